Source: an optimization exercise on an open RTL-to-GDS flow (aim: small area, a short achievable clock period and few clock cycles). Production flows keep margins and buffers that such runs may drop. At most, simulation tests tie the RTL to the original design; equivalence was not proved. Order is by start time. A run may have started before the one above it ended, and the first run may already hold edits. The series may have gaps, and a smaller design here may also do less where the tests do not look. For runs 2 to 6, 14, 21 and 29, only the layout was checked, not whether the RTL still works.

File: flow/design.v
module SP(
	clk,
	rst_n,
	cg_en,
	in_valid,
	in_data,
	in_mode,
	out_valid,
	out_data
);
input		clk;
input		rst_n;
input		in_valid;
input		cg_en;
input [8:0] in_data;
input [2:0] in_mode;
output reg 		  out_valid;
output reg signed[9:0] out_data;
reg [3:0] c_state, n_state;
parameter ST_IDLE = 'd0,
		  ST_IN_MODE = 'd1,
		  ST_IN = 'd2,
		  ST_ADDSUB = 'd3,
		  ST_SMA = 'd4,
		  ST_MMM = 'd5,
		  ST_OUT = 'd6;
reg [2:0] mode;
reg signed [9:0] data [8:0];
reg [1:0] out_cnt;
wire signed [8:0] bin_code;
reg signed [9:0] final_in_data;
wire signed [8:0] bin_code_two_comp;
wire signed [9:0] max_wire, med_wire, min_wire;
wire signed [9:0] max_min_sub,
			  	  max_min_add,
				  half_diff_temp,
				  midpoint_temp,
				  half_diff,
				  midpoint;
reg signed [9:0] addsub_max, addsub_min;
reg signed [9:0] add_sub [8:0];
wire signed [9:0] sma [8:0];
reg signed [9:0] out_max, out_med, out_min;
reg [3:0] in_cnt;
genvar i;
wire signed [9:0] hor_0 [2:0];  
wire signed [9:0] hor_1 [2:0];  
wire signed [9:0] hor_2 [2:0];  
wire signed [9:0] ver_0 [2:0];  
wire signed [9:0] ver_1 [2:0];  
wire signed [9:0] ver_2 [2:0];  
wire signed [9:0] iter1_winner [6:0];
wire signed [9:0] iter1_loser [6:0];
wire signed [9:0] iter2_winner [6:0];
wire signed [9:0] iter2_loser [6:0];
always @(posedge clk or negedge rst_n) begin
	if(!rst_n) c_state <= ST_IDLE;
	else c_state <= n_state;
end
always @(*) begin
	case (c_state)
	ST_IDLE: begin
		if(in_valid) n_state = ST_IN_MODE;
		else n_state = ST_IDLE;
	end
	ST_IN_MODE: n_state = ST_IN;
	ST_IN: begin
		if(in_cnt <= 4'd8) n_state = ST_IN;
		else begin
			if(mode[1]) n_state = ST_ADDSUB;
			else if(mode[2]) n_state = ST_SMA;
			else n_state = ST_OUT;
		end
	end
	ST_ADDSUB: begin
		if(mode[2]) n_state = ST_SMA;
		else n_state = ST_OUT;
	end
	ST_SMA: n_state = ST_OUT;
	ST_OUT: begin
		if(out_cnt == 2'b11) n_state = ST_IDLE;
		else n_state = ST_OUT;
	end
	default: n_state = ST_IDLE;
	endcase
end
always @(posedge clk or negedge rst_n) begin
	if(!rst_n) in_cnt <= 4'b0;
	else begin
		case (n_state)
			ST_IN_MODE: in_cnt <= in_cnt + 1'b1;
			ST_IN: in_cnt <= in_cnt + 1'b1;
			default: in_cnt <= 1'b0;
		endcase
	end
end
always @(posedge clk or negedge rst_n) begin
	if(!rst_n) mode <= 3'b0;
	else begin
		case (n_state)
		ST_IN_MODE: mode <= in_mode;
		default: mode <= mode;
		endcase
	end
end
always @(*) begin
	case (c_state)
	ST_IDLE: begin
		if(in_valid) begin
			if(in_mode[0]) final_in_data = {bin_code[8], bin_code};
			else final_in_data = {in_data[8], in_data};
		end
		else final_in_data = 10'd0;
	end
	ST_IN_MODE: begin
		if(mode[0]) final_in_data = {bin_code[8], bin_code};
		else final_in_data = {in_data[8], in_data};
	end
	ST_IN: begin
		if(in_valid) begin
			if(mode[0]) final_in_data = {bin_code[8], bin_code};
			else final_in_data = {in_data[8], in_data};
		end
		else final_in_data = 10'd0;
	end
	default: final_in_data = 10'd0;
	endcase
end
always @(posedge clk or negedge rst_n) begin
	if(!rst_n) data[0] <= 10'b0;
	else begin
		case (n_state)
		ST_IN_MODE: data[0] <= final_in_data;
		ST_IN: data[0] <= data[0];
		ST_ADDSUB: begin
			if(data[0] > midpoint) data[0] <= data[0] - half_diff;
			else if(data[0] < midpoint) data[0] <= data[0] + half_diff;
			else data[0] <= data[0];
		end
		ST_SMA: data[0] <= sma[0];
		default: data[0] <= data[0];
		endcase
	end
end
generate
for(i = 1; i < 9; i = i + 1) begin
	always @(posedge clk or negedge rst_n) begin
		if(!rst_n) data[i] <= 10'b0;
		else begin
			case (n_state)
			ST_IN: begin
				if(in_cnt == i)	data[i] <= final_in_data;
				else data[i] <= data[i];
			end
			ST_ADDSUB: begin
				if(data[i] > midpoint) data[i] <= data[i] - half_diff;
				else if(data[i] < midpoint) data[i] <= data[i] + half_diff;
				else data[i] <= data[i];
			end
			ST_SMA: data[i] <= sma[i];
			default: data[i] <= ~data[i];
			endcase
		end
	end
end
endgenerate
always @(posedge clk or negedge rst_n) begin
	if(!rst_n) addsub_max <= 10'b0;
	else begin
		case (n_state)
		ST_IN_MODE: addsub_max <= final_in_data;
		ST_IN: begin
			if(final_in_data > addsub_max) addsub_max <= final_in_data;
			else addsub_max <= addsub_max;
		end
		ST_ADDSUB: addsub_max <= addsub_max;
		default: addsub_max <= ~addsub_max;
		endcase
	end
end
always @(posedge clk or negedge rst_n) begin
	if(!rst_n) addsub_min <= 10'b0;
	else begin
		case (n_state)
		ST_IN_MODE: addsub_min <= final_in_data;
		ST_IN: begin
			if(final_in_data < addsub_min) addsub_min <= final_in_data;
			else addsub_min <= addsub_min;
		end
		ST_ADDSUB: addsub_min <= addsub_min;
		default: addsub_min <= ~addsub_min;
		endcase
	end
end
always @(posedge clk or negedge rst_n) begin
	if(!rst_n) out_max <= 10'b0;
	else begin
		case (n_state)
		ST_OUT: begin
			if(c_state == ST_IN || c_state == ST_ADDSUB || c_state == ST_SMA) out_max <= max_wire;
			else out_max <= out_max;
		end
		default: out_max <= ~out_max;
		endcase
	end
end
always @(posedge clk or negedge rst_n) begin
	if(!rst_n) out_med <= 10'b0;
	else begin
		case (n_state)
		ST_OUT: begin
			if(c_state == ST_IN || c_state == ST_ADDSUB || c_state == ST_SMA) out_med <= med_wire;
			else out_med <= out_med;
		end
		default: out_med <= ~out_med;
		endcase
	end
end
always @(posedge clk or negedge rst_n) begin
	if(!rst_n) out_min <= 10'b0;
	else begin
		case (n_state)
		ST_OUT: begin
			if(c_state == ST_IN || c_state == ST_ADDSUB || c_state == ST_SMA) out_min <= min_wire;
			else out_min <= out_min;
		end
		default: out_min <= ~out_min;
		endcase
	end
end
GRAYCODE2BINARY U_g2b(.gray(in_data), .bin(bin_code));
assign bin_code_two_comp = (in_data[8])? {1'b1, (~bin_code[7:0]) + 1'b1} : bin_code;
assign max_min_sub = addsub_max - addsub_min;
assign max_min_add = addsub_max + addsub_min;
assign half_diff = max_min_sub / 2;
assign midpoint = max_min_add / 2;
assign sma[0] = (data[0] + data[1] + data[8]) / 3;
assign sma[8] = (data[7] + data[8] + data[0]) / 3;
generate
for(i = 1; i < 8; i = i + 1) begin
	assign sma[i] = (data[i-1] + data[i] + data[i+1]) / 3;
end	
endgenerate
always @(posedge clk or negedge rst_n) begin
	if(!rst_n) out_cnt <= 2'b0;
	else begin
		case (n_state)
			ST_OUT: out_cnt <= out_cnt + 1'b1;
			default: out_cnt <= 2'b0;
		endcase
	end
end
always @(posedge clk or negedge rst_n) begin
	if(!rst_n) out_valid <= 1'b0;
	else begin
		case (n_state)
		ST_OUT : out_valid <= 1'b1;		
		default: out_valid <= 1'b0;
		endcase
	end
end
always @(*) begin
	case (c_state)
	ST_OUT: begin
		case (out_cnt)
		2'b01: out_data = out_max;
		2'b10: out_data = out_med;
		2'b11: out_data = out_min;
		default: out_data = 10'b0;
		endcase
		end
	default: out_data = 10'b0;
	endcase
end
assign iter1_winner[0] = (data[0] >= data[1])? data[0] : data[1];
assign iter1_loser[0] = (data[0] >= data[1])? data[1] : data[0];
assign iter2_winner[0] = (iter1_loser[0] >= data[2])? iter1_loser[0] : data[2];
assign iter2_loser[0] = (iter1_loser[0] >= data[2])? data[2] : iter1_loser[0];
assign iter1_winner[1] = (data[3] >= data[4])? data[3] : data[4];
assign iter1_loser[1] = (data[3] >= data[4])? data[4] : data[3];
assign iter2_winner[1] = (iter1_loser[1] >= data[5])? iter1_loser[1] : data[5];
assign iter2_loser[1] = (iter1_loser[1] >= data[5])? data[5] : iter1_loser[1];
assign iter1_winner[2] = (data[6] >= data[7])? data[6] : data[7];
assign iter1_loser[2] = (data[6] >= data[7])? data[7] : data[6];
assign iter2_winner[2] = (iter1_loser[2] >= data[8])? iter1_loser[2] : data[8];
assign iter2_loser[2] = (iter1_loser[2] >= data[8])? data[8] : iter1_loser[2];
assign hor_0[0] = (iter1_winner[0] >= iter2_winner[0])? iter1_winner[0] : iter2_winner[0];
assign hor_0[1] = (iter1_winner[0] >= iter2_winner[0])? iter2_winner[0] : iter1_winner[0];
assign hor_0[2] = iter2_loser[0];
assign hor_1[0] = (iter1_winner[1] >= iter2_winner[1])? iter1_winner[1] : iter2_winner[1];
assign hor_1[1] = (iter1_winner[1] >= iter2_winner[1])? iter2_winner[1] : iter1_winner[1];
assign hor_1[2] = iter2_loser[1];
assign hor_2[0] = (iter1_winner[2] >= iter2_winner[2])? iter1_winner[2] : iter2_winner[2];
assign hor_2[1] = (iter1_winner[2] >= iter2_winner[2])? iter2_winner[2] : iter1_winner[2];
assign hor_2[2] = iter2_loser[2];
assign iter1_winner[3] = (hor_0[0] >= hor_1[0])? hor_0[0] : hor_1[0];
assign iter1_loser[3] = (hor_0[0] >= hor_1[0])? hor_1[0] : hor_0[0];
assign iter2_winner[3] = (iter1_loser[3] >= hor_2[0])? iter1_loser[3] : hor_2[0];
assign iter2_loser[3] = (iter1_loser[3] >= hor_2[0])? hor_2[0] : iter1_loser[3];
assign iter1_winner[4] = (hor_0[1] >= hor_1[1])? hor_0[1] : hor_1[1];
assign iter1_loser[4] = (hor_0[1] >= hor_1[1])? hor_1[1] : hor_0[1];
assign iter2_winner[4] = (iter1_loser[4] >= hor_2[1])? iter1_loser[4] : hor_2[1];
assign iter2_loser[4] = (iter1_loser[4] >= hor_2[1])? hor_2[1] : iter1_loser[4];
assign iter1_winner[5] = (hor_0[2] >= hor_1[2])? hor_0[2] : hor_1[2];
assign iter1_loser[5] = (hor_0[2] >= hor_1[2])? hor_1[2] : hor_0[2];
assign iter2_winner[5] = (iter1_loser[5] >= hor_2[2])? iter1_loser[5] : hor_2[2];
assign iter2_loser[5] = (iter1_loser[5] >= hor_2[2])? hor_2[2] : iter1_loser[5];
assign ver_0[0] = (iter1_winner[3] >= iter2_winner[3])? iter1_winner[3] : iter2_winner[3];
assign ver_0[1] = (iter1_winner[3] >= iter2_winner[3])? iter2_winner[3] : iter1_winner[3];
assign ver_0[2] = iter2_loser[3];
assign ver_1[0] = (iter1_winner[4] >= iter2_winner[4])? iter1_winner[4] : iter2_winner[4];
assign ver_1[1] = (iter1_winner[4] >= iter2_winner[4])? iter2_winner[4] : iter1_winner[4];
assign ver_1[2] = iter2_loser[4];
assign ver_2[0] = (iter1_winner[5] >= iter2_winner[5])? iter1_winner[5] : iter2_winner[5];
assign ver_2[1] = (iter1_winner[5] >= iter2_winner[5])? iter2_winner[5] : iter1_winner[5];
assign ver_2[2] = iter2_loser[5];
assign iter1_winner[6] = (ver_0[2] >= ver_1[1])? ver_0[2] : ver_1[1];
assign iter1_loser[6] = (ver_0[2] >= ver_1[1])? ver_1[1] : ver_0[2];
assign iter2_winner[6] = (iter1_loser[6] >= ver_2[0])? iter1_loser[6] : ver_2[0];
assign iter2_loser[6] = (iter1_loser[6] >= ver_2[0])? ver_2[0] : iter1_loser[6];
assign max_wire = ver_0[0];
assign med_wire = (iter1_winner[6] >= iter2_winner[6])? iter2_winner[6] : iter1_winner[6];
assign min_wire = ver_2[2];
endmodule
module GRAYCODE2BINARY(
	gray, bin
);
input signed [8:0] gray;
output signed [8:0] bin;
wire [7:0] w;
wire [7:0] w_neg;
wire zeroFlag;
assign w[7] = gray[7];
assign w[6] = gray[6] ^ w[7];
assign w[5] = gray[5] ^ w[6];
assign w[4] = gray[4] ^ w[5];
assign w[3] = gray[3] ^ w[4];
assign w[2] = gray[2] ^ w[3];
assign w[1] = gray[1] ^ w[2];
assign w[0] = gray[0] ^ w[1];
assign zeroFlag = |w;
assign bin = (zeroFlag)? ((gray[8])? {1'b1, (~w[7:0]) + 1'b1} : w) : 9'b0;
endmodule
File: flow/run.sh
#!/bin/bash
# synth_recipe.tcl (not shown) runs the flow's synth.tcl, then flattens the netlist and writes it again
# the make line also repeats each setting of config.mk as NAME=value (left out here)
make -C /OpenROAD-flow-scripts/flow DESIGN_CONFIG=/design/flow/config.mk WORK_HOME=/design/flow/orfs CLKGATE_MAP_FILE= SYNTH_SCRIPT=/design/flow/synth_recipe.tcl finish
File: flow/config.mk
export PLATFORM = sky130hd
export DESIGN_NAME = SP
export DESIGN_NICKNAME = SP
export VERILOG_FILES = /design/flow/design.v
export SDC_FILE = /design/flow/constraint.sdc
export NUM_CORES = 4
export LEC_CHECK = 0
export CAP_MARGIN = 20
export CORE_MARGIN = 2
export CORE_UTILIZATION = 40
export SLEW_MARGIN = 20
File: flow/constraint.sdc
create_clock -name core_clock -period 22.0 [get_ports {clk}]
set_input_delay 4.4000 -clock core_clock [delete_from_list [all_inputs] [get_ports {clk}]]
set_output_delay 4.4000 -clock core_clock [all_outputs]
set_load 0.01 [all_outputs]
==> metrics list, run 1 <==
- For the worst setup path, the data arrival time is 20900 ps.
- Number of sinks driven by the clock tree: 153
- Met3 routing resource usage after global routing: 3.860%
- Each instance of the synthesized netlist takes up on average 7.395 sq um.
- I/O pin total: 27
- In this run the cell area of the synthesized design comes to 45400 sq um.
- TritonCTS created 17 clock buffers.
* Starting density of the core: 40.36%
- Number of antenna violations at the first check in global routing: 1
* Vias in the first global route: 42420
- For the worst setup path, the data required time is 22390 ps.
- The worst pin sits at a relative slew slack of 20.08%.
- CTS Hold Bufs: 0
* Part of the cycle the worst path needs: 93.23%
- Flip-flop and latch area: 3829 sq um
- Register clock-pin slew on the reported worst setup and hold paths: 70 ps
- Sequential fraction of the synthesis area: 8.433%
- Portion of netlist area occupied by mux cells: 7.228%
* Fraction of met1 tracks used by global routing: 38.64%
- Final setup vio count: 0
- After synthesis, the largest family of logic cells by area is compound AO/OA/AOI/OAI gates.
- EDFF count, synth: 0
- From bottom edge to top edge, the die measures 340.9 um.
- CTS tree: yes
- In this run the tool buffered the top-level ports with 25 buffer cells.
* Endpoint type of the worst setup path: register
- Mean routed wirelength per cell: 21.89 um
- Clock insertion delay at the later pin of the skew report: 510 ps
* DRC Markers: 0
- The first routing iteration left 4516 violations.
* Final Wtd Congestion: 1.020
* Outcome: finished clean
- The final layout contains routed wiring with a total length of 166700 um.
* Synth area leader: ha_1
- Register-to-register path setup slack: 1490 ps
- The largest single stage delay on the critical path is 420 ps.
* Post-synthesis xor/xnor area fraction: 8.389%
- Number of max-slew violations in the final report: 0
- The setup path with the least slack is of type register to register.
- The HPWL after detailed placement is 126600 um.
* Antenna violation net count after detailed routing: 0
- In this run the core area contains 123 standard-cell rows.
- Total global-route track usage: 27.53%
- Most instantiated library cell after synthesis: ha_1
- The Yosys step of the flow raised 2 warnings.
* Adder and majority cell fraction of the synthesized area: 19.82%
- The pre-antenna-repair detailed-routing pass consisted of 8 iterations.
- Post-layout utilization of the core: 43.40%
- The routed layout has 47100 vias.
* Basic-gate share of the synthesized area counting and, or, nand and nor cells: 21.27%
- Of all nets on the critical path, the largest fanout is 18.
* Via-to-Cell Ratio: 6.183
* List of most frequent post-synthesis cells: ha_1, nor2_1, nand2_1
* Layout Nets: 6778
* Nets in the synthesized netlist: 6815
* Total count of hold-check failures in the final report: 0
- For the pin with the worst max-slew slack, the measured transition is 1199 ps.
* Global-route met2 utilization: 42.91%
* Path category of the worst min-delay check: register to register
- Die footprint: 116200 sq um
- After filler insertion, the fill cell instance count of the layout stands at 11400.
- Routing layer with the top usage in global route: met2
* Global-route wire length before repair: 253300 um
- Ratio of cells with drive above 1 in the final layout: 8.666%
- Summing the areas of all compound-gate instances in the mapped netlist gives 29.46% of the synthesized area.
- Synthesis produced a netlist whose cell count is 6140.
* # H-tree levels: 4
* Kind of start point of the critical path: register
* Critical Path Most Common Cell: o21a_1
* Area Growth Syn to Fin: 7.526%
- Async SR Flop Fraction: 100.0%
- Final Skew: 13.29 ps
* Post-layout min period: 20510 ps
- Entering global routing, the biggest net connects 67 pins.
- In this run the horizontal extent of the chip is 340.9 um.
- Count of state elements after synthesis: 153
- Number of distinct library cells after synthesis: 139
- Maximum achievable frequency: 48.76 MHz
* Slowest stage cell, crit path: mux2_2
- Core area: 112500 sq um
* Total overflow reported by the global router: 0
- CTS root buf: clkbuf_16
- Main area contributors after synthesis: ha_1, dfrtp_1, a21oi_1
- No sink is reached through more buffers than the 2 on the longest clock path.
- Summing all multi-input logic gate instances after layout gives 39470 sq um.
- Max Cap Viol: 0
* Ys flop type: dfrtp_1
- Of the post-synthesis cell area, the dominant cell type holds 15.65%.
[what timing repair did]
action                                  in CTS  in global routing
pin swaps                                    0                 11
hold endpoints to repair                     0                  0
endpoints found under the setup margin       6                 10
buffers inserted                             4                 18
gates cloned                                 0                  1
gates resized for setup                      1                 59
[area by class of cell]
cell class                 instances  share of cell area (%)
tap                             1500                   3.844
multi-input combinational       5362                   80.85
inverter                         356                   2.737
clock inverter                    15                  0.3409
antenna                            1                0.005126
sequential                       153                   7.843
timing repair buffer             213                   3.511
clock buffer                      17                  0.8714
[metal layers]
metal	wire [um]	part of all wire, %
met1	74630	45
met2	72830	44
met3	12850	7.7
met4	6391	3.8
met5	18	0.011
[critical path, delay by kind of cell (launching register included)]
kind | cells | cell delay, ps
AO/OA/AOI/OAI | 70 | 11380
adder cells (fa/ha/maj) | 9 | 2540
buffers and inverters | 9 | 1350
flip-flops | 1 | 380
multiplexers | 7 | 2230
AND/OR/NAND/NOR | 28 | 2490
[stage by stage]
step,instance area [sq um],setup slack (ps),std cells,setup TNS [ps],hold WS (ps)
after global placement,47770,-217.8,7560,-569.6,462.3
final,48820,1490,7617,0,485.9
after detailed placement,47780,-212.1,7560,-539.1,473.6
after global routing,48820,-41.27,7616,-70.14,518.0
after floorplan,45420,5.411,6140,0,443.2
after CTS,48400,48.43,7596,0,481.7
[layout by cell type (no fill, tap or decap), drive strengths merged, types with 103 or more instances in the layout]
| cell type | Yosys | layout |
|---|---|---|
| nand3 | 152 | 152 |
| inv | 355 | 362 |
| nor3 | 172 | 172 |
| mux2i | 221 | 221 |
| buf | 72 | 188 |
| xnor2 | 274 | 274 |
| dfrtp | 153 | 153 |
| ha | 568 | 568 |
| o21ai | 485 | 485 |
| nor2 | 554 | 554 |
| xor2 | 145 | 145 |
| nand2b | 103 | 103 |
| nand2 | 496 | 496 |
| a21oi | 489 | 489 |
| nor2b | 144 | 144 |
| o21a | 122 | 122 |
[registers in the layout, summed over array words and instances, names as in the netlist]
| signal | flops |
|---|---|
| addsub_min | 10 |
| out_max | 10 |
| data | 90 |
| in_cnt | 4 |
| out_med | 10 |
| out_valid | 1 |
| out_min | 10 |
| c_state | 3 |
| mode | 3 |
| out_cnt | 2 |
| addsub_max | 10 |
[path summary, 6_finish.rpt]
kind | from | end | cells past startpoint
worst max-delay path | data[1][1] | out_med[3] | 123
worst max register to register | data[1][1] | out_med[3] | 123
worst min register to register | out_min[4] | out_min[4] | 1
min in group asynchronous | rst_n | out_med[5] | 1
max in group asynchronous | rst_n | data[2][0] | 2
worst min-delay path | out_min[4] | out_min[4] | 1
[logic make-up after synthesis]
logic type | after synthesis
AOI/OAI and AO/OA | 1971
and+or+nand+nor | 1985
adders and majority gates | 666
DFF | 153
muxes | 316
xor gates and xnor gates | 423
buffers and inverters | 626
Testbench counts, summed over its fixed seeds: cycles 7,173.
Power of run 1 is left out: the tool's default activity adds up to more than one toggle a clock period on the data nets, which glitch-free logic cannot reach.
==> inputs of run 2 (changes only) <==
==> flow/design.v (replaced) <==
module SP(
	clk,
	rst_n,
	cg_en,
	in_valid,
	in_data,
	in_mode,
	out_valid,
	out_data
);
input		clk;
input		rst_n;
input		in_valid;
input		cg_en;
input [8:0] in_data;
input [2:0] in_mode;
output reg 		  out_valid;
output reg [9:0]  out_data;
integer i;
reg       busy;
reg [4:0] c;
reg [2:0] mode;
reg       o1, o2;
wire start = in_valid && !busy;
always @(posedge clk or negedge rst_n) begin
	if (!rst_n) busy <= 1'b0;
	else if (start) busy <= 1'b1;
	else if (o2) busy <= 1'b0;
end
always @(posedge clk) begin
	c <= busy ? c + 5'd1 : 5'd0;
	if (start) mode <= in_mode;
end
wire m1 = mode[1];
wire m2 = mode[2];
wire inph = (c <= 5'd8);           
wire rep  = (c >= 5'd9);           
wire ins_raw = busy && inph && !m2 && !(m1 && c == 5'd8) ||
               busy && m1 && c <= 5'd7;
wire ins_f   = busy && m1 && !m2 && c >= 5'd10 && c <= 5'd18;
wire ins_q   = busy && m2 && (m1 ? (c >= 5'd13 && c <= 5'd21) : (c >= 5'd4 && c <= 5'd12));
wire ins     = ins_raw || ins_f || ins_q;
wire lastins = busy && (m2 ? (m1 ? c == 5'd21 : c == 5'd12) : (m1 ? c == 5'd18 : c == 5'd8));
wire clr     = busy && m1 && c == 5'd8;    
reg [8:0] raw;
always @(posedge clk) raw <= in_data;
wire [7:0] gb;
wire [7:0] nb;
genvar k;
generate for (k = 0; k < 8; k = k + 1) begin : g_gray
	assign gb[k] = ^raw[7:k];
	if (k == 0) assign nb[k] = gb[0];
	else assign nb[k] = gb[k] ^ (raw[8] & (|gb[k-1:0]));
end endgenerate
wire signed [8:0] vdec = mode[0] ? {raw[8] & (|gb), nb} : $signed(raw);
reg signed [8:0] S [0:8];
wire signed [8:0] e = inph ? vdec : S[0];
always @(posedge clk) begin
	for (i = 0; i < 8; i = i + 1) S[i] <= S[i+1];
	S[8] <= e;
end
reg signed [8:0] mid;
reg [7:0] half;
wire fen = m1 && rep;
wire signed [8:0] hs = {1'b0, half};
wire signed [8:0] fe = !fen ? e : (e > mid) ? e - hs : (e < mid) ? e + hs : e;
reg signed [8:0] f, f1, f2;
always @(posedge clk) begin
	f <= fe; f1 <= f; f2 <= f1;
end
wire signed [10:0] s3 = f + f1 + f2;
wire signed [10:0] q3 = s3 / 3;
reg signed [8:0] q;
always @(posedge clk) q <= q3[8:0];
wire signed [8:0] x = (m2 && !(m1 && inph)) ? q : (rep ? f : vdec);
reg signed [8:0] L [1:5];
reg signed [8:0] mn;
reg [3:0] n;                   
reg [5:0] gt;                  
always @(*) begin
	gt[0] = 1'b1;
	for (i = 1; i <= 5; i = i + 1) gt[i] = (n < i) || (x > L[i]);
end
wire signed [8:0] nmax = gt[1] ? x : L[1];
always @(posedge clk) begin
	if (!busy || clr) n <= 4'd0;
	else if (ins) n <= n + 4'd1;
	if (ins) begin
		L[1] <= nmax;
		for (i = 2; i <= 5; i = i + 1)
			L[i] <= gt[i-1] ? L[i-1] : (gt[i] ? x : L[i]);
		if (n == 4'd0 || x < mn) mn <= x;
	end
end
wire signed [8:0] MX = (vdec > L[1]) ? vdec : L[1];
wire signed [8:0] MN = (vdec < mn) ? vdec : mn;
wire signed [9:0] msum = MX + MN;
wire [9:0] mdiff = MX - MN;
always @(posedge clk) begin
	if (clr) begin
		mid <= (msum + {9'd0, msum[9]}) >>> 1;
		half <= mdiff[8:1];
	end
end
always @(posedge clk or negedge rst_n) begin
	if (!rst_n) begin
		o1 <= 1'b0; o2 <= 1'b0;
		out_valid <= 1'b0;
		out_data <= 10'd0;
	end else begin
		o1 <= lastins;
		o2 <= o1;
		out_valid <= lastins | o1 | o2;
		out_data <= lastins ? {nmax[8], nmax} : o1 ? {L[5][8], L[5]} : o2 ? {mn[8], mn} : 10'd0;
	end
end
endmodule
==> run 2 against run 1 <==
- cell area fell by 69%
- first-iteration DRC count is 80% lower
- critical path depth down 96
- critical endpoint is now q[6]
==> metrics list, run 2 <==
* Sequential fraction of the synthesis area: 38.41% (+30 points)
- Grouping stages by cell kind, the critical path spends the most delay in compound AO/OA/AOI/OAI gates.
* Endpoint type of the worst setup path: register
- Depth of the most critical reg-to-reg path: 27 (-78%)
- Among the stages of the critical path, the cell type that occurs most often is ha_1.
- The height of the chip came to 188.8 um (-45%).
- The startpoint identified for the worst register-to-register timing path is f[1].
- Synth Area per Inst: 9.361 sq um (+27%)
- The number of diodes added for antenna fixing is 0 (-1).
* Part of the cycle the worst path needs: 34.99% (-58 points)
- The vias after detailed routing came to 10770 (-77%).
- The detailed-routed wire length on met2 was 15380 um (-79%).
- The number of global-route vias before repair is 10350 (-76%).
- Among all flip-flop cells after synthesis, the most frequent one is dfxtp_1.
* Max FO, Critical Path: 17 (-1)
* Path category of the worst min-delay check: register to register
- The highest attainable clock frequency is 129.9 MHz (+170%).
- Worst path buffer plus inverter count: 1 (-8)
* Post-layout min period: 7699 ps (-12810 ps)
- Data required time at the worst endpoint: 22450 ps (+60 ps)
- Counting instances in the post-synthesis netlist gives the leading cell types as dfxtp_1, nand2_1, ha_1.
- The number of flops mapped to enable cells by yosys is 74 (+74).
- Total global-route track usage: 18.90% (-8.6 points)
- Main area contributors after synthesis: dfxtp_1, edfxtp_1, ha_1
* CTS root buf: clkbuf_16
- The largest registers in the layout are S (81), L (45).
- Async SR Flop Fraction: 5.856% (-94 points)
- The post-synthesis instance total came to 1460 (-76%).
- Yosys warns: 3 (+1)
- TritonCTS built the clock tree.
* Total overflow reported by the global router: 0 (unchanged)
* Number of cells on the worst hold path: 0 (-1)
- The slowest stage of the critical path belongs to the cell nor2_1.
- Cell area after synthesis: 13670 sq um (-70%)
- Top cell type's share of synthesized area: 19.77% (+4.1 points)
- Final Skew: 10.44 ps (-2.852 ps)
- Worst-case clock buffer depth: 3 (+1)
* Max Cap Viol: 0 (unchanged)
* Die Wd: 188.8 um (-45%)
* M1 WL: 15840 um (-79%)
- Number of distinct library cells after synthesis: 100 (-28%)
* Outcome: finished clean
* Most flop-heavy register: S
- The count of endpoints failing setup in the final report was 0 (unchanged).
- The delay contributed by the slowest stage of the critical path was 670 ps (+250 ps).
* Capturing point of the worst reg2reg path: q[6]
- The fraction of layout instances using a drive strength above 1 was 8.661% (about the same).
- The setup TNS came to 0 ps (unchanged).
* Number of sinks driven by the clock tree: 222 (+45%)
* Mean routed wirelength per cell: 17.35 um (-21%)
- The DRC marker count from the first detailed-route iteration is 885 (-80%).
* First-pass iteration count of the detailed router: 5 (-3)
- The clock transition at the register clock pins on the worst setup and hold paths after CTS was 60 ps (about the same).
- Start-to-end type of the worst setup path: register to register
- Largest register FFs: 81 (-10%)
* Starting density of the core: 40.66% (+0.30 points)
* Area Growth Syn to Fin: 11.43%
- Die footprint: 35660 sq um (-69%)
* Unrepaired setup endpoints after global routing: false
- The count of buffers added by post-CTS timing repair for setup was 0 (-4).
* Global-route wire length before repair: 54700 um (-78%)
- The worst slew margin relative to its limit was 32.36% (+12 points).
* HPWL after detailed placement: 25130 um (-80%)
- The layout filler cell count was 3207 (-72%).
* Slew @ Worst Pin: 1015 ps (-184.2 ps)
- The post-cts gate resize count was 0 (-1).
- The remaining antenna violation count came to 0 (unchanged).
- The number of nets in the layout came to 1642 (-76%).
* I/O pin total: 27 (unchanged)
- Final Wtd Congestion: 0.9164 (-10%)
- The routed wire length came to 33810 um (-80%).
* Number of max-slew violations in the final report: 0 (unchanged)
- Signal routing reaches up to met4.
- Number of antenna violations at the first check in global routing: 0 (-1)
- Synth area leader: dfxtp_1
- Via-to-Cell Ratio: 5.525 (-11%)
* Most instantiated library cell after synthesis: dfxtp_1
- DRC Markers: 0 (unchanged)
- Number of buffers added by the clock tree synthesis step: 25 (+8)
* Flip-flop and latch area: 5250 sq um (+37%)
- The post-synthesis net count was 1620 (-76%).
- The number of hold buffers added after cts came to 0 (unchanged).
- In this run the most critical hold path is launched from S[6][4].
- The H-tree depth came to 1 (-3).
* Terminating pin of the worst hold path: S[5][4]
- Core area: 33620 sq um (-70%)
* Kind of start point of the critical path: register
- CP Data Arrival Time: 8150 ps (-12750 ps)
- Count of state elements after synthesis: 222 (+45%)
- The area of combinational cells with multiple inputs was 7760 sq um (-80%).
- Register-to-register path setup slack: 14300 ps (+12810 ps)
- Total length of routed met3 wires: 1785 um (-86%)
* Largest net degree at the start of global routing: 29 (-57%)
- The number of port buffers is 25 (unchanged).
- Total count of hold-check failures in the final report: 0 (unchanged)
- Most common library cell in the layout ignoring fill and taps: dfxtp_1
- Number of placement rows: 67 (-46%)
- Most used cells in the layout excluding fill and tap cells: dfxtp_1, nand2_1, ha_1
* Clock insertion delay at the later pin of the skew report: 530 ps (+20 ps)
[run 2: changes by cell type after synthesis, moves of 242 or more]
cell	previous run	this run
ha_1	568	130
nor2_1	549	116
a21oi_1	476	79
nand2_1	493	131
o21ai_0	450	98
inv_1	354	112
[run 2: cell type report]
cell class,instances,share of cell area [%]
Timing Repair Buffer,51,2.925
Inverter,112,2.760
Sequential cell,222,34.47
Multi-Input combinational cell,1070,50.95
Clock inverter,11,0.6572
Tap cell,448,3.681
Clock buffer,35,4.551
[run 2: worst max-delay path by stage]
stage | cells past startpoint | start | end
floorplan | 27 | f[1] | q[1]
global placement | 27 | f[1] | q[6]
detailed placement | 27 | f[1] | q[6]
CTS | 27 | f[1] | q[6]
global route | 27 | f[1] | q[6]
finish | 27 | f[1] | q[6]
[run 2: cell families (layout without fill, tap and decap cells)]
logic type	after synthesis	in the layout	synth area share [%]
and+or+nand+nor	422	422	14.86
AOI/OAI and AO/OA	393	393	19.77
DFF	222	222	38.41
buffers and inverters	168	209	4.935
adders and majority gates	144	144	13.95
xor gates and xnor gates	59	59	4.037
muxes	52	52	4.037
[run 2: routing by layer]
layer	up-vias	global-route usage (%)
met1	5076	26.23
met5	-	0
li1	5340	-
met4	0	5.349
met2	291	30.92
met3	61	2.403
[run 2: worst reg2reg max path, stage by stage (launching register included)]
cell	delay, ps
dfxtp_1	340
fa_1	550
ha_1	200
inv_1	70
fa_1	500
nor2b_1	210
o22a_2	210
a31oi_1	130
nor2_1	670
o21ai_1	310
a22oi_2	470
o21ai_1	230
a31oi_4	520
a221oi_1	180
o21ai_0	210
nand3_1	150
nand2_1	90
ha_1	170
nor3_1	80
o221a_2	160
a22o_1	250
a211oi_2	460
mux2_1	390
nor4_1	210
ha_1	220
nand4_1	150
o31ai_1	340
xnor2_1	160
[run 2: per-stage QoR]
step / util [%] / hold slack (ps) / cell area (sq um) / worst slack, ps / instances
after floorplan: - / 309.6 / 13670 / 15450 / 1460
after global placement: 42.90 / 309.8 / 14420 / 14380 / 1903
after detailed placement: 42.93 / 312.1 / 14430 / 14380 / 1903
after CTS: 45.29 / 324.5 / 15220 / 14330 / 1949
after global routing: 45.30 / 324.9 / 15230 / 13700 / 1949
final: 45.30 / 320.5 / 15230 / 14300 / 1949
Power of run 2 is left out for the same reason.
==> inputs of run 3 (changes only) <==
==> flow/design.v (replaced) <==
module SP(
	clk,
	rst_n,
	cg_en,
	in_valid,
	in_data,
	in_mode,
	out_valid,
	out_data
);
input		clk;
input		rst_n;
input		in_valid;
input		cg_en;
input [8:0] in_data;
input [2:0] in_mode;
output reg 		  out_valid;
output reg [9:0]  out_data;
integer i;
reg       busy;
reg [4:0] c;
reg [2:0] mode;
reg       o1, o2;
wire start = in_valid && !busy;
always @(posedge clk or negedge rst_n) begin
	if (!rst_n) busy <= 1'b0;
	else if (start) busy <= 1'b1;
	else if (o2) busy <= 1'b0;
end
always @(posedge clk) begin
	c <= busy ? c + 5'd1 : 5'd0;
	if (start) mode <= in_mode;
end
wire m1 = mode[1];
wire m2 = mode[2];
wire [4:0] nc = c + 5'd1;
reg inph, fen, ins_raw, ins_f, ins_q, clr, lastins;
wire nraw0 = !(in_mode[2] && !in_mode[1]);
always @(posedge clk or negedge rst_n) begin
	if (!rst_n) begin
		inph <= 1'b0; fen <= 1'b0; ins_raw <= 1'b0; ins_f <= 1'b0; ins_q <= 1'b0;
		clr <= 1'b0; lastins <= 1'b0;
	end else begin
		inph    <= start || busy && nc <= 5'd8;
		fen     <= busy && m1 && nc >= 5'd9 && nc <= 5'd17;
		ins_raw <= start && nraw0 ||
		           busy && (m1 ? nc <= 5'd7 : !m2 && nc <= 5'd8);
		ins_f   <= busy && m1 && !m2 && nc >= 5'd10 && nc <= 5'd18;
		ins_q   <= busy && m2 && (m1 ? (nc >= 5'd13 && nc <= 5'd21) : (nc >= 5'd4 && nc <= 5'd12));
		clr     <= busy && m1 && nc == 5'd8;
		lastins <= busy && (m2 ? (m1 ? nc == 5'd21 : nc == 5'd12) : (m1 ? nc == 5'd18 : nc == 5'd8));
	end
end
wire ins = ins_raw || ins_f || ins_q;
reg [7:0] gi;                 
reg       sg;
wire [7:0] gin;
genvar k;
generate for (k = 0; k < 8; k = k + 1) begin : g_gray
	if (k >= 4) assign gin[k] = ^in_data[7:k];
	else assign gin[k] = ^in_data[3:k];
end endgenerate
always @(posedge clk) begin
	gi <= gin;
	sg <= in_data[8];
end
wire [7:0] gb = {gi[7:4], gi[3:0] ^ {4{gi[4]}}};
wire [7:0] gr = {gi[7:4] ^ {1'b0, gi[7:5]}, gi[3:0] ^ {1'b0, gi[3:1]}};    
wire [7:0] nb;
generate for (k = 0; k < 8; k = k + 1) begin : g_neg
	if (k == 0) assign nb[k] = gb[0];
	else assign nb[k] = gb[k] ^ (sg & (|gb[k-1:0]));
end endgenerate
wire signed [8:0] vdec = mode[0] ? {sg & (|gb), nb} : {sg, gr};
reg signed [8:0] S [0:8];
reg signed [9:0] msum;         
reg [7:0] half;                
wire signed [8:0] hs = {1'b0, half};
wire signed [8:0] e = inph ? vdec : S[0];
wire signed [10:0] D = $signed({e, 1'b0}) - msum;
wire signed [10:0] t = msum[0] ? (msum[9] ? 11'sd1 : -11'sd1) : 11'sd0;
wire signed [8:0] fe = !fen ? e : (D > t) ? e - hs : (D < t) ? e + hs : e;
always @(posedge clk) begin
	for (i = 0; i < 8; i = i + 1) S[i] <= S[i+1];
	S[8] <= fe;
end
wire signed [10:0] s3 = S[6] + S[7] + S[8];
wire signed [8:0] q3;
SP_div3 u_div3(.t(s3), .q(q3));
reg signed [8:0] q;
always @(posedge clk) q <= q3;
wire signed [8:0] x = ins_q ? q : ins_f ? S[8] : vdec;
reg signed [8:0] L [1:5];
reg signed [8:0] mn;
reg [5:1] full;                
reg [5:0] gt;                  
always @(*) begin
	gt[0] = 1'b1;
	for (i = 1; i <= 5; i = i + 1) gt[i] = !full[i] || (x > L[i]);
end
wire signed [8:0] nmax = gt[1] ? x : L[1];
always @(posedge clk) begin
	if (!busy || clr) full <= 5'd0;
	else if (ins) full <= {full[4:1], 1'b1};
	if (ins) begin
		L[1] <= nmax;
		for (i = 2; i <= 5; i = i + 1)
			L[i] <= gt[i-1] ? L[i-1] : (gt[i] ? x : L[i]);
		mn <= nmin;
	end
end
wire signed [8:0] nmin = (!full[1] || x < mn) ? x : mn;
wire [9:0] mdiff = nmax - nmin;
always @(posedge clk) begin
	if (clr) begin
		msum <= nmax + nmin;
		half <= mdiff[8:1];
	end
end
always @(posedge clk or negedge rst_n) begin
	if (!rst_n) begin
		o1 <= 1'b0; o2 <= 1'b0;
		out_valid <= 1'b0;
		out_data <= 10'd0;
	end else begin
		o1 <= lastins;
		o2 <= o1;
		out_valid <= lastins | o1 | o2;
		out_data <= lastins ? {nmax[8], nmax} : o1 ? {L[5][8], L[5]} : o2 ? {mn[8], mn} : 10'd0;
	end
end
endmodule
module SP_div3(input [10:0] t, output [8:0] q);
wire [11:0] u;
assign u[8:0] = t[8:0];
assign u[9] = ~t[9];
assign u[10] = ~t[10] ^ t[9];
assign u[11] = ~t[10] & t[9];
wire [1:0] r_0_0 = {1'b0, u[0]};
wire [1:0] r_1_1 = {1'b0, u[1]};
wire [1:0] r_2_2 = {1'b0, u[2]};
wire [1:0] r_3_3 = {1'b0, u[3]};
wire [1:0] r_4_4 = {1'b0, u[4]};
wire [1:0] r_5_5 = {1'b0, u[5]};
wire [1:0] r_6_6 = {1'b0, u[6]};
wire [1:0] r_7_7 = {1'b0, u[7]};
wire [1:0] r_8_8 = {1'b0, u[8]};
wire [1:0] r_9_9 = {1'b0, u[9]};
wire [1:0] r_10_10 = {1'b0, u[10]};
wire [1:0] r_11_11 = {1'b0, u[11]};
wire [1:0] r_11_10 = m3sub(r_10_10, r_11_11);
wire [1:0] r_11_9 = m3sub(r_9_9, r_11_10);
wire [1:0] r_8_7 = m3sub(r_7_7, r_8_8);
wire [1:0] r_8_6 = m3sub(r_6_6, r_8_7);
wire [1:0] r_11_8 = m3sub(r_8_8, r_11_9);
wire [1:0] r_11_7 = m3add(r_11_9, r_8_7);
wire [1:0] r_11_6 = m3sub(r_8_6, r_11_9);
wire [1:0] r_5_4 = m3sub(r_4_4, r_5_5);
wire [1:0] r_5_3 = m3sub(r_3_3, r_5_4);
wire [1:0] r_2_1 = m3sub(r_1_1, r_2_2);
wire [1:0] r_2_0 = m3sub(r_0_0, r_2_1);
wire [1:0] r_5_2 = m3sub(r_2_2, r_5_3);
wire [1:0] r_5_1 = m3add(r_5_3, r_2_1);
wire [1:0] r_5_0 = m3sub(r_2_0, r_5_3);
wire [1:0] r_11_5 = m3sub(r_5_5, r_11_6);
wire [1:0] r_11_4 = m3add(r_11_6, r_5_4);
wire [1:0] r_11_3 = m3sub(r_5_3, r_11_6);
wire [1:0] r_11_2 = m3add(r_11_6, r_5_2);
wire [1:0] r_11_1 = m3sub(r_5_1, r_11_6);
wire [1:0] r_11_0 = m3add(r_11_6, r_5_0);
wire [11:0] qb;
assign qb[11] = 1'b0;
assign qb[0] = r_11_1[1] | (r_11_1[0] & u[0]);
assign qb[1] = r_11_2[1] | (r_11_2[0] & u[1]);
assign qb[2] = r_11_3[1] | (r_11_3[0] & u[2]);
assign qb[3] = r_11_4[1] | (r_11_4[0] & u[3]);
assign qb[4] = r_11_5[1] | (r_11_5[0] & u[4]);
assign qb[5] = r_11_6[1] | (r_11_6[0] & u[5]);
assign qb[6] = r_11_7[1] | (r_11_7[0] & u[6]);
assign qb[7] = r_11_8[1] | (r_11_8[0] & u[7]);
assign qb[8] = r_11_9[1] | (r_11_9[0] & u[8]);
assign qb[9] = r_11_10[1] | (r_11_10[0] & u[9]);
assign qb[10] = r_11_11[1] | (r_11_11[0] & u[10]);
wire neg_rem = t[10] & (r_11_0 != 2'd0);
assign q = qb[8:0] + {8'd0, neg_rem};
function [1:0] m3add(input [1:0] a, input [1:0] b);
  case ({a,b}) 4'b0000: m3add=0; 4'b0001: m3add=1; 4'b0010: m3add=2;
    4'b0100: m3add=1; 4'b0101: m3add=2; 4'b0110: m3add=0;
    4'b1000: m3add=2; 4'b1001: m3add=0; 4'b1010: m3add=1; default: m3add=2'b00; endcase
endfunction
function [1:0] m3sub(input [1:0] b, input [1:0] a);  
  case ({b,a}) 4'b0000: m3sub=0; 4'b0001: m3sub=2; 4'b0010: m3sub=1;
    4'b0100: m3sub=1; 4'b0101: m3sub=0; 4'b0110: m3sub=2;
    4'b1000: m3sub=2; 4'b1001: m3sub=1; 4'b1010: m3sub=0; default: m3sub=2'b00; endcase
endfunction
endmodule
==> flow/flow/run.sh (new file) <==
#!/bin/bash
# Standard layout with stronger port buffers.
set -e
bash standard.sh BUFFER_PORTS_ARGS="-buffer_cell sky130_fd_sc_hd__buf_4" finish > standard.log 2>&1
==> flow/standard.sh (new file) <==
#!/bin/bash
# synth_recipe.tcl (not shown) runs the flow's synth.tcl, then flattens the netlist and writes it again
# the make line also repeats each setting of config.mk as NAME=value (left out here)
make -C /OpenROAD-flow-scripts/flow DESIGN_CONFIG=/design/flow/config.mk WORK_HOME=/design/flow/orfs CLKGATE_MAP_FILE= SYNTH_SCRIPT=/design/flow/synth_recipe.tcl "${@:-finish}"
removed: flow/run.sh
==> run 3 against run 2 <==
- still clean
- via count decreased by 20%
- critical path depth did not move
- synthesized area is 13% lower
- cell area decreased by 12%
- routed wire length decreased by 20%
- core utilization decreased by 0.16 points
- clock skew is essentially flat
- fmax up 16%
- worst hold slack better by 3.9 ps
==> metrics list, run 3 <==
- Antenna violation net count after detailed routing: 0 (unchanged)
* EDFF count, synth: 75 (+1.4%)
- Filler cell count: 2799 (-13%)
* Max FO, Critical Path: 27 (+10)
- Number of sinks driven by the clock tree: 204 (-8.1%)
- Number of antenna violations at the first check in global routing: 0 (unchanged)
- The number of buffers between clock root and the deepest sink was 3 (unchanged).
* Outcome: finished clean
* Yosys warns: 4 (+1)
- The number of nets in the layout is 1394 (-15%).
- Mean routed wirelength per cell: 16.54 um (-4.6%)
* Terminating pin of the worst hold path: S[0][0]
- Worst R2R Start: gi[4]
- The register-to-register setup slack is 15380 ps (+1080 ps).
- Die Wd: 176.8 um (-6.4%)
* Kind of start point of the critical path: register
* Number of buffers added by the clock tree synthesis step: 23 (-8.0%)
- The sequential fraction of the synthesis area was 41.30% (+2.9 points).
- After synthesis, the cell types taking the most area are edfxtp_1, dfxtp_1, ha_1.
* Slowest stage cell, crit path: a32o_1
- Number of max-slew violations in the final report: 0 (unchanged)
* Worst path buffer plus inverter count: 3 (+2)
- Maximum achievable frequency: 151.1 MHz (+16%)
- Area Growth Syn to Fin: 11.69%
* Crit-path leading delay family: compound AO/OA/AOI/OAI gates
* Critical Path Most Common Cell: a21oi_1
- Most common library cell in the layout ignoring fill and taps: inv_1
- Most instantiated library cell after synthesis: inv_1
- Start-to-end type of the worst setup path: register to register
- WL met2: 12390 um (-19%)
- The total iterations of the first detailed-routing run was 7 (+2).
* Vias in the first global route: 8230 (-21%)
- Number of cells on the worst hold path: 0 (unchanged)
- The worst register-to-register path ends at msum[8].
- Endpoint type of the worst setup path: register
- Top routing layer used: met4
* Total overflow reported by the global router: 0 (unchanged)
- The setup TNS came to 0 ps (unchanged).
- The total count of hold-check failures in the final report came to 0 (unchanged).
* M1 WL: 13230 um (-16%)
- Most used cells in the layout excluding fill and tap cells: inv_1, ha_1, dfxtp_1
- Global-route wire length before repair: 43900 um (-20%)
- DRC Markers: 0 (unchanged)
- The height of the chip came to 176.8 um (-6.4%).
* Antenna cell count: 0 (unchanged)
* Synth Area per Inst: 9.924 sq um (+6.0%)
- Slew @ Worst Pin: 952.0 ps (-62.60 ps)
- Largest net degree at the start of global routing: 28 (-3.4%)
* HPWL after detailed placement: 20370 um (-19%)
- Largest register FFs: 81 (unchanged)
- The proportion of register bits with asynchronous set or reset after synthesis came to 9.804% (+3.9 points).
- Top cell type's share of synthesized area: 18.85% (-0.93 points)
- Clock insertion delay at the later pin of the skew report: 500 ps (-30 ps)
- I/O pin total: 27 (unchanged)
- The cell area after synthesis was 11950 sq um (-13%).
* Count of state elements after synthesis: 204 (-8.1%)
- The synthesized design spends more area on one cell type than any other, namely edfxtp_1.
* Buffers added on ports: 25 (unchanged)
- Total length of routed met3 wires: 1063 um (-40%)
- The ratio of routed vias to standard cells came to 5.244 (-5.1%).
- Final Skew: 10.83 ps (+0.3891 ps)
* Number of placement rows: 63 (-6.0%)
- Core area: 29560 sq um (-12%)
* Worst setup path start: gi[4]
* Post-Layout Inst Area: 13350 sq um (-12%)
- # H-tree levels: 1 (unchanged)
* Number of distinct library cells after synthesis: 71 (-29%)
- Detailed Route WL: 27120 um (-20%)
- Path category of the worst min-delay check: register to register
- Post-layout min period: 6619 ps (-1080 ps)
* Most flop-heavy register: S
* CTS root buf: clkbuf_16
- The weighted congestion reported at the end of routability-driven placement is 0.8225 (-10%).
- The commonest cells after synthesis are inv_1, ha_1, dfxtp_1.
* Ys flop type: dfxtp_1
- Register clock-pin slew on the reported worst setup and hold paths: 60 ps (about the same)
- The post-synthesis instance total was 1204 (-18%).
- 1st-iter DRT viols: 495 (-44%)
- The area of combinational cells with multiple inputs is 6410 sq um (-17%).
* Ratio of cells with drive above 1 in the final layout: 11.05% (+2.4 points)
- Nets in the synthesized netlist: 1365 (-16%)
- The required time reported for the critical path endpoint came to 22250 ps (-200 ps).
- The worst slew margin relative to its limit was 36.24% (+3.9 points).
- Final setup vio count: 0 (unchanged)
- CTS tree: yes
- The storage element area is 4935 sq um (-6.0%).
- Number of gates resized after cts: 0 (unchanged)
- Total global-route track usage: 17.69% (-1.2 points)
- Die footprint: 31270 sq um (-12%)
* CP peak stage delay: 840 ps (+170 ps)
* Launch point of the worst hold path: S[1][0]
* CP Data Arrival Time: 6870 ps (-1280 ps)
- CTS Hold Bufs: 0 (unchanged)
- The number of max-capacitance violations reported came to 0 (unchanged).
- Part of the cycle the worst path needs: 30.09% (-4.9 points)
- Setup repair after global routing left no endpoint under its margin.
- The number of cells on the worst reg-to-reg path came to 27 (unchanged).
- Buffers inserted by post-CTS timing repair: 0 (unchanged)
- Starting density of the core: 40.42% (-0.23 points)
- The standard cell area after detailed placement was 12580 sq um (-13%).
- In the final layout, the registers with the most flip-flops are S (81), L (45), msum (10).
- Detailed-route via count: 8595 (-20%)
[run 3: kinds of logic after synthesis]
| family | Yosys count | share of synthesized area (%) |
|---|---|---|
| compound gates | 280 | 15.31 |
| mux | 81 | 7.414 |
| fa+ha+maj | 147 | 16.29 |
| buf+inv | 165 | 5.288 |
| flops | 204 | 41.30 |
| xor+xnor | 49 | 3.592 |
| simple gates | 278 | 10.81 |
[run 3: worst register-to-register path: stages, from the launching register on]
cell and delay [ps]:
dfxtp_1 470, inv_1 160, ha_1 390, nand2_1 90, o21ai_0 70, a21oi_1 160
mux2i_1 100, xnor2_1 290, mux2i_1 120, o21ai_1 130, buf_4 270, ha_1 310
o21ai_0 160, a21oi_1 60, o31ai_1 220, a32o_1 840, mux2i_1 630, inv_1 100
ha_1 240, fa_1 410, nand2_1 90, nand2_1 60, a21oi_1 250, o21ai_0 140
a21oi_1 230, o21ai_0 110, a21oi_1 180, xnor2_1 70
[run 3: how the worst max path moves through the flow]
stage	cells after the start	slack (ps)	to
floorplan	28	16490	msum[8]
global placement	27	15490	msum[8]
detailed placement	27	15480	msum[8]
CTS	27	15390	msum[8]
global route	27	14750	msum[8]
finish	27	15380	msum[8]
[run 3: routing by layer]
layer,GRT usage (%),vias up
li1,-,4329
met1,25.62,4088
met2,28.53,143
met3,2.105,35
met4,3.444,0
met5,0,-
[run 3: final cells by class]
type / instances / area share, %
sequential: 204 / 36.98
clock buffer: 30 / 4.969
multi-input combinational: 835 / 48.03
timing repair buffer: 34 / 1.913
inverter: 135 / 3.797
clock inverter: 11 / 0.6563
tap: 390 / 3.656
[run 3: metrics by stage]
step                util, %  instances  hold slack, ps  setup WS [ps]
global route          45.15       1639           326.1          14750
floorplan                 -       1204           309.6          16490
detailed placement    42.57       1598           312.1          15480
global placement      42.54       1598           310.4          15490
CTS                   45.10       1639           325.7          15390
finish                45.15       1639           324.4          15380
Power of run 3 is left out for the same reason.
==> inputs of run 4 (changes only) <==
==> flow/flow/run.sh (replaced) <==
#!/bin/bash
# Standard layout with stronger port buffers; timing repair aims for slack well
# beyond the clock's (the clock and constraints are unchanged).
set -e
bash standard.sh BUFFER_PORTS_ARGS="-buffer_cell sky130_fd_sc_hd__buf_4" SETUP_SLACK_MARGIN=16.5 finish > standard.log 2>&1
==> run 4 against run 3 <==
- still clean
- worst hold slack about the same
- critical path depth down 26
- synthesized area unchanged
- global-route usage about the same
- flip-flop and latch count unchanged
- final cell count up 2.9%
- register-to-register slack better by 1200 ps
- core utilization up 2.7 points
- fmax up 22%
- via count up 2.9%
- highest routed layer unchanged
==> metrics list, run 4 <==
* Outcome: finished clean
* Nets in the synthesized netlist: 1365 (unchanged)
- By area, the combinational part of the netlist is dominated by adder cells.
- The worst slew margin relative to its limit came to 34.35% (-1.9 points).
- Part of the cycle the worst path needs: 24.70% (-5.4 points)
* Largest register FFs: 81 (unchanged)
- The library cell used most frequently in the layout, excluding fill and tap cells, is inv_1.
- The area growth from synthesis to layout is 18.42%.
- The DRC violation count after routing was 0 (unchanged).
* Antenna violation net count after detailed routing: 0 (unchanged)
- Crit-path leading delay family: flip-flops
- CP peak stage delay: 380 ps (-460 ps)
* Adder and majority cell fraction of the synthesized area: 16.29% (unchanged)
- The vias after detailed routing came to 8845 (+2.9%).
* Max Cap Viol: 0 (unchanged)
* Worst path buffer plus inverter count: 1 (-2)
* Max FO, Critical Path: 2 (-93%)
- Clock insertion delay at the later pin of the skew report: 520 ps (+20 ps)
- Detailed Route WL: 28150 um (+3.8%)
- Worst-case clock buffer depth: 3 (unchanged)
- The die width is 176.8 um (unchanged).
- Number of distinct library cells after synthesis: 71 (unchanged)
- The count of endpoints failing setup in the final report came to 0 (unchanged).
- The fraction of layout instances using a drive strength above 1 was 18.36% (+7.3 points).
* Total overflow reported by the global router: 0 (unchanged)
- HPWL after detailed placement: 20220 um (-0.78%)
- Top cell type's share of synthesized area: 18.85% (unchanged)
* Buffers added on ports: 25 (unchanged)
* Count of state elements after synthesis: 204 (unchanged)
- Largest registers in the final layout: S (81), L (45), msum (10)
- Number of placement rows: 63 (unchanged)
- The routed wire length per instance was 16.70 um (+0.91%).
- Number of antenna violations at the first check in global routing: 0 (unchanged)
- The sequential fraction of the synthesis area is 41.30% (unchanged).
- Final Wtd Congestion: 0.8595 (+4.5%)
- The pin count of the biggest net entering global routing was 28 (unchanged).
- Maximum achievable frequency: 184.0 MHz (+22%)
- The required time reported for the critical path endpoint was 17600 ps (-4650 ps).
- Worst-case setup margin in the final layout: 16570 ps (+1185 ps)
* Die boundary height: 176.8 um (unchanged)
- Start-to-end type of the worst setup path: register to primary output
- The post-placement setup slack was 15770 ps (+290.1 ps).
* Endpoint type of the worst setup path: primary output
- The clock transition at the register clock pins on the worst setup and hold paths after CTS was 60 ps (about the same).
- The placeable core region came to 29560 sq um (unchanged).
- In the layout the commonest cells are inv_1, ha_1, dfxtp_1.
* Global-route wire length before repair: 43550 um (-0.79%)
- The post-synthesis instance total is 1204 (unchanged).
* Kind of start point of the critical path: register
- 1st-iter DRT viols: 629 (+27%)
* Most flop-heavy register: S
- The clock sink count is 204 (unchanged).
- List of most frequent post-synthesis cells: inv_1, ha_1, dfxtp_1
- By area the synthesized netlist is led by edfxtp_1, dfxtp_1, ha_1.
- Total global-route track usage: 17.65% (-0.035 points)
* I/O pin total: 27 (unchanged)
* # H-tree levels: 1 (unchanged)
* CTS tree: yes
- Setup repair after global routing could not meet its margin everywhere.
- The slew at the pin closest to its max-slew limit is 979.4 ps (+27.44 ps).
* Async SR Flop Fraction: 9.804% (unchanged)
* Most instantiated library cell after synthesis: inv_1
- Basic-gate share of the synthesized area counting and, or, nand and nor cells: 10.81% (unchanged)
* Starting density of the core: 40.42% (unchanged)
- CP Data Arrival Time: 1030 ps (-5840 ps)
* Cell area after synthesis: 11950 sq um (unchanged)
- Synth area leader: edfxtp_1
- Setup total negative slack: 0 ps (unchanged)
* Ys flop type: dfxtp_1
- The total count of hold-check failures in the final report came to 0 (unchanged).
- Synthesized-area fraction occupied by ao, oa, aoi and oai cells: 15.31% (unchanged)
- The worst hold path belongs to the class register to register.
* Post-synthesis xor/xnor area fraction: 3.592% (unchanged)
- Layout Nets: 1439 (+3.2%)
- Portion of netlist area occupied by mux cells: 7.414% (unchanged)
- Sequence of cells on the critical path: buf_4
* Antenna cell count: 0 (unchanged)
* Yosys warns: 4 (unchanged)
- The number of slew-limit violations in the final report came to 0 (unchanged).
* CTS root buf: clkbuf_16
* EDFF count, synth: 75 (unchanged)
- The number of hold buffers added after cts is 0 (unchanged).
* Number of buffers added by the clock tree synthesis step: 24 (+4.3%)
- The final critical delay including setup and external delays came to 5434 ps (-1185 ps).
* Final Skew: 18.07 ps (+7.241 ps)
* Die footprint: 31270 sq um (unchanged)
- Vias in the first global route: 8305 (+0.91%)
* Synth Area per Inst: 9.924 sq um (unchanged)
- The total iterations of the first detailed-routing run is 5 (-2).
- The ratio of routed vias to standard cells came to 5.246 (about the same).
* Slowest stage cell, crit path: dfrtp_1
run 4: cell counts after synthesis:
Identical to the previous run, type by type.
run 4: final cells by class:
class	count	area, sq um
Clock buffer	28	636.9
Sequential cell	204	4941
Timing Repair Buffer	78	654.4
Multi-Input combinational cell	835	6739
Inverter	135	509.2
Tap cell	390	488.0
Fill cell	2739	15410
Clock inverter	16	181.4
run 4: per-layer routing:
metal | global-route usage (%) | wire, um | vias up
met1 | 25.70 | 13880 | 4242
met2 | 28.19 | 12800 | 144
met5 | 0 | 0 | -
met4 | 3.926 | 441 | 0
li1 | - | - | 4421
met3 | 1.976 | 1036 | 38
run 4: stage by stage:
step                      utilization (%)  instance area [sq um]  instances  hold slack, ps
after floorplan                         -                  11950       1204           309.6
after global placement              42.63                  12600       1601           310.5
after detailed placement            42.63                  12600       1601           312.1
after CTS                           46.43                  13720       1661           326.7
after global routing                47.87                  14150       1686           328.9
final                               47.87                  14150       1686           324.5
run 4: logic make-up (layout without fill, tap and decap cells):
family / Yosys count / in the layout
compound gates: 280 / 280
xor+xnor: 49 / 49
fa+ha+maj: 147 / 147
buf+inv: 165 / 257
flops: 204 / 204
mux: 81 / 81
simple gates: 278 / 278
run 4: worst paths after layout:
check                            startpoint          end  slack (ps)  depth (start not counted)
worst max-delay path            out_data[8]  out_data[8]       16570                          1
worst min-delay path                S[2][5]      S[1][5]         320                          0
worst max register to register        gi[4]      msum[8]       16600                         29
worst min register to register      S[2][5]      S[1][5]         320                          0
max in group asynchronous             rst_n         inph       18030                          1
min in group asynchronous             rst_n  out_data[4]        3760                          1
run 4: repair_timing:
| action | 4_1_cts | 5_1_grt |
|---|---|---|
| setup buffers | 16 | 24 |
| gates resized for setup | 42 | 52 |
| hold endpoints to repair | 0 | 0 |
| gates cloned | 0 | 1 |
| setup endpoints to repair | 28 | 20 |
| pin swaps | 7 | 22 |
Power of run 4 is left out for the same reason.
==> inputs of run 5 (changes only) <==
==> flow/flow/run.sh (replaced) <==
#!/bin/bash
# Standard layout with stronger port buffers; timing repair aims for slack well
# beyond the clock's (the clock and constraints are unchanged).
set -e
bash standard.sh BUFFER_PORTS_ARGS="-buffer_cell sky130_fd_sc_hd__buf_4" SETUP_SLACK_MARGIN=17.0 finish > standard.log 2>&1
==> run 5 against run 4 <==
- clock skew increased by 5.6 ps
- first-iteration DRC count decreased by 20%
- synthesized cell count unchanged
- worst hold slack got worse by 3.6 ps
- clock-buffer cell count increased by 11
- core utilization increased by 2.6 points
- highest routed layer unchanged
- critical endpoint unchanged
- non-clock buffer count increased by 34
- cell area increased by 5.5%
- sequential share of layout area decreased by 1.7 points
- via count increased by 3.5%
- routed wire length increased by 4.6%
- final cell count increased by 2.1%
==> metrics list, run 5 <==
* Outcome: finished clean
* Worst R2R Start: S[7][2]
- Register clock-pin slew on the reported worst setup and hold paths: 60 ps (about the same)
- The synthesized design spends more area on one cell type than any other, namely edfxtp_1.
- The number of rows in the core area was 63 (unchanged).
* Start-to-end type of the worst setup path: register to primary output
- The detailed router used layers up to and including met4.
- The vias after detailed routing came to 9151 (+3.5%).
- Via-to-Cell Ratio: 5.317 (+1.4%)
- Yosys warns: 4 (unchanged)
- Starting density of the core: 40.42% (unchanged)
* Final setup vio count: 0 (unchanged)
* Number of sinks driven by the clock tree: 204 (unchanged)
- Most used cells in the layout excluding fill and tap cells: inv_1, ha_1, nand2_1
* Most flop-heavy register: S
- Die footprint: 31270 sq um (unchanged)
- The number of slew-limit violations in the final report came to 0 (unchanged).
* Number of antenna violations at the first check in global routing: 0 (unchanged)
- Count of state elements after synthesis: 204 (unchanged)
- Path category of the worst min-delay check: register to register
- Traced cell by cell, the critical path runs through buf_4.
- Number of distinct library cells after synthesis: 71 (unchanged)
- The number of diodes added for antenna fixing is 0 (unchanged).
* Buffers added on ports: 25 (unchanged)
- Main area contributors after synthesis: edfxtp_1, dfxtp_1, ha_1
- CP Data Arrival Time: 1040 ps (about the same)
- The DRC marker count from the first detailed-route iteration came to 503 (-20%).
- CTS root buf: clkbuf_16
- WL met2: 13780 um (+7.7%)
- Relative to the synthesized area, the layout overhead comes to 24.93%.
- Largest register FFs: 81 (unchanged)
- The total clock buffers created by CTS was 24 (unchanged).
* Synth Area per Inst: 9.924 sq um (unchanged)
* Most instantiated library cell after synthesis: inv_1
* Kind of start point of the critical path: register
- Worst-case setup margin in the final layout: 16560 ps (-4.000 ps)
- The setup TNS was 0 ps (unchanged).
- The number of hold buffers added after cts was 0 (unchanged).
- In this run the critical register-to-register path is captured at q[5].
* Worst-case clock buffer depth: 3 (unchanged)
- Die boundary height: 176.8 um (unchanged)
- The number of nets in the layout came to 1474 (+2.4%).
- CTS tree: yes
* First-pass iteration count of the detailed router: 5 (unchanged)
- The number of flops mapped to enable cells by yosys is 75 (unchanged).
- The final cycle utilization of the critical path was 24.72% (about the same).
- The total count of hold-check failures in the final report came to 0 (unchanged).
* Total overflow reported by the global router: 0 (unchanged)
* Total length of routed met3 wires: 1118 um (+7.9%)
* Synthesized instance count: 1204 (unchanged)
- Register-to-register path setup slack: 16780 ps (+180 ps)
* Slowest stage cell, crit path: dfrtp_1
- Antenna violation net count after detailed routing: 0 (unchanged)
- The final critical delay including setup and external delays is 5438 ps (+4.000 ps).
- The largest registers in the layout are S (81), L (45), msum (10).
- Die Wd: 176.8 um (unchanged)
* List of most frequent post-synthesis cells: inv_1, ha_1, dfxtp_1
* Most common library cell in the layout ignoring fill and taps: inv_1
* Data required time at the worst endpoint: 17600 ps (about the same)
* Post-layout utilization of the core: 50.50% (+2.6 points)
- Depth of the most critical reg-to-reg path: 22 (-24%)
- Setup repair after global routing could not meet its margin everywhere.
- Global-route wire length before repair: 45960 um (+5.5%)
- The routed wire length was 29450 um (+4.6%).
* Crit-path leading delay family: flip-flops
- The sequential fraction of the synthesis area came to 41.30% (unchanged).
- Core area: 29560 sq um (unchanged)
* Max Cap Viol: 0 (unchanged)
- The maximum fanout along the worst path was 2 (unchanged).
- Worst setup path start: out_data[8]
- The worst slew margin relative to its limit was 37.00% (+2.6 points).
- The DRC violation count after routing is 0 (unchanged).
* Maximum achievable frequency: 183.9 MHz (about the same)
- The fraction of layout instances using a drive strength above 1 was 25.47% (+7.1 points).
- The slew at the pin closest to its max-slew limit is 940.7 ps (-38.72 ps).
* Mean routed wirelength per cell: 17.11 um (+2.5%)
- Final Wtd Congestion: 0.8751 (+1.8%)
- I/O pin total: 27 (unchanged)
* Top cell type's share of synthesized area: 18.85% (unchanged)
- The post-route met1 wirelength was 13830 um (-0.31%).
* # H-tree levels: 1 (unchanged)
* Cell area after synthesis: 11950 sq um (unchanged)
- The post-synthesis net count is 1365 (unchanged).
- The proportion of register bits with asynchronous set or reset after synthesis came to 9.804% (unchanged).
* Placement Setup Slack: 15740 ps (-34.30 ps)
- The global-route usage over all layers came to 18.44% (+0.78 points).
* Clock insertion delay at the later pin of the skew report: 520 ps (about the same)
* Vias in the first global route: 8702 (+4.8%)
- The critical path buffer and inverter count is 1 (unchanged).
- The pin count of the biggest net entering global routing is 24 (-14%).
* Endpoint type of the worst setup path: primary output
- The total stage count of the critical path came to 1 (unchanged).
* Ys flop type: dfxtp_1
* Crit path to: out_data[8]
* HPWL after detailed placement: 20550 um (+1.6%)
* CP peak stage delay: 380 ps (about the same)
- Final Skew: 23.67 ps (+5.597 ps)
## run 5: cell counts after synthesis
No cell type changed its count.
## run 5: cell families after synthesis
group | Yosys count | synth area share (%)
flops | 204 | 41.30
fa+ha+maj | 147 | 16.29
mux | 81 | 7.414
compound gates | 280 | 15.31
simple gates | 278 | 10.81
xor+xnor | 49 | 3.592
buf+inv | 165 | 5.288
## run 5: worst min path at each step
stage / startpoint / to / slack (ps) / cells past startpoint
3_3_place_gp: S[1][8] / S[0][8] / 310 / 0
4_1_cts: S[1][3] / S[0][3] / 320 / 0
6_report: S[1][5] / S[0][5] / 320 / 0
3_5_place_dp: S[2][0] / S[1][0] / 310 / 0
5_1_grt: S[4][1] / S[3][1] / 330 / 0
2_1_floorplan: S[1][0] / S[0][0] / 310 / 0
## run 5: area by class of cell
cell class	count	area, sq um
fill	2665	14630
timing repair buffer	112	958.4
clock inverter	5	32.53
inverter	135	518.0
sequential	204	4954
multi-input combinational	836	7207
tap	390	488.0
clock buffer	39	770.7
## run 5: through the flow
step | hold WS, ps | cells | instance area (sq um)
2_1_floorplan | 309.6 | 1204 | 12060
6_report | 320.9 | 1721 | 14930
3_5_place_dp | 312.1 | 1600 | 12670
5_1_grt | 325.7 | 1721 | 14930
3_3_place_gp | 309.8 | 1600 | 12670
4_1_cts | 324.5 | 1693 | 14260
## run 5: metal layers
layer / global-route usage (%) / up-vias
li1: - / 4485
met1: 25.69 / 4457
met2: 30.66 / 162
met3: 2.105 / 47
met4: 4.373 / 0
met5: 0 / -
## run 5: what timing repair did
item                                    in CTS  in global routing
resized for setup                           99                 95
pin swaps                                   54                 50
buffers inserted                            48                 28
endpoints found under the setup margin      64                 93
gates cloned                                 1                  0
Power of run 5 is left out for the same reason.
==> inputs of run 6 (changes only) <==
==> flow/flow/run.sh (replaced) <==
#!/bin/bash
# Standard layout with stronger port buffers; timing repair aims for slack well
# beyond the clock's (the clock and constraints are unchanged).
set -e
bash standard.sh BUFFER_PORTS_ARGS="-buffer_cell sky130_fd_sc_hd__buf_4" SETUP_SLACK_MARGIN=17.5 finish > standard.log 2>&1
==> run 6 against run 5 <==
- synthesized area stayed put
- worst hold slack got worse by 1.7 ps
- largest cell class unchanged
- global-route usage increased by 1.1 points
- non-clock buffer count increased by 56
- routed wire length is 6.2% higher
- critical endpoint is now out_data[5]
- sequential share of layout area shrank 2.6 points
- clock-buffer cell count shrank 7
- core utilization increased by 4.3 points
- critical path depth is the same
==> metrics list, run 6 <==
* Vias in the first global route: 9154 (+5.2%)
* CTS root buf: clkbuf_16
* Worst-case clock buffer depth: 3 (unchanged)
- Starting density of the core: 40.42% (unchanged)
* Most instantiated library cell after synthesis: inv_1
- Worst R2R Start: S[6][2]
- The full die area was 31270 sq um (unchanged).
- CP Data Arrival Time: 1070 ps (+30 ps)
- Worst-case setup margin in the final layout: 16530 ps (-32.90 ps)
- Mean routed wirelength per cell: 17.59 um (+2.8%)
- The standard cell area after detailed placement was 12840 sq um (+1.3%).
- Clock insertion delay at the later pin of the skew report: 530 ps (about the same)
- The highest attainable clock frequency was 182.8 MHz (-0.60%).
* Number of gates on the worst path with buffers counted: 1 (unchanged)
- Post-layout min period: 5471 ps (+32.90 ps)
- Filler-free cell count of the finished design: 1777 (+3.3%)
- Number of instances in the placed design: 1599 (-0.063%)
- The pin count of the biggest net entering global routing came to 24 (unchanged).
* HPWL after detailed placement: 20560 um (about the same)
- Layout Nets: 1530 (+3.8%)
- Worst path buffer plus inverter count: 1 (unchanged)
- Crit path to: out_data[5]
* Top cell type's share of synthesized area: 18.85% (unchanged)
- The total iterations of the first detailed-routing run was 5 (unchanged).
- STA classifies the critical path endpoint as a primary output.
* Main area contributors after synthesis: edfxtp_1, dfxtp_1, ha_1
- The path class of the tightest hold or removal check is register to register.
* Global-route wire length before repair: 48200 um (+4.9%)
* Synth Area per Inst: 9.924 sq um (unchanged)
- The area of combinational cells with multiple inputs is 7843 sq um (+8.8%).
* Depth of the most critical reg-to-reg path: 21 (-4.5%)
- CTS Hold Bufs: 0 (unchanged)
- The signal on the critical path passes through buf_6.
* Number of buffers added by the clock tree synthesis step: 24 (unchanged)
- Final Skew: 16.10 ps (-7.569 ps)
- The storage element area is 4954 sq um (unchanged).
- The worst slew margin relative to its limit is 11.37% (-26 points).
- The layout filler cell count was 2479 (-7.0%).
- Most used cells in the layout excluding fill and tap cells: inv_1, buf_4, dfxtp_1, nand2_1, ha_1
* Async SR Flop Fraction: 9.804% (unchanged)
- The slowest stage of the critical path is the dfrtp_1 cell.
- The setup TNS is 0 ps (unchanged).
- The required time reported for the critical path endpoint is 17600 ps (about the same).
- The placeable core region was 29560 sq um (unchanged).
* Count of state elements after synthesis: 204 (unchanged)
* Buffers added on ports: 25 (unchanged)
- Ratio of cells with drive above 1 in the final layout: 35.04% (+9.6 points)
* CTS tree: yes
- The weighted congestion reported at the end of routability-driven placement was 0.8282 (-5.4%).
- Max Cap Viol: 0 (unchanged)
* Placement Setup Slack: 16170 ps (+429.7 ps)
- The delay contributed by the slowest stage of the critical path is 410 ps (+30 ps).
- Detailed-route via count: 9449 (+3.3%)
* Number of distinct library cells after synthesis: 71 (unchanged)
- The number of slew-limit violations in the final report is 0 (unchanged).
- Register-to-register path setup slack: 16860 ps (+80 ps)
- The Yosys warning count was 4 (unchanged).
- Synthesized instance count: 1204 (unchanged)
- EDFF count, synth: 75 (unchanged)
- The final instance area came to 16210 sq um (+8.6%).
* Part of the cycle the worst path needs: 24.87% (+0.15 points)
* Max FO, Critical Path: 1 (-1)
- Slew @ Worst Pin: 1322 ps (+381.6 ps)
- Capturing point of the worst reg2reg path: q[8]
* Die Wd: 176.8 um (unchanged)
* Outcome: finished clean
- Worst setup path start: out_data[5]
- Setup repair after global routing could not meet its margin everywhere.
* Most common library cell in the layout ignoring fill and taps: inv_1
- Area Growth Syn to Fin: 35.65%
* Register clock-pin slew on the reported worst setup and hold paths: 60 ps (about the same)
- In this design, the largest share of critical-path delay is due to flip-flops.
- The largest registers in the layout are S (81), L (45), msum (10).
- The total count of hold-check failures in the final report came to 0 (unchanged).
- Kind of start point of the critical path: register
- # H-tree levels: 1 (unchanged)
* Via-to-Cell Ratio: 5.317 (about the same)
* 1st-iter DRT viols: 568 (+13%)
* Number of placement rows: 63 (unchanged)
* Total global-route track usage: 19.50% (+1.1 points)
- The number of diodes added for antenna fixing came to 0 (unchanged).
- The remaining antenna violation count was 0 (unchanged).
* List of most frequent post-synthesis cells: inv_1, ha_1, dfxtp_1
* Synth area leader: edfxtp_1
- Number of sinks driven by the clock tree: 204 (unchanged)
- The total overflow reported by the global router was 0 (unchanged).
- The DRC violation count after routing came to 0 (unchanged).
- For this run, the leading register cell type out of synthesis is dfxtp_1.
- Nets in the synthesized netlist: 1365 (unchanged)
- The count of endpoints failing setup in the final report was 0 (unchanged).
- Start-to-end type of the worst setup path: register to primary output
- Sequential fraction of the synthesis area: 41.30% (unchanged)
- I/O pin total: 27 (unchanged)
- Die boundary height: 176.8 um (unchanged)
- The number of flip-flops in the largest register came to 81 (unchanged).
- Number of antenna violations at the first check in global routing: 0 (unchanged)
* Most flop-heavy register: S
* Cell area after synthesis: 11950 sq um (unchanged)
- The routed wire length is 31260 um (+6.2%).
run 6: how the worst min path moves through the flow:
stage / endpoint / cells past startpoint / from
floorplan: S[0][0] / 0 / S[1][0]
global placement: S[3][2] / 0 / S[4][2]
detailed placement: S[3][7] / 0 / S[4][7]
CTS: S[2][1] / 0 / S[3][1]
global route: S[2][5] / 0 / S[3][5]
finish: S[2][1] / 0 / S[3][1]
run 6: final cells by class:
| class | count | share of cell area [%] |
|---|---|---|
| inverter | 135 | 3.234 |
| multi-input combinational | 836 | 48.38 |
| clock inverter | 12 | 0.6098 |
| sequential | 204 | 30.56 |
| tap | 390 | 3.010 |
| timing repair buffer | 168 | 9.533 |
| clock buffer | 32 | 4.670 |
run 6: per-stage QoR:
stage / util [%] / hold WS, ps
floorplan: - / 309.6
global placement: 43.44 / 309.9
detailed placement: 43.44 / 312.1
CTS: 51.67 / 320.2
global route: 54.84 / 328.2
finish: 54.84 / 319.2
run 6: cells by family after synthesis:
group           count (synthesis)  share of synthesized area, %
compound gates                280                         15.31
flops                         204                         41.30
fa+ha+maj                     147                         16.29
xor+xnor                       49                         3.592
buf+inv                       165                         5.288
simple gates                  278                         10.81
mux                            81                         7.414
run 6: layer usage:
metal,track usage (%),vias up,share of wire (%)
li1,-,4611,-
met1,27.19,4612,46
met2,32.23,173,47
met3,2.513,53,3.9
met4,4.545,0,2.4
met5,0,-,0
run 6: timing repair:
item | in CTS | in global routing
hold endpoints to repair | 0 | 0
endpoints found under the setup margin | 94 | 113
buffers inserted | 94 | 38
pin swaps | 106 | 97
gates cloned | 1 | 1
resized for setup | 172 | 125
Power of run 6 is left out for the same reason.
==> inputs of run 7 (changes only) <==
--- a/flow/design.v
+++ b/flow/design.v
@@ -77,7 +77,8 @@
 reg [7:0] half;                
 wire signed [8:0] hs = {1'b0, half};
 wire signed [8:0] e = inph ? vdec : S[0];
-wire signed [10:0] D = $signed({e, 1'b0}) - msum;
+wire signed [10:0] e2 = {e[8], e, 1'b0};
+wire signed [10:0] D = e2 - msum;
 wire signed [10:0] t = msum[0] ? (msum[9] ? 11'sd1 : -11'sd1) : 11'sd0;
 wire signed [8:0] fe = !fen ? e : (D > t) ? e - hs : (D < t) ? e + hs : e;
 always @(posedge clk) begin
==> flow/flow/run.sh (replaced) <==
#!/bin/bash
# Standard layout with stronger port buffers; timing repair aims for slack well
# beyond the clock's (the clock and constraints are unchanged).
set -e
bash standard.sh BUFFER_PORTS_ARGS="-buffer_cell sky130_fd_sc_hd__buf_4" SETUP_SLACK_MARGIN=16.5 finish > standard.log 2>&1
==> run 7 against run 6 <==
- highest routed layer unchanged
- synthesized area is the same
- still clean on timing, DRC and antenna
- critical path type unchanged
- first-iteration DRC count grew 11%
- flip-flop and latch count is the same
- final cell count shrank 5.1%
- worst hold slack gained 5.3 ps
- sequential share of layout area grew 4.4 points
==> metrics list, run 7 <==
* Outcome: finished clean
* Final Skew: 18.07 ps (+1.971 ps)
- Sequential fraction of the synthesis area: 41.30% (unchanged)
- Clock insertion delay at the later pin of the skew report: 520 ps (about the same)
* Async SR Flop Fraction: 9.804% (unchanged)
* Largest net degree at the start of global routing: 28 (+17%)
* Antenna cell count: 0 (unchanged)
- The number of rows in the core area came to 63 (unchanged).
- CTS Hold Bufs: 0 (unchanged)
* Slowest stage cell, crit path: dfrtp_1
- The full die area was 31270 sq um (unchanged).
- Data required time at the worst endpoint: 17600 ps (about the same)
- Die boundary height: 176.8 um (unchanged)
- The startpoint identified for the worst hold timing path is S[2][5].
- Starting density of the core: 40.42% (unchanged)
- Most common library cell in the layout ignoring fill and taps: inv_1
* # H-tree levels: 1 (unchanged)
- The initial antenna violation count was 0 (unchanged).
* Number of sinks driven by the clock tree: 204 (unchanged)
- Most used cells in the layout excluding fill and tap cells: inv_1, ha_1, dfxtp_1
- Area Growth Syn to Fin: 18.42%
- The highest attainable clock frequency was 184.0 MHz (+0.68%).
- Cell area after synthesis: 11950 sq um (unchanged)
- The met1 demand-to-capacity share in global routing came to 25.70% (-1.5 points).
* Setup total negative slack: 0 ps (unchanged)
* First-pass iteration count of the detailed router: 5 (unchanged)
- The routing usage on met2 was 28.19% (-4.0 points).
- Capturing point of the worst reg2reg path: msum[8]
- Yosys warns: 4 (unchanged)
* Layout Nets: 1439 (-5.9%)
* 1st-iter DRT viols: 629 (+11%)
* Total overflow reported by the global router: 0 (unchanged)
- Kind of start point of the critical path: register
- Global-route wire length before repair: 43550 um (-9.6%)
- Post-layout min period: 5434 ps (-36.90 ps)
* Via-to-Cell Ratio: 5.246 (-1.3%)
* CTS tree: yes
- Part of the cycle the worst path needs: 24.70% (-0.17 points)
- Unrepaired setup endpoints after global routing: true
* Most instantiated library cell after synthesis: inv_1
* Largest register FFs: 81 (unchanged)
* Synth Area per Inst: 9.924 sq um (unchanged)
- Total count of hold-check failures in the final report: 0 (unchanged)
- CP peak stage delay: 380 ps (-30 ps)
- The filler-free cell count of the finished design is 1686 (-5.1%).
- Met3 routing resource usage after global routing: 1.976% (-0.54 points)
* Worst R2R Start: gi[4]
* Ys flop type: dfxtp_1
* Synth area leader: edfxtp_1
- The slew at the pin closest to its max-slew limit came to 979.4 ps (-342.8 ps).
* Slew margin rel.: 34.35% (+23 points)
* Nets in the synthesized netlist: 1365 (unchanged)
- The worst hold path terminates at S[1][5].
- Register-to-register path setup slack: 16600 ps (-260 ps)
* Vias in the first global route: 8305 (-9.3%)
* Synthesized instance count: 1204 (unchanged)
* Number of max-slew violations in the final report: 0 (unchanged)
* Buffers added on ports: 25 (unchanged)
- The global-route usage over all layers came to 17.65% (-1.8 points).
- Detailed Route WL: 28150 um (-10%)
- Walking the worst path, the cells encountered are buf_4.
- CP Data Arrival Time: 1030 ps (-40 ps)
* Ratio of cells with drive above 1 in the final layout: 18.36% (-17 points)
- List of most frequent post-synthesis cells: inv_1, ha_1, dfxtp_1
* Detailed-route via count: 8845 (-6.4%)
- The cell depth of the worst hold path came to 0 (unchanged).
- Core area: 29560 sq um (unchanged)
- Most flop-heavy register: S
* Final Wtd Congestion: 0.8595 (+3.8%)
- The count of endpoints failing setup in the final report is 0 (unchanged).
- The remaining antenna violation count came to 0 (unchanged).
* Max FO, Critical Path: 2 (+1)
- The boundary pin count came to 27 (unchanged).
* Depth of the most critical reg-to-reg path: 29 (+38%)
- Routing layer with the top usage in global route: met2
- Number of instances in the placed design: 1601 (+0.13%)
- Top cell type's share of synthesized area: 18.85% (unchanged)
- CTS root buf: clkbuf_16
* Largest registers in the final layout: S (81), L (45), msum (10)
* Crit-path leading delay family: flip-flops
- DRC Markers: 0 (unchanged)
* Worst-case clock buffer depth: 3 (unchanged)
- Die Wd: 176.8 um (unchanged)
- Mean routed wirelength per cell: 16.70 um (-5.1%)
* Count of state elements after synthesis: 204 (unchanged)
- Start-to-end type of the worst setup path: register to primary output
* HPWL after detailed placement: 20220 um (-1.7%)
* Worst hold slack across all endpoints: 324.5 ps (+5.288 ps)
* Number of buffers added by the clock tree synthesis step: 24 (unchanged)
- The number of flops mapped to enable cells by yosys is 75 (unchanged).
- The critical path buffer and inverter count was 1 (unchanged).
* Number of distinct library cells after synthesis: 71 (unchanged)
- Path category of the worst min-delay check: register to register
- The clock transition at the register clock pins on the worst setup and hold paths after CTS was 60 ps (about the same).
* Endpoint type of the worst setup path: primary output
- The number of max-capacitance violations reported was 0 (unchanged).
- Main area contributors after synthesis: edfxtp_1, dfxtp_1, ha_1
run 7: area by class of cell:
| type | count | area (sq um) |
|---|---|---|
| Inverter | 135 | 509.2 |
| Clock inverter | 16 | 181.4 |
| Clock buffer | 28 | 636.9 |
| Fill cell | 2739 | 15410 |
| Sequential cell | 204 | 4941 |
| Tap cell | 390 | 488.0 |
| Multi-Input combinational cell | 835 | 6739 |
| Timing Repair Buffer | 78 | 654.4 |
run 7: kinds of logic after synthesis:
kind of cell	Yosys count	share of synthesized area, %
xor gates and xnor gates	49	3.592
AOI/OAI and AO/OA	280	15.31
and+or+nand+nor	278	10.81
DFF	204	41.30
adders and majority gates	147	16.29
muxes	81	7.414
buffers and inverters	165	5.288
run 7: stage by stage:
step	instance area (sq um)	utilization [%]	setup slack [ps]
final	14150	47.87	16570
after global routing	14150	47.87	16320
after CTS	13720	46.43	16500
after detailed placement	12600	42.63	15770
after global placement	12600	42.63	15810
after floorplan	11950	-	16560
run 7: what timing repair did:
| action | in CTS | in global routing |
|---|---|---|
| gates cloned | 0 | 1 |
| pin swaps | 7 | 22 |
| buffers inserted | 16 | 24 |
| resized for setup | 42 | 52 |
| setup endpoints to repair | 28 | 20 |
run 7: worst max path at each step:
stage,to,startpoint,cells after the start
finish,out_data[8],out_data[8],1
CTS,q[8],S[6][1],26
global placement,S[8][2],gi[4],22
floorplan,msum[8],gi[4],27
detailed placement,msum[8],gi[4],28
global route,msum[8],gi[4],29
run 7: per-layer routing:
layer,vias up,part of all wire (%)
li1,4421,-
met1,4242,49
met2,144,45
met3,38,3.7
met4,0,1.6
met5,-,0
Testbench counts for the RTL of run 7, summed over its fixed seeds: cycles 10,357.
Power of run 7 is left out for the same reason.
==> inputs of run 8 (changes only) <==
==> flow/flow/run.sh (replaced) <==
#!/bin/bash
# Standard layout with stronger port buffers and area-oriented mapping; timing
# repair aims for slack well beyond the clock's (clock and constraints unchanged).
set -e
bash standard.sh BUFFER_PORTS_ARGS="-buffer_cell sky130_fd_sc_hd__buf_4" SETUP_SLACK_MARGIN=16.5 ABC_AREA=1 finish > standard.log 2>&1
==> run 8 against run 7 <==
- still clean on timing, DRC and antenna
- via count rose by 5.3%
- fmax barely moved
- non-clock buffer count fell by 19
- worst hold slack got worse by 1.6 ps
- clock skew fell by 3.3 ps
- global-route usage rose by 0.39 points
- first-iteration DRC count fell by 16%
- critical path type unchanged
- critical endpoint is now out_data[3]
- highest routed layer unchanged
==> metrics list, run 8 <==
- Outcome: finished clean
- The cell count after placement is 1789 (+12%).
- The minimum hold slack is 322.9 ps (-1.615 ps).
- Most instantiated library cell after synthesis: nand2_1
- Most common library cell in the layout ignoring fill and taps: nand2_1
- Broken down by cell family, the worst path's largest delay share belongs to flip-flops.
* EDFF count, synth: 75 (unchanged)
- The maximum fanout along the worst path came to 1 (-1).
- The proportion of register bits with asynchronous set or reset after synthesis came to 9.804% (unchanged).
- The half-perimeter wire length after detailed placement is 21050 um (+4.1%).
- The die width came to 176.5 um (-0.21%).
- Antenna cell count: 0 (unchanged)
- The number of cells on the worst reg-to-reg path is 30 (+3.4%).
- Buffers added on ports: 25 (unchanged)
- Count of state elements after synthesis: 204 (unchanged)
* Detailed Route WL: 28110 um (-0.14%)
- Walking the worst path, the cells encountered are buf_4.
- Unrepaired setup endpoints after global routing: true
- The clock transition at the register clock pins on the worst setup and hold paths after CTS is 60 ps (about the same).
- Post-layout min period: 5428 ps (-5.400 ps)
- Detailed-route via count: 9311 (+5.3%)
* Worst-case clock buffer depth: 3 (unchanged)
- Slowest stage cell, crit path: dfrtp_1
- Slew margin rel.: 38.28% (+3.9 points)
- The worst setup path is captured at a primary output.
* Layout Nets: 1617 (+12%)
* Filler-free cell count of the finished design: 1864 (+11%)
- The DRC marker count from the first detailed-route iteration came to 526 (-16%).
* Final Wtd Congestion: 0.8699 (+1.2%)
- The post-synthesis instance total was 1392 (+16%).
- The number of slew-limit violations in the final report is 0 (unchanged).
- Antenna violation net count after detailed routing: 0 (unchanged)
- Setup total negative slack: 0 ps (unchanged)
- Worst R2R Start: gi[4]
- The share of the synthesized area in the top cell type was 18.93% (+0.083 points).
* Most used cells in the layout excluding fill and tap cells: nand2_1, inv_1, ha_1
* Core area: 29480 sq um (-0.27%)
* Die footprint: 31140 sq um (-0.43%)
- Maximum achievable frequency: 184.2 MHz (about the same)
* Via-to-Cell Ratio: 4.995 (-4.8%)
* I/O pin total: 27 (unchanged)
* Number of distinct library cells after synthesis: 53 (-25%)
* DRC Markers: 0 (unchanged)
- The final cycle utilization of the critical path is 24.67% (about the same).
- Most flop-heavy register: S
- Die boundary height: 176.5 um (-0.21%)
* Ratio of cells with drive above 1 in the final layout: 12.62% (-5.7 points)
* Mean routed wirelength per cell: 15.08 um (-9.7%)
- The pin count of the biggest net entering global routing came to 24 (-14%).
* Final setup vio count: 0 (unchanged)
- # H-tree levels: 1 (unchanged)
- Sequential fraction of the synthesis area: 41.48% (+0.18 points)
* Kind of start point of the critical path: register
* Total overflow reported by the global router: 0 (unchanged)
- Starting density of the core: 40.35% (-0.070 points)
* Register-to-register path setup slack: 16790 ps (+190 ps)
* Clock insertion delay at the later pin of the skew report: 520 ps (about the same)
- Cell area after synthesis: 11900 sq um (-0.44%)
- The tree is rooted in a clkbuf_16.
- The worst clock skew on the final layout came to 14.81 ps (-3.262 ps).
* Number of gates on the worst path with buffers counted: 1 (unchanged)
- Main area contributors after synthesis: edfxtp_1, dfxtp_1, ha_1
- Number of placement rows: 63 (unchanged)
* First-pass iteration count of the detailed router: 5 (unchanged)
* CP Data Arrival Time: 1030 ps (about the same)
* Worst path buffer plus inverter count: 1 (unchanged)
- Nets in the synthesized netlist: 1553 (+14%)
- Area Growth Syn to Fin: 15.68%
- Synth Area per Inst: 8.546 sq um (-14%)
* Number of sinks driven by the clock tree: 204 (unchanged)
- By count the netlist is led by nand2_1, inv_1, ha_1.
- CP peak stage delay: 370 ps (about the same)
- Worst setup path start: out_data[3]
- Start-to-end type of the worst setup path: register to primary output
- Data required time at the worst endpoint: 17600 ps (about the same)
- The total count of hold-check failures in the final report was 0 (unchanged).
* Slew @ Worst Pin: 925.8 ps (-53.60 ps)
- Max Cap Viol: 0 (unchanged)
* Largest register FFs: 81 (unchanged)
- Number of buffers added by the clock tree synthesis step: 24 (unchanged)
- CTS tree: yes
* Synth area leader: edfxtp_1
- The endpoint identified for the worst register-to-register timing path is half[7].
- Number of antenna violations at the first check in global routing: 0 (unchanged)
* Total global-route track usage: 18.05% (+0.39 points)
* Path category of the worst min-delay check: register to register
* Yosys warns: 4 (unchanged)
* Global-route wire length before repair: 44590 um (+2.4%)
- The most used flip-flop cell after synthesis is dfxtp_1.
- Crit path to: out_data[3]
- The number of global-route vias before repair is 8678 (+4.5%).
* Largest registers in the final layout: S (81), L (45), msum (10)
-- run 8: cell types whose count changed after synthesis, sizes merged, moves of 26 or more --
| cell | delta |
|---|---|
| nor2 | +37 |
| mux2 | -54 |
| o21ai | +50 |
| inv | +69 |
| nand3 | +26 |
| mux2i | -27 |
| a21oi | +27 |
| nand2 | +170 |
-- run 8: timing repair --
item,in CTS,in global routing
gates cloned,0,3
resized for setup,23,48
hold buffers,0,0
setup buffers,7,21
pin swaps,1,24
setup endpoints to repair,34,34
-- run 8: kinds of logic after synthesis --
logic type / synth area share (%)
flops: 41.48
buf+inv: 7.530
compound gates: 13.79
simple gates: 16.96
xor+xnor: 4.039
fa+ha+maj: 16.20
-- run 8: worst min path at each step --
stage	from	endpoint	slack, ps	depth (start not counted)
after floorplan	S[1][0]	S[0][0]	310	0
after global placement	S[3][5]	S[2][5]	310	0
after detailed placement	S[3][2]	S[2][2]	310	0
after CTS	S[3][5]	S[2][5]	330	0
after global routing	S[5][2]	S[4][2]	330	0
final	S[3][5]	S[2][5]	320	0
-- run 8: routing by layer --
| layer | vias up | GRT usage (%) | share of wire (%) |
|---|---|---|---|
| li1 | 4753 | - | - |
| met4 | 0 | 4.683 | 1.5 |
| met3 | 31 | 2.692 | 4.9 |
| met2 | 182 | 29.15 | 45 |
| met1 | 4345 | 25.32 | 48 |
| met5 | - | 0 | 0 |
-- run 8: cell type report --
type                    instances  area [sq um]
well taps                     390         488.0
repair buffers                 59         450.4
flip-flops and latches        204          4940
multi-input cells             957          6280
inverters                     210         804.5
clock buffers                  36         718.2
fillers                      2821         15720
clock inverters                 8         81.33
-- run 8: through the flow --
stage / worst slack, ps / utilization [%] / area (sq um)
floorplan: 16950 / - / 11900
global placement: 15190 / 42.46 / 12520
detailed placement: 15170 / 42.46 / 12520
CTS: 16420 / 45.56 / 13430
global route: 16450 / 46.68 / 13760
finish: 16570 / 46.68 / 13760
Power of run 8 is left out for the same reason.
==> inputs of run 9 (changes only) <==
==> flow/flow/run.sh (replaced) <==
#!/bin/bash
set -e
bash standard.sh BUFFER_PORTS_ARGS="-buffer_cell sky130_fd_sc_hd__buf_4" SETUP_SLACK_MARGIN=16.5 ABC_AREA=1 CTS_CLUSTER_SIZE=20 CTS_CLUSTER_DIAMETER=120 finish > standard.log 2>&1
==> run 9 against run 8 <==
- non-clock buffer count fell by 5
- still clean
- routed wire length fell by 1.4%
- flip-flop and latch count did not move
- first-iteration DRC count rose by 8.9%
- highest routed layer unchanged
- via count fell by 1.5%
- fmax rose by 0.55%
- clock-buffer cell count fell by 14
- critical endpoint is now out_data[9]
- global-route usage fell by 0.25 points
==> metrics list, run 9 <==
* Synthesized instance count: 1392 (unchanged)
- EDFF count, synth: 75 (unchanged)
- The Yosys warning count came to 4 (unchanged).
- The vias after detailed routing came to 9168 (-1.5%).
- The clock sink count was 204 (unchanged).
- Die footprint: 31140 sq um (unchanged)
- The cell area after synthesis was 11900 sq um (unchanged).
- The number of flip-flops in the largest register is 81 (unchanged).
- The total iterations of the first detailed-routing run is 5 (unchanged).
* Number of buffers added by the clock tree synthesis step: 14 (-42%)
- In the synthesized netlist the dominant register cell turns out to be dfxtp_1.
* Kind of start point of the critical path: register
* Largest registers in the final layout: S (81), L (45), msum (10)
- Sequential fraction of the synthesis area: 41.48% (unchanged)
- Final Wtd Congestion: 0.8699 (unchanged)
- Count of state elements after synthesis: 204 (unchanged)
- Core area: 29480 sq um (unchanged)
- List of most frequent post-synthesis cells: nand2_1, inv_1, ha_1
* Endpoint type of the worst setup path: primary output
- Mean routed wirelength per cell: 15.08 um (about the same)
- Ratio of cells with drive above 1 in the final layout: 11.05% (-1.6 points)
- The half-perimeter wire length after detailed placement is 21050 um (unchanged).
* Maximum achievable frequency: 185.2 MHz (+0.55%)
- Synth Area per Inst: 8.546 sq um (unchanged)
* Final setup vio count: 0 (unchanged)
- Combined area of the multi-input logic cells: 6285 sq um (about the same)
- Top cell type's share of synthesized area: 18.93% (unchanged)
* Total overflow reported by the global router: 0 (unchanged)
* Most used cells in the layout excluding fill and tap cells: nand2_1, inv_1, ha_1
* Number of antenna violations at the first check in global routing: 0 (unchanged)
- Die Wd: 176.5 um (unchanged)
- The number of slew-limit violations in the final report came to 0 (unchanged).
- The total stage count of the critical path was 1 (unchanged).
* Filler-free cell count of the finished design: 1838 (-1.4%)
- Main area contributors after synthesis: edfxtp_1, dfxtp_1, ha_1
- Start-to-end type of the worst setup path: register to primary output
* Slowest stage cell, crit path: dfrtp_1
- Among all cell types in the netlist, the one instantiated most often is nand2_1.
* Filler cell count: 2879 (+2.1%)
* Unrepaired setup endpoints after global routing: true
- Worst-case clock buffer depth: 3 (unchanged)
- Die boundary height: 176.5 um (unchanged)
* Number of cells on the worst hold path: 0 (unchanged)
- The register with the most flip-flops in the final layout is S.
- Data required time at the worst endpoint: 17600 ps (about the same)
- The maximum fanout along the worst path came to 2 (+1).
- Total global-route track usage: 17.80% (-0.25 points)
- Detailed Route WL: 27730 um (-1.4%)
- The worst clock skew on the final layout was 31.56 ps (+16.75 ps).
- DRC Markers: 0 (unchanged)
- The cell count after placement came to 1789 (unchanged).
- Buffers added on ports: 25 (unchanged)
* Register clock-pin slew on the reported worst setup and hold paths: 80 ps (+20 ps)
- The number of cells on the worst reg-to-reg path came to 31 (+3.3%).
- Slew margin rel.: 37.26% (-1.0 points)
- The final cycle utilization of the critical path was 24.54% (-0.14 points).
- The DRC marker count from the first detailed-route iteration is 573 (+8.9%).
- Layout Nets: 1602 (-0.93%)
* Number of distinct library cells after synthesis: 53 (unchanged)
- The boundary pin count was 27 (unchanged).
- Clock insertion delay at the later pin of the skew report: 490 ps (-30 ps)
* Area Growth Syn to Fin: 12.14%
- CP peak stage delay: 380 ps (about the same)
- The proportion of register bits with asynchronous set or reset after synthesis is 9.804% (unchanged).
- Via-to-Cell Ratio: 4.988 (-0.14%)
- The effective utilization at floorplan was 40.35% (unchanged).
* Slew @ Worst Pin: 936.8 ps (+10.96 ps)
- Nets in the synthesized netlist: 1553 (unchanged)
- edfxtp_1 takes more of the synthesized area than any other cell.
* Worst path buffer plus inverter count: 1 (unchanged)
- Antenna cell count: 0 (unchanged)
* Post-layout min period: 5399 ps (-29.80 ps)
* Largest net degree at the start of global routing: 24 (unchanged)
* Sequence of cells on the critical path: buf_4
- Most common library cell in the layout ignoring fill and taps: nand2_1
- The number of global-route vias before repair came to 8550 (-1.5%).
- Among cell families on the critical path, the largest total delay comes from flip-flops.
- Max Cap Viol: 0 (unchanged)
- CTS tree: yes
- Outcome: finished clean
* CP Data Arrival Time: 1000 ps (-30 ps)
- The storage element area was 4938 sq um (about the same).
- Path category of the worst min-delay check: register to register
- Setup total negative slack: 0 ps (unchanged)
- The H-tree depth is 1 (unchanged).
* Post-layout utilization of the core: 45.25% (-1.4 points)
* Number of placement rows: 63 (unchanged)
- The root buffer cell chosen for the clock tree is clkbuf_16.
- The wire length of the first global-routing pass is 44130 um (-1.0%).
- The remaining antenna violation count was 0 (unchanged).
- Total count of hold-check failures in the final report: 0 (unchanged)
run 9: changes by cell type in the layout (fill, tap and decap cells not counted), moves of 2 or more:
cell / before / now
buf_4: 57 / 53
clkbuf_16: 26 / 15
clkbuf_8: 3 / 0
clkinv_2: 2 / 0
ha_1: 127 / 125
ha_2: 0 / 2
inv_4: 3 / 1
inv_6: 4 / 0
run 9: repair_timing:
action / in CTS / in global routing
cloned: 0 / 3
gates resized for setup: 25 / 42
hold buffers: 0 / 0
setup endpoints to repair: 34 / 33
setup buffers: 5 / 18
pin swaps: 0 / 12
run 9: worst paths after layout:
check	startpoint	endpoint	slack [ps]
worst max-delay path	out_data[8]	out_data[9]	16600
worst min-delay path	S[4][0]	S[3][0]	310
worst max register to register	gi[4]	msum[9]	16760
worst min register to register	S[4][0]	S[3][0]	310
max in group asynchronous	rst_n	fen	18000
min in group asynchronous	rst_n	o1	3780
run 9: logic make-up after synthesis:
kind of cell             after synthesis  share of synthesized area [%]
adder cells (fa/ha/maj)              145                          16.20
XOR/XNOR                              54                          4.039
AO/OA/AOI/OAI                        289                          13.79
buffers and inverters                234                          7.530
flip-flops                           204                          41.48
AND/OR/NAND/NOR                      466                          16.96
run 9: area by class of cell:
type / instances / share of cell area (%)
clock inverters: 1 / 0.1219
multi-input cells: 957 / 47.11
clock buffers: 22 / 3.011
inverters: 210 / 6.012
repair buffers: 54 / 3.067
flip-flops and latches: 204 / 37.02
well taps: 390 / 3.658
run 9: stage by stage:
stage	setup WS (ps)	hold WS, ps	instance area, sq um
after floorplan	16950	309.6	11900
after global placement	15190	309.8	12520
after detailed placement	15170	312.1	12520
after CTS	16490	312.0	13040
after global routing	16440	314.6	13340
final	16600	312.7	13340
run 9: metal layers:
layer  wire, um  global-route usage (%)  part of all wire [%]  up-vias
li1           -                       -                     -     4712
met1      13490                   25.24                    49     4264
met2      12690                   29.18                    46      173
met3       1258                   2.196                   4.5       19
met4        282                   3.753                   1.0        0
met5          0                       0                     0        -
Power of run 9 is left out for the same reason.
==> inputs of run 10 (changes only) <==
==> flow/flow/run.sh (replaced) <==
#!/bin/bash
set -e
bash standard.sh BUFFER_PORTS_ARGS="-buffer_cell sky130_fd_sc_hd__buf_4" SETUP_SLACK_MARGIN=16.5 ABC_AREA=1 CTS_CLUSTER_SIZE=30 CTS_CLUSTER_DIAMETER=120 finish > standard.log 2>&1
==> run 10 against run 9 <==
- still clean
- synthesized area stayed put
- core utilization is 0.53 points lower
- die area stayed put
- non-clock buffer count stayed put
- synthesized cell count stayed put
- sequential share of layout area is 0.44 points higher
- critical endpoint unchanged
- largest cell class unchanged
- highest routed layer unchanged
==> metrics list, run 10 <==
- The total clock buffers created by CTS came to 10 (-4).
* Filler cell count: 2894 (+0.52%)
- Crit-path leading delay family: flip-flops
- The critical path ends at out_data[9].
* Buffers added on ports: 25 (unchanged)
- Die boundary height: 176.5 um (unchanged)
- The filler-free cell count of the finished design was 1829 (-0.49%).
* Antenna cell count: 0 (unchanged)
* Number of max-slew violations in the final report: 0 (unchanged)
- Number of instances in the placed design: 1789 (unchanged)
* Number of gates on the worst path with buffers counted: 1 (unchanged)
- Slowest stage cell, crit path: dfrtp_1
- The number of cells on the worst reg-to-reg path is 31 (unchanged).
- The routed wire length was 27540 um (-0.69%).
* Nets in the synthesized netlist: 1553 (unchanged)
- The number of distinct standard cells referenced by the synthesized netlist is 53 (unchanged).
* DRC Markers: 0 (unchanged)
- Data required time at the worst endpoint: 17600 ps (about the same)
* Slew @ Worst Pin: 947.6 ps (+10.87 ps)
* CP peak stage delay: 400 ps (+20 ps)
- Post-layout min period: 5419 ps (+20.10 ps)
- Most common library cell in the layout ignoring fill and taps: nand2_1
* Area Growth Syn to Fin: 10.81%
- Register-to-register path setup slack: 16800 ps (+40 ps)
- 1st-iter DRT viols: 559 (-2.4%)
- Die footprint: 31140 sq um (unchanged)
* Total count of hold-check failures in the final report: 0 (unchanged)
- Yosys warns: 4 (unchanged)
- The number of flops mapped to enable cells by yosys is 75 (unchanged).
- Setup total negative slack: 0 ps (unchanged)
- Most used cells in the layout excluding fill and tap cells: nand2_1, inv_1, ha_1
* Most instantiated library cell after synthesis: nand2_1
- Max Cap Viol: 0 (unchanged)
- The routed wire length per instance was 15.05 um (-0.20%).
- Synth area leader: edfxtp_1
* Worst path buffer plus inverter count: 1 (unchanged)
- Final Skew: 25.30 ps (-6.264 ps)
* Worst R2R Start: gi[4]
- Synthesized instance count: 1392 (unchanged)
- Worst setup path start: out_data[8]
- List of most frequent post-synthesis cells: nand2_1, inv_1, ha_1
* HPWL after detailed placement: 21050 um (unchanged)
* Antenna violation net count after detailed routing: 0 (unchanged)
* Count of state elements after synthesis: 204 (unchanged)
* Die Wd: 176.5 um (unchanged)
* Unrepaired setup endpoints after global routing: true
* Outcome: finished clean
- The maximum fanout along the worst path came to 2 (unchanged).
- I/O pin total: 27 (unchanged)
- The total overflow reported by the global router is 0 (unchanged).
- The clock transition at the register clock pins on the worst setup and hold paths after CTS was 120 ps (+40 ps).
* Path category of the worst min-delay check: register to register
* Number of placement rows: 63 (unchanged)
* Start-to-end type of the worst setup path: register to primary output
* Kind of start point of the critical path: register
- Vias in the first global route: 8486 (-0.75%)
- The wire length of the first global-routing pass was 43910 um (-0.50%).
- Most flop-heavy register: S
- The global-route usage over all layers came to 17.74% (-0.055 points).
- Worst-case clock buffer depth: 3 (unchanged)
- The placeable core region came to 29480 sq um (unchanged).
* CTS root buf: clkbuf_16
* Main area contributors after synthesis: edfxtp_1, dfxtp_1, ha_1
- The weighted congestion reported at the end of routability-driven placement came to 0.8699 (unchanged).
- Starting density of the core: 40.35% (unchanged)
- The clock sink count is 204 (unchanged).
- TritonCTS built the clock tree.
* # H-tree levels: 1 (unchanged)
* Endpoint type of the worst setup path: primary output
* Ratio of cells with drive above 1 in the final layout: 10.49% (-0.56 points)
* Ys flop type: dfxtp_1
- The highest attainable clock frequency came to 184.5 MHz (-0.37%).
* Number of antenna violations at the first check in global routing: 0 (unchanged)
- Sequential fraction of the synthesis area: 41.48% (unchanged)
- The cell area after synthesis is 11900 sq um (unchanged).
* Largest registers in the final layout: S (81), L (45), msum (10)
- The startpoint identified for the worst hold timing path is S[5][6].
- The total iterations of the first detailed-routing run was 5 (unchanged).
- The endpoint arrival time on the critical path is 1020 ps (+20 ps).
* Async SR Flop Fraction: 9.804% (unchanged)
- The number of flip-flops in the largest register came to 81 (unchanged).
- Capturing point of the worst reg2reg path: msum[9]
- Synth Area per Inst: 8.546 sq um (unchanged)
- The number of nets in the layout was 1598 (-0.25%).
- The count of endpoints failing setup in the final report is 0 (unchanged).
- The clock latency on the worst-skew pair was 490 ps (about the same).
- The critical path goes through buf_4.
- Worst hold slack across all endpoints: 325.9 ps (+13.14 ps)
- The vias after detailed routing came to 9179 (+0.12%).
- Via-to-Cell Ratio: 5.019 (+0.61%)
- Top cell type's share of synthesized area: 18.93% (unchanged)
* Largest net degree at the start of global routing: 32 (+33%)
* Slew margin rel.: 36.82% (-0.43 points)
- Part of the cycle the worst path needs: 24.63% (+0.091 points)
run 10: cell counts after synthesis:
Identical to the previous run, type by type.
run 10: metal layers:
layer | up-vias | wire length [um] | track usage, %
met3 | 19 | 1115 | 1.809
met5 | - | 0 | 0
met4 | 0 | 329 | 3.650
met2 | 186 | 12510 | 29.05
met1 | 4282 | 13580 | 25.47
li1 | 4692 | - | -
run 10: kinds of logic (layout without fill, tap and decap cells):
| logic type | Yosys count | in the layout | synth area share [%] |
|---|---|---|---|
| AOI/OAI and AO/OA | 289 | 289 | 13.79 |
| buffers and inverters | 234 | 278 | 7.530 |
| xor gates and xnor gates | 54 | 54 | 4.039 |
| and+or+nand+nor | 466 | 469 | 16.96 |
| DFF | 204 | 204 | 41.48 |
| adders and majority gates | 145 | 145 | 16.20 |
run 10: worst min-delay path by stage:
stage | to | slack [ps] | depth (start not counted)
detailed placement | S[2][2] | 310 | 0
finish | S[4][6] | 330 | 0
floorplan | S[0][0] | 310 | 0
global route | S[0][3] | 340 | 0
CTS | S[4][6] | 330 | 0
global placement | S[2][5] | 310 | 0
run 10: metrics by stage:
stage	setup slack, ps	area [sq um]	util (%)
floorplan	16950	11900	-
global placement	15190	12520	42.46
detailed placement	15170	12520	42.46
CTS	16400	12930	43.85
global route	16460	13180	44.72
finish	16580	13180	44.72
run 10: worst register-to-register path: cells and delay by family, from the launching register on:
| family | cells | cell delay [ps] |
|---|---|---|
| AO/OA/AOI/OAI | 11 | 1680 |
| AND/OR/NAND/NOR | 12 | 1430 |
| adder cells (fa/ha/maj) | 3 | 920 |
| buffers and inverters | 5 | 610 |
| flip-flops | 1 | 410 |
run 10: cell type report:
type	count	area, sq um	share of cell area [%]
inverter	210	802.0	6.084
multi-input combinational	957	6254	47.44
clock buffer	13	282.8	2.145
tap	390	488.0	3.702
clock inverter	1	8.758	0.06644
timing repair buffer	54	409.1	3.104
sequential	204	4938	37.46
run 10: timing repair:
item                                    4_1_cts  5_1_grt
setup buffers                                 7       16
hold buffers                                  0        0
resized for setup                            24       37
hold endpoints to repair                      0        0
endpoints found under the setup margin       34       34
gates cloned                                  0        3
pin swaps                                     1        6
Power of run 10 is left out for the same reason.
==> inputs of run 11 (changes only) <==
--- a/flow/design.v
+++ b/flow/design.v
@@ -17,6 +17,19 @@
 output reg 		  out_valid;
 output reg [9:0]  out_data;
 integer i;
+function sgt;
+	input [8:0] a;
+	input [8:0] b;
+	reg [8:0] u, v;
+	integer j;
+	begin
+		u = {~a[8], a[7:0]};
+		v = {~b[8], b[7:0]};
+		sgt = 1'b0;
+		for (j = 0; j < 9; j = j + 1)
+			sgt = (u[j] & ~v[j]) | (~(~u[j] & v[j]) & sgt);
+	end
+endfunction
 reg       busy;
 reg [4:0] c;
 reg [2:0] mode;
@@ -97,7 +110,7 @@
 reg [5:0] gt;                  
 always @(*) begin
 	gt[0] = 1'b1;
-	for (i = 1; i <= 5; i = i + 1) gt[i] = !full[i] || (x > L[i]);
+	for (i = 1; i <= 5; i = i + 1) gt[i] = !full[i] || sgt(x, L[i]);
 end
 wire signed [8:0] nmax = gt[1] ? x : L[1];
 always @(posedge clk) begin
@@ -110,7 +123,7 @@
 		mn <= nmin;
 	end
 end
-wire signed [8:0] nmin = (!full[1] || x < mn) ? x : mn;
+wire signed [8:0] nmin = (!full[1] || sgt(mn, x)) ? x : mn;
 wire [9:0] mdiff = nmax - nmin;
 always @(posedge clk) begin
 	if (clr) begin
==> flow/flow/run.sh (replaced) <==
#!/bin/bash
set -e
bash standard.sh BUFFER_PORTS_ARGS="-buffer_cell sky130_fd_sc_hd__buf_4" SETUP_SLACK_MARGIN=16.5 CTS_CLUSTER_SIZE=20 CTS_CLUSTER_DIAMETER=120 finish > standard.log 2>&1
==> run 11 against run 10 <==
- register-to-register slack worse by 80 ps
- sequential share of layout area up 0.82 points
- die area down 1.8%
- non-clock buffer count down 9
- routed wire length down 0.60%
- flip-flop and latch count unchanged
- via count down 6.3%
- clock skew down 3.2 ps
- first-iteration DRC count up 9.7%
- synthesized cell count down 15%
- core utilization up 0.28 points
- still clean
- worst hold slack worse by 23 ps
- critical endpoint unchanged
==> metrics list, run 11 <==
- Final Wtd Congestion: 0.8789 (+1.0%)
* Cell area after synthesis: 11670 sq um (-1.9%)
- Launch point of the worst hold path: S[3][0]
- The die width was 174.8 um (-0.92%).
- EDFF count, synth: 75 (unchanged)
- The tree is rooted in a clkbuf_16.
- The total overflow reported by the global router came to 0 (unchanged).
- The height of the chip came to 174.8 um (-0.92%).
- The number of max-capacitance violations reported is 0 (unchanged).
- Walking the worst path, the cells encountered are buf_4.
- Maximum achievable frequency: 184.6 MHz (about the same)
- The number of nets in the layout is 1303 (-18%).
- Core area: 28700 sq um (-2.6%)
- Total count of hold-check failures in the final report: 0 (unchanged)
* Number of buffers added by the clock tree synthesis step: 14 (+4)
- Slew margin rel.: 38.21% (+1.4 points)
- The Yosys warning count was 4 (unchanged).
- Part of the cycle the worst path needs: 24.62% (about the same)
* Worst-case clock buffer depth: 3 (unchanged)
* Unrepaired setup endpoints after global routing: false
* Nets in the synthesized netlist: 1287 (-17%)
- The maximum fanout along the worst path is 2 (unchanged).
- The number of global-route vias before repair is 8135 (-4.1%).
- Top cell type's share of synthesized area: 19.29% (+0.36 points)
* Synth Area per Inst: 9.918 sq um (+16%)
* Starting density of the core: 40.67% (+0.32 points)
- The number of cells on the worst reg-to-reg path is 23 (-26%).
* Die footprint: 30570 sq um (-1.8%)
- The remaining antenna violation count came to 0 (unchanged).
* Number of antenna violations at the first check in global routing: 2 (+2)
- The largest registers in the layout are S (81), L (45), msum (10).
* Clock insertion delay at the later pin of the skew report: 490 ps (about the same)
- The routed wire length is 27370 um (-0.60%).
- The critical path is of the register to primary output type.
* Outcome: finished clean
- The ratio of routed vias to standard cells was 5.436 (+8.3%).
- Most common library cell in the layout ignoring fill and taps: dfxtp_1
- First-pass iteration count of the detailed router: 7 (+2)
* Slew @ Worst Pin: 920.2 ps (-27.41 ps)
* Register clock-pin slew on the reported worst setup and hold paths: 90 ps (-30 ps)
* Count of state elements after synthesis: 204 (unchanged)
* Number of distinct library cells after synthesis: 91 (+72%)
- The DRC marker count from the first detailed-route iteration was 613 (+9.7%).
- dfxtp_1 is the most common cell in the netlist.
- The wire length of the first global-routing pass came to 43990 um (+0.19%).
- The post-synthesis instance total came to 1177 (-15%).
- The delay contributed by the slowest stage of the critical path is 390 ps (about the same).
* I/O pin total: 27 (unchanged)
- CTS tree: yes
* Largest register FFs: 81 (unchanged)
- Async SR Flop Fraction: 9.804% (unchanged)
- Final setup vio count: 0 (unchanged)
* Filler cell count: 2766 (-4.4%)
- The pin count of the biggest net entering global routing is 28 (-13%).
- Sequential fraction of the synthesis area: 42.27% (+0.79 points)
- Synth area leader: edfxtp_1
* Area Growth Syn to Fin: 10.64%
- The standard cell area after detailed placement came to 12170 sq um (-2.8%).
- The critical path buffer and inverter count came to 1 (unchanged).
- Combined area of the multi-input logic cells: 6435 sq um (+2.9%)
- List of most frequent post-synthesis cells: dfxtp_1, nand2_1, nor2_1
- Post-Layout Inst Area: 12920 sq um (-2.0%)
* Main area contributors after synthesis: edfxtp_1, dfxtp_1, ha_1
- Most flop-heavy register: S
- Path category of the worst min-delay check: register to register
- In this design, the largest share of critical-path delay is due to flip-flops.
- STA classifies the critical path startpoint as a register.
- The endpoint arrival time on the critical path was 1020 ps (about the same).
- Mean routed wirelength per cell: 17.29 um (+15%)
- The required time reported for the critical path endpoint is 17600 ps (about the same).
* Buffers added on ports: 25 (unchanged)
- The fraction of layout instances using a drive strength above 1 is 12.94% (+2.4 points).
- The critical path starts at out_data[8].
* Worst-case setup margin in the final layout: 16580 ps (+2.500 ps)
- The cell depth of the worst hold path came to 0 (unchanged).
- Setup total negative slack: 0 ps (unchanged)
- # H-tree levels: 1 (unchanged)
- In the synthesized netlist the dominant register cell turns out to be dfxtp_1.
* CTS Hold Bufs: 0 (unchanged)
- Detailed-route via count: 8605 (-6.3%)
* Placement Setup Slack: 15600 ps (+423.6 ps)
- The clock sink count came to 204 (unchanged).
* Number of max-slew violations in the final report: 0 (unchanged)
* Worst R2R Start: gi[4]
- The half-perimeter wire length after detailed placement is 19930 um (-5.3%).
- Post-layout utilization of the core: 45.00% (+0.28 points)
- The global-route usage over all layers was 17.96% (+0.22 points).
- The worst setup path is captured at a primary output.
* Number of placement rows: 62 (-1.6%)
- In the layout the commonest cells are dfxtp_1, nand2_1, nor2_1.
- The DRC violation count after routing came to 0 (unchanged).
- The slowest stage of the critical path is the dfrtp_1 cell.
- The final critical delay including setup and external delays is 5416 ps (-2.500 ps).
- Final Skew: 22.06 ps (-3.241 ps)
* Number of gates on the worst path with buffers counted: 1 (unchanged)
* Flip-flop and latch area: 4945 sq um (+0.13%)
[run 11: cell types whose count changed after synthesis, sizes merged, moves of 16 or more]
cell   before  now
inv       204   82
buf         5   26
mux2        0   40
nor2b       0   16
mux2i       0   22
nand3      49   15
nor3        7   23
xor2       41   25
nand2     275   95
o21ai     136   65
xnor2      13   30
ha        130   79
[run 11: cell families (layout without fill, tap and decap cells)]
kind of cell             after synthesis  in the layout  share of synthesized area [%]
flip-flops                           204            204                          42.27
AO/OA/AOI/OAI                        316            317                          18.50
XOR/XNOR                              55             55                          4.126
AND/OR/NAND/NOR                      306            306                          12.53
other                                  0              1                              0
buffers and inverters                128            148                          4.512
multiplexers                          64             64                          6.131
adder cells (fa/ha/maj)              104            104                          11.93
[run 11: final timing paths]
path	end	slack [ps]
max	out_data[9]	16580
min	S[2][0]	300
max reg2reg	S[8][5]	16720
min reg2reg	S[2][0]	300
max in group asynchronous	fen	17990
min in group asynchronous	out_valid	3780
[run 11: what timing repair did]
item / in CTS / in global routing
endpoints found under the setup margin: 28 / 20
gates cloned: 1 / 0
resized for setup: 16 / 43
pin swaps: 2 / 4
setup buffers: 7 / 9
[run 11: per-stage QoR]
step	cells	hold slack, ps
after floorplan	1177	309.6
after global placement	1544	310.6
after detailed placement	1544	312.1
after CTS	1573	312.9
after global routing	1583	332.0
final	1583	302.5
[run 11: cell type report]
cell class	count	share of cell area [%]
diodes	1	0.01937
clock buffers	20	3.051
clock inverters	1	0.1259
inverters	82	2.383
multi-input cells	846	49.82
flip-flops and latches	204	38.28
well taps	384	3.720
repair buffers	45	2.596
[run 11: per-layer routing]
metal	vias to the layer above	global-route usage (%)	wire, um
met5	-	0	0
met4	0	4.410	622
met3	38	2.654	1464
met2	217	28.61	12250
met1	4086	25.71	13030
li1	4264	-	-
Testbench counts for the RTL of run 11, summed over its fixed seeds: cycles 10,357.
Power of run 11 is left out for the same reason.
==> inputs of run 12 (changes only) <==
==> flow/flow/run.sh (replaced) <==
#!/bin/bash
set -e
bash standard.sh BUFFER_PORTS_ARGS="-buffer_cell sky130_fd_sc_hd__buf_4" SETUP_SLACK_MARGIN=16.5 ABC_AREA=1 CTS_CLUSTER_SIZE=20 CTS_CLUSTER_DIAMETER=120 finish > standard.log 2>&1
==> run 12 against run 11 <==
- fmax about the same
- synthesized cell count grew 21%
- global-route usage shrank 1.1 points
- die area up 0.13%
- core utilization is 0.97 points lower
- synthesized area rose by 0.14%
- worst hold slack gained 20 ps
- flip-flop and latch count did not move
- non-clock buffer count is 18 lower
- critical endpoint is now out_data[8]
- largest cell class unchanged
==> metrics list, run 12 <==
- The boundary pin count came to 27 (unchanged).
- The final critical delay including setup and external delays was 5417 ps (+1.100 ps).
* Post-layout utilization of the core: 44.03% (-0.97 points)
- The number of rows in the core area was 62 (unchanged).
* Worst path buffer plus inverter count: 1 (unchanged)
* Synth area leader: edfxtp_1
* Most used cells in the layout excluding fill and tap cells: nand2_1, inv_1, dfxtp_1
- The share of the synthesized area in the top cell type was 19.27% (-0.027 points).
* First-pass iteration count of the detailed router: 5 (-2)
* EDFF count, synth: 75 (unchanged)
* Max FO, Critical Path: 2 (unchanged)
* Synthesized instance count: 1419 (+21%)
* Number of distinct library cells after synthesis: 54 (-41%)
- Detailed Route WL: 25030 um (-8.6%)
* Cell area after synthesis: 11690 sq um (+0.14%)
- The cell depth of the worst hold path came to 0 (unchanged).
* Start-to-end type of the worst setup path: register to primary output
- Via-to-Cell Ratio: 4.912 (-9.6%)
- STA classifies the critical path endpoint as a primary output.
* Sequential fraction of the synthesis area: 42.21% (-0.059 points)
* Maximum achievable frequency: 184.6 MHz (about the same)
- Register-to-register path setup slack: 17030 ps (+310 ps)
* CTS root buf: clkbuf_16
- Relative to the synthesized area, the layout overhead comes to 8.102%.
- Clock insertion delay at the later pin of the skew report: 480 ps (about the same)
- Final setup vio count: 0 (unchanged)
- CTS tree: yes
- The average instance area after synthesis was 8.238 sq um (-17%).
* Vias in the first global route: 8551 (+5.1%)
- The clock sink count is 204 (unchanged).
- The slowest stage of the critical path is the dfrtp_1 cell.
- Number of gates on the worst path with buffers counted: 1 (unchanged)
- The vias after detailed routing came to 8959 (+4.1%).
* Largest net degree at the start of global routing: 26 (-7.1%)
* Most instantiated library cell after synthesis: nand2_1
* Depth of the most critical reg-to-reg path: 28 (+22%)
* Placement Setup Slack: 16200 ps (+603.5 ps)
- The post-synthesis net count came to 1529 (+19%).
- Among all flip-flop cells after synthesis, the most frequent one is dfxtp_1.
- Yosys warns: 4 (unchanged)
* Most common library cell in the layout ignoring fill and taps: nand2_1
- Core area: 28700 sq um (unchanged)
- Layout Nets: 1544 (+18%)
- Sequence of cells on the critical path: buf_4
- Largest register FFs: 81 (unchanged)
* Worst-case clock buffer depth: 3 (unchanged)
- The worst setup path is launched from a register.
- CTS Hold Bufs: 0 (unchanged)
* Antenna violation net count after detailed routing: 0 (unchanged)
- Worst-case setup margin in the final layout: 16580 ps (-1.100 ps)
- The slew at the pin closest to its max-slew limit was 953.6 ps (+33.43 ps).
- Die footprint: 30610 sq um (+0.13%)
- Setup total negative slack: 0 ps (unchanged)
* # H-tree levels: 1 (unchanged)
* Mean routed wirelength per cell: 13.72 um (-21%)
- The required time reported for the critical path endpoint was 17600 ps (about the same).
* CP peak stage delay: 390 ps (about the same)
- The number of port buffers came to 25 (unchanged).
* Largest registers in the final layout: S (81), L (45), msum (10)
- Most flop-heavy register: S
- In this run the worst hold path is classified as register to register.
* Final Skew: 22.67 ps (+0.6104 ps)
* Number of buffers added by the clock tree synthesis step: 14 (unchanged)
* Crit-path leading delay family: flip-flops
- Die Wd: 175.0 um (about the same)
- The DRC violation count after routing is 0 (unchanged).
- The fraction of layout instances using a drive strength above 1 came to 9.028% (-3.9 points).
- Number of max-slew violations in the final report: 0 (unchanged)
- Count of state elements after synthesis: 204 (unchanged)
* Antenna cell count: 0 (-1)
- Starting density of the core: 40.73% (+0.057 points)
- In the synthesized netlist, the cells that appear most often are nand2_1, inv_1, dfxtp_1.
* Total overflow reported by the global router: 0 (unchanged)
* Outcome: finished clean
- Main area contributors after synthesis: edfxtp_1, dfxtp_1, nand2_1
* Async SR Flop Fraction: 9.804% (unchanged)
- The number of max-capacitance violations reported came to 0 (unchanged).
- Global-route wire length before repair: 42230 um (-4.0%)
- 1st-iter DRT viols: 762 (+24%)
- The endpoint arrival time on the critical path was 1020 ps (about the same).
- The clock transition at the register clock pins on the worst setup and hold paths after CTS is 90 ps (about the same).
- Number of antenna violations at the first check in global routing: 0 (-2)
- Setup repair after global routing left no endpoint under its margin.
- Final Wtd Congestion: 0.8780 (-0.10%)
* Total global-route track usage: 16.82% (-1.1 points)
- The final cycle utilization of the critical path came to 24.62% (about the same).
- HPWL after detailed placement: 19680 um (-1.3%)
- Die boundary height: 175.0 um (about the same)
* Total count of hold-check failures in the final report: 0 (unchanged)
* Slew margin rel.: 36.35% (-1.9 points)
==> run 12: cell type report <==
type,count,area (sq um)
multi-input combinational,991,5863
tap,384,480.5
timing repair buffer,27,202.7
inverter,196,738.2
sequential,204,4938
fill,2872,16070
clock buffer,21,397.9
clock inverter,1,16.27
==> run 12: worst paths after layout <==
check,from,endpoint
max in group asynchronous,rst_n,clr
max reg2reg,S[8][1],q[6]
min in group asynchronous,rst_n,out_data[5]
min,S[4][2],S[3][2]
max,out_data[8],out_data[8]
min reg2reg,S[4][2],S[3][2]
==> run 12: kinds of logic (layout without fill, tap and decap cells) <==
kind of cell	Yosys count	after routing	synth area share [%]
xor gates and xnor gates	50	50	3.875
adders and majority gates	94	94	11.02
buffers and inverters	224	245	8.027
DFF	204	204	42.21
AOI/OAI and AO/OA	250	250	12.07
and+or+nand+nor	597	597	22.79
==> run 12: routing by layer <==
layer | track usage (%) | vias up | wire, um
li1 | - | 4684 | -
met1 | 23.76 | 4070 | 12140
met2 | 27.77 | 169 | 11410
met3 | 1.632 | 36 | 952
met4 | 4.167 | 0 | 522
met5 | 0 | - | 0
==> run 12: through the flow <==
step	hold slack (ps)	instance area, sq um	std cells
floorplan	309.6	11690	1419
CTS	326.3	12590	1823
detailed placement	312.1	12170	1801
finish	322.7	12640	1824
global placement	310.0	12170	1801
global route	335.4	12640	1824
==> run 12: timing repair <==
| action | 4_1_cts | 5_1_grt |
|---|---|---|
| pin swaps | 0 | 2 |
| gates resized for setup | 4 | 16 |
| endpoints found under the setup margin | 8 | 16 |
| setup buffers | 0 | 1 |
Power of run 12 is left out for the same reason.
==> inputs of run 13 (changes only) <==
==> flow/flow/run.sh (replaced) <==
#!/bin/bash
set -e
bash standard.sh BUFFER_PORTS_ARGS="-buffer_cell sky130_fd_sc_hd__buf_4" SETUP_SLACK_MARGIN=16.0 ABC_AREA=1 CTS_CLUSTER_SIZE=20 CTS_CLUSTER_DIAMETER=120 finish > standard.log 2>&1
==> run 13 against run 12 <==
- still clean on timing, DRC and antenna
- cell area is 0.40% lower
- first-iteration DRC count is 13% lower
- synthesized area stayed put
- routed wire length is 0.18% lower
- final cell count hardly changed
- worst hold slack better by 1.3 ps
- largest cell class unchanged
==> metrics list, run 13 <==
- Cell area after synthesis: 11690 sq um (unchanged)
- The initial antenna violation count was 0 (unchanged).
- Synthesized instance count: 1419 (unchanged)
* Detailed Route WL: 24980 um (-0.18%)
- CP Data Arrival Time: 1020 ps (about the same)
* Antenna cell count: 0 (unchanged)
* 1st-iter DRT viols: 660 (-13%)
- The critical path buffer and inverter count came to 1 (unchanged).
- Outcome: finished clean
- The maximum fanout along the worst path is 2 (unchanged).
* Yosys warns: 4 (unchanged)
- The half-perimeter wire length after detailed placement came to 19680 um (unchanged).
* Register clock-pin slew on the reported worst setup and hold paths: 90 ps (about the same)
- Main area contributors after synthesis: edfxtp_1, dfxtp_1, nand2_1
- Die boundary height: 175.0 um (unchanged)
- In the final layout, the registers with the most flip-flops are S (81), L (45), msum (10).
- The global-route usage over all layers came to 16.81% (about the same).
- The DRC violation count after routing came to 0 (unchanged).
- The share of the synthesized area in the top cell type came to 19.27% (unchanged).
- # H-tree levels: 1 (unchanged)
* Slew @ Worst Pin: 950.0 ps (-3.670 ps)
- Number of buffers added by the clock tree synthesis step: 14 (unchanged)
- Path category of the worst min-delay check: register to register
- Number of sinks driven by the clock tree: 204 (unchanged)
- Start-to-end type of the worst setup path: register to primary output
* Async SR Flop Fraction: 9.804% (unchanged)
- The setup TNS came to 0 ps (unchanged).
* Final Wtd Congestion: 0.8780 (unchanged)
* Unrepaired setup endpoints after global routing: false
- Counting instances in the post-synthesis netlist gives the leading cell types as nand2_1, inv_1, dfxtp_1.
* Count of state elements after synthesis: 204 (unchanged)
* Buffers added on ports: 25 (unchanged)
- Synth area leader: edfxtp_1
- The count of buffers added by post-CTS timing repair for setup came to 0 (unchanged).
* Worst hold slack across all endpoints: 324.0 ps (+1.265 ps)
- For this run, the leading register cell type out of synthesis is dfxtp_1.
* Slowest stage cell, crit path: dfrtp_1
- The wire length of the first global-routing pass is 42200 um (about the same).
- The fraction of layout instances using a drive strength above 1 is 8.478% (-0.55 points).
- Total overflow reported by the global router: 0 (unchanged)
- Area Growth Syn to Fin: 7.674%
* Part of the cycle the worst path needs: 24.63% (about the same)
* Endpoint type of the worst setup path: primary output
- The pin count of the biggest net entering global routing came to 26 (unchanged).
- Mean routed wirelength per cell: 13.70 um (-0.13%)
- CP peak stage delay: 390 ps (about the same)
- Max Cap Viol: 0 (unchanged)
* Maximum achievable frequency: 184.6 MHz (about the same)
- Leaving out fill and tap cells, the most frequent cells in the layout are nand2_1, inv_1, dfxtp_1.
- The final core utilization came to 43.85% (-0.17 points).
* Post-layout min period: 5418 ps (+0.6000 ps)
* Vias in the first global route: 8546 (-0.058%)
- Die Wd: 175.0 um (unchanged)
* Sequence of cells on the critical path: buf_4
- I/O pin total: 27 (unchanged)
- The worst slew margin relative to its limit is 36.60% (+0.24 points).
- Leaving out fill and tap cells, the most frequent cell in the layout is nand2_1.
- Clock insertion delay at the later pin of the skew report: 480 ps (about the same)
- Most flop-heavy register: S
- Synth Area per Inst: 8.238 sq um (unchanged)
* Layout Nets: 1543 (-0.065%)
- The number of rows in the core area was 62 (unchanged).
* EDFF count, synth: 75 (unchanged)
* Core area: 28700 sq um (unchanged)
* Via-to-Cell Ratio: 4.929 (+0.35%)
- CTS tree: yes
- Final setup vio count: 0 (unchanged)
- Number of max-slew violations in the final report: 0 (unchanged)
- The filler-free cell count of the finished design is 1823 (-0.055%).
- Crit-path leading delay family: flip-flops
- The cell count after placement is 1801 (unchanged).
* Starting density of the core: 40.73% (unchanged)
- The sequential fraction of the synthesis area came to 42.21% (unchanged).
- In this run the clock root is driven by a clkbuf_16.
- First-pass iteration count of the detailed router: 5 (unchanged)
- The worst clock skew on the final layout came to 23.33 ps (+0.6624 ps).
- The full die area came to 30610 sq um (unchanged).
- The total count of hold-check failures in the final report came to 0 (unchanged).
* Antenna violation net count after detailed routing: 0 (unchanged)
- The required time reported for the critical path endpoint is 17600 ps (about the same).
- The number of flip-flops in the largest register is 81 (unchanged).
- Kind of start point of the critical path: register
* Nets in the synthesized netlist: 1529 (unchanged)
- Worst-case clock buffer depth: 3 (unchanged)
- The vias after detailed routing was 8985 (+0.29%).
- Number of distinct library cells after synthesis: 54 (unchanged)
- nand2_1 is the most common cell in the netlist.
-- run 13: cell count changes in the layout (fill, tap and decap cells not counted), moves of 2 or more --
cell,delta
nand2_4,-3
o31ai_1,+2
o31ai_2,-2
nand2_1,+4
o21ai_0,+2
o21ai_1,-2
-- run 13: timing repair --
action                                  in CTS  in global routing
hold buffers                                 0                  0
gates resized for setup                      0                  6
endpoints found under the setup margin       0                  8
-- run 13: routing by layer --
metal	track usage [%]	vias up	share of wire [%]
li1	-	4684	-
met1	23.73	4085	49
met2	27.77	178	45
met3	1.632	38	3.9
met4	4.167	0	2.1
met5	0	-	0
-- run 13: area by class of cell --
cell class,count,area [sq um]
clock inverters,1,16.27
fillers,2879,16120
inverters,196,738.2
well taps,384,480.5
clock buffers,21,397.9
multi-input cells,991,5823
repair buffers,26,195.2
flip-flops and latches,204,4936
-- run 13: path summary, 6_finish.rpt --
path,startpoint,to,slack (ps),cells past startpoint
hold / removal,S[4][2],S[3][2],320,0
setup reg to reg,gi[4],S[8][2],16710,33
hold reg to reg,S[4][2],S[3][2],320,0
setup / recovery,out_data[8],out_data[8],16580,1
min in group asynchronous,rst_n,out_data[5],3780,1
max in group asynchronous,rst_n,clr,17970,1
-- run 13: stage by stage --
step           instance area [sq um]  setup slack [ps]
6_report                       12590             16580
4_1_cts                        12580             16180
3_5_place_dp                   12170             16200
5_1_grt                        12590             16080
3_3_place_gp                   12170             16240
2_1_floorplan                  11690             17060
-- run 13: kinds of logic (layout without fill, tap and decap cells) --
logic type	after synthesis	after routing	synth area share [%]
flip-flops	204	204	42.21
AO/OA/AOI/OAI	250	250	12.07
adder cells (fa/ha/maj)	94	94	11.02
buffers and inverters	224	244	8.027
AND/OR/NAND/NOR	597	597	22.79
XOR/XNOR	50	50	3.875
Power of run 13 is left out for the same reason.
==> inputs of run 14 (changes only) <==
--- a/flow/design.v
+++ b/flow/design.v
@@ -93,7 +93,10 @@
 wire signed [10:0] e2 = {e[8], e, 1'b0};
 wire signed [10:0] D = e2 - msum;
 wire signed [10:0] t = msum[0] ? (msum[9] ? 11'sd1 : -11'sd1) : 11'sd0;
-wire signed [8:0] fe = !fen ? e : (D > t) ? e - hs : (D < t) ? e + hs : e;
+wire up = fen && (D < t);      
+wire dn = fen && (D > t);      
+wire [8:0] hop = dn ? ~hs : up ? hs : 9'd0;
+wire signed [8:0] fe = e + hop + {8'd0, dn};
 always @(posedge clk) begin
 	for (i = 0; i < 8; i = i + 1) S[i] <= S[i+1];
 	S[8] <= fe;
==> flow/flow/run.sh (replaced) <==
#!/bin/bash
set -e
bash standard.sh BUFFER_PORTS_ARGS="-buffer_cell sky130_fd_sc_hd__buf_4" SETUP_SLACK_MARGIN=16.5 ABC_AREA=1 CTS_CLUSTER_SIZE=20 CTS_CLUSTER_DIAMETER=120 finish > standard.log 2>&1
==> run 14 against run 13 <==
- cell area is 2.5% higher
- synthesized area is 2.8% lower
- die area is 2.7% lower
- sequential share of layout area is 0.89 points lower
- clock-buffer cell count is 1 lower
- core utilization is 2.4 points higher
- critical path depth is 39 higher
- fmax is 3.6% lower
- non-clock buffer count is 38 higher
- clock skew is 12 ps higher
- routed wire length is 0.87% lower
- setup slack worse by 200 ps
==> metrics list, run 14 <==
- Setup repair after global routing could not meet its margin everywhere.
* Register clock-pin slew on the reported worst setup and hold paths: 80 ps (about the same)
* Largest register FFs: 81 (unchanged)
- The H-tree depth is 1 (unchanged).
- The post-synthesis instance total came to 1369 (-3.5%).
- The cell area after synthesis was 11370 sq um (-2.8%).
* Antenna violation net count after detailed routing: 0 (unchanged)
- The layout filler cell count is 2668 (-7.3%).
- Largest registers in the final layout: S (81), L (45), msum (10)
- Number of buffers added by the clock tree synthesis step: 14 (unchanged)
* Final Wtd Congestion: 0.8391 (-4.4%)
- EDFF count, synth: 75 (unchanged)
* Sequential fraction of the synthesis area: 43.41% (+1.2 points)
- The clock sink count came to 204 (unchanged).
- List of most frequent post-synthesis cells: nand2_1, inv_1, dfxtp_1
* Yosys warns: 4 (unchanged)
- Via-to-Cell Ratio: 4.853 (-1.5%)
* Data required time at the worst endpoint: 22370 ps (+4770 ps)
- Nets in the synthesized netlist: 1470 (-3.9%)
- The routed wire length per instance was 13.71 um (about the same).
- Most instantiated library cell after synthesis: nand2_1
- HPWL after detailed placement: 18840 um (-4.2%)
- The share of the synthesized area in the top cell type came to 19.81% (+0.54 points).
- The number of distinct standard cells referenced by the synthesized netlist was 55 (+1.9%).
- Critical Path Most Common Cell: a21oi_2
- The worst setup path is of the register to register kind.
* I/O pin total: 27 (unchanged)
* Die Wd: 172.6 um (-1.4%)
- Total overflow reported by the global router: 0 (unchanged)
* Number of placement rows: 61 (-1.6%)
- The delay contributed by the slowest stage of the critical path is 370 ps (-20 ps).
- CP Data Arrival Time: 5990 ps (+4970 ps)
* Max FO, Critical Path: 4 (+2)
* Slew @ Worst Pin: 976.3 ps (+26.34 ps)
- The worst slew margin relative to its limit was 34.84% (-1.8 points).
- Post-layout min period: 5621 ps (+202.7 ps)
- Count of state elements after synthesis: 204 (unchanged)
- The number of global-route vias before repair is 8343 (-2.4%).
- The final cycle utilization of the critical path is 25.55% (+0.92 points).
* Final setup vio count: 0 (unchanged)
- 1st-iter DRT viols: 524 (-21%)
- The worst setup path is captured at a register.
- The effective utilization at floorplan came to 40.81% (+0.080 points).
- The number of max-capacitance violations reported is 0 (unchanged).
- The clock latency on the worst-skew pair was 470 ps (about the same).
- The number of port buffers is 25 (unchanged).
- Global-route wire length before repair: 40730 um (-3.5%)
- Area Growth Syn to Fin: 13.44%
- The fraction of layout instances using a drive strength above 1 came to 14.99% (+6.5 points).
- Async SR Flop Fraction: 9.804% (unchanged)
- Detailed-route via count: 8765 (-2.4%)
- Leaving out fill and tap cells, the most frequent cell in the layout is nand2_1.
- Die boundary height: 172.6 um (-1.4%)
- The highest attainable clock frequency was 177.9 MHz (-3.6%).
- STA classifies the critical path startpoint as a register.
* CTS Hold Bufs: 0 (unchanged)
- The worst hold path belongs to the class register to register.
- CTS tree: yes
- The number of buffers between clock root and the deepest sink is 3 (unchanged).
- Most used cells in the layout excluding fill and tap cells: nand2_1, inv_1, dfxtp_1
* Synth area leader: edfxtp_1
- The number of nets in the layout is 1524 (-1.2%).
- Total count of hold-check failures in the final report: 0 (unchanged)
- More flip-flops sit in one register than any other, and that register is S.
- Number of max-slew violations in the final report: 0 (unchanged)
- Core area: 27860 sq um (-2.9%)
- The number of diodes added for antenna fixing was 0 (unchanged).
- Main area contributors after synthesis: edfxtp_1, dfxtp_1, nand2_1
- Final Skew: 35.67 ps (+12.34 ps)
- Largest net degree at the start of global routing: 26 (unchanged)
- Outcome: finished clean
* Setup total negative slack: 0 ps (unchanged)
* First-pass iteration count of the detailed router: 5 (unchanged)
* Ys flop type: dfxtp_1
- Number of antenna violations at the first check in global routing: 0 (unchanged)
- The routed wire length was 24770 um (-0.87%).
* CTS root buf: clkbuf_16
- On the critical path, the stage with the largest delay is an instance of dfxtp_4.
- The DRC violation count after routing was 0 (unchanged).
- The average instance area after synthesis is 8.304 sq um (+0.80%).
- Total global-route track usage: 16.51% (-0.30 points)
* Die footprint: 29790 sq um (-2.7%)
[run 14: logic make-up (layout without fill, tap and decap cells)]
group	after synthesis	count (layout)	share of synthesized area, %
and+or+nand+nor	610	610	23.92
buffers and inverters	205	264	7.561
DFF	204	204	43.41
adders and majority gates	86	86	10.43
xor gates and xnor gates	46	46	3.610
AOI/OAI and AO/OA	218	218	11.07
[run 14: critical path, delay by kind of cell (launching register included)]
kind,cells,cell delay (ps)
adder cells (fa/ha/maj),5,1430
AO/OA/AOI/OAI,11,1270
XOR/XNOR,3,510
AND/OR/NAND/NOR,16,1600
buffers and inverters,5,310
flip-flops,1,370
[run 14: worst paths after layout]
check	slack [ps]	startpoint	cells past startpoint	to
max	16380	gi[4]	40	S[8][8]
min	320	S[1][3]	0	S[0][3]
max reg2reg	16380	gi[4]	40	S[8][8]
min reg2reg	320	S[1][3]	0	S[0][3]
max in group asynchronous	17940	rst_n	1	ins_raw
min in group asynchronous	3790	rst_n	1	out_data[6]
[run 14: final cells by class]
class                           count  area [sq um]  area share (%)
Sequential cell                   204          4942           38.32
Timing Repair Buffer               64         488.0           3.784
Clock buffer                       20         394.1           3.056
Clock inverter                      1         16.27          0.1261
Multi-Input combinational cell    960          5903           45.77
Tap cell                          378         473.0           3.667
Inverter                          179         679.4           5.268
[run 14: routing by layer]
metal  up-vias  part of all wire, %  GRT usage (%)
li1       4577                    -              -
met1      4025                   49          22.80
met2       127                   46          27.71
met3        36                  3.0          1.847
met4         0                  1.9          4.095
met5         -                    0              0
[run 14: metrics by stage]
stage | area (sq um) | cells | hold slack (ps) | utilization, % | setup slack, ps
global route | 12900 | 1806 | 332.8 | 46.29 | 16010
CTS | 12670 | 1796 | 323.9 | 45.49 | 16230
detailed placement | 11870 | 1746 | 312.1 | 42.61 | 15220
global placement | 11870 | 1746 | 309.6 | 42.61 | 15380
finish | 12900 | 1806 | 324.7 | 46.29 | 16380
floorplan | 11400 | 1369 | 309.6 | - | 16360
[run 14: timing repair]
item	in CTS	in global routing
gates resized for setup	49	27
endpoints found under the setup margin	9	7
pin swaps	37	41
setup buffers	29	10
Power of run 14 is left out for the same reason.
==> inputs of run 15 (changes only) <==
--- a/flow/design.v
+++ b/flow/design.v
@@ -93,10 +93,7 @@
 wire signed [10:0] e2 = {e[8], e, 1'b0};
 wire signed [10:0] D = e2 - msum;
 wire signed [10:0] t = msum[0] ? (msum[9] ? 11'sd1 : -11'sd1) : 11'sd0;
-wire up = fen && (D < t);      
-wire dn = fen && (D > t);      
-wire [8:0] hop = dn ? ~hs : up ? hs : 9'd0;
-wire signed [8:0] fe = e + hop + {8'd0, dn};
+wire signed [8:0] fe = !fen ? e : (D > t) ? e - hs : (D < t) ? e + hs : e;
 always @(posedge clk) begin
 	for (i = 0; i < 8; i = i + 1) S[i] <= S[i+1];
 	S[8] <= fe;
==> flow/flow/run.sh (replaced) <==
#!/bin/bash
set -e
bash standard.sh BUFFER_PORTS_ARGS="-buffer_cell sky130_fd_sc_hd__buf_4" SETUP_SLACK_MARGIN=16.5 ABC_AREA=1 CTS_BUF_LIST=sky130_fd_sc_hd__clkbuf_8 CTS_CLUSTER_SIZE=16 CTS_CLUSTER_DIAMETER=100 finish > standard.log 2>&1
==> run 15 against run 14 <==
- clock-buffer cell count fell by 3
- setup slack better by 140 ps
- non-clock buffer count down 34
- clock skew increased by 9.2 ps
- worst hold slack got worse by 8.8 ps
- register-to-register slack improved by 650 ps
- global-route usage up 0.37 points
- cell area decreased by 3.0%
- die area is 2.8% higher
==> metrics list, run 15 <==
- Outcome: finished clean
- The number of buffers between clock root and the deepest sink is 3 (unchanged).
* Most common library cell in the layout ignoring fill and taps: nand2_1
- The number of cells on the worst reg-to-reg path is 28 (-30%).
* Top cell type's share of synthesized area: 19.27% (-0.54 points)
- The clock latency on the worst-skew pair was 530 ps (+60 ps).
- Of all cell types, the one taking the most synthesized area is edfxtp_1.
* Total overflow reported by the global router: 0 (unchanged)
- I/O pin total: 27 (unchanged)
* Maximum achievable frequency: 182.6 MHz (+2.6%)
* Final Skew: 44.85 ps (+9.173 ps)
- The number of rows in the core area was 62 (+1.6%).
- The worst register-to-register path ends at q[6].
- The cell depth of the worst hold path came to 0 (unchanged).
- Starting density of the core: 40.73% (-0.080 points)
- EDFF count, synth: 75 (unchanged)
- Most instantiated library cell after synthesis: nand2_1
- The weighted congestion reported at the end of routability-driven placement is 0.8780 (+4.6%).
* Placement Setup Slack: 16200 ps (+984.0 ps)
- Main area contributors after synthesis: edfxtp_1, dfxtp_1, nand2_1
- Worst path buffer plus inverter count: 1 (-4)
- Antenna violation net count after detailed routing: 0 (unchanged)
- The setup TNS was 0 ps (unchanged).
* Layout Nets: 1549 (+1.6%)
* Async SR Flop Fraction: 9.804% (unchanged)
- The vias after detailed routing was 8993 (+2.6%).
- Filler cell count: 2893 (+8.4%)
- The pin count of the biggest net entering global routing is 26 (unchanged).
* Path category of the worst min-delay check: register to register
- The global-route usage over all layers was 16.88% (+0.37 points).
- The initial antenna violation count was 0 (unchanged).
* First-pass iteration count of the detailed router: 5 (unchanged)
- Area Growth Syn to Fin: 7.011%
- Detailed Route WL: 25130 um (+1.5%)
- The cell area after synthesis came to 11690 sq um (+2.8%).
- Buffers added on ports: 25 (unchanged)
- The total count of hold-check failures in the final report came to 0 (unchanged).
* Kind of start point of the critical path: register
* Ratio of cells with drive above 1 in the final layout: 9.191% (-5.8 points)
- Number of buffers added by the clock tree synthesis step: 16 (+2)
- Count of state elements after synthesis: 204 (unchanged)
* Slew margin rel.: 32.62% (-2.2 points)
- Sequence of cells on the critical path: buf_4
- The routed wire length per instance came to 13.72 um (about the same).
- The clock sink count is 204 (unchanged).
- Global-route wire length before repair: 42330 um (+3.9%)
- Synth Area per Inst: 8.238 sq um (-0.79%)
* Antenna cell count: 0 (unchanged)
- Vias in the first global route: 8563 (+2.6%)
- Part of the cycle the worst path needs: 24.89% (-0.65 points)
* Crit-path leading delay family: flip-flops
* Register clock-pin slew on the reported worst setup and hold paths: 120 ps (+40 ps)
* Final setup vio count: 0 (unchanged)
- The full die area came to 30610 sq um (+2.8%).
* Flip-flop and latch area: 4938 sq um (about the same)
- The final critical delay including setup and external delays was 5477 ps (-144.0 ps).
- Most flop-heavy register: S
* Via-to-Cell Ratio: 4.912 (+1.2%)
* Slew @ Worst Pin: 1010 ps (+33.20 ps)
- The post-synthesis instance total came to 1419 (+3.7%).
* Combined area of the multi-input logic cells: 5851 sq um (-0.89%)
* CP peak stage delay: 400 ps (+30 ps)
* Number of distinct library cells after synthesis: 54 (-1.8%)
* Nets in the synthesized netlist: 1529 (+4.0%)
* HPWL after detailed placement: 19680 um (+4.4%)
- Filler-free cell count of the finished design: 1831 (+1.4%)
- The cell sitting at the root of the clock tree is a clkbuf_8.
- Largest register FFs: 81 (unchanged)
- Worst R2R Start: S[8][1]
* Max FO, Critical Path: 2 (-2)
* CP Data Arrival Time: 1080 ps (-4910 ps)
* # H-tree levels: 1 (unchanged)
* Number of max-slew violations in the final report: 0 (unchanged)
- Ys flop type: dfxtp_1
- Die Wd: 175.0 um (+1.4%)
* DRC Markers: 0 (unchanged)
* Worst setup path start: out_data[8]
- Following the worst setup path forward leads to its endpoint at out_data[8].
- The required time reported for the critical path endpoint was 17600 ps (-4770 ps).
- The register-to-register setup slack was 17030 ps (+650 ps).
- CTS tree: yes
- List of most frequent post-synthesis cells: nand2_1, inv_1, dfxtp_1
- The cell count after placement is 1801 (+3.2%).
* Most used cells in the layout excluding fill and tap cells: nand2_1, inv_1, dfxtp_1
- Number of gates on the worst path with buffers counted: 1 (-98%)
- By startpoint and endpoint, the worst setup path is classified as register to primary output.
* Endpoint type of the worst setup path: primary output
* Slowest stage cell, crit path: dfrtp_1
* Die boundary height: 175.0 um (+1.4%)
* Max Cap Viol: 0 (unchanged)
- Unrepaired setup endpoints after global routing: true
* CTS Hold Bufs: 0 (unchanged)
* Sequential fraction of the synthesis area: 42.21% (-1.2 points)
* Yosys warns: 4 (unchanged)
* Core area: 28700 sq um (+3.0%)
* 1st-iter DRT viols: 621 (+19%)
* Worst-case setup margin in the final layout: 16520 ps (+144.0 ps)
- Largest registers in the final layout: S (81), L (45), msum (10)
## run 15: cell count changes after synthesis, sizes merged, moves of 5 or more
cell | before | now
or2 | 19 | 28
o21ai | 107 | 130
xnor2 | 10 | 18
nand3 | 106 | 94
o22ai | 7 | 12
a22oi | 11 | 6
ha | 70 | 79
nor2 | 82 | 87
nand2 | 379 | 358
a21oi | 57 | 64
inv | 178 | 194
## run 15: metal layers
layer	part of all wire [%]	vias to the layer above	GRT usage [%]
li1	-	4689	-
met1	48	4098	23.73
met2	46	178	28.10
met3	4.3	28	1.828
met4	1.6	0	3.681
met5	0	-	0
## run 15: layout make-up
class	instances	area share [%]
flip-flops and latches	204	39.48
clock inverters	9	0.2801
clock buffers	17	1.870
well taps	384	3.841
repair buffers	30	1.860
inverters	196	5.901
multi-input cells	991	46.77
## run 15: cells by family after synthesis
logic type,after synthesis,share of synthesized area (%)
AND/OR/NAND/NOR,597,22.79
AO/OA/AOI/OAI,250,12.07
buffers and inverters,224,8.027
flip-flops,204,42.21
adder cells (fa/ha/maj),94,11.02
XOR/XNOR,50,3.875
## run 15: repair_timing
item                                    CTS  global route
setup buffers                             0             4
resized for setup                         4            14
endpoints found under the hold margin     0             0
pin swaps                                 0             2
endpoints found under the setup margin    9            18
## run 15: worst min path at each step
stage             from  endpoint  slack (ps)
6_report       S[4][3]   S[3][3]         320
5_1_grt        S[4][0]   S[3][0]         320
4_1_cts        S[4][0]   S[3][0]         320
3_5_place_dp   S[2][1]   S[1][1]         310
3_3_place_gp   S[1][1]   S[0][1]         310
2_1_floorplan  S[1][0]   S[0][0]         310
## run 15: stage by stage
step	instance area, sq um	utilization, %	hold slack [ps]
after global routing	12510	43.58	322.4
after CTS	12440	43.35	316.6
after detailed placement	12170	42.38	312.1
after global placement	12170	42.38	310.0
after floorplan	11690	-	309.6
final	12510	43.58	315.9
Testbench counts for the RTL of run 15, summed over its fixed seeds: cycles 10,357.
Power of run 15 is left out for the same reason.
==> inputs of run 16 (changes only) <==
==> flow/flow/run.sh (replaced) <==
#!/bin/bash
set -e
bash standard.sh BUFFER_PORTS_ARGS="-buffer_cell sky130_fd_sc_hd__buf_4" SETUP_SLACK_MARGIN=16.5 ABC_AREA=1 CTS_BUF_LIST="sky130_fd_sc_hd__clkbuf_8 sky130_fd_sc_hd__clkbuf_16" CTS_CLUSTER_SIZE=20 CTS_CLUSTER_DIAMETER=120 finish > standard.log 2>&1
==> run 16 against run 15 <==
- sequential share of layout area fell by 0.40 points
- still clean
- setup slack improved by 58 ps
- clock-buffer cell count fell by 2
- largest cell class unchanged
- synthesized cell count did not move
- critical path depth did not move
- non-clock buffer count fell by 3
- die area did not move
- cell area rose by 1.0%
- routed wire length fell by 0.39%
- via count fell by 0.54%
==> metrics list, run 16 <==
* Outcome: finished clean
* Most common library cell in the layout ignoring fill and taps: nand2_1
- Vias in the first global route: 8551 (-0.14%)
* # H-tree levels: 1 (unchanged)
* Async SR Flop Fraction: 9.804% (unchanged)
- Register-to-register path setup slack: 17030 ps (about the same)
- Cell area after synthesis: 11690 sq um (unchanged)
- Via-to-Cell Ratio: 4.904 (-0.16%)
- The clock latency on the worst-skew pair came to 480 ps (-50 ps).
- Unrepaired setup endpoints after global routing: false
* Start-to-end type of the worst setup path: register to primary output
- Crit path to: out_data[8]
* Worst-case setup margin in the final layout: 16580 ps (+58.10 ps)
- The fraction of layout instances using a drive strength above 1 is 9.028% (-0.16 points).
* Portion of netlist area occupied by mux cells: 0% (unchanged)
* Total count of hold-check failures in the final report: 0 (unchanged)
* Largest family of logic cells by synthesized area: simple AND/OR/NAND/NOR gates
- Number of max-slew violations in the final report: 0 (unchanged)
- The clock sink count is 204 (unchanged).
* Largest registers in the final layout: S (81), L (45), msum (10)
* Top cell type's share of synthesized area: 19.27% (unchanged)
- The initial antenna violation count was 0 (unchanged).
- Path category of the worst min-delay check: register to register
- The met1 demand-to-capacity share in global routing is 23.76% (+0.031 points).
- Routing layer with the top usage in global route: met2
* Synth Area per Inst: 8.238 sq um (unchanged)
* First-pass iteration count of the detailed router: 5 (unchanged)
* Most instantiated library cell after synthesis: nand2_1
* Antenna violation net count after detailed routing: 0 (unchanged)
- CP peak stage delay: 390 ps (about the same)
- Global-route met2 utilization: 27.77% (-0.33 points)
- The number of diodes added for antenna fixing is 0 (unchanged).
- Largest net degree at the start of global routing: 26 (unchanged)
* Die footprint: 30610 sq um (unchanged)
- The largest total area in the synthesized netlist belongs to edfxtp_1.
- Buffers added on ports: 25 (unchanged)
- Maximum achievable frequency: 184.6 MHz (+1.1%)
- Ranked by total cell area, the synthesized netlist is headed by edfxtp_1, dfxtp_1, nand2_1.
- The layout filler cell count came to 2872 (-0.73%).
- The worst setup path is launched from a register.
- Post-layout min period: 5419 ps (-58.10 ps)
- Adder and majority cell fraction of the synthesized area: 11.02% (unchanged)
* Final setup vio count: 0 (unchanged)
- The die width was 175.0 um (unchanged).
- Met3 routing resource usage after global routing: 1.632% (-0.20 points)
- The routed wire length came to 25030 um (-0.39%).
- The worst register-to-register path ends at q[6].
* Data required time at the worst endpoint: 17600 ps (about the same)
- Worst-case clock buffer depth: 3 (unchanged)
- Core area: 28700 sq um (unchanged)
- The filler-free cell count of the finished design was 1824 (-0.38%).
- In the layout the commonest cells are nand2_1, inv_1, dfxtp_1.
- The setup TNS was 0 ps (unchanged).
* Sequential fraction of the synthesis area: 42.21% (unchanged)
* Nets in the synthesized netlist: 1529 (unchanged)
- Register clock-pin slew on the reported worst setup and hold paths: 90 ps (-30 ps)
- The share of the synthesized netlist area taken by xor and xnor gates was 3.875% (unchanged).
- The cell family contributing the most delay on the critical path is flip-flops.
- Placement Setup Slack: 16200 ps (unchanged)
- Worst R2R Start: S[8][1]
- EDFF count, synth: 75 (unchanged)
* Area Growth Syn to Fin: 8.102%
- By count the netlist is led by nand2_1, inv_1, dfxtp_1.
- Number of instances in the placed design: 1801 (unchanged)
- 1st-iter DRT viols: 749 (+21%)
- CTS tree: yes
- Slowest stage cell, crit path: dfrtp_1
- The number of cells on the worst reg-to-reg path was 28 (unchanged).
- The maximum fanout along the worst path was 2 (unchanged).
* HPWL after detailed placement: 19680 um (unchanged)
- Worst path buffer plus inverter count: 1 (unchanged)
- Yosys warns: 4 (unchanged)
- The worst slew margin relative to its limit came to 36.38% (+3.8 points).
* Worst setup path start: out_data[8]
- Synthesized instance count: 1419 (unchanged)
* Total overflow reported by the global router: 0 (unchanged)
- The simple-gate share of the synthesized area came to 22.79% (unchanged).
- DRC Markers: 0 (unchanged)
- Endpoint type of the worst setup path: primary output
- The tree is rooted in a clkbuf_16.
* Synthesized-area fraction occupied by ao, oa, aoi and oai cells: 12.07% (unchanged)
* Final Skew: 23.58 ps (-21.26 ps)
- Final Wtd Congestion: 0.8780 (unchanged)
- CP Data Arrival Time: 1020 ps (-60 ps)
* Ys flop type: dfxtp_1
- The height of the chip is 175.0 um (unchanged).
- The slew at the pin closest to its max-slew limit is 953.3 ps (-56.24 ps).
- The number of max-capacitance violations reported was 0 (unchanged).
- The routed wire length per instance came to 13.72 um (about the same).
- The boundary pin count came to 27 (unchanged).
- Number of placement rows: 62 (unchanged)
- Count of state elements after synthesis: 204 (unchanged)
* Post-layout utilization of the core: 44.03% (+0.44 points)
* Detailed-route via count: 8944 (-0.54%)
- Total global-route track usage: 16.82% (-0.060 points)
* Number of buffers added by the clock tree synthesis step: 14 (-2)
- The effective utilization at floorplan is 40.73% (unchanged).
* Number of gates on the worst path with buffers counted: 1 (unchanged)
- The number of flip-flops in the largest register came to 81 (unchanged).
- Sequence of cells on the critical path: buf_4
- Most flop-heavy register: S
- The number of distinct standard cells referenced by the synthesized netlist was 54 (unchanged).
- The wire length of the first global-routing pass was 42230 um (-0.23%).
- The number of nets in the layout came to 1544 (-0.32%).
- Part of the cycle the worst path needs: 24.63% (-0.26 points)
## run 16: changes by cell type in the layout (fill, tap and decap cells not counted), moves of 2 or more
cell / delta
buf_6: -2
clkbuf_8: -17
inv_1: -2
clkbuf_16: +15
## run 16: timing repair
item,CTS,global route
buffers inserted,0,1
hold buffers,0,0
resized for setup,4,16
setup endpoints to repair,8,16
pin swaps,0,2
## run 16: final cells by class
type / instances / area, sq um / share of cell area (%)
Tap cell: 384 / 480.5 / 3.802
Inverter: 196 / 738.2 / 5.842
Clock buffer: 15 / 375.4 / 2.970
Clock inverter: 7 / 38.79 / 0.3069
Sequential cell: 204 / 4938 / 39.08
Multi-Input combinational cell: 991 / 5863 / 46.40
Timing Repair Buffer: 27 / 202.7 / 1.604
## run 16: worst min path at each step
| stage | startpoint | end | slack (ps) | cells past startpoint |
|---|---|---|---|---|
| global route | S[1][5] | S[0][5] | 340 | 0 |
| finish | S[4][2] | S[3][2] | 320 | 0 |
| detailed placement | S[2][1] | S[1][1] | 310 | 0 |
| CTS | S[3][7] | S[2][7] | 330 | 0 |
| global placement | S[1][1] | S[0][1] | 310 | 0 |
| floorplan | S[1][0] | S[0][0] | 310 | 0 |
## run 16: cell families after synthesis
kind of cell	after synthesis
and+or+nand+nor	597
buffers and inverters	224
AOI/OAI and AO/OA	250
adders and majority gates	94
xor gates and xnor gates	50
DFF	204
## run 16: layer usage
metal | vias up | wire length (um)
met3 | 36 | 965
met2 | 164 | 11420
met1 | 4061 | 12120
met4 | 0 | 522
li1 | 4683 | -
met5 | - | 0
## run 16: metrics by stage
| stage | hold slack (ps) | instance area (sq um) |
|---|---|---|
| detailed placement | 312.1 | 12170 |
| floorplan | 309.6 | 11690 |
| CTS | 326.3 | 12590 |
| finish | 322.5 | 12640 |
| global route | 335.4 | 12640 |
| global placement | 310.0 | 12170 |
Power of run 16 is left out for the same reason.
==> inputs of run 17 (changes only) <==
==> flow/flow/run.sh (replaced) <==
#!/bin/bash
set -e
bash standard.sh BUFFER_PORTS_ARGS="-buffer_cell sky130_fd_sc_hd__buf_4" SETUP_SLACK_MARGIN=16.5 ABC_AREA=1 CTS_ARGS="-sink_clustering_enable -repair_clock_nets -sink_clustering_size 20 -sink_clustering_max_diameter 120 -sink_clustering_levels 1" finish > standard.log 2>&1
==> run 17 against run 16 <==
- clock skew down 0.92 ps
- cell area unchanged
- fmax about the same
- flip-flop and latch count unchanged
- die area unchanged
- non-clock buffer count unchanged
- register-to-register slack about the same
- sequential share of layout area unchanged
- critical path type unchanged
- critical endpoint unchanged
- largest cell class unchanged
==> metrics list, run 17 <==
* Outcome: finished clean
* Max FO, Critical Path: 2 (unchanged)
* Starting density of the core: 40.73% (unchanged)
- Leaving out fill and tap cells, the most frequent cell in the layout is nand2_1.
- Largest registers in the final layout: S (81), L (45), msum (10)
- Flip-flop and latch area: 4938 sq um (unchanged)
- The number of slew-limit violations in the final report was 0 (unchanged).
- The fraction of layout instances using a drive strength above 1 was 9.028% (unchanged).
* Main area contributors after synthesis: edfxtp_1, dfxtp_1, nand2_1
- Die Wd: 175.0 um (unchanged)
- Slew @ Worst Pin: 953.6 ps (+0.3645 ps)
* DRC Markers: 0 (unchanged)
- Count of state elements after synthesis: 204 (unchanged)
- Antenna violation net count after detailed routing: 0 (unchanged)
- The routed wire length is 25030 um (about the same).
* Path category of the worst min-delay check: register to register
* Ys flop type: dfxtp_1
- The number of global-route vias before repair is 8551 (unchanged).
- The number of buffers between clock root and the deepest sink came to 3 (unchanged).
* Start-to-end type of the worst setup path: register to primary output
* Via-to-Cell Ratio: 4.912 (+0.17%)
- The register-to-register setup slack is 17030 ps (about the same).
- Number of distinct library cells after synthesis: 54 (unchanged)
- Antenna cell count: 0 (unchanged)
* Detailed-route via count: 8959 (+0.17%)
- The post-placement setup slack was 16200 ps (unchanged).
- EDFF count, synth: 75 (unchanged)
* Max Cap Viol: 0 (unchanged)
- Maximum achievable frequency: 184.6 MHz (about the same)
- 1st-iter DRT viols: 762 (+1.7%)
- Global-route wire length before repair: 42230 um (unchanged)
* Yosys warns: 4 (unchanged)
* Number of gates on the worst path with buffers counted: 1 (unchanged)
* Nets in the synthesized netlist: 1529 (unchanged)
- Total count of hold-check failures in the final report: 0 (unchanged)
- The pin count of the biggest net entering global routing was 26 (unchanged).
- The clock transition at the register clock pins on the worst setup and hold paths after CTS came to 90 ps (about the same).
- The sequential fraction of the synthesis area is 42.21% (unchanged).
- Largest register FFs: 81 (unchanged)
- CTS tree: yes
- Mean routed wirelength per cell: 13.72 um (about the same)
- The cell area after synthesis was 11690 sq um (unchanged).
- The average instance area after synthesis is 8.238 sq um (unchanged).
* Post-layout min period: 5417 ps (-1.200 ps)
- Unrepaired setup endpoints after global routing: false
* Most flop-heavy register: S
- The worst clock skew on the final layout came to 22.67 ps (-0.9170 ps).
- The height of the chip was 175.0 um (unchanged).
- Final setup vio count: 0 (unchanged)
- Synthesized instance count: 1419 (unchanged)
* Worst R2R Start: S[8][1]
- The total iterations of the first detailed-routing run is 5 (unchanged).
- Layout Nets: 1544 (unchanged)
- The weighted congestion reported at the end of routability-driven placement is 0.8780 (unchanged).
- The share of the synthesized area in the top cell type came to 19.27% (unchanged).
- The delay contributed by the slowest stage of the critical path was 390 ps (about the same).
- The most common cell in the synthesized netlist is nand2_1.
* Sequence of cells on the critical path: buf_4
- The global-route usage over all layers was 16.82% (unchanged).
* I/O pin total: 27 (unchanged)
- The worst setup slack after layout was 16580 ps (+1.200 ps).
- Buffers added on ports: 25 (unchanged)
* Setup total negative slack: 0 ps (unchanged)
- Tracing the worst setup path back leads to its startpoint at out_data[8].
- Async SR Flop Fraction: 9.804% (unchanged)
* Clock insertion delay at the later pin of the skew report: 480 ps (about the same)
* Die footprint: 30610 sq um (unchanged)
- Crit-path leading delay family: flip-flops
- Part of the cycle the worst path needs: 24.62% (about the same)
- The initial antenna violation count was 0 (unchanged).
- Slew margin rel.: 36.35% (about the same)
- The tree is rooted in a clkbuf_16.
- Endpoint type of the worst setup path: primary output
- STA classifies the critical path startpoint as a register.
- Number of buffers added by the clock tree synthesis step: 14 (unchanged)
* Depth of the most critical reg-to-reg path: 28 (unchanged)
- CTS Hold Bufs: 0 (unchanged)
* Filler cell count: 2872 (unchanged)
- Crit path to: out_data[8]
- Data required time at the worst endpoint: 17600 ps (about the same)
- Sorting the synthesized cells by how often they occur yields nand2_1, inv_1, dfxtp_1.
- Slowest stage cell, crit path: dfrtp_1
- Combined area of the multi-input logic cells: 5863 sq um (unchanged)
- CP Data Arrival Time: 1020 ps (about the same)
* Most used cells in the layout excluding fill and tap cells: nand2_1, inv_1, dfxtp_1
* Number of sinks driven by the clock tree: 204 (unchanged)
- Capturing point of the worst reg2reg path: q[6]
- Synth area leader: edfxtp_1
* Number of placement rows: 62 (unchanged)
- # H-tree levels: 1 (unchanged)
* Area Growth Syn to Fin: 8.102% (unchanged)
* Total overflow reported by the global router: 0 (unchanged)
* Worst path buffer plus inverter count: 1 (unchanged)
- The placeable core region is 28700 sq um (unchanged).
- HPWL after detailed placement: 19680 um (unchanged)
run 17: cell counts after synthesis:
Identical to the previous run, type by type.
run 17: layer usage:
metal	up-vias	GRT usage (%)	part of all wire (%)
met1	4070	23.76	49
met5	-	0	0
met3	36	1.632	3.8
met2	169	27.77	46
met4	0	4.167	2.1
li1	4684	-	-
run 17: how the worst min path moves through the flow:
stage | start | endpoint | slack [ps] | cells past startpoint
floorplan | S[1][0] | S[0][0] | 310 | 0
finish | S[4][2] | S[3][2] | 320 | 0
global route | S[1][5] | S[0][5] | 340 | 0
detailed placement | S[2][1] | S[1][1] | 310 | 0
CTS | S[3][7] | S[2][7] | 330 | 0
global placement | S[1][1] | S[0][1] | 310 | 0
run 17: what timing repair did:
action,in CTS,in global routing
resized for setup,4,16
endpoints found under the setup margin,8,16
gates cloned,0,0
pin swaps,0,2
setup buffers,0,1
run 17: final cells by class:
cell class / instances / share of cell area (%)
Sequential cell: 204 / 39.08
Clock inverter: 1 / 0.1287
Timing Repair Buffer: 27 / 1.604
Tap cell: 384 / 3.802
Inverter: 196 / 5.842
Clock buffer: 21 / 3.149
Multi-Input combinational cell: 991 / 46.40
run 17: worst reg2reg max path: cells and delay by family (launching register included):
family | cells | cell delay, ps
compound gates | 7 | 910
xor+xnor | 1 | 240
fa+ha+maj | 6 | 1800
buf+inv | 4 | 370
flops | 1 | 430
simple gates | 10 | 1110
run 17: logic make-up after synthesis:
kind of cell / after synthesis / synth area share (%)
xor gates and xnor gates: 50 / 3.875
DFF: 204 / 42.21
AOI/OAI and AO/OA: 250 / 12.07
and+or+nand+nor: 597 / 22.79
buffers and inverters: 224 / 8.027
adders and majority gates: 94 / 11.02
run 17: through the flow:
stage | instance area [sq um] | hold slack (ps) | util, % | std cells
after global placement | 12170 | 310.0 | 42.38 | 1801
after detailed placement | 12170 | 312.1 | 42.38 | 1801
after CTS | 12590 | 326.3 | 43.85 | 1823
final | 12640 | 322.7 | 44.03 | 1824
after global routing | 12640 | 335.4 | 44.03 | 1824
after floorplan | 11690 | 309.6 | - | 1419
Power of run 17 is left out for the same reason.
==> inputs of run 18 (changes only) <==
==> flow/flow/run.sh (replaced) <==
#!/bin/bash
set -e
bash standard.sh BUFFER_PORTS_ARGS="-buffer_cell sky130_fd_sc_hd__buf_4" SETUP_SLACK_MARGIN=16.5 ABC_AREA=1 CTS_ARGS="-sink_clustering_enable -repair_clock_nets -sink_clustering_size 20 -sink_clustering_max_diameter 120 -num_static_layers 1" finish > standard.log 2>&1
==> run 18 against run 17 <==
- flip-flop and latch count is the same
- register-to-register slack is essentially flat
- final cell count is the same
- critical path depth is the same
- critical path type unchanged
==> metrics list, run 18 <==
- Vias in the first global route: 8560 (+0.11%)
* Count of state elements after synthesis: 204 (unchanged)
* Cell area after synthesis: 11690 sq um (unchanged)
* Area Growth Syn to Fin: 8.059% (about the same)
- The number of diodes added for antenna fixing was 0 (unchanged).
- The number of port buffers came to 25 (unchanged).
* Number of antenna violations at the first check in global routing: 0 (unchanged)
* Worst path buffer plus inverter count: 1 (unchanged)
* Sequential fraction of the synthesis area: 42.21% (unchanged)
* Post-synthesis xor/xnor area fraction: 3.875% (unchanged)
- Capturing point of the worst reg2reg path: q[6]
- Path category of the worst min-delay check: register to register
* Number of placement rows: 62 (unchanged)
- 1st-iter DRT viols: 707 (-7.2%)
- Adder and majority cell fraction of the synthesized area: 11.02% (unchanged)
- Setup total negative slack: 0 ps (unchanged)
* Number of max-slew violations in the final report: 0 (unchanged)
- The count of endpoints failing setup in the final report was 0 (unchanged).
* Final Skew: 22.94 ps (+0.2749 ps)
- The number of nets in the layout was 1544 (unchanged).
- The die width is 175.0 um (unchanged).
- The clock sink count was 204 (unchanged).
- The final cycle utilization of the critical path was 24.64% (about the same).
* Kind of start point of the critical path: register
* Number of instances in the placed design: 1801 (unchanged)
- Via-to-Cell Ratio: 4.935 (+0.48%)
- The endpoint arrival time on the critical path is 1020 ps (about the same).
* Largest family of logic cells by synthesized area: simple AND/OR/NAND/NOR gates
- The final critical delay including setup and external delays is 5420 ps (+2.900 ps).
- Core area: 28700 sq um (unchanged)
- Ys flop type: dfxtp_1
- The average instance area after synthesis was 8.238 sq um (unchanged).
* CTS tree: yes
- Crit-path leading delay family: flip-flops
- CTS root buf: clkbuf_16
* Data required time at the worst endpoint: 17600 ps (about the same)
- The library cell used most frequently in the layout, excluding fill and tap cells, is nand2_1.
- Worst R2R Start: S[8][1]
- The post-synthesis instance total came to 1419 (unchanged).
- The run finished with no timing, DRC or antenna violations.
- Ratio of cells with drive above 1 in the final layout: 8.958% (-0.069 points)
* Async SR Flop Fraction: 9.804% (unchanged)
- The clock latency on the worst-skew pair was 490 ps (about the same).
* Placed Area: 12170 sq um (unchanged)
- The boundary pin count is 27 (unchanged).
- The total clock buffers created by CTS was 14 (unchanged).
- Mean routed wirelength per cell: 13.75 um (+0.23%)
- The vias after detailed routing is 9002 (+0.48%).
- The effective utilization at floorplan is 40.73% (unchanged).
- Portion of netlist area occupied by mux cells: 0% (unchanged)
- The filler-free cell count of the finished design came to 1824 (unchanged).
- The total iterations of the first detailed-routing run came to 8 (+3).
- Max FO, Critical Path: 2 (unchanged)
* Detailed Route WL: 25090 um (+0.23%)
- More flip-flops sit in one register than any other, and that register is S.
- Die boundary height: 175.0 um (unchanged)
- The clock transition at the register clock pins on the worst setup and hold paths after CTS is 90 ps (about the same).
- Setup repair after global routing left no endpoint under its margin.
- Number of cells on the worst hold path: 0 (unchanged)
- CP peak stage delay: 390 ps (about the same)
- The simple-gate share of the synthesized area was 22.79% (unchanged).
* EDFF count, synth: 75 (unchanged)
* List of most frequent post-synthesis cells: nand2_1, inv_1, dfxtp_1
- The number of cells on the worst reg-to-reg path was 27 (-3.6%).
- The worst slew margin relative to its limit is 36.44% (+0.084 points).
- CTS Hold Bufs: 0 (unchanged)
- The pin count of the biggest net entering global routing is 26 (unchanged).
* Post-layout utilization of the core: 44.01% (about the same)
- Most used cells in the layout excluding fill and tap cells: nand2_1, inv_1, dfxtp_1
- Synth area leader: edfxtp_1
- STA classifies the critical path endpoint as a primary output.
- Antenna violation net count after detailed routing: 0 (unchanged)
- Yosys warns: 4 (unchanged)
- DRC Markers: 0 (unchanged)
* Start-to-end type of the worst setup path: register to primary output
- In the final layout, the registers with the most flip-flops are S (81), L (45), msum (10).
- Post-Layout Inst Area: 12630 sq um (about the same)
- HPWL after detailed placement: 19680 um (unchanged)
- Die footprint: 30610 sq um (unchanged)
- The highest attainable clock frequency was 184.5 MHz (about the same).
- The slew at the pin closest to its max-slew limit is 952.4 ps (-1.255 ps).
* Worst-case clock buffer depth: 3 (unchanged)
- The wire length of the first global-routing pass came to 42260 um (about the same).
- Main area contributors after synthesis: edfxtp_1, dfxtp_1, nand2_1
* Total count of hold-check failures in the final report: 0 (unchanged)
- The path with the worst hold slack has its endpoint at S[3][2].
- Max Cap Viol: 0 (unchanged)
- Traced cell by cell, the critical path runs through buf_4.
- The compound-gate portion of the synthesized area was 12.07% (unchanged).
- In this run the most critical hold path is launched from S[4][2].
* Nets in the synthesized netlist: 1529 (unchanged)
- The slowest stage of the critical path belongs to the cell dfrtp_1.
* Number of distinct library cells after synthesis: 54 (unchanged)
- The weighted congestion reported at the end of routability-driven placement came to 0.8780 (unchanged).
* Total global-route track usage: 16.85% (+0.037 points)
- The number of flip-flops in the largest register came to 81 (unchanged).
* Register-to-register path setup slack: 17020 ps (about the same)
- The H-tree depth was 1 (unchanged).
- The most common cell in the synthesized netlist is nand2_1.
* Top cell type's share of synthesized area: 19.27% (unchanged)
* Total overflow reported by the global router: 0 (unchanged)
run 18: changes by cell type in the layout (fill, tap and decap cells not counted):
cell     before  now
o31ai_1       4    5
o31ai_2       2    1
run 18: worst max-delay path by stage:
stage | startpoint | to | slack, ps | cells after the start
2_1_floorplan | out_data[8] | out_data[9] | 17060 | 1
3_3_place_gp | gi[4] | S[8][2] | 16240 | 34
3_5_place_dp | gi[4] | S[8][2] | 16200 | 34
4_1_cts | out_data[8] | out_data[8] | 16560 | 1
5_1_grt | gi[4] | msum[9] | 16480 | 25
6_report | out_data[8] | out_data[8] | 16580 | 1
run 18: through the flow:
step	worst slack (ps)	hold slack [ps]
2_1_floorplan	17060	309.6
3_3_place_gp	16240	310.0
3_5_place_dp	16200	312.1
4_1_cts	16560	326.3
6_report	16580	322.8
5_1_grt	16480	335.4
run 18: metal layers:
metal | vias to the layer above | track usage [%] | share of wire, %
met5 | - | 0 | 0
li1 | 4688 | - | -
met3 | 33 | 1.806 | 3.5
met1 | 4117 | 23.76 | 49
met4 | 0 | 4.132 | 2.0
met2 | 164 | 27.78 | 46
run 18: worst reg2reg max path, stage by stage, from the launching register on:
cell and delay (ps):
dfxtp_1 430, fa_1 460, ha_1 240, fa_1 380, nand2_1 80, inv_1 50
o21ai_0 150, nand2_1 100, a21oi_1 130, o21ai_0 130, a21oi_1 150, o21bai_1 80
xor2_1 240, inv_1 100, ha_1 360, inv_2 140, o21ai_0 120, nand2_2 160
o311ai_0 180, xnor2_1 160, nor2_1 150, ha_1 210, ha_1 170, nand2_1 60
inv_2 80, nand2_1 100, o21ai_1 160, nand2_1 90
run 18: kinds of logic (layout without fill, tap and decap cells):
kind of cell / Yosys count / after routing
adders and majority gates: 94 / 94
buffers and inverters: 224 / 245
DFF: 204 / 204
AOI/OAI and AO/OA: 250 / 250
and+or+nand+nor: 597 / 597
xor gates and xnor gates: 50 / 50
run 18: layout make-up:
| class | count | area [sq um] |
|---|---|---|
| tap | 384 | 480.5 |
| timing repair buffer | 27 | 202.7 |
| clock buffer | 21 | 397.9 |
| multi-input combinational | 991 | 5858 |
| sequential | 204 | 4938 |
| clock inverter | 1 | 16.27 |
| fill | 2874 | 16070 |
| inverter | 196 | 738.2 |
run 18: timing repair:
| action | 4_1_cts | 5_1_grt |
|---|---|---|
| buffers inserted | 0 | 1 |
| setup endpoints to repair | 8 | 15 |
| resized for setup | 4 | 15 |
| pin swaps | 0 | 2 |
Power of run 18 is left out for the same reason.
==> inputs of run 19 (changes only) <==
--- a/flow/design.v
+++ b/flow/design.v
@@ -86,14 +86,13 @@
 end endgenerate
 wire signed [8:0] vdec = mode[0] ? {sg & (|gb), nb} : {sg, gr};
 reg signed [8:0] S [0:8];
-reg signed [9:0] msum;         
+reg signed [8:0] mid;          
 reg [7:0] half;                
-wire signed [8:0] hs = {1'b0, half};
 wire signed [8:0] e = inph ? vdec : S[0];
-wire signed [10:0] e2 = {e[8], e, 1'b0};
-wire signed [10:0] D = e2 - msum;
-wire signed [10:0] t = msum[0] ? (msum[9] ? 11'sd1 : -11'sd1) : 11'sd0;
-wire signed [8:0] fe = !fen ? e : (D > t) ? e - hs : (D < t) ? e + hs : e;
+wire dn = fen && sgt(S[0], mid);
+wire up = fen && sgt(mid, S[0]);
+wire [8:0] hop = dn ? ~{1'b0, half} : up ? {1'b0, half} : 9'd0;
+wire signed [8:0] fe = e + hop + {8'd0, dn};
 always @(posedge clk) begin
 	for (i = 0; i < 8; i = i + 1) S[i] <= S[i+1];
 	S[8] <= fe;
@@ -125,9 +124,10 @@
 end
 wire signed [8:0] nmin = (!full[1] || sgt(mn, x)) ? x : mn;
 wire [9:0] mdiff = nmax - nmin;
+wire signed [9:0] msum = nmax + nmin;
 always @(posedge clk) begin
 	if (clr) begin
-		msum <= nmax + nmin;
+		mid <= (msum + {9'd0, msum[9]}) >>> 1;
 		half <= mdiff[8:1];
 	end
 end
==> flow/flow/run.sh (replaced) <==
#!/bin/bash
set -e
bash standard.sh BUFFER_PORTS_ARGS="-buffer_cell sky130_fd_sc_hd__buf_4" SETUP_SLACK_MARGIN=16.5 ABC_AREA=1 CTS_CLUSTER_SIZE=20 CTS_CLUSTER_DIAMETER=120 finish > standard.log 2>&1
==> run 19 against run 18 <==
- synthesized area down 5.5%
- sequential share of layout area grew 0.98 points
- final cell count decreased by 5.3%
- fmax fell by 0.19%
- still clean
==> metrics list, run 19 <==
* Outcome: finished clean
- CP peak stage delay: 410 ps (+20 ps)
* Global-route wire length before repair: 40950 um (-3.1%)
* Via-to-Cell Ratio: 4.954 (+0.38%)
- Most instantiated library cell after synthesis: nand2_1
- The total clock buffers created by CTS was 14 (unchanged).
* First-pass iteration count of the detailed router: 5 (-3)
- The height of the chip came to 170.2 um (-2.7%).
- Among cell families on the critical path, the largest total delay comes from flip-flops.
* Worst path buffer plus inverter count: 1 (unchanged)
- Async SR Flop Fraction: 9.852% (+0.048 points)
- In this run the critical register-to-register path is launched from gi[4].
- The full die area came to 28970 sq um (-5.4%).
- The number of nets in the layout was 1461 (-5.4%).
- TritonCTS built the clock tree.
- Setup total negative slack: 0 ps (unchanged)
- Number of placement rows: 60 (-3.2%)
* Filler cell count: 2658 (-7.5%)
- Combined area of the multi-input logic cells: 5419 sq um (-7.5%)
- Largest net degree at the start of global routing: 24 (-7.7%)
- Detailed-route via count: 8556 (-5.0%)
- The total stage count of the critical path is 1 (unchanged).
* Nets in the synthesized netlist: 1424 (-6.9%)
- The die width came to 170.2 um (-2.7%).
- The number of distinct standard cells referenced by the synthesized netlist was 52 (-3.7%).
- Register clock-pin slew on the reported worst setup and hold paths: 80 ps (about the same)
- Number of sinks driven by the clock tree: 203 (-0.49%)
- After synthesis, the cell types taking the most area are edfxtp_1, dfxtp_1, nand2_1.
* 1st-iter DRT viols: 614 (-13%)
- Endpoint type of the worst setup path: primary output
* Max Cap Viol: 0 (unchanged)
- Maximum achievable frequency: 184.1 MHz (-0.19%)
* Top cell type's share of synthesized area: 20.11% (+0.85 points)
- Capturing point of the worst reg2reg path: mid[7]
- Synth area leader: edfxtp_1
- Depth of the most critical reg-to-reg path: 31 (+15%)
* Starting density of the core: 40.88% (+0.15 points)
- The required time reported for the critical path endpoint is 17600 ps (about the same).
- Synth Area per Inst: 8.233 sq um (about the same)
* Most used cells in the layout excluding fill and tap cells: nand2_1, inv_1, dfxtp_1
- Worst-case setup margin in the final layout: 16570 ps (-10.50 ps)
- The remaining antenna violation count came to 0 (unchanged).
- The maximum fanout along the worst path is 2 (unchanged).
* Sequential fraction of the synthesis area: 44.39% (+2.2 points)
* Total global-route track usage: 17.46% (+0.61 points)
* List of most frequent post-synthesis cells: nand2_1, inv_1, dfxtp_1
* CTS Hold Bufs: 0 (unchanged)
- Worst-case clock buffer depth: 3 (unchanged)
- The fraction of layout instances using a drive strength above 1 came to 11.76% (+2.8 points).
- The register bit count reported by yosys was 203 (-0.49%).
- The register-to-register setup slack came to 16830 ps (-190 ps).
* Post-layout min period: 5431 ps (+10.50 ps)
- The endpoint arrival time on the critical path is 1030 ps (about the same).
* Start-to-end type of the worst setup path: register to primary output
- The boundary pin count is 27 (unchanged).
* Synthesized instance count: 1342 (-5.4%)
- Largest register FFs: 81 (unchanged)
* Number of max-slew violations in the final report: 0 (unchanged)
- Kind of start point of the critical path: register
* Sequence of cells on the critical path: buf_4
- Most common library cell in the layout ignoring fill and taps: nand2_1
- More flip-flops sit in one register than any other, and that register is S.
- Among all flip-flop cells after synthesis, the most frequent one is dfxtp_1.
- The storage element area was 4911 sq um (-0.56%).
- Cell area after synthesis: 11050 sq um (-5.5%)
- The number of global-route vias before repair was 8114 (-5.2%).
- The most critical setup path has its startpoint at out_data[8].
- The slew at the pin closest to its max-slew limit was 1046 ps (+93.28 ps).
- Detailed Route WL: 24760 um (-1.3%)
- Area Growth Syn to Fin: 10.93%
- Clock insertion delay at the later pin of the skew report: 480 ps (about the same)
- The tree is rooted in a clkbuf_16.
- HPWL after detailed placement: 18600 um (-5.5%)
- The final cycle utilization of the critical path came to 24.69% (+0.048 points).
- The standard cell area after detailed placement was 11480 sq um (-5.6%).
* Unrepaired setup endpoints after global routing: true
- The worst hold path belongs to the class register to register.
- Core area: 27030 sq um (-5.8%)
- The number of flops mapped to enable cells by yosys is 74 (-1.3%).
- Antenna cell count: 0 (unchanged)
- DRC Markers: 0 (unchanged)
* Total count of hold-check failures in the final report: 0 (unchanged)
- Final Wtd Congestion: 0.8639 (-1.6%)
- Largest registers in the final layout: S (81), L (45)
- The minimum hold slack came to 325.1 ps (+2.321 ps).
* Slowest stage cell, crit path: dfrtp_1
* Post-Layout Inst Area: 12260 sq um (-3.0%)
- Final setup vio count: 0 (unchanged)
* Number of antenna violations at the first check in global routing: 0 (unchanged)
- In this run the worst setup path terminates at out_data[9].
- Placement Setup Slack: 15430 ps (-771.7 ps)
- The worst slew margin relative to its limit is 29.75% (-6.7 points).
* Buffers added on ports: 25 (unchanged)
- Final Skew: 18.63 ps (-4.308 ps)
* Yosys warns: 4 (unchanged)
- The total overflow reported by the global router is 0 (unchanged).
- # H-tree levels: 1 (unchanged)
- Mean routed wirelength per cell: 14.34 um (+4.2%)
[run 19: logic make-up after synthesis]
family | count (synthesis) | share of synthesized area [%]
compound gates | 207 | 10.82
simple gates | 606 | 24.50
fa+ha+maj | 66 | 8.426
xor+xnor | 48 | 3.805
flops | 203 | 44.39
buf+inv | 212 | 8.064
[run 19: cell type report]
cell class	count	area share, %
multi-input combinational	928	44.22
sequential	203	40.07
inverter	185	5.840
tap	341	3.481
clock buffer	21	3.247
timing repair buffer	47	2.981
clock inverter	2	0.1633
[run 19: how the worst min path moves through the flow]
stage / startpoint / end / slack, ps / cells after the start
after floorplan: S[1][0] / S[0][0] / 310 / 0
after global placement: S[3][3] / S[2][3] / 310 / 0
after detailed placement: S[1][1] / S[0][1] / 310 / 0
after CTS: S[3][2] / S[2][2] / 330 / 0
after global routing: S[3][2] / S[2][2] / 330 / 0
final: S[3][2] / S[2][2] / 330 / 0
[run 19: through the flow]
step                      instances  util [%]
after floorplan                1342         -
after global placement         1682     42.47
after detailed placement       1682     42.47
after CTS                      1716     44.64
after global routing           1727     45.35
final                          1727     45.35
[run 19: metal layers]
metal  wire length [um]  global-route usage [%]
met2              11020                   28.17
met5                  0                       0
met3                960                   1.791
met1              12460                   25.43
met4                326                   3.642
[run 19: repair_timing]
| action | 4_1_cts | 5_1_grt |
|---|---|---|
| endpoints found under the hold margin | 0 | 0 |
| buffers inserted | 10 | 11 |
| pin swaps | 3 | 7 |
| endpoints found under the setup margin | 9 | 9 |
| resized for setup | 19 | 23 |
| gates cloned | 1 | 0 |
Testbench counts for the RTL of run 19, summed over its fixed seeds: cycles 10,357.
Power of run 19 is left out for the same reason.
==> inputs of run 20 (changes only) <==
==> flow/flow/run.sh (replaced) <==
#!/bin/bash
set -e
bash standard.sh BUFFER_PORTS_ARGS="-buffer_cell sky130_fd_sc_hd__buf_4" SETUP_SLACK_MARGIN=16.5 CTS_CLUSTER_SIZE=20 CTS_CLUSTER_DIAMETER=120 finish > standard.log 2>&1
==> run 20 against run 19 <==
- setup slack worse by 42 ps
- highest routed layer unchanged
- critical path depth up 21
- still clean
- sequential share of layout area down 2.3 points
- routed wire length up 3.2%
- global-route usage about the same
- clock skew up 14 ps
- flip-flop and latch count unchanged
- core utilization up 2.9 points
- synthesized area down 0.25%
- cell area up 6.3%
- fmax down 0.76%
==> metrics list, run 20 <==
* Slew @ Worst Pin: 987.4 ps (-58.29 ps)
- Synthesized instance count: 1071 (-20%)
- By instance count, the leading cell after synthesis is dfxtp_1.
* Total count of hold-check failures in the final report: 0 (unchanged)
- Final setup vio count: 0 (unchanged)
- TritonCTS built the clock tree.
- The proportion of register bits with asynchronous set or reset after synthesis is 9.852% (unchanged).
- The worst slew margin relative to its limit came to 34.17% (+4.4 points).
- Unrepaired setup endpoints after global routing: true
- Antenna violation net count after detailed routing: 0 (unchanged)
- Synth Area per Inst: 10.29 sq um (+25%)
- The share of the synthesized area in the top cell type came to 20.16% (+0.050 points).
- Yosys warns: 4 (unchanged)
* Data required time at the worst endpoint: 22360 ps (+4760 ps)
- The filler-free cell count of the finished design came to 1480 (-14%).
* I/O pin total: 27 (unchanged)
- Die footprint: 28890 sq um (-0.25%)
- The final critical delay including setup and external delays is 5472 ps (+41.60 ps).
* Cell area after synthesis: 11020 sq um (-0.25%)
- The wire length of the first global-routing pass was 40290 um (-1.6%).
* Count of state elements after synthesis: 203 (unchanged)
- The number of cells on the worst reg-to-reg path is 22 (-29%).
* Largest net degree at the start of global routing: 24 (unchanged)
- # H-tree levels: 1 (unchanged)
- The sequential fraction of the synthesis area is 44.50% (+0.11 points).
- Maximum achievable frequency: 182.7 MHz (-0.76%)
- The global-route usage over all layers came to 17.42% (-0.039 points).
- The post-synthesis net count was 1153 (-19%).
- HPWL after detailed placement: 18040 um (-3.0%)
- Most common library cell in the layout ignoring fill and taps: dfxtp_1
- Summed over all instances, the cell type with the most area after synthesis is edfxtp_1.
- The critical path is of the register to register type.
- Clock insertion delay at the later pin of the skew report: 490 ps (about the same)
* Ratio of cells with drive above 1 in the final layout: 25.55% (+14 points)
- The number of nets in the layout was 1216 (-17%).
- Detailed Route WL: 25540 um (+3.2%)
- The run finished with no timing, DRC or antenna violations.
- The maximum fanout along the worst path was 5 (+3).
* Largest register FFs: 81 (unchanged)
- First-pass iteration count of the detailed router: 6 (+1)
- Most used cells in the layout excluding fill and tap cells: dfxtp_1, nand2_1, buf_4
- Area Growth Syn to Fin: 18.26%
- Mean routed wirelength per cell: 17.26 um (+20%)
- In the final layout, the registers with the most flip-flops are S (81), L (45).
* Max Cap Viol: 0 (unchanged)
- The DRC marker count from the first detailed-route iteration is 449 (-27%).
* Vias in the first global route: 7583 (-6.5%)
- The min-delay analysis places its worst path in the category register to register.
- The clock transition at the register clock pins on the worst setup and hold paths after CTS came to 90 ps (about the same).
- Antenna cell count: 0 (unchanged)
- Part of the cycle the worst path needs: 24.87% (+0.19 points)
- Main area contributors after synthesis: edfxtp_1, dfxtp_1, ha_1
- Number of max-slew violations in the final report: 0 (unchanged)
- CTS Hold Bufs: 0 (unchanged)
* List of most frequent post-synthesis cells: dfxtp_1, nand2_1, a21oi_1
- Number of placement rows: 60 (unchanged)
* Number of buffers added by the clock tree synthesis step: 14 (unchanged)
- Number of sinks driven by the clock tree: 203 (unchanged)
- The cell depth of the worst hold path is 0 (unchanged).
- S holds more flip-flops than any other register.
* Core area: 27030 sq um (unchanged)
- The worst setup path is launched from a register.
- The DRC violation count after routing is 0 (unchanged).
* Die Wd: 170.0 um (-0.12%)
- Die boundary height: 170.0 um (-0.12%)
- The endpoint arrival time on the critical path came to 5830 ps (+4800 ps).
- The worst clock skew on the final layout is 33.12 ps (+14.48 ps).
* Final Wtd Congestion: 0.8721 (+0.95%)
* Starting density of the core: 40.78% (-0.10 points)
- CTS root buf: clkbuf_16
* Setup total negative slack: 0 ps (unchanged)
- Worst-case clock buffer depth: 3 (unchanged)
* Endpoint type of the worst setup path: register
- For this run, the leading register cell type out of synthesis is dfxtp_1.
- The initial antenna violation count was 1 (+1).
* Via-to-Cell Ratio: 5.422 (+9.4%)
- Number of instances in the placed design: 1399 (-17%)
- The number of port buffers was 25 (unchanged).
* Detailed-route via count: 8025 (-6.2%)
* Total overflow reported by the global router: 0 (unchanged)
* Number of distinct library cells after synthesis: 79 (+52%)
* EDFF count, synth: 74 (unchanged)
==> run 20: what timing repair did <==
action,in CTS,in global routing
endpoints found under the setup margin,23,16
gates cloned,1,0
endpoints found under the hold margin,0,0
gates resized for setup,66,94
setup buffers,22,37
pin swaps,25,60
==> run 20: cell type report <==
class                           count  area, sq um
Inverter                           65        246.5
Multi-Input combinational cell    760         6332
Clock inverter                      1        20.02
Tap cell                          341        426.7
Timing Repair Buffer               90        691.9
Sequential cell                   203         4921
Fill cell                        2518        13990
Clock buffer                       20        394.1
==> run 20: stage by stage <==
step | util, % | hold slack, ps | worst slack, ps | cell area (sq um)
final | 48.22 | 300.2 | 16530 | 13030
after global routing | 48.22 | 302.8 | 16310 | 13030
after CTS | 45.71 | 302.8 | 16500 | 12350
after detailed placement | 42.54 | 312.1 | 14790 | 11500
after global placement | 42.54 | 310.8 | 14860 | 11500
after floorplan | - | 309.6 | 16460 | 11050
==> run 20: final timing paths <==
kind                       startpoint      end  slack [ps]
max in group asynchronous       rst_n    ins_q       17910
setup / recovery              S[6][1]     q[5]       16530
hold reg to reg               S[3][0]  S[2][0]         300
hold / removal                S[3][0]  S[2][0]         300
min in group asynchronous       rst_n       o2        3800
setup reg to reg              S[6][1]     q[5]       16530
==> run 20: kinds of logic after synthesis <==
logic type,Yosys count,share of synthesized area (%)
AOI/OAI and AO/OA,263,16.19
muxes,68,7.243
buffers and inverters,109,4.076
DFF,203,44.50
adders and majority gates,95,11.21
xor gates and xnor gates,62,4.927
and+or+nand+nor,271,11.85
==> run 20: per-layer routing <==
layer | GRT usage [%] | routed length, um | vias to the layer above
met5 | 0 | 0 | -
met3 | 2.116 | 1026 | 25
li1 | - | - | 3983
met1 | 25.50 | 12590 | 3873
met2 | 27.81 | 11540 | 144
met4 | 3.605 | 391 | 0
==> run 20: worst max-delay path: stages (launching register included) <==
cell and delay (ps):
dfxtp_2 330, fa_1 530, ha_4 200, fa_2 340, a21o_1 200, a21oi_2 130
o21bai_1 100, a21oi_2 170, o21bai_1 110, a21oi_2 180, xnor2_2 150, ha_1 280
nor2b_2 180, nor3b_4 170, or4_4 580, maj3_1 340, a32o_2 270, ha_2 180
and2_4 130, a32o_2 270, nand4_1 200, o21ai_1 100, a21o_1 190
Power of run 20 is left out for the same reason.
==> inputs of run 21 (changes only) <==
--- a/flow/design.v
+++ b/flow/design.v
@@ -65,26 +65,17 @@
 	end
 end
 wire ins = ins_raw || ins_f || ins_q;
-reg [7:0] gi;                 
-reg       sg;
-wire [7:0] gin;
+reg [8:0] raw;
+always @(posedge clk) raw <= in_data;
+wire [7:0] gb;
+wire [7:0] nb;
 genvar k;
-generate for (k = 0; k < 8; k = k + 1) begin : g_gray
-	if (k >= 4) assign gin[k] = ^in_data[7:k];
-	else assign gin[k] = ^in_data[3:k];
+generate for (k = 0; k < 8; k = k + 1) begin : g_dec
+	assign gb[k] = ^raw[7:k];
+	if (k == 0) assign nb[k] = gb[0];
+	else assign nb[k] = gb[k] ^ (raw[8] & (|gb[k-1:0]));
 end endgenerate
-always @(posedge clk) begin
-	gi <= gin;
-	sg <= in_data[8];
-end
-wire [7:0] gb = {gi[7:4], gi[3:0] ^ {4{gi[4]}}};
-wire [7:0] gr = {gi[7:4] ^ {1'b0, gi[7:5]}, gi[3:0] ^ {1'b0, gi[3:1]}};    
-wire [7:0] nb;
-generate for (k = 0; k < 8; k = k + 1) begin : g_neg
-	if (k == 0) assign nb[k] = gb[0];
-	else assign nb[k] = gb[k] ^ (sg & (|gb[k-1:0]));
-end endgenerate
-wire signed [8:0] vdec = mode[0] ? {sg & (|gb), nb} : {sg, gr};
+wire signed [8:0] vdec = mode[0] ? {raw[8] & (|gb), nb} : raw;
 reg signed [8:0] S [0:8];
 reg signed [8:0] mid;          
 reg [7:0] half;                
==> flow/flow/run.sh (replaced) <==
#!/bin/bash
set -e
bash standard.sh BUFFER_PORTS_ARGS="-buffer_cell sky130_fd_sc_hd__buf_4" SETUP_SLACK_MARGIN=16.5 ABC_AREA=1 CTS_CLUSTER_SIZE=20 CTS_CLUSTER_DIAMETER=120 finish > standard.log 2>&1
==> run 21 against run 20 <==
- still clean
- setup slack worse by 8.2 ps
- synthesized area down 1.1%
- flip-flop and latch count unchanged
- clock-buffer cell count unchanged
- cell area down 2.2%
- highest routed layer unchanged
==> metrics list, run 21 <==
- Die Wd: 169.0 um (-0.56%)
- The required time reported for the critical path endpoint was 22220 ps (-140 ps).
- CTS Hold Bufs: 0 (unchanged)
- Kind of start point of the critical path: register
- The total iterations of the first detailed-routing run is 5 (-1).
- Launch point of the worst hold path: S[1][1]
* Register clock-pin slew on the reported worst setup and hold paths: 90 ps (about the same)
- Worst path buffer plus inverter count: 5 (+5)
- Most flop-heavy register: S
- Die footprint: 28570 sq um (-1.1%)
- Total overflow reported by the global router: 0 (unchanged)
- Core area: 26880 sq um (-0.56%)
- Main area contributors after synthesis: edfxtp_1, dfxtp_1, nand2_1
- Synthesized instance count: 1330 (+24%)
- Max Cap Viol: 0 (unchanged)
- CTS root buf: clkbuf_16
- After synthesis, the most frequently instantiated cells are nand2_1, inv_1, dfxtp_1.
* Top cell type's share of synthesized area: 20.40% (+0.23 points)
* Total global-route track usage: 16.99% (-0.44 points)
- Starting density of the core: 40.54% (-0.24 points)
- Detailed Route WL: 24930 um (-2.4%)
* Via-to-Cell Ratio: 4.993 (-7.9%)
- The vias after detailed routing was 8713 (+8.6%).
- Unrepaired setup endpoints after global routing: true
- Total count of hold-check failures in the final report: 0 (unchanged)
* Post-layout min period: 5480 ps (+8.200 ps)
* Capturing point of the worst reg2reg path: mid[7]
- The number of nets in the layout is 1476 (+21%).
- Largest net degree at the start of global routing: 22 (-8.3%)
- Number of cells on the worst hold path: 0 (unchanged)
* Number of buffers added by the clock tree synthesis step: 14 (unchanged)
- Depth of the most critical reg-to-reg path: 46 (+110%)
- Worst-case clock buffer depth: 3 (unchanged)
- The count of endpoints failing setup in the final report is 0 (unchanged).
* Most instantiated library cell after synthesis: nand2_1
* Count of state elements after synthesis: 203 (unchanged)
- Cell area after synthesis: 10890 sq um (-1.1%)
- The worst setup slack after layout was 16520 ps (-8.200 ps).
- Sequential fraction of the synthesis area: 45.02% (+0.52 points)
* 1st-iter DRT viols: 680 (+51%)
- The highest attainable clock frequency is 182.5 MHz (-0.15%).
- The area growth from synthesis to layout is 17.04%.
* Number of sinks driven by the clock tree: 203 (unchanged)
- The DRC violation count after routing is 0 (unchanged).
- The number of slew-limit violations in the final report came to 0 (unchanged).
- The endpoint arrival time on the critical path came to 5700 ps (-130 ps).
* EDFF count, synth: 74 (unchanged)
* Antenna cell count: 0 (unchanged)
- Path category of the worst min-delay check: register to register
- Filler cell count: 2576 (+2.3%)
* Async SR Flop Fraction: 9.852% (unchanged)
* Crit-path leading delay family: simple AND/OR/NAND/NOR gates
* Outcome: finished clean
- The post-synthesis net count was 1409 (+22%).
- For hold timing, the worst endpoint is S[0][1].
- Die boundary height: 169.0 um (-0.56%)
- The weighted congestion reported at the end of routability-driven placement came to 0.8415 (-3.5%).
* Setup total negative slack: 0 ps (unchanged)
- Global-route wire length before repair: 39620 um (-1.7%)
- The maximum fanout along the worst path came to 6 (+1).
- Most common library cell in the layout ignoring fill and taps: nand2_1
- The half-perimeter wire length after detailed placement was 17990 um (-0.27%).
- The H-tree depth was 1 (unchanged).
- The clock latency on the worst-skew pair came to 480 ps (about the same).
- Slew margin rel.: 42.29% (+8.1 points)
- Yosys warns: 4 (unchanged)
* Mean routed wirelength per cell: 14.28 um (-17%)
- Leaving out fill and tap cells, the most frequent cells in the layout are nand2_1, inv_1, dfxtp_1.
- Vias in the first global route: 7881 (+3.9%)
- The number of flip-flops in the largest register came to 81 (unchanged).
* Slew @ Worst Pin: 864.6 ps (-122.7 ps)
* I/O pin total: 27 (unchanged)
- Largest registers in the final layout: S (81), L (45)
- Ys flop type: dfxtp_1
- The worst register-to-register path begins at raw[6].
* CP peak stage delay: 400 ps (-180 ps)
- Part of the cycle the worst path needs: 24.91% (+0.037 points)
* Ratio of cells with drive above 1 in the final layout: 18.52% (-7.0 points)
* Number of distinct library cells after synthesis: 56 (-29%)
- The worst setup path is captured at a register.
- The synthesized design spends more area on one cell type than any other, namely edfxtp_1.
* Slowest stage cell, crit path: dfxtp_4
- The worst clock skew on the final layout came to 25.66 ps (-7.459 ps).
- Among the stages of the critical path, the cell type that occurs most often is nand2_2.
- Buffers added on ports: 25 (unchanged)
* Number of antenna violations at the first check in global routing: 0 (-1)
- The average instance area after synthesis was 8.191 sq um (-20%).
- Antenna violation net count after detailed routing: 0 (unchanged)
- Placement Setup Slack: 15430 ps (+642.0 ps)
- Start-to-end type of the worst setup path: register to register
- Number of placement rows: 60 (unchanged)
- TritonCTS built the clock tree.
- The register-to-register setup slack was 16520 ps (about the same).
-- run 21: cells by family (layout without fill, tap and decap cells) --
group | Yosys count | in the layout | share of synthesized area (%)
AO/OA/AOI/OAI | 227 | 227 | 12.04
flip-flops | 203 | 203 | 45.02
AND/OR/NAND/NOR | 596 | 598 | 23.90
buffers and inverters | 200 | 272 | 7.477
adder cells (fa/ha/maj) | 63 | 63 | 8.200
XOR/XNOR | 41 | 41 | 3.365
-- run 21: final cells by class --
class                           count  area (sq um)  area share (%)
Tap cell                          341         426.7           3.346
Sequential cell                   203          4932           38.68
Clock buffer                       20         372.9           2.924
Inverter                          170         683.2           5.358
Timing Repair inverter              1         5.005         0.03925
Clock inverter                      3         36.28          0.2846
Multi-Input combinational cell    929          5685           44.59
Timing Repair Buffer               78         609.3           4.779
-- run 21: worst max-delay path by stage --
stage	startpoint	depth (start not counted)	slack, ps	to
finish	raw[6]	46	16520	mid[7]
global route	raw[6]	46	16240	mid[7]
CTS	raw[7]	47	16520	mid[7]
detailed placement	raw[7]	45	15430	mid[7]
global placement	raw[7]	45	15510	mid[7]
floorplan	raw[7]	46	16940	mid[7]
-- run 21: layer usage --
metal	vias up	wire (um)	GRT usage (%)
met2	170	11410	27.89
met4	0	331	3.159
met3	20	1052	1.754
met5	-	0	0
li1	4494	-	-
met1	4029	12130	24.57
-- run 21: worst register-to-register path: cells and delay by family, from the launching register on --
kind                     cells  cell delay [ps]
adder cells (fa/ha/maj)      2              390
buffers and inverters        5              310
flip-flops                   1              400
XOR/XNOR                     1              110
AND/OR/NAND/NOR             33             3300
AO/OA/AOI/OAI                5              750
-- run 21: per-stage QoR --
step           util, %  hold slack [ps]  cell area (sq um)  cells
5_1_grt          47.44            315.9              12750   1745
2_1_floorplan        -            309.6              10890   1330
4_1_cts          44.66            312.4              12000   1702
3_3_place_gp     42.19            310.1              11340   1667
3_5_place_dp     42.19            312.1              11340   1667
6_report         47.44            311.9              12750   1745
-- run 21: what timing repair did --
action | in CTS | in global routing
buffers inserted | 11 | 41
setup endpoints to repair | 9 | 6
resized for setup | 39 | 121
pin swaps | 10 | 40
gates cloned | 1 | 2
Power of run 21 is left out for the same reason.
==> inputs of run 22 (changes only) <==
--- a/flow/design.v
+++ b/flow/design.v
@@ -65,17 +65,26 @@
 	end
 end
 wire ins = ins_raw || ins_f || ins_q;
-reg [8:0] raw;
-always @(posedge clk) raw <= in_data;
-wire [7:0] gb;
+reg [7:0] gi;                 
+reg       sg;
+wire [7:0] gin;
+genvar k;
+generate for (k = 0; k < 8; k = k + 1) begin : g_gray
+	if (k >= 4) assign gin[k] = ^in_data[7:k];
+	else assign gin[k] = ^in_data[3:k];
+end endgenerate
+always @(posedge clk) begin
+	gi <= gin;
+	sg <= in_data[8];
+end
+wire [7:0] gb = {gi[7:4], gi[3:0] ^ {4{gi[4]}}};
+wire [7:0] gr = {gi[7:4] ^ {1'b0, gi[7:5]}, gi[3:0] ^ {1'b0, gi[3:1]}};    
 wire [7:0] nb;
-genvar k;
-generate for (k = 0; k < 8; k = k + 1) begin : g_dec
-	assign gb[k] = ^raw[7:k];
+generate for (k = 0; k < 8; k = k + 1) begin : g_neg
 	if (k == 0) assign nb[k] = gb[0];
-	else assign nb[k] = gb[k] ^ (raw[8] & (|gb[k-1:0]));
+	else assign nb[k] = gb[k] ^ (sg & (|gb[k-1:0]));
 end endgenerate
-wire signed [8:0] vdec = mode[0] ? {raw[8] & (|gb), nb} : raw;
+wire signed [8:0] vdec = mode[0] ? {sg & (|gb), nb} : {sg, gr};
 reg signed [8:0] S [0:8];
 reg signed [8:0] mid;          
 reg [7:0] half;                
==> flow/flow/run.sh (replaced) <==
#!/bin/bash
set -e
bash standard.sh BUFFER_PORTS_ARGS="-buffer_cell sky130_fd_sc_hd__buf_4" SETUP_SLACK_MARGIN=16.7 ABC_AREA=1 CTS_CLUSTER_SIZE=20 CTS_CLUSTER_DIAMETER=120 finish > standard.log 2>&1
==> run 22 against run 21 <==
- still clean
- non-clock buffer count is 27 lower
- setup slack better by 52 ps
- worst hold slack better by 13 ps
- critical path type is now register to primary output
- critical endpoint is now out_data[9]
==> metrics list, run 22 <==
- Outcome: finished clean
- Slowest stage cell, crit path: dfrtp_1
- Basic-gate share of the synthesized area counting and, or, nand and nor cells: 24.50% (+0.60 points)
* Antenna violation net count after detailed routing: 0 (unchanged)
* Largest family of logic cells by synthesized area: simple AND/OR/NAND/NOR gates
* Number of sinks driven by the clock tree: 203 (unchanged)
* Number of max-slew violations in the final report: 0 (unchanged)
* Endpoint type of the worst setup path: primary output
* DRC Markers: 0 (unchanged)
- Total overflow reported by the global router: 0 (unchanged)
- Number of buffers added by the clock tree synthesis step: 14 (unchanged)
* Largest register FFs: 81 (unchanged)
- The number of nets in the layout came to 1465 (-0.75%).
- The minimum hold slack was 324.8 ps (+12.96 ps).
* Yosys warns: 4 (unchanged)
* Register clock-pin slew on the reported worst setup and hold paths: 80 ps (about the same)
* Starting density of the core: 40.88% (+0.34 points)
- Number of placement rows: 60 (unchanged)
- The weighted congestion reported at the end of routability-driven placement is 0.8639 (+2.7%).
* Total global-route track usage: 17.46% (+0.48 points)
* Most flop-heavy register: S
* Die boundary height: 170.2 um (+0.69%)
- Maximum achievable frequency: 184.2 MHz (+0.95%)
* Post-layout min period: 5429 ps (-51.60 ps)
* Number of distinct library cells after synthesis: 52 (-7.1%)
* Synthesized-area fraction occupied by ao, oa, aoi and oai cells: 10.82% (-1.2 points)
- The setup TNS was 0 ps (unchanged).
- Core area: 27030 sq um (+0.56%)
- The routed wire length per instance was 14.39 um (+0.71%).
- Clock tree synthesis selected as its root buffer the cell clkbuf_16.
- The required time reported for the critical path endpoint is 17600 ps (-4620 ps).
- The post-synthesis net count is 1424 (+1.1%).
* Main area contributors after synthesis: edfxtp_1, dfxtp_1, nand2_1
* CTS Hold Bufs: 0 (unchanged)
- The maximum fanout along the worst path is 2 (-4).
- The die width came to 170.2 um (+0.69%).
- Setup repair after global routing could not meet its margin everywhere.
- The cell area after synthesis was 11050 sq um (+1.4%).
* Global-route wire length before repair: 40950 um (+3.4%)
- Antenna cell count: 0 (unchanged)
- The layout filler cell count was 2647 (+2.8%).
* Final setup vio count: 0 (unchanged)
- Most used cells in the layout excluding fill and tap cells: nand2_1, inv_1, dfxtp_1
* Synthesized instance count: 1342 (+0.90%)
- The largest registers in the layout are S (81), L (45).
- The critical path goes through buf_4.
- The delay contributed by the slowest stage of the critical path was 410 ps (about the same).
* Top cell type's share of synthesized area: 20.11% (-0.28 points)
- Async SR Flop Fraction: 9.852% (unchanged)
* EDFF count, synth: 74 (unchanged)
- Detailed-route via count: 8619 (-1.1%)
- Most common library cell in the layout ignoring fill and taps: nand2_1
- List of most frequent post-synthesis cells: nand2_1, inv_1, dfxtp_1
- The half-perimeter wire length after detailed placement was 18600 um (+3.4%).
- nand2_1 is the most common cell in the netlist.
- The ratio of routed vias to standard cells is 4.979 (-0.28%).
- The area of combinational cells with multiple inputs was 5455 sq um (-4.0%).
- Compared with the post-synthesis result, the final layout area differs by 11.86%.
* Number of antenna violations at the first check in global routing: 0 (unchanged)
- CP Data Arrival Time: 1030 ps (-4670 ps)
- Sequential fraction of the synthesis area: 44.39% (-0.63 points)
* Crit-path leading delay family: flip-flops
* Ratio of cells with drive above 1 in the final layout: 12.45% (-6.1 points)
- I/O pin total: 27 (unchanged)
* Adder and majority cell fraction of the synthesized area: 8.426% (+0.23 points)
* Buffers added on ports: 25 (unchanged)
- The H-tree depth came to 1 (unchanged).
* Part of the cycle the worst path needs: 24.68% (-0.23 points)
- Synth Area per Inst: 8.233 sq um (+0.51%)
- Detailed Route WL: 24900 um (-0.10%)
- CTS tree: yes
- The setup path with the least slack is of type register to primary output.
- The tightest min-delay check is of the register to register type.
- Slew margin rel.: 29.71% (-13 points)
* Worst-case clock buffer depth: 3 (unchanged)
* Die footprint: 28970 sq um (+1.4%)
- Flip-flop and latch area: 4913 sq um (-0.38%)
* First-pass iteration count of the detailed router: 5 (unchanged)
- Vias in the first global route: 8114 (+3.0%)
* Total count of hold-check failures in the final report: 0 (unchanged)
- The worst clock skew on the final layout is 16.65 ps (-9.007 ps).
- The number of max-capacitance violations reported came to 0 (unchanged).
- Clock insertion delay at the later pin of the skew report: 480 ps (about the same)
* Count of state elements after synthesis: 203 (unchanged)
- Worst path buffer plus inverter count: 1 (-4)
- Largest net degree at the start of global routing: 24 (+9.1%)
- The share of the synthesized netlist area taken by xor and xnor gates was 3.805% (+0.44 points).
* Portion of netlist area occupied by mux cells: 0% (unchanged)
- Synth area leader: edfxtp_1
* Kind of start point of the critical path: register
- 1st-iter DRT viols: 577 (-15%)
* Ys flop type: dfxtp_1
- Slew @ Worst Pin: 1046 ps (+181.6 ps)
[run 22: cell count changes in the layout (fill, tap and decap cells not counted), sizes merged, moves of 4 or more]
cell,previous run,this run
xnor2,9,14
clkinv,4,0
o211ai,11,5
or2,18,11
nand3,93,112
nor3,6,12
a21oi,55,46
nand2,360,370
nand3b,3,7
nand4,11,6
buf,78,51
inv,169,184
nor2,99,82
[run 22: final timing paths]
check | start | to | slack (ps) | cells past startpoint
hold reg to reg | S[3][2] | S[2][2] | 320 | 0
setup / recovery | out_data[8] | out_data[9] | 16570 | 1
setup reg to reg | gi[4] | mid[7] | 16890 | 38
hold / removal | S[3][2] | S[2][2] | 320 | 0
max in group asynchronous | rst_n | ins_q | 17890 | 1
min in group asynchronous | rst_n | out_data[1] | 3820 | 1
[run 22: cells by family after synthesis]
group / Yosys count
AND/OR/NAND/NOR: 606
buffers and inverters: 212
flip-flops: 203
XOR/XNOR: 48
AO/OA/AOI/OAI: 207
adder cells (fa/ha/maj): 66
[run 22: repair_timing]
action                     in CTS  in global routing
gates cloned                    1                  0
setup endpoints to repair      22                 25
setup buffers                  10                 15
pin swaps                       3                 12
resized for setup              29                 35
[run 22: layout make-up]
class | instances | share of cell area [%]
multi-input combinational | 928 | 44.14
sequential | 203 | 39.76
inverter | 185 | 5.791
timing repair buffer | 51 | 3.473
tap | 341 | 3.452
clock buffer | 21 | 3.220
clock inverter | 2 | 0.1620
[run 22: stage by stage]
stage,instances,setup slack (ps),util (%),instance area (sq um)
after floorplan,1342,17060,-,11050
after global placement,1682,15560,42.47,11480
after detailed placement,1682,15430,42.47,11480
after CTS,1716,16540,44.78,12100
after global routing,1731,16530,45.73,12360
final,1731,16570,45.73,12360
[run 22: per-layer routing]
| metal | up-vias | global-route usage [%] | routed length, um |
|---|---|---|---|
| met5 | - | 0 | 0 |
| met2 | 171 | 28.17 | 11090 |
| met3 | 21 | 1.791 | 956 |
| met1 | 3972 | 25.43 | 12530 |
| met4 | 0 | 3.642 | 327 |
| li1 | 4455 | - | - |
Testbench counts for the RTL of run 22, summed over its fixed seeds: cycles 10,357.
Power of run 22 is left out for the same reason.
==> inputs of run 23 (changes only) <==
==> flow/flow/run.sh (replaced) <==
#!/bin/bash
set -e
bash standard.sh BUFFER_PORTS_ARGS="-buffer_cell sky130_fd_sc_hd__buf_4" SETUP_SLACK_MARGIN=16.5 ABC_AREA=1 CTS_CLUSTER_SIZE=20 CTS_CLUSTER_DIAMETER=120 finish > standard.log 2>&1
--- a/flow/config.mk
+++ b/flow/config.mk
@@ -7,5 +7,5 @@
 export LEC_CHECK = 0
 export CAP_MARGIN = 20
 export CORE_MARGIN = 2
-export CORE_UTILIZATION = 40
+export CORE_UTILIZATION = 60
 export SLEW_MARGIN = 20
==> run 23 against run 22 <==
- register-to-register slack got worse by 20 ps
- via count rose by 1.5%
- highest routed layer unchanged
- die area fell by 33%
- clock skew rose by 6.0 ps
- global-route usage rose by 7.3 points
- largest cell class unchanged
==> metrics list, run 23 <==
- The cell depth of the worst hold path is 0 (unchanged).
- By instance count, the leading cell after synthesis is nand2_1.
- The half-perimeter wire length after detailed placement was 18230 um (-2.0%).
- Launch point of the worst hold path: S[2][6]
* Cell area after synthesis: 11050 sq um (unchanged)
- The maximum fanout along the worst path came to 2 (unchanged).
- S holds more flip-flops than any other register.
- The sequential fraction of the synthesis area came to 44.39% (unchanged).
- Relative to the synthesized area, the layout overhead comes to 9.819%.
* Terminating pin of the worst hold path: S[1][6]
- The clock latency on the worst-skew pair came to 480 ps (about the same).
- The run finished with no timing, DRC or antenna violations.
* Buffers added on ports: 25 (unchanged)
* Synth area leader: edfxtp_1
* CTS tree: yes
- The number of diodes added for antenna fixing is 0 (unchanged).
* Number of buffers added by the clock tree synthesis step: 14 (unchanged)
* Count of state elements after synthesis: 203 (unchanged)
- Main area contributors after synthesis: edfxtp_1, dfxtp_1, nand2_1
* Synthesized instance count: 1342 (unchanged)
- The vias after detailed routing is 8746 (+1.5%).
- Final Wtd Congestion: 0.9061 (+4.9%)
- The worst setup path is of the register to primary output kind.
* Max Cap Viol: 0 (unchanged)
* Largest net degree at the start of global routing: 24 (unchanged)
- The startpoint identified for the worst register-to-register timing path is gi[4].
* Synth Area per Inst: 8.233 sq um (unchanged)
* Post-layout min period: 5416 ps (-13.00 ps)
- Final setup vio count: 0 (unchanged)
* Data required time at the worst endpoint: 17600 ps (about the same)
- The number of rows in the core area was 49 (-18%).
- Top cell type's share of synthesized area: 20.11% (unchanged)
* Crit-path leading delay family: flip-flops
- Path category of the worst min-delay check: register to register
- CTS root buf: clkbuf_16
- The slew at the pin closest to its max-slew limit is 974.4 ps (-71.88 ps).
* Register-to-register path setup slack: 16870 ps (-20 ps)
- Depth of the most critical reg-to-reg path: 39 (+2.6%)
- The endpoint arrival time on the critical path came to 1020 ps (about the same).
- Number of antenna violations at the first check in global routing: 0 (unchanged)
* Die Wd: 139.7 um (-18%)
* Largest registers in the final layout: S (81), L (45)
* Worst-case clock buffer depth: 3 (unchanged)
- The placeable core region was 18020 sq um (-33%).
* Register clock-pin slew on the reported worst setup and hold paths: 80 ps (about the same)
- Number of sinks driven by the clock tree: 203 (unchanged)
* 1st-iter DRT viols: 604 (+4.7%)
- Largest register FFs: 81 (unchanged)
- Setup repair after global routing could not meet its margin everywhere.
- The effective utilization at floorplan was 61.29% (+20 points).
* Total count of hold-check failures in the final report: 0 (unchanged)
- In the layout the commonest cells are nand2_1, inv_1, dfxtp_1.
- CP peak stage delay: 390 ps (-20 ps)
- The routed wire length came to 24290 um (-2.4%).
* Maximum achievable frequency: 184.6 MHz (+0.24%)
- STA classifies the critical path endpoint as a primary output.
- The final cycle utilization of the critical path was 24.62% (-0.059 points).
* First-pass iteration count of the detailed router: 6 (+1)
- The DRC violation count after routing is 0 (unchanged).
- # H-tree levels: 1 (unchanged)
- The worst clock skew on the final layout is 22.62 ps (+5.970 ps).
* Mean routed wirelength per cell: 14.97 um (+4.0%)
- The fraction of layout instances using a drive strength above 1 is 11.98% (-0.47 points).
- Yosys warns: 4 (unchanged)
* Setup total negative slack: 0 ps (unchanged)
- Ys flop type: dfxtp_1
- The worst slew margin relative to its limit is 34.80% (+5.1 points).
- The slowest stage of the critical path belongs to the cell dfrtp_1.
- CTS Hold Bufs: 0 (unchanged)
- Die footprint: 19510 sq um (-33%)
* Kind of start point of the critical path: register
* Async SR Flop Fraction: 9.852% (unchanged)
* Nets in the synthesized netlist: 1424 (unchanged)
* EDFF count, synth: 74 (unchanged)
- The total overflow reported by the global router came to 0 (unchanged).
* Most common library cell in the layout ignoring fill and taps: nand2_1
- The number of nets in the layout is 1470 (+0.34%).
- Die boundary height: 139.7 um (-18%)
- Traced cell by cell, the critical path runs through buf_4.
- The ratio of routed vias to standard cells was 5.389 (+8.2%).
* Total global-route track usage: 24.74% (+7.3 points)
* Worst path buffer plus inverter count: 1 (unchanged)
* Global-route wire length before repair: 39470 um (-3.6%)
* Filler cell count: 1553 (-41%)
* Antenna violation net count after detailed routing: 0 (unchanged)
* List of most frequent post-synthesis cells: nand2_1, inv_1, dfxtp_1
- Number of max-slew violations in the final report: 0 (unchanged)
* Vias in the first global route: 7868 (-3.0%)
- The boundary pin count is 27 (unchanged).
- The number of distinct standard cells referenced by the synthesized netlist was 52 (unchanged).
* Capturing point of the worst reg2reg path: mid[5]
==> run 23: worst max-delay path by stage <==
stage	start	to	slack (ps)	depth (start not counted)
after global placement	gi[4]	mid[7]	15590	39
after CTS	gi[4]	mid[7]	16520	33
after detailed placement	gi[4]	mid[7]	15510	40
final	out_data[8]	out_data[9]	16580	1
after floorplan	out_data[8]	out_data[9]	17060	1
after global routing	gi[4]	mid[7]	16450	39
==> run 23: cell type report <==
class	count	area, sq um	area share [%]
clock inverter	1	20.02	0.1650
multi-input combinational	929	5396	44.48
timing repair buffer	55	412.9	3.403
sequential	203	4910	40.47
inverter	185	709.4	5.847
clock buffer	21	397.9	3.279
tap	229	286.5	2.362
==> run 23: kinds of logic (layout without fill, tap and decap cells) <==
logic type | Yosys count | after routing | synth area share (%)
compound gates | 207 | 207 | 10.82
buf+inv | 212 | 262 | 8.064
flops | 203 | 203 | 44.39
xor+xnor | 48 | 48 | 3.805
fa+ha+maj | 66 | 66 | 8.426
simple gates | 606 | 608 | 24.50
==> run 23: metal layers <==
layer | wire [um] | GRT usage [%] | vias up | part of all wire (%)
li1 | - | - | 4472 | -
met1 | 12170 | 38.99 | 4022 | 50
met2 | 10440 | 37.56 | 224 | 43
met3 | 1386 | 2.684 | 28 | 5.7
met4 | 296 | 3.947 | 0 | 1.2
met5 | 0 | 0 | - | 0
==> run 23: per-stage QoR <==
step | std cells | util (%) | setup WS, ps | instance area, sq um | hold slack (ps)
3_5_place_dp | 1571 | 62.95 | 15510 | 11350 | 312.1
3_3_place_gp | 1571 | 62.95 | 15590 | 11350 | 309.6
6_report | 1623 | 67.31 | 16580 | 12130 | 326.5
4_1_cts | 1600 | 65.95 | 16520 | 11890 | 325.1
2_1_floorplan | 1342 | - | 17060 | 11050 | 309.6
5_1_grt | 1623 | 67.31 | 16450 | 12130 | 333.6
==> run 23: repair_timing <==
action | 4_1_cts | 5_1_grt
gates cloned | 1 | 1
setup endpoints to repair | 9 | 10
pin swaps | 2 | 11
setup buffers | 6 | 22
resized for setup | 18 | 17
==> run 23: worst register-to-register path, delay by kind of cell (launching register included) <==
kind | cells | cell delay, ps
AND/OR/NAND/NOR | 26 | 2470
adder cells (fa/ha/maj) | 3 | 730
buffers and inverters | 5 | 610
AO/OA/AOI/OAI | 4 | 530
flip-flops | 1 | 410
XOR/XNOR | 1 | 130
Power of run 23 is left out for the same reason.
==> inputs of run 24 (changes only) <==
==> flow/flow/run.sh (replaced) <==
#!/bin/bash
set -e
bash standard.sh BUFFER_PORTS_ARGS="-buffer_cell sky130_fd_sc_hd__buf_4" SETUP_SLACK_MARGIN=16.5 ABC_AREA=1 CTS_BUF_LIST=sky130_fd_sc_hd__clkbuf_8 CTS_CLUSTER_SIZE=12 CTS_CLUSTER_DIAMETER=100 finish > standard.log 2>&1
--- a/flow/config.mk
+++ b/flow/config.mk
@@ -7,5 +7,5 @@
 export LEC_CHECK = 0
 export CAP_MARGIN = 20
 export CORE_MARGIN = 2
-export CORE_UTILIZATION = 60
+export CORE_UTILIZATION = 40
 export SLEW_MARGIN = 20
==> run 24 against run 23 <==
- still clean on timing, DRC and antenna
- die area grew 48%
- core utilization shrank 22 points
- flip-flop and latch count is the same
- fmax shrank 1.3%
- non-clock buffer count shrank 3
- routed wire length grew 3.8%
- highest routed layer unchanged
==> metrics list, run 24 <==
* Async SR Flop Fraction: 9.852% (unchanged)
- The commonest cells after synthesis are nand2_1, inv_1, dfxtp_1.
- Start-to-end type of the worst setup path: register to primary output
- Mean routed wirelength per cell: 14.47 um (-3.3%)
* Register clock-pin slew on the reported worst setup and hold paths: 90 ps (about the same)
- First-pass iteration count of the detailed router: 5 (-1)
- Number of cells on the worst hold path: 0 (unchanged)
- Slowest stage cell, crit path: dfrtp_1
- The final cycle utilization of the critical path came to 24.94% (+0.32 points).
- Walking the worst path, the cells encountered are buf_6.
* Largest registers in the final layout: S (81), L (45)
- Number of placement rows: 60 (+22%)
- The share of the synthesized area in the top cell type is 20.11% (unchanged).
- Final Wtd Congestion: 0.8639 (-4.7%)
- Die Wd: 170.2 um (+22%)
* Area Growth Syn to Fin: 10.26%
- Largest net degree at the start of global routing: 24 (unchanged)
- The number of slew-limit violations in the final report was 0 (unchanged).
- CP peak stage delay: 420 ps (+30 ps)
- Combined area of the multi-input logic cells: 5403 sq um (+0.12%)
- In the post-synthesis netlist, the cell with the most instances is nand2_1.
* Global-route wire length before repair: 41010 um (+3.9%)
* Largest register FFs: 81 (unchanged)
- The total clock buffers created by CTS came to 20 (+6).
- Slew @ Worst Pin: 1046 ps (+71.96 ps)
- Setup repair after global routing could not meet its margin everywhere.
- Post-layout min period: 5486 ps (+70.60 ps)
- Max Cap Viol: 0 (unchanged)
- Synthesized instance count: 1342 (unchanged)
* 1st-iter DRT viols: 672 (+11%)
- I/O pin total: 27 (unchanged)
- The DRC violation count after routing came to 0 (unchanged).
* Core area: 27030 sq um (+50%)
* Ys flop type: dfxtp_1
- Depth of the most critical reg-to-reg path: 37 (-5.1%)
- Met3 routing resource usage after global routing: 2.209% (-0.47 points)
- Total count of hold-check failures in the final report: 0 (unchanged)
- Clock insertion delay at the later pin of the skew report: 550 ps (+70 ps)
- The flow ran to the end and the layout has no timing, DRC or antenna violations.
- The effective utilization at floorplan is 40.88% (-20 points).
* HPWL after detailed placement: 18600 um (+2.0%)
- The number of global-route vias before repair came to 8120 (+3.2%).
* Cell area after synthesis: 11050 sq um (unchanged)
* CP Data Arrival Time: 1090 ps (+70 ps)
- Ratio of cells with drive above 1 in the final layout: 12.21% (+0.23 points)
- Leaving out fill and tap cells, the most frequent cells in the layout are nand2_1, inv_1, dfxtp_1.
* Crit-path leading delay family: flip-flops
- The storage element area is 4911 sq um (about the same).
* Number of sinks driven by the clock tree: 203 (unchanged)
- Die footprint: 28970 sq um (+48%)
- The worst slew margin relative to its limit came to 29.71% (-5.1 points).
- The register with the most flip-flops in the final layout is S.
* Yosys warns: 4 (unchanged)
- Detailed Route WL: 25210 um (+3.8%)
* Final setup vio count: 0 (unchanged)
- Filler cell count: 2667 (+72%)
- Synth Area per Inst: 8.233 sq um (unchanged)
- Maximum achievable frequency: 182.3 MHz (-1.3%)
- The critical path buffer and inverter count was 1 (unchanged).
- Global-route met2 utilization: 28.01% (-9.5 points)
- The setup TNS came to 0 ps (unchanged).
* EDFF count, synth: 74 (unchanged)
* Fraction of met1 tracks used by global routing: 25.36% (-14 points)
- The global-route usage over all layers is 17.57% (-7.2 points).
- CTS root buf: clkbuf_8
- The vias after detailed routing came to 8650 (-1.1%).
- Antenna cell count: 0 (unchanged)
* Number of gates on the worst path with buffers counted: 1 (unchanged)
- TritonCTS built the clock tree.
* Most common library cell in the layout ignoring fill and taps: nand2_1
- Path category of the worst min-delay check: register to register
- Buffers added on ports: 25 (unchanged)
- Layout Nets: 1474 (+0.27%)
- The number of buffers between clock root and the deepest sink came to 3 (unchanged).
- Endpoint type of the worst setup path: primary output
- The ratio of routed vias to standard cells is 4.966 (-7.9%).
- The number of distinct standard cells referenced by the synthesized netlist came to 52 (unchanged).
* Die boundary height: 170.2 um (+22%)
* Final Skew: 37.06 ps (+14.43 ps)
- CTS Hold Bufs: 0 (unchanged)
* Number of antenna violations at the first check in global routing: 0 (unchanged)
- Synth area leader: edfxtp_1
- Antenna violation net count after detailed routing: 0 (unchanged)
- Count of state elements after synthesis: 203 (unchanged)
- Kind of start point of the critical path: register
* Routing layer with the top usage in global route: met2
- Sequential fraction of the synthesis area: 44.39% (unchanged)
* Max FO, Critical Path: 2 (unchanged)
- After synthesis, the cell types taking the most area are edfxtp_1, dfxtp_1, nand2_1.
- The required time reported for the critical path endpoint is 17600 ps (about the same).
- The post-synthesis net count is 1424 (unchanged).
* Total overflow reported by the global router: 0 (unchanged)
- # H-tree levels: 1 (unchanged)
## run 24: cell count changes in the layout (fill, tap and decap cells not counted), sizes merged
| cell | delta |
|---|---|
| buf | -4 |
| clkinvlp | +1 |
| inv | +8 |
| nand2 | +1 |
| clkbuf | +1 |
## run 24: cell type report
cell class	instances	area share, %
flip-flops and latches	203	40.31
inverters	185	5.875
repair buffers	52	3.276
clock buffers	21	2.373
well taps	341	3.502
multi-input cells	930	44.35
clock inverters	10	0.3081
## run 24: metal layers
layer  up-vias  wire, um
li1       4479         -
met1      3961     12540
met2       179     10970
met3        31      1248
met4         0       452
met5         -         0
## run 24: cell families after synthesis
group / after synthesis / synth area share, %
xor+xnor: 48 / 3.805
simple gates: 606 / 24.50
fa+ha+maj: 66 / 8.426
buf+inv: 212 / 8.064
flops: 203 / 44.39
compound gates: 207 / 10.82
## run 24: path summary, 6_finish.rpt
path	startpoint	end	slack, ps
min reg2reg	S[3][2]	S[2][2]	320
min in group asynchronous	rst_n	out_data[5]	3750
max in group asynchronous	rst_n	ins_q	17980
max	out_data[8]	out_data[9]	16510
min	S[3][2]	S[2][2]	320
max reg2reg	gi[4]	mid[7]	16800
## run 24: what timing repair did
| item | CTS | global route |
|---|---|---|
| setup endpoints to repair | 11 | 12 |
| pin swaps | 2 | 11 |
| cloned | 1 | 2 |
| buffers inserted | 7 | 19 |
| resized for setup | 19 | 21 |
## run 24: metrics by stage
step           hold slack (ps)  setup WS [ps]  utilization [%]  area, sq um  cells
5_1_grt                  330.0          16370            45.07        12180   1742
4_1_cts                  323.9          16480            44.18        11940   1721
2_1_floorplan            309.6          17060                -        11050   1342
3_5_place_dp             312.1          15430            42.47        11480   1682
6_report                 320.8          16510            45.07        12180   1742
3_3_place_gp             310.1          15560            42.47        11480   1682
Power of run 24 is left out for the same reason.
==> inputs of run 25 (changes only) <==
==> flow/flow/run.sh (replaced) <==
#!/bin/bash
set -e
bash standard.sh BUFFER_PORTS_ARGS="-buffer_cell sky130_fd_sc_hd__buf_4" SETUP_SLACK_MARGIN=16.5 ABC_AREA=1 CTS_ARGS="-sink_clustering_enable -repair_clock_nets -sink_clustering_size 20 -sink_clustering_max_diameter 120 -dont_use_dummy_load" finish > standard.log 2>&1
==> run 25 against run 24 <==
- sequential share of layout area shrank 0.058 points
- highest routed layer unchanged
- first-iteration DRC count shrank 14%
- register-to-register slack gained 60 ps
- still clean on timing, DRC and antenna
- final cell count shrank 1.3%
- critical path type unchanged
==> metrics list, run 25 <==
* Antenna cell count: 0 (unchanged)
* CTS Hold Bufs: 0 (unchanged)
- Among all stages on the critical path, the largest delay is contributed by dfrtp_1.
* Endpoint type of the worst setup path: primary output
- Max FO, Critical Path: 2 (unchanged)
- I/O pin total: 27 (unchanged)
- The cell count after placement was 1682 (unchanged).
- The vias after detailed routing came to 8607 (-0.50%).
- Via-to-Cell Ratio: 5.004 (+0.78%)
- The effective utilization at floorplan came to 40.88% (unchanged).
- The height of the chip came to 170.2 um (unchanged).
- Slew margin rel.: 30.89% (+1.2 points)
* Final Skew: 29.58 ps (-7.478 ps)
- The die width is 170.2 um (unchanged).
* Sequential fraction of the synthesis area: 44.39% (unchanged)
* Start-to-end type of the worst setup path: register to primary output
- Register clock-pin slew on the reported worst setup and hold paths: 80 ps (about the same)
- TritonCTS built the clock tree.
- Most common library cell in the layout ignoring fill and taps: nand2_1
- Cell area after synthesis: 11050 sq um (unchanged)
* 1st-iter DRT viols: 579 (-14%)
* Maximum achievable frequency: 184.3 MHz (+1.1%)
* Top cell type's share of synthesized area: 20.11% (unchanged)
- Final Wtd Congestion: 0.8639 (unchanged)
* Largest net degree at the start of global routing: 24 (unchanged)
* Detailed Route WL: 24880 um (-1.3%)
- The placeable core region came to 27030 sq um (unchanged).
* Total overflow reported by the global router: 0 (unchanged)
- The DRC violation count after routing came to 0 (unchanged).
- The worst setup path is launched from a register.
- The number of buffers between clock root and the deepest sink was 3 (unchanged).
- In the post-synthesis netlist, the cell with the most instances is nand2_1.
- Outcome: finished clean
- Main area contributors after synthesis: edfxtp_1, dfxtp_1, nand2_1
- Synth Area per Inst: 8.233 sq um (unchanged)
- Ys flop type: dfxtp_1
* Async SR Flop Fraction: 9.852% (unchanged)
- The clock sink count was 203 (unchanged).
- The initial antenna violation count came to 0 (unchanged).
- S holds more flip-flops than any other register.
- The total count of hold-check failures in the final report came to 0 (unchanged).
* Worst path buffer plus inverter count: 1 (unchanged)
- The global-route usage over all layers was 17.51% (-0.064 points).
- The number of max-capacitance violations reported came to 0 (unchanged).
- The number of distinct standard cells referenced by the synthesized netlist came to 52 (unchanged).
* CP Data Arrival Time: 1030 ps (-60 ps)
- The filler-free cell count of the finished design was 1720 (-1.3%).
* Final setup vio count: 0 (unchanged)
* Slew @ Worst Pin: 1029 ps (-17.61 ps)
* HPWL after detailed placement: 18600 um (unchanged)
- Area Growth Syn to Fin: 10.42%
- Synthesized instance count: 1342 (unchanged)
- Number of max-slew violations in the final report: 0 (unchanged)
- The total clock buffers created by CTS was 14 (-30%).
- # H-tree levels: 1 (unchanged)
- Clock insertion delay at the later pin of the skew report: 480 ps (-70 ps)
- The required time reported for the critical path endpoint is 17600 ps (about the same).
- The final critical delay including setup and external delays came to 5426 ps (-60.60 ps).
- Broken down by cell family, the worst path's largest delay share belongs to flip-flops.
* Nets in the synthesized netlist: 1424 (unchanged)
* Unrepaired setup endpoints after global routing: false
- First-pass iteration count of the detailed router: 5 (unchanged)
* Worst hold slack across all endpoints: 309.1 ps (-11.70 ps)
- Setup total negative slack: 0 ps (unchanged)
- The number of flip-flops in the largest register is 81 (unchanged).
* Buffers added on ports: 25 (unchanged)
- The register bit count reported by yosys was 203 (unchanged).
- Largest registers in the final layout: S (81), L (45)
* Part of the cycle the worst path needs: 24.66% (-0.28 points)
* Synth area leader: edfxtp_1
* Die footprint: 28970 sq um (unchanged)
- The number of nets in the layout was 1463 (-0.75%).
* Yosys warns: 4 (unchanged)
- The library cells used most frequently in the layout, excluding fill and tap cells, are nand2_1, inv_1, dfxtp_1.
* Ratio of cells with drive above 1 in the final layout: 11.82% (-0.39 points)
- The worst hold path belongs to the class register to register.
* Number of placement rows: 60 (unchanged)
- The wire length of the first global-routing pass was 41010 um (about the same).
- Post-layout utilization of the core: 45.14% (+0.065 points)
- The critical path goes through buf_4.
- The remaining antenna violation count came to 0 (unchanged).
- Sorting the synthesized cells by how often they occur yields nand2_1, inv_1, dfxtp_1.
* Mean routed wirelength per cell: 14.46 um (about the same)
* CP peak stage delay: 410 ps (about the same)
- Vias in the first global route: 8094 (-0.32%)
- EDFF count, synth: 74 (unchanged)
- CTS root buf: clkbuf_16
==> run 25: changes by cell type in the layout (fill, tap and decap cells not counted), sizes merged <==
cell	previous run	this run
clkbuf	22	14
nand2	372	370
inv	192	182
buf	51	49
==> run 25: kinds of logic (layout without fill, tap and decap cells) <==
family / after synthesis / in the layout / synth area share [%]
AND/OR/NAND/NOR: 606 / 607 / 24.50
buffers and inverters: 212 / 248 / 8.064
AO/OA/AOI/OAI: 207 / 207 / 10.82
flip-flops: 203 / 203 / 44.39
adder cells (fa/ha/maj): 66 / 66 / 8.426
XOR/XNOR: 48 / 48 / 3.805
==> run 25: timing repair <==
item	in CTS	in global routing
cloned	1	0
pin swaps	4	9
buffers inserted	11	12
gates resized for setup	19	25
setup endpoints to repair	9	9
==> run 25: worst paths after layout <==
path,cells after the start,slack [ps],startpoint,to
max,1,16570,out_data[8],out_data[9]
min,0,310,S[2][8],S[1][8]
max reg2reg,37,16860,gi[4],mid[7]
min reg2reg,0,310,S[2][8],S[1][8]
max in group asynchronous,1,17880,rst_n,fen
min in group asynchronous,1,3820,rst_n,out_data[4]
==> run 25: metrics by stage <==
stage	cell area (sq um)	worst slack, ps
floorplan	11050	17060
global placement	11480	15560
detailed placement	11480	15430
CTS	11990	16510
global route	12200	16480
finish	12200	16570
==> run 25: routing by layer <==
layer  vias up  wire length [um]  track usage, %
met2       179             10920           28.10
met4         0               357           3.790
li1       4437                 -               -
met3        26              1126           2.163
met5         -                 0               0
met1      3965             12470           25.32
==> run 25: final cells by class <==
class / count / area, sq um
Clock buffer: 14 / 350.3
Fill cell: 2664 / 14830
Inverter: 185 / 715.7
Multi-Input combinational cell: 928 / 5428
Sequential cell: 203 / 4911
Tap cell: 341 / 426.7
Timing Repair Buffer: 49 / 367.9
Power of run 25 is left out for the same reason.
==> inputs of run 26 (changes only) <==
--- a/flow/design.v
+++ b/flow/design.v
@@ -47,24 +47,23 @@
 wire m1 = mode[1];
 wire m2 = mode[2];
 wire [4:0] nc = c + 5'd1;
-reg inph, fen, ins_raw, ins_f, ins_q, clr, lastins;
+reg inph, fen, ins_e, ins_q, clr, lastins;
 wire nraw0 = !(in_mode[2] && !in_mode[1]);
 always @(posedge clk or negedge rst_n) begin
 	if (!rst_n) begin
-		inph <= 1'b0; fen <= 1'b0; ins_raw <= 1'b0; ins_f <= 1'b0; ins_q <= 1'b0;
+		inph <= 1'b0; fen <= 1'b0; ins_e <= 1'b0; ins_q <= 1'b0;
 		clr <= 1'b0; lastins <= 1'b0;
 	end else begin
 		inph    <= start || busy && nc <= 5'd8;
-		fen     <= busy && m1 && nc >= 5'd9 && nc <= 5'd17;
-		ins_raw <= start && nraw0 ||
-		           busy && (m1 ? nc <= 5'd7 : !m2 && nc <= 5'd8);
-		ins_f   <= busy && m1 && !m2 && nc >= 5'd10 && nc <= 5'd18;
-		ins_q   <= busy && m2 && (m1 ? (nc >= 5'd13 && nc <= 5'd21) : (nc >= 5'd4 && nc <= 5'd12));
-		clr     <= busy && m1 && nc == 5'd8;
-		lastins <= busy && (m2 ? (m1 ? nc == 5'd21 : nc == 5'd12) : (m1 ? nc == 5'd18 : nc == 5'd8));
-	end
-end
-wire ins = ins_raw || ins_f || ins_q;
+		fen     <= busy && m1 && nc >= 5'd10 && nc <= 5'd18;
+		ins_e   <= start && nraw0 ||
+		           busy && (nc <= 5'd8 ? (m1 || !m2) : (m1 && !m2 && nc >= 5'd10 && nc <= 5'd18));
+		ins_q   <= busy && m2 && (m1 ? (nc >= 5'd13 && nc <= 5'd21) : (nc >= 5'd3 && nc <= 5'd11));
+		clr     <= busy && m1 && nc == 5'd9;
+		lastins <= busy && (m2 ? (m1 ? nc == 5'd21 : nc == 5'd11) : (m1 ? nc == 5'd18 : nc == 5'd8));
+	end
+end
+wire ins = ins_e || ins_q;
 reg [7:0] gi;                 
 reg       sg;
 wire [7:0] gin;
@@ -97,12 +96,11 @@
 	for (i = 0; i < 8; i = i + 1) S[i] <= S[i+1];
 	S[8] <= fe;
 end
-wire signed [10:0] s3 = S[6] + S[7] + S[8];
+reg signed [10:0] s3;
+always @(posedge clk) s3 <= S[7] + S[8] + fe;
 wire signed [8:0] q3;
 SP_div3 u_div3(.t(s3), .q(q3));
-reg signed [8:0] q;
-always @(posedge clk) q <= q3;
-wire signed [8:0] x = ins_q ? q : ins_f ? S[8] : vdec;
+wire signed [8:0] x = ins_q ? q3 : fe;
 reg signed [8:0] L [1:5];
 reg signed [8:0] mn;
 reg [5:1] full;                
@@ -112,6 +110,7 @@
 	for (i = 1; i <= 5; i = i + 1) gt[i] = !full[i] || sgt(x, L[i]);
 end
 wire signed [8:0] nmax = gt[1] ? x : L[1];
+wire signed [8:0] nmin = (!full[1] || sgt(mn, x)) ? x : mn;
 always @(posedge clk) begin
 	if (!busy || clr) full <= 5'd0;
 	else if (ins) full <= {full[4:1], 1'b1};
@@ -122,9 +121,8 @@
 		mn <= nmin;
 	end
 end
-wire signed [8:0] nmin = (!full[1] || sgt(mn, x)) ? x : mn;
-wire [9:0] mdiff = nmax - nmin;
-wire signed [9:0] msum = nmax + nmin;
+wire signed [9:0] msum = L[1] + mn;
+wire [9:0] mdiff = L[1] - mn;
 always @(posedge clk) begin
 	if (clr) begin
 		mid <= (msum + {9'd0, msum[9]}) >>> 1;
==> flow/flow/run.sh (replaced) <==
#!/bin/bash
set -e
bash standard.sh BUFFER_PORTS_ARGS="-buffer_cell sky130_fd_sc_hd__buf_4" SETUP_SLACK_MARGIN=16.5 ABC_AREA=1 CTS_CLUSTER_SIZE=20 CTS_CLUSTER_DIAMETER=120 finish > standard.log 2>&1
==> run 26 against run 25 <==
- global-route usage decreased by 0.92 points
- core utilization decreased by 0.35 points
- clock skew decreased by 1.8 ps
- synthesized cell count decreased by 3.7%
- die area fell by 1.5%
- sequential share of layout area up 1.7 points
- synthesized area shrank 1.6%
- critical endpoint unchanged
==> metrics list, run 26 <==
- Outcome: finished clean
* List of most frequent post-synthesis cells: nand2_1, inv_1, dfxtp_1
- CTS tree: yes
- Setup repair after global routing left no endpoint under its margin.
- DRC Markers: 0 (unchanged)
- The highest attainable clock frequency came to 183.3 MHz (-0.52%).
- The remaining antenna violation count was 0 (unchanged).
* Filler cell count: 2562 (-3.8%)
* Terminating pin of the worst hold path: S[5][0]
* Count of state elements after synthesis: 210 (+3.4%)
- The count of endpoints failing setup in the final report came to 0 (unchanged).
- Part of the cycle the worst path needs: 24.79% (+0.13 points)
* Clock insertion delay at the later pin of the skew report: 490 ps (about the same)
- The DRC marker count from the first detailed-route iteration came to 647 (+12%).
* Worst path buffer plus inverter count: 1 (unchanged)
* Data required time at the worst endpoint: 17600 ps (about the same)
- Post-layout utilization of the core: 44.79% (-0.35 points)
- Crit-path leading delay family: flip-flops
- Max Cap Viol: 0 (unchanged)
- The most common cell in the synthesized netlist is nand2_1.
* Vias in the first global route: 7880 (-2.6%)
- The min-delay analysis places its worst path in the category register to register.
- The half-perimeter wire length after detailed placement is 17810 um (-4.3%).
- Final Skew: 27.75 ps (-1.833 ps)
* Total overflow reported by the global router: 0 (unchanged)
* Filler-free cell count of the finished design: 1676 (-2.6%)
- The number of slew-limit violations in the final report was 0 (unchanged).
* Launch point of the worst hold path: S[6][0]
- EDFF count, synth: 74 (unchanged)
* Antenna cell count: 0 (unchanged)
* Capturing point of the worst reg2reg path: L[2][0]
* Endpoint type of the worst setup path: primary output
- The critical path in this run is classified as register to primary output.
- The H-tree depth came to 1 (unchanged).
- Register clock-pin slew on the reported worst setup and hold paths: 100 ps (+20 ps)
- The post-synthesis net count is 1369 (-3.9%).
- Traced cell by cell, the critical path runs through buf_4.
* Worst-case clock buffer depth: 3 (unchanged)
- The number of nets in the layout is 1404 (-4.0%).
- The slew at the pin closest to its max-slew limit is 725.9 ps (-302.8 ps).
* Number of antenna violations at the first check in global routing: 0 (unchanged)
- The cell sitting at the root of the clock tree is a clkbuf_16.
- Largest register FFs: 81 (unchanged)
- The worst slew margin relative to its limit was 51.61% (+21 points).
- The die width is 168.9 um (-0.77%).
- STA classifies the critical path startpoint as a register.
* Max FO, Critical Path: 2 (unchanged)
- The routed wire length per instance came to 14.11 um (-2.5%).
* Number of sinks driven by the clock tree: 210 (+3.4%)
* Setup total negative slack: 0 ps (unchanged)
- S holds more flip-flops than any other register.
- The delay contributed by the slowest stage of the critical path was 420 ps (about the same).
- Worst hold slack across all endpoints: 304.7 ps (-4.444 ps)
- The relative area change from synthesis to final layout came to 10.38% (about the same).
* Cell area after synthesis: 10870 sq um (-1.6%)
- The cell depth of the worst hold path was 0 (unchanged).
- Total global-route track usage: 16.58% (-0.92 points)
* Synth area leader: dfxtp_1
* Async SR Flop Fraction: 9.048% (-0.80 points)
- The fraction of layout instances using a drive strength above 1 came to 9.663% (-2.2 points).
- The boundary pin count was 27 (unchanged).
* Final Wtd Congestion: 0.8577 (-0.72%)
* CP Data Arrival Time: 1050 ps (+20 ps)
- The routed wire length came to 23640 um (-5.0%).
* Yosys warns: 4 (unchanged)
- The library cell used most frequently in the layout, excluding fill and tap cells, is nand2_1.
* Main area contributors after synthesis: dfxtp_1, edfxtp_1, nand2_1
* Total count of hold-check failures in the final report: 0 (unchanged)
- The largest individual stage delay along the critical path comes from the cell dfrtp_1.
* Top cell type's share of synthesized area: 21.54% (+1.4 points)
- Number of instances in the placed design: 1637 (-2.7%)
* Starting density of the core: 40.57% (-0.31 points)
- The full die area came to 28520 sq um (-1.5%).
* Detailed-route via count: 8296 (-3.6%)
* Global-route wire length before repair: 38610 um (-5.8%)
* Ys flop type: dfxtp_1
- Most used cells in the layout excluding fill and tap cells: nand2_1, inv_1, dfxtp_1
- Post-layout min period: 5454 ps (+28.30 ps)
- The startpoint identified for the worst register-to-register timing path is mid[1].
- Register-to-register path setup slack: 16850 ps (about the same)
* Depth of the most critical reg-to-reg path: 32 (-14%)
- The number of hold buffers added after cts is 0 (unchanged).
- The number of distinct standard cells referenced by the synthesized netlist was 51 (-1.9%).
- First-pass iteration count of the detailed router: 5 (unchanged)
- Largest net degree at the start of global routing: 22 (-8.3%)
- Buffers added on ports: 25 (unchanged)
- The total clock buffers created by CTS is 14 (unchanged).
* Number of gates on the worst path with buffers counted: 1 (unchanged)
- Synth Area per Inst: 8.410 sq um (+2.2%)
- The height of the chip is 168.9 um (-0.77%).
- The ratio of routed vias to standard cells is 4.950 (-1.1%).
- Core area: 26800 sq um (-0.83%)
- The largest registers in the layout are S (81), L (45), s3 (11).
* Number of placement rows: 60 (unchanged)
- The post-synthesis instance total is 1293 (-3.7%).
- Sequential fraction of the synthesis area: 46.35% (+2.0 points)
==> run 26: cell count changes in the layout (fill, tap and decap cells not counted), sizes merged, moves of 12 or more <==
cell and delta:
a21oi +14, nand3 -35, nor2 +13, buf -12, nand2 -77, inv +25
==> run 26: area by class of cell <==
class                   instances  area [sq um]  area share, %
well taps                     341         426.7          3.555
clock buffers                  22         401.6          3.346
inverters                     211         792.0          6.599
multi-input cells             854          5025          41.86
clock inverters                 1         11.26        0.09382
flip-flops and latches        210          5040          41.99
repair buffers                 37         306.5          2.554
==> run 26: logic make-up after synthesis <==
| logic type | after synthesis | share of synthesized area (%) |
|---|---|---|
| AND/OR/NAND/NOR | 508 | 20.79 |
| flip-flops | 210 | 46.35 |
| adder cells (fa/ha/maj) | 60 | 7.870 |
| XOR/XNOR | 52 | 4.188 |
| AO/OA/AOI/OAI | 230 | 12.08 |
| buffers and inverters | 233 | 8.722 |
==> run 26: worst max-delay path by stage <==
stage | startpoint | to
after floorplan | out_data[8] | out_data[9]
after global placement | S[0][1] | L[2][1]
after detailed placement | S[0][1] | L[2][1]
after CTS | out_data[8] | out_data[9]
after global routing | mid[1] | L[2][7]
final | out_data[8] | out_data[9]
==> run 26: timing repair <==
action	4_1_cts	5_1_grt
endpoints found under the setup margin	56	98
pin swaps	2	13
resized for setup	13	22
buffers inserted	2	9
cloned	1	3
hold endpoints to repair	0	0
==> run 26: metal layers <==
layer,up-vias,track usage (%),wire [um]
met1,3802,22.25,11110
met2,194,28.10,10970
met3,34,2.408,990
met5,-,0,0
met4,0,4.385,567
li1,4266,-,-
==> run 26: through the flow <==
step	instance area, sq um	setup WS, ps
2_1_floorplan	10870	17060
3_3_place_gp	11330	15830
3_5_place_dp	11330	15780
4_1_cts	11820	16530
5_1_grt	12000	16480
6_report	12000	16550
Testbench counts for the RTL of run 26, summed over its fixed seeds: cycles 10,253.
Power of run 26 is left out for the same reason.
==> inputs of run 27 (changes only) <==
==> flow/flow/run.sh (replaced) <==
#!/bin/bash
set -e
bash standard.sh BUFFER_PORTS_ARGS="-buffer_cell sky130_fd_sc_hd__buf_4" SETUP_SLACK_MARGIN=16.5 ABC_AREA=1 CTS_ARGS="-sink_clustering_enable -repair_clock_nets -sink_clustering_size 20 -sink_clustering_max_diameter 120 -dont_use_dummy_load" finish > standard.log 2>&1
==> run 27 against run 26 <==
- non-clock buffer count increased by 4
- via count is essentially flat
- synthesized cell count unchanged
- sequential share of layout area rose by 0.14 points
- register-to-register slack barely moved
- fmax grew 0.17%
- critical endpoint unchanged
- core utilization is 0.15 points lower
==> metrics list, run 27 <==
- Outcome: finished clean
* Max Cap Viol: 0 (unchanged)
* CP Data Arrival Time: 1040 ps (about the same)
- Setup total negative slack: 0 ps (unchanged)
* DRC Markers: 0 (unchanged)
- # H-tree levels: 1 (unchanged)
- The number of port buffers came to 25 (unchanged).
- The required time reported for the critical path endpoint is 17600 ps (about the same).
* Start-to-end type of the worst setup path: register to primary output
- Total global-route track usage: 16.58% (about the same)
* Vias in the first global route: 7855 (-0.32%)
- I/O pin total: 27 (unchanged)
* Slew margin rel.: 50.86% (-0.74 points)
* Synthesized-area fraction occupied by ao, oa, aoi and oai cells: 12.08% (unchanged)
- The largest registers in the layout are S (81), L (45), s3 (11).
- Number of sinks driven by the clock tree: 210 (unchanged)
- The clock latency on the worst-skew pair came to 490 ps (about the same).
- Maximum achievable frequency: 183.7 MHz (+0.17%)
- CTS Hold Bufs: 0 (unchanged)
- The simple-gate share of the synthesized area was 20.79% (unchanged).
- List of most frequent post-synthesis cells: nand2_1, inv_1, dfxtp_1
- Flip-flop and latch area: 5040 sq um (unchanged)
* Number of instances in the placed design: 1637 (unchanged)
- Number of buffers added by the clock tree synthesis step: 14 (unchanged)
* Detailed-route via count: 8290 (-0.072%)
- Synth area leader: dfxtp_1
* Number of antenna violations at the first check in global routing: 0 (unchanged)
- The worst clock skew on the final layout came to 53.63 ps (+25.89 ps).
* Filler cell count: 2561 (-0.039%)
- On the critical path, the stage with the largest delay is an instance of dfrtp_1.
- Path category of the worst min-delay check: register to register
- Most instantiated library cell after synthesis: nand2_1
* Portion of netlist area occupied by mux cells: 0% (unchanged)
- The post-synthesis instance total was 1293 (unchanged).
- Global-route wire length before repair: 38530 um (-0.21%)
- Adder and majority cell fraction of the synthesized area: 7.870% (unchanged)
* Mean routed wirelength per cell: 14.18 um (+0.51%)
- The share of the synthesized netlist area taken by xor and xnor gates is 4.188% (unchanged).
- Slew @ Worst Pin: 737.0 ps (+11.11 ps)
* Top cell type's share of synthesized area: 21.54% (unchanged)
* Most common library cell in the layout ignoring fill and taps: nand2_1
- Most used cells in the layout excluding fill and tap cells: nand2_1, inv_1, dfxtp_1
- Area Growth Syn to Fin: 10.01%
- The height of the chip was 168.9 um (unchanged).
- Ys flop type: dfxtp_1
- The number of nets in the layout is 1408 (+0.28%).
- After synthesis, the largest family of logic cells by area is simple AND/OR/NAND/NOR gates.
- Filler-free cell count of the finished design: 1672 (-0.24%)
- Core area: 26800 sq um (unchanged)
- Among cell families on the critical path, the largest total delay comes from flip-flops.
- The critical path buffer and inverter count came to 1 (unchanged).
- The fraction of layout instances using a drive strength above 1 came to 9.699% (+0.036 points).
- CTS tree: yes
- Final Wtd Congestion: 0.8577 (unchanged)
- Number of placement rows: 60 (unchanged)
- Most flop-heavy register: S
- The area of combinational cells with multiple inputs is 5015 sq um (-0.20%).
- Number of distinct library cells after synthesis: 51 (unchanged)
* Via-to-Cell Ratio: 4.958 (+0.17%)
- The delay contributed by the slowest stage of the critical path is 420 ps (about the same).
- The proportion of register bits with asynchronous set or reset after synthesis came to 9.048% (unchanged).
* First-pass iteration count of the detailed router: 5 (unchanged)
- Yosys warns: 4 (unchanged)
- The final cycle utilization of the critical path is 24.75% (-0.043 points).
- Nets in the synthesized netlist: 1369 (unchanged)
- The effective utilization at floorplan is 40.57% (unchanged).
- The full die area came to 28520 sq um (unchanged).
- Sequence of cells on the critical path: buf_4
- The count of endpoints failing setup in the final report was 0 (unchanged).
* Die Wd: 168.9 um (unchanged)
- Endpoint type of the worst setup path: primary output
* Register clock-pin slew on the reported worst setup and hold paths: 100 ps (about the same)
- The average instance area after synthesis was 8.410 sq um (unchanged).
- 1st-iter DRT viols: 635 (-1.9%)
* Largest register FFs: 81 (unchanged)
* Max FO, Critical Path: 2 (unchanged)
- The register bit count reported by yosys came to 210 (unchanged).
- Sequential fraction of the synthesis area: 46.35% (unchanged)
- The total count of hold-check failures in the final report came to 0 (unchanged).
- The number of flops mapped to enable cells by yosys is 74 (unchanged).
- The number of slew-limit violations in the final report is 0 (unchanged).
- In the post-synthesis netlist, the biggest area contributors are dfxtp_1, edfxtp_1, nand2_1.
- The final critical delay including setup and external delays came to 5445 ps (-9.400 ps).
- The cell area after synthesis was 10870 sq um (unchanged).
- Setup repair after global routing left no endpoint under its margin.
* Worst-case clock buffer depth: 3 (unchanged)
* Kind of start point of the critical path: register
- The half-perimeter wire length after detailed placement was 17810 um (unchanged).
- Total overflow reported by the global router: 0 (unchanged)
- The remaining antenna violation count is 0 (unchanged).
* Largest net degree at the start of global routing: 21 (-4.5%)
- Clock tree synthesis selected as its root buffer the cell clkbuf_16.
- Detailed Route WL: 23710 um (+0.27%)
-- run 27: cell counts after synthesis --
Identical to the previous run, type by type.
-- run 27: path summary, 6_finish.rpt --
check                            startpoint          end  cells past startpoint  slack [ps]
min in group asynchronous             rst_n  out_data[6]                      1        3770
worst max-delay path            out_data[8]  out_data[9]                      1       16560
worst min register to register      S[6][0]      S[5][0]                      0         310
worst max register to register       mid[1]      L[2][0]                     32       16860
worst min-delay path                S[6][0]      S[5][0]                      0         310
max in group asynchronous             rst_n          clr                      1       17950
-- run 27: cells by family after synthesis --
logic type / count (synthesis)
AO/OA/AOI/OAI: 230
XOR/XNOR: 52
adder cells (fa/ha/maj): 60
buffers and inverters: 233
flip-flops: 210
AND/OR/NAND/NOR: 508
-- run 27: what timing repair did --
item / CTS / global route
gates resized for setup: 13 / 20
buffers inserted: 2 / 13
pin swaps: 2 / 12
hold endpoints to repair: 0 / 0
endpoints found under the setup margin: 56 / 98
cloned: 1 / 3
-- run 27: per-stage QoR --
step,setup slack [ps],utilization [%],instance area (sq um),hold slack (ps)
after floorplan,17060,-,10870,309.6
after global placement,15830,42.28,11330,309.9
after detailed placement,15780,42.28,11330,312.1
after CTS,16520,43.85,11750,315.1
after global routing,16480,44.63,11960,332.8
final,16560,44.64,11960,305.6
-- run 27: worst register-to-register path: cells and delay by family, from the launching register on --
family | cells | cell delay [ps]
flops | 1 | 420
buf+inv | 3 | 260
fa+ha+maj | 2 | 650
compound gates | 7 | 960
simple gates | 18 | 2070
xor+xnor | 2 | 500
-- run 27: routing by layer --
layer  up-vias  wire [um]  GRT usage (%)
li1       4272          -              -
met1      3822      11220          22.24
met2       157      10940          28.10
met3        39        895          2.408
met4         0        650          4.385
met5         -          0              0
-- run 27: area by class of cell --
| class | count | share of cell area, % |
|---|---|---|
| Antenna cell | 1 | 0.02092 |
| Clock buffer | 14 | 2.929 |
| Inverter | 211 | 6.621 |
| Multi-Input combinational cell | 854 | 41.92 |
| Sequential cell | 210 | 42.13 |
| Tap cell | 341 | 3.567 |
| Timing Repair Buffer | 41 | 2.814 |
Power of run 27 is left out for the same reason.
==> inputs of run 28 (changes only) <==
==> flow/flow/run.sh (replaced) <==
#!/bin/bash
# Layout flow: the standard ORFS flow (standard.sh, standard synthesis
# unchanged), with these settings passed on to ORFS:
#  - port buffers are buf_4 cells (the default pick is a slow delay cell);
#  - ABC's area script for technology mapping;
#  - timing repair aims for 16.5 ns of setup slack at the unchanged 22 ns
#    clock, i.e. it works on paths longer than 5.5 ns;
#  - clock tree: sink clusters of up to 20 registers within 120 um, and no
#    dummy loads.
# The clock, its period and the I/O constraints are the standard flow's, unchanged.
# The full make output goes to standard.log; ORFS keeps each tool's own log
# under orfs/logs/.
set -e
bash standard.sh \
  BUFFER_PORTS_ARGS="-buffer_cell sky130_fd_sc_hd__buf_4" \
  ABC_AREA=1 \
  SETUP_SLACK_MARGIN=16.5 \
  CTS_ARGS="-sink_clustering_enable -repair_clock_nets -sink_clustering_size 20 -sink_clustering_max_diameter 120 -dont_use_dummy_load" \
  finish > standard.log 2>&1
==> run 28 against run 27 <==
- still clean
- register-to-register slack about the same
- clock-buffer cell count unchanged
- fmax unchanged
- setup slack unchanged
- synthesized cell count unchanged
- non-clock buffer count unchanged
- sequential share of layout area unchanged
- worst hold slack unchanged
- cell area unchanged
- core utilization unchanged
- critical path depth unchanged
- final cell count unchanged
- critical endpoint unchanged
- largest cell class unchanged
==> metrics list, run 28 <==
- The run finished with no timing, DRC or antenna violations.
- The met3 routing resource usage after global routing was 2.408% (unchanged).
- Largest net degree at the start of global routing: 21 (unchanged)
- In the layout the commonest cells are nand2_1, inv_1, dfxtp_1.
- After global routing, the most crowded layer is met2.
- The final critical delay including setup and external delays was 5445 ps (unchanged).
- The endpoint arrival time on the critical path was 1040 ps (about the same).
* Sequential fraction of the synthesis area: 46.35% (unchanged)
- The post-placement setup slack is 15780 ps (unchanged).
- Yosys warns: 4 (unchanged)
* Synth area leader: dfxtp_1
* # H-tree levels: 1 (unchanged)
- Walking the worst path, the cells encountered are buf_4.
* EDFF count, synth: 74 (unchanged)
- The DRC marker count from the first detailed-route iteration came to 635 (unchanged).
- Total count of hold-check failures in the final report: 0 (unchanged)
- Number of buffers added by the clock tree synthesis step: 14 (unchanged)
- The tightest min-delay check is of the register to register type.
- Slowest stage cell, crit path: dfrtp_1
- The boundary pin count was 27 (unchanged).
- CP peak stage delay: 420 ps (about the same)
* Layout Nets: 1408 (unchanged)
* Starting density of the core: 40.57% (unchanged)
* Global-route wire length before repair: 38530 um (unchanged)
- Global-route met2 utilization: 28.10% (unchanged)
- The post-synthesis net count was 1369 (unchanged).
- The largest registers in the layout are S (81), L (45), s3 (11).
- The full die area is 28520 sq um (unchanged).
- Number of distinct library cells after synthesis: 51 (unchanged)
- Slew @ Worst Pin: 737.0 ps (unchanged)
- Via-to-Cell Ratio: 4.958 (unchanged)
- Part of the cycle the worst path needs: 24.75% (unchanged)
- The initial antenna violation count came to 0 (unchanged).
- The number of max-capacitance violations reported was 0 (unchanged).
- The number of buffers between clock root and the deepest sink was 3 (unchanged).
* Count of state elements after synthesis: 210 (unchanged)
* Final Skew: 53.63 ps (unchanged)
- The clock latency on the worst-skew pair is 490 ps (about the same).
- Endpoint type of the worst setup path: primary output
* Cell area after synthesis: 10870 sq um (unchanged)
- The required time reported for the critical path endpoint was 17600 ps (about the same).
* Maximum achievable frequency: 183.7 MHz (unchanged)
- List of most frequent post-synthesis cells: nand2_1, inv_1, dfxtp_1
- Worst setup path start: out_data[8]
* Number of max-slew violations in the final report: 0 (unchanged)
* Final setup vio count: 0 (unchanged)
- By area the synthesized netlist is led by dfxtp_1, edfxtp_1, nand2_1.
- Total global-route track usage: 16.58% (unchanged)
- The fraction of layout instances using a drive strength above 1 was 9.699% (unchanged).
- The DRC violation count after routing was 0 (unchanged).
- Broken down by cell family, the worst path's largest delay share belongs to flip-flops.
* Die Wd: 168.9 um (unchanged)
- Total overflow reported by the global router: 0 (unchanged)
- The worst slew margin relative to its limit came to 50.86% (unchanged).
- Unrepaired setup endpoints after global routing: false
* CTS Hold Bufs: 0 (unchanged)
- Top cell type's share of synthesized area: 21.54% (unchanged)
- CTS root buf: clkbuf_16
* Max FO, Critical Path: 2 (unchanged)
* HPWL after detailed placement: 17810 um (unchanged)
* Detailed-route via count: 8290 (unchanged)
* Setup total negative slack: 0 ps (unchanged)
* Number of placement rows: 60 (unchanged)
- The worst setup slack after layout was 16560 ps (unchanged).
- TritonCTS built the clock tree.
- The proportion of register bits with asynchronous set or reset after synthesis was 9.048% (unchanged).
- The critical path buffer and inverter count came to 1 (unchanged).
* Kind of start point of the critical path: register
* Mean routed wirelength per cell: 14.18 um (unchanged)
- Synthesized instance count: 1293 (unchanged)
* Antenna violation net count after detailed routing: 0 (unchanged)
- Fraction of met1 tracks used by global routing: 22.24% (unchanged)
* Number of sinks driven by the clock tree: 210 (unchanged)
- Largest register FFs: 81 (unchanged)
* Ys flop type: dfxtp_1
* Synth Area per Inst: 8.410 sq um (unchanged)
- Die boundary height: 168.9 um (unchanged)
- Leaving out fill and tap cells, the most frequent cell in the layout is nand2_1.
- Buffers added on ports: 25 (unchanged)
- The total iterations of the first detailed-routing run was 5 (unchanged).
- Core area: 26800 sq um (unchanged)
- Launch point of the worst hold path: S[6][0]
- The most common cell in the synthesized netlist is nand2_1.
- Worst R2R Start: mid[1]
- The clock transition at the register clock pins on the worst setup and hold paths after CTS was 100 ps (about the same).
- Area Growth Syn to Fin: 10.01% (unchanged)
* Most flop-heavy register: S
- Detailed Route WL: 23710 um (unchanged)
- The register-to-register setup slack was 16860 ps (about the same).
* Start-to-end type of the worst setup path: register to primary output
- The number of global-route vias before repair came to 7855 (unchanged).
- Final Wtd Congestion: 0.8577 (unchanged)
==> run 28: cell families (layout without fill, tap and decap cells) <==
kind of cell    count (synthesis)  after routing  synth area share, %
fa+ha+maj                      60             60                7.870
other cells                     0              1                    0
buf+inv                       233            266                8.722
simple gates                  508            512                20.79
compound gates                230            230                12.08
xor+xnor                       52             52                4.188
flops                         210            210                46.35
==> run 28: through the flow <==
stage,util [%],area (sq um),cells,hold slack [ps]
floorplan,-,10870,1293,309.6
global placement,42.28,11330,1637,309.9
detailed placement,42.28,11330,1637,312.1
CTS,43.85,11750,1654,315.1
global route,44.63,11960,1671,332.8
finish,44.64,11960,1672,305.6
==> run 28: final cells by class <==
| class | instances | area (sq um) |
|---|---|---|
| well taps | 341 | 426.7 |
| fillers | 2561 | 14840 |
| repair buffers | 41 | 336.6 |
| flip-flops and latches | 210 | 5040 |
| clock buffers | 14 | 350.3 |
| multi-input cells | 854 | 5015 |
| diodes | 1 | 2.502 |
| inverters | 211 | 792.0 |
==> run 28: layer usage <==
metal,routed length [um],vias to the layer above
li1,-,4272
met1,11220,3822
met2,10940,157
met3,895,39
met4,650,0
met5,0,-
==> run 28: path summary, 6_finish.rpt <==
kind / to / depth (start not counted)
max: out_data[9] / 1
max in group asynchronous: clr / 1
min: S[5][0] / 0
min reg2reg: S[5][0] / 0
min in group asynchronous: out_data[6] / 1
max reg2reg: L[2][0] / 32
==> run 28: what timing repair did <==
action                     in CTS  in global routing
gates resized for setup        13                 20
pin swaps                       2                 12
buffers inserted                2                 13
setup endpoints to repair      56                 98
gates cloned                    1                  3
Power of run 28 is left out for the same reason.
==> inputs of run 29 (changes only) <==
--- a/flow/design.v
+++ b/flow/design.v
@@ -41,29 +41,31 @@
 	else if (o2) busy <= 1'b0;
 end
 always @(posedge clk) begin
-	c <= busy ? c + 5'd1 : 5'd0;
+	c <= jump ? 5'd10 : busy ? nc : 5'd0;
 	if (start) mode <= in_mode;
 end
 wire m1 = mode[1];
 wire m2 = mode[2];
+wire jump;
 wire [4:0] nc = c + 5'd1;
-reg inph, fen, ins_e, ins_q, clr, lastins;
+reg inph, fen, ins_e, ins_q, clr, at8, lastins;
 wire nraw0 = !(in_mode[2] && !in_mode[1]);
 always @(posedge clk or negedge rst_n) begin
 	if (!rst_n) begin
 		inph <= 1'b0; fen <= 1'b0; ins_e <= 1'b0; ins_q <= 1'b0;
-		clr <= 1'b0; lastins <= 1'b0;
+		clr <= 1'b0; at8 <= 1'b0; lastins <= 1'b0;
 	end else begin
 		inph    <= start || busy && nc <= 5'd8;
-		fen     <= busy && m1 && nc >= 5'd10 && nc <= 5'd18;
-		ins_e   <= start && nraw0 ||
+		fen     <= jump || busy && m1 && nc >= 5'd10 && nc <= 5'd18;
+		ins_e   <= start && nraw0 || jump && !m2 ||
 		           busy && (nc <= 5'd8 ? (m1 || !m2) : (m1 && !m2 && nc >= 5'd10 && nc <= 5'd18));
 		ins_q   <= busy && m2 && (m1 ? (nc >= 5'd13 && nc <= 5'd21) : (nc >= 5'd3 && nc <= 5'd11));
-		clr     <= busy && m1 && nc == 5'd9;
+		clr     <= !jump && busy && m1 && nc == 5'd9;
+		at8     <= busy && m1 && nc == 5'd8;
 		lastins <= busy && (m2 ? (m1 ? nc == 5'd21 : nc == 5'd11) : (m1 ? nc == 5'd18 : nc == 5'd8));
 	end
 end
-wire ins = ins_e || ins_q;
+wire ins = ins_e && !jump || ins_q;
 reg [7:0] gi;                 
 reg       sg;
 wire [7:0] gin;
@@ -111,8 +113,9 @@
 end
 wire signed [8:0] nmax = gt[1] ? x : L[1];
 wire signed [8:0] nmin = (!full[1] || sgt(mn, x)) ? x : mn;
-always @(posedge clk) begin
-	if (!busy || clr) full <= 5'd0;
+assign jump = at8 && !gt[1] && !sgt(mn, x);
+always @(posedge clk) begin
+	if (!busy || clr || jump) full <= 5'd0;
 	else if (ins) full <= {full[4:1], 1'b1};
 	if (ins) begin
 		L[1] <= nmax;
@@ -124,7 +127,7 @@
 wire signed [9:0] msum = L[1] + mn;
 wire [9:0] mdiff = L[1] - mn;
 always @(posedge clk) begin
-	if (clr) begin
+	if (clr || at8) begin
 		mid <= (msum + {9'd0, msum[9]}) >>> 1;
 		half <= mdiff[8:1];
 	end
==> run 29 against run 28 <==
- still clean on timing, DRC and antenna
- critical path depth stayed put
- clock skew is 18 ps lower
- non-clock buffer count is 4 higher
- final cell count is 0.78% higher
- critical path type unchanged
- highest routed layer unchanged
==> metrics list, run 29 <==
* Number of distinct library cells after synthesis: 54 (+5.9%)
* CTS Hold Bufs: 0 (unchanged)
- The clock latency on the worst-skew pair came to 470 ps (-20 ps).
- The clock transition at the register clock pins on the worst setup and hold paths after CTS is 90 ps (about the same).
- Capturing point of the worst reg2reg path: u_div3.r_8_7[0]
- List of most frequent post-synthesis cells: nand2_1, inv_1, dfxtp_1
* I/O pin total: 27 (unchanged)
* Crit-path leading delay family: flip-flops
- The initial antenna violation count was 0 (unchanged).
* Part of the cycle the worst path needs: 24.62% (-0.13 points)
- Count of state elements after synthesis: 211 (+0.48%)
* Layout Nets: 1422 (+0.99%)
- The fraction of layout instances using a drive strength above 1 was 13.47% (+3.8 points).
- Most instantiated library cell after synthesis: nand2_1
- Number of instances in the placed design: 1644 (+0.43%)
* Global-route wire length before repair: 36830 um (-4.4%)
- Final Wtd Congestion: 0.8483 (-1.1%)
- Crit path to: out_data[5]
* EDFF count, synth: 74 (unchanged)
* Kind of start point of the critical path: register
- Antenna violation net count after detailed routing: 0 (unchanged)
* CP peak stage delay: 390 ps (-30 ps)
- Antenna cell count: 0 (-1)
* Mean routed wirelength per cell: 13.87 um (-2.2%)
* Largest register FFs: 81 (unchanged)
- Die boundary height: 170.2 um (+0.78%)
- Worst-case clock buffer depth: 3 (unchanged)
- Detailed Route WL: 23370 um (-1.4%)
- In the post-synthesis netlist, the biggest area contributors are dfxtp_1, edfxtp_1, nand2_1.
- The ratio of routed vias to standard cells is 4.894 (-1.3%).
- CTS root buf: clkbuf_16
- Synthesized instance count: 1299 (+0.46%)
* Path category of the worst min-delay check: register to register
- Slew @ Worst Pin: 669.9 ps (-67.14 ps)
- Area Growth Syn to Fin: 11.10%
* First-pass iteration count of the detailed router: 5 (unchanged)
* Nets in the synthesized netlist: 1375 (+0.44%)
* Synth Area per Inst: 8.505 sq um (+1.1%)
* Async SR Flop Fraction: 9.479% (+0.43 points)
- Max Cap Viol: 0 (unchanged)
- Placed Area: 11500 sq um (+1.5%)
- Global-route met2 utilization: 27.02% (-1.1 points)
- Core area: 27030 sq um (+0.84%)
* Worst setup path start: out_data[5]
* Post-Layout Inst Area: 12270 sq um (+2.6%)
* Total global-route track usage: 15.71% (-0.86 points)
* Data required time at the worst endpoint: 17600 ps (about the same)
* Top cell type's share of synthesized area: 21.20% (-0.34 points)
* Most flop-heavy register: S
- Fraction of met1 tracks used by global routing: 21.34% (-0.90 points)
* Register-to-register path setup slack: 16920 ps (+60 ps)
- CP Data Arrival Time: 1020 ps (-20 ps)
* Die footprint: 28970 sq um (+1.6%)
- The H-tree depth came to 1 (unchanged).
- Maximum achievable frequency: 184.7 MHz (+0.54%)
* Ys flop type: dfxtp_1
* Filler-free cell count of the finished design: 1685 (+0.78%)
* Outcome: finished clean
- Largest net degree at the start of global routing: 29 (+38%)
- Of all cell types, the one taking the most synthesized area is dfxtp_1.
- The total clock buffers created by CTS was 14 (unchanged).
- Cell area after synthesis: 11050 sq um (+1.6%)
* Largest registers in the final layout: S (81), L (45), s3 (11)
* Sequence of cells on the critical path: buf_4
* Total overflow reported by the global router: 0 (unchanged)
- Setup repair after global routing left no endpoint under its margin.
- The maximum fanout along the worst path was 1 (-1).
- Yosys warns: 4 (unchanged)
* Routing layer with the top usage in global route: met2
- Number of sinks driven by the clock tree: 211 (+0.48%)
* Launch point of the worst hold path: S[3][8]
- Post-layout min period: 5416 ps (-29.20 ps)
- The vias after detailed routing was 8246 (-0.53%).
* Worst path buffer plus inverter count: 1 (unchanged)
- Die Wd: 170.2 um (+0.78%)
- The worst register-to-register path begins at S[0][2].
* Depth of the most critical reg-to-reg path: 31 (-3.1%)
* Vias in the first global route: 7641 (-2.7%)
* Most used cells in the layout excluding fill and tap cells: nand2_1, inv_1, dfxtp_1
- Met3 routing resource usage after global routing: 1.907% (-0.50 points)
* Slew margin rel.: 55.29% (+4.4 points)
- 1st-iter DRT viols: 476 (-25%)
- The library cell used most frequently in the layout, excluding fill and tap cells, is nand2_1.
- The count of endpoints failing setup in the final report came to 0 (unchanged).
- The worst setup path is captured at a primary output.
- On the critical path, the stage with the largest delay is an instance of dfrtp_1.
- The worst clock skew on the final layout is 35.74 ps (-17.89 ps).
- The effective utilization at floorplan came to 40.88% (+0.31 points).
- The setup TNS came to 0 ps (unchanged).
* Buffers added on ports: 25 (unchanged)
- The half-perimeter wire length after detailed placement is 17380 um (-2.4%).
- The total stage count of the critical path came to 1 (unchanged).
* Total count of hold-check failures in the final report: 0 (unchanged)
- Start-to-end type of the worst setup path: register to primary output
- The number of slew-limit violations in the final report came to 0 (unchanged).
* DRC Markers: 0 (unchanged)
- The number of rows in the core area came to 60 (unchanged).
- TritonCTS built the clock tree.
* Sequential fraction of the synthesis area: 45.84% (-0.50 points)
run 29: cell types whose count changed after synthesis, moves of 6 or more:
cell | previous run | this run
a21oi_1 | 60 | 70
and2_1 | 10 | 2
inv_2 | 7 | 14
nand2_1 | 271 | 264
nand2_2 | 14 | 25
nor2_1 | 92 | 81
o21a_1 | 1 | 7
o21ai_0 | 71 | 61
o21ai_1 | 35 | 26
o21ai_2 | 6 | 14
run 29: metrics by stage:
| step | hold slack [ps] | util (%) | setup slack (ps) |
|---|---|---|---|
| detailed placement | 312.1 | 42.55 | 15380 |
| global placement | 311.2 | 42.55 | 15410 |
| finish | 306.1 | 45.42 | 16580 |
| global route | 301.2 | 45.42 | 16500 |
| CTS | 300.8 | 44.31 | 16530 |
| floorplan | 309.6 | - | 17060 |
run 29: routing by layer:
layer | wire, um | share of wire (%)
met5 | 0 | 0
met4 | 351 | 1.5
met3 | 680 | 2.9
met2 | 11040 | 47
met1 | 11290 | 48
run 29: cell type report:
type	count	area [sq um]
fillers	2670	14750
multi-input cells	854	5253
flip-flops and latches	211	5065
inverters	220	842.1
well taps	341	426.7
clock buffers	14	350.3
repair buffers	45	337.8
run 29: timing repair:
action	4_1_cts	5_1_grt
resized for setup	27	23
setup endpoints to repair	86	81
cloned	0	7
pin swaps	1	9
buffers inserted	2	18
run 29: cells by family after synthesis:
group / share of synthesized area (%)
AOI/OAI and AO/OA: 12.60
xor gates and xnor gates: 4.439
adders and majority gates: 7.848
buffers and inverters: 9.003
DFF: 45.84
and+or+nand+nor: 20.26
run 29: worst min path at each step:
stage               to  depth (start not counted)
2_1_floorplan  S[0][0]                          0
3_3_place_gp   S[5][2]                          0
3_5_place_dp   S[0][8]                          0
4_1_cts        S[2][8]                          0
5_1_grt        S[2][8]                          0
6_report       S[2][8]                          0
Power of run 29 is left out for the same reason.
==> inputs of run 30 (changes only) <==
--- a/flow/design.v
+++ b/flow/design.v
@@ -65,7 +65,7 @@
 		lastins <= busy && (m2 ? (m1 ? nc == 5'd21 : nc == 5'd11) : (m1 ? nc == 5'd18 : nc == 5'd8));
 	end
 end
-wire ins = ins_e && !jump || ins_q;
+wire ins = ins_e || ins_q;
 reg [7:0] gi;                 
 reg       sg;
 wire [7:0] gin;
==> run 30 against run 29 <==
- final cell count shrank 1.5%
- first-iteration DRC count grew 14%
- die area shrank 1.3%
- clock skew grew 0.92 ps
- via count shrank 1.2%
- worst hold slack gained 22 ps
- clock-buffer cell count is the same
- non-clock buffer count shrank 9
- routed wire length shrank 3.8%
- critical path depth is the same
==> metrics list, run 30 <==
* Outcome: finished clean
* Main area contributors after synthesis: dfxtp_1, edfxtp_1, nand2_1
- The Yosys warning count is 4 (unchanged).
* Most common library cell in the layout ignoring fill and taps: nand2_1
- The number of port buffers was 25 (unchanged).
- The worst slew margin relative to its limit came to 59.33% (+4.0 points).
- 1st-iter DRT viols: 543 (+14%)
- Number of gates on the worst path with buffers counted: 1 (unchanged)
- Data required time at the worst endpoint: 17600 ps (about the same)
- Summed over all instances, the cell type with the most area after synthesis is dfxtp_1.
- The final critical delay including setup and external delays is 5408 ps (-7.800 ps).
- Most instantiated library cell after synthesis: nand2_1
- The global-route usage over all layers was 15.53% (-0.19 points).
- Setup repair after global routing left no endpoint under its margin.
* Endpoint type of the worst setup path: primary output
* Number of distinct library cells after synthesis: 51 (-5.6%)
- The share of the synthesized area in the top cell type came to 21.49% (+0.29 points).
* Worst-case clock buffer depth: 3 (unchanged)
- The fraction of layout instances using a drive strength above 1 is 10.54% (-2.9 points).
- The half-perimeter wire length after detailed placement is 16850 um (-3.1%).
- Total count of hold-check failures in the final report: 0 (unchanged)
- Kind of start point of the critical path: register
- Die footprint: 28580 sq um (-1.3%)
- The average instance area after synthesis is 8.461 sq um (-0.52%).
* Crit-path leading delay family: flip-flops
- Synthesized instance count: 1288 (-0.85%)
- The height of the chip came to 169.1 um (-0.67%).
- Depth of the most critical reg-to-reg path: 32 (+3.2%)
- Clock insertion delay at the later pin of the skew report: 480 ps (about the same)
- The number of rows in the core area was 60 (unchanged).
* First-pass iteration count of the detailed router: 5 (unchanged)
- The number of global-route vias before repair is 7444 (-2.6%).
- The critical path buffer and inverter count is 1 (unchanged).
- I/O pin total: 27 (unchanged)
* List of most frequent post-synthesis cells: nand2_1, inv_1, dfxtp_1
- The highest attainable clock frequency came to 184.9 MHz (+0.14%).
* Area Growth Syn to Fin: 10.30%
- Number of cells on the worst hold path: 0 (unchanged)
- The number of flip-flops in the largest register is 81 (unchanged).
- The slew at the pin closest to its max-slew limit was 610.0 ps (-59.85 ps).
- In this run the worst hold path is classified as register to register.
- The ratio of routed vias to standard cells came to 4.905 (+0.24%).
- TritonCTS built the clock tree.
- CP Data Arrival Time: 1010 ps (about the same)
- The most used flip-flop cell after synthesis is dfxtp_1.
- Layout Nets: 1397 (-1.8%)
- DRC Markers: 0 (unchanged)
- Cell area after synthesis: 10900 sq um (-1.4%)
- The die width is 169.1 um (-0.67%).
- The setup TNS came to 0 ps (unchanged).
- The weighted congestion reported at the end of routability-driven placement came to 0.8364 (-1.4%).
- Most flop-heavy register: S
- Traced cell by cell, the critical path runs through buf_4.
- Global-route wire length before repair: 36090 um (-2.0%)
* Largest registers in the final layout: S (81), L (45), s3 (11)
- Register clock-pin slew on the reported worst setup and hold paths: 80 ps (about the same)
- The count of endpoints failing setup in the final report was 0 (unchanged).
* Number of buffers added by the clock tree synthesis step: 14 (unchanged)
- Antenna violation net count after detailed routing: 0 (unchanged)
* Start-to-end type of the worst setup path: register to primary output
- The proportion of register bits with asynchronous set or reset after synthesis is 9.479% (unchanged).
- Total overflow reported by the global router: 0 (unchanged)
* CP peak stage delay: 390 ps (about the same)
- The area of combinational cells with multiple inputs is 5066 sq um (-3.5%).
- Number of max-slew violations in the final report: 0 (unchanged)
* Flip-flop and latch area: 5065 sq um (unchanged)
- Filler cell count: 2654 (-0.60%)
* Largest net degree at the start of global routing: 34 (+17%)
- The sequential fraction of the synthesis area is 46.48% (+0.63 points).
* Detailed-route via count: 8143 (-1.2%)
- The number of max-capacitance violations reported came to 0 (unchanged).
- Nets in the synthesized netlist: 1364 (-0.80%)
* Max FO, Critical Path: 2 (+1)
- Clock tree synthesis selected as its root buffer the cell clkbuf_16.
* Detailed Route WL: 22480 um (-3.8%)
* Part of the cycle the worst path needs: 24.58% (-0.035 points)
* Mean routed wirelength per cell: 13.54 um (-2.4%)
- The number of diodes added for antenna fixing was 0 (unchanged).
- Count of state elements after synthesis: 211 (unchanged)
* Number of sinks driven by the clock tree: 211 (unchanged)
- The number of flops mapped to enable cells by yosys is 74 (unchanged).
- Slowest stage cell, crit path: dfrtp_1
- Final Skew: 36.67 ps (+0.9230 ps)
* Starting density of the core: 40.55% (-0.33 points)
- Register-to-register path setup slack: 16910 ps (about the same)
* # H-tree levels: 1 (unchanged)
- The initial antenna violation count is 0 (unchanged).
- Core area: 26880 sq um (-0.56%)
- The top cell types in the final layout, fill and taps aside, are nand2_1, inv_1, dfxtp_1.
## run 30: kinds of logic (layout without fill, tap and decap cells)
logic type	Yosys count	after routing	share of synthesized area, %
AND/OR/NAND/NOR	495	498	19.76
AO/OA/AOI/OAI	239	239	12.87
buffers and inverters	229	257	8.703
flip-flops	211	211	46.48
adder cells (fa/ha/maj)	60	60	7.853
XOR/XNOR	54	54	4.340
## run 30: worst paths after layout
path	startpoint	end
min in group asynchronous	rst_n	o1
worst min register to register	S[2][2]	S[1][2]
worst min-delay path	S[2][2]	S[1][2]
max in group asynchronous	rst_n	clr
worst max-delay path	out_data[8]	out_data[8]
worst max register to register	mid[1]	c[4]
## run 30: through the flow
step / setup slack, ps / hold WS [ps] / instance area, sq um / std cells / utilization (%)
4_1_cts: 16510 / 328.7 / 11760 / 1646 / 43.74
2_1_floorplan: 17000 / 309.6 / 10900 / 1288 / -
3_5_place_dp: 15800 / 312.1 / 11340 / 1632 / 42.21
5_1_grt: 16460 / 333.0 / 12020 / 1660 / 44.73
6_report: 16590 / 328.1 / 12020 / 1660 / 44.73
3_3_place_gp: 15930 / 309.9 / 11340 / 1632 / 42.21
## run 30: what timing repair did
item                                    in CTS  in global routing
endpoints found under the setup margin      82                112
resized for setup                           14                 31
pin swaps                                    0                 13
cloned                                       0                  3
hold buffers                                 0                  0
setup buffers                                0                 10
## run 30: cell type report
type | count | share of cell area [%]
clock buffer | 14 | 2.915
inverter | 207 | 6.558
multi-input combinational | 851 | 42.15
sequential | 211 | 42.14
tap | 341 | 3.549
timing repair buffer | 36 | 2.696
## run 30: layer usage
| layer | global-route usage (%) | vias up | part of all wire [%] |
|---|---|---|---|
| met3 | 2.198 | 30 | 3.9 |
| met5 | 0 | - | 0 |
| met1 | 21.57 | 3735 | 48 |
| li1 | - | 4246 | - |
| met4 | 3.196 | 0 | 1.9 |
| met2 | 25.96 | 132 | 47 |
Testbench counts for the RTL of run 30, summed over its fixed seeds: cycles 9,997.
Power of run 30 is left out for the same reason.

## static timing again, ports no longer ideal
How much do the figures lean on ideal ports? The routed layouts below were timed once more, with nothing changed but the port constraints. Step 1 sets driving cells, clkbuf_16 on the clock port and buf_2 on the other inputs (assumed; they add their load-dependent delay and slew). Step 2 times the ports against the registers' clock, not the clock port: input delays grow and output delays shrink by t, the midpoint of the rising clock arrivals with the driver on. Slacks: no drivers / after step 1 / after step 2; pairs: no drivers / after step 1.
run | shift t [ns] | setup slack, ns | hold WS [ns] | latest minus earliest clock arrival (ns) | worst data-port slew with drivers (ns)
run 1 | 0.560 | 1.490 / 1.490 / 1.490 | 0.486 / 0.486 / 0.486 | 0.014 / 0.013 | 0.04
run 2 | 0.577 | 14.301 / 14.301 / 14.301 | 0.321 / 0.321 / 0.321 | 0.011 / 0.011 | 0.04
run 3 | 0.545 | 15.381 / 15.381 / 15.381 | 0.324 / 0.324 / 0.324 | 0.011 / 0.010 | 0.05
run 4 | 0.557 | 16.566 / 16.516 / 16.599 | 0.324 / 0.324 / 0.324 | 0.018 / 0.018 | 0.05
run 5 | 0.561 | 16.562 / 16.511 / 16.678 | 0.321 / 0.321 / 0.321 | 0.024 / 0.024 | 0.04
run 6 | 0.571 | 16.529 / 16.480 / 16.851 | 0.319 / 0.319 / 0.319 | 0.016 / 0.017 | 0.05
run 7 | 0.557 | 16.566 / 16.516 / 16.599 | 0.324 / 0.324 / 0.324 | 0.018 / 0.018 | 0.05
run 8 | 0.562 | 16.572 / 16.520 / 16.699 | 0.323 / 0.323 / 0.323 | 0.015 / 0.015 | 0.04
run 9 | 0.520 | 16.601 / 16.550 / 16.734 | 0.313 / 0.313 / 0.313 | 0.043 / 0.043 | 0.04
run 10 | 0.525 | 16.581 / 16.529 / 16.753 | 0.326 / 0.326 / 0.326 | 0.025 / 0.026 | 0.04
run 11 | 0.518 | 16.584 / 16.537 / 16.647 | 0.302 / 0.302 / 0.302 | 0.036 / 0.036 | 0.09
run 12 | 0.518 | 16.583 / 16.534 / 16.735 | 0.323 / 0.323 / 0.323 | 0.029 / 0.029 | 0.03
run 13 | 0.517 | 16.582 / 16.534 / 16.707 | 0.324 / 0.324 / 0.324 | 0.031 / 0.030 | 0.03
run 14 | 0.506 | 16.379 / 16.379 / 16.379 | 0.325 / 0.325 / 0.325 | 0.036 / 0.036 | 0.04
run 15 | 0.545 | 16.523 / 16.485 / 16.764 | 0.316 / 0.316 / 0.316 | 0.045 / 0.045 | 0.03
run 16 | 0.518 | 16.581 / 16.533 / 16.743 | 0.323 / 0.323 / 0.323 | 0.029 / 0.030 | 0.03
run 17 | 0.518 | 16.583 / 16.534 / 16.735 | 0.323 / 0.323 / 0.323 | 0.029 / 0.029 | 0.03
run 18 | 0.520 | 16.580 / 16.531 / 16.739 | 0.323 / 0.323 / 0.323 | 0.029 / 0.029 | 0.03
run 19 | 0.516 | 16.569 / 16.525 / 16.818 | 0.325 / 0.325 / 0.325 | 0.021 / 0.021 | 0.03
run 20 | 0.517 | 16.528 / 16.528 / 16.528 | 0.300 / 0.300 / 0.300 | 0.034 / 0.034 | 0.03
run 21 | 0.517 | 16.519 / 16.519 / 16.519 | 0.312 / 0.312 / 0.312 | 0.026 / 0.026 | 0.03
run 22 | 0.516 | 16.571 / 16.527 / 16.816 | 0.325 / 0.325 / 0.325 | 0.019 / 0.019 | 0.03
run 23 | 0.517 | 16.584 / 16.536 / 16.875 | 0.326 / 0.326 / 0.326 | 0.023 / 0.022 | 0.03
run 24 | 0.574 | 16.514 / 16.472 / 16.805 | 0.321 / 0.321 / 0.321 | 0.040 / 0.039 | 0.03
run 25 | 0.506 | 16.574 / 16.529 / 16.825 | 0.309 / 0.309 / 0.309 | 0.030 / 0.030 | 0.03
run 26 | 0.522 | 16.546 / 16.497 / 16.784 | 0.305 / 0.305 / 0.305 | 0.028 / 0.027 | 0.04
run 27 | 0.513 | 16.555 / 16.506 / 16.781 | 0.306 / 0.306 / 0.306 | 0.054 / 0.054 | 0.04
run 28 | 0.513 | 16.555 / 16.506 / 16.781 | 0.306 / 0.306 / 0.306 | 0.054 / 0.054 | 0.04
run 29 | 0.503 | 16.584 / 16.539 / 16.920 | 0.306 / 0.306 / 0.306 | 0.036 / 0.036 | 0.04
run 30 | 0.504 | 16.592 / 16.548 / 16.756 | 0.328 / 0.328 / 0.328 | 0.037 / 0.037 | 0.04
After both steps setup and hold are still met in every run listed.
